From an optimization exercise on the open Yosys and OpenROAD flow, aimed at a short achievable clock period and few clock cycles; shortcuts taken in it are not production practice.
Only simulation tests tie the RTL to the original design; equivalence was not proved.
The runs stand in the order in which they began. Some may have run side by side, so a run need not build on the results above it, and the first need not be the original design.
Not every run is shown, and edits may drop behaviour that the tests do not exercise.
Power and IR drop assume default switching activity.

**design/flow/run.sh**
```bash
#!/bin/bash
# synth_recipe.tcl (not shown) runs the flow's synth.tcl, then flattens the netlist and writes it again
# the make line also repeats each setting of config.mk as NAME=value (left out here)
make -C /OpenROAD-flow-scripts/flow DESIGN_CONFIG=/design/flow/config.mk WORK_HOME=/design/flow/orfs CLKGATE_MAP_FILE= SYNTH_SCRIPT=/design/flow/synth_recipe.tcl finish
```
**design/flow/config.mk**
```make
export PLATFORM = sky130hd
export DESIGN_NAME = SCPU_W_1
export DESIGN_NICKNAME = SCPU_W_1
export VERILOG_FILES = /design/flow/design.v
export SDC_FILE = /design/flow/constraint.sdc
export NUM_CORES = 4
export LEC_CHECK = 0
export CAP_MARGIN = 20
export CORE_MARGIN = 2
export CORE_UTILIZATION = 40
export PLACE_DENSITY = 0.6
export SLEW_MARGIN = 20
```
**design/flow/constraint.sdc**
```tcl
create_clock -name core_clock -period 10.0 [get_ports {clk}]
set_input_delay 2.0000 -clock core_clock [delete_from_list [all_inputs] [get_ports {clk}]]
set_output_delay 2.0000 -clock core_clock [all_outputs]
set_load 0.01 [all_outputs]
```
**design/flow/design.v**
```verilog
`timescale 1ns / 1ps
module SCPU_W_1(
  input wire clk,
  input wire rst,
  input wire [31:0]inst_in,
  input wire [31:0]Data_in,
  output wire MemRW,
  output wire [31:0]PC_out,
  output wire [31:0]Data_out,
  output wire [31:0]Addr_out,
  output wire [3:0]wea,
  output wire [31:0] Reg00,
  output wire [31:0] Reg01,
  output wire [31:0] Reg02,
  output wire[31:0] Reg03,
  output wire[31:0] Reg04,
  output wire[31:0] Reg05,
  output wire[31:0] Reg06,
  output wire[31:0] Reg07,
  output wire[31:0] Reg08,
  output wire[31:0] Reg09,
  output wire[31:0] Reg10,
  output wire[31:0] Reg11,
  output wire[31:0] Reg12,
  output wire[31:0] Reg13,
  output wire[31:0] Reg14,
  output wire[31:0] Reg15,
  output wire[31:0] Reg16,
  output wire[31:0] Reg17,
  output wire[31:0] Reg18,
  output wire[31:0] Reg19,
  output wire[31:0] Reg20,
  output wire[31:0] Reg21,
  output wire[31:0] Reg22,
  output wire[31:0] Reg23,
  output wire[31:0] Reg24,
  output wire[31:0] Reg25,
  output wire[31:0] Reg26,
  output wire[31:0] Reg27,
  output wire[31:0] Reg28,
  output wire[31:0] Reg29,
  output wire[31:0] Reg30,
  output wire[31:0] Reg31
);
  DataPath_W DataPath1(
    .clk(clk), 
    .rst(rst), 
    .OPcode(inst_in[6:2]), 
    .Fun3(inst_in[14:12]), 
    .Fun7(inst_in[30]),
    .MIO_ready(1'b0), 
    .inst_field(inst_in), 
    .Data_in(Data_in),
    .EX_MEM_MemRW(MemRW),
    .PC_out(PC_out), 
    .Data_out(Data_out), 
    .EX_MEM_ALU_out(Addr_out),
    .wea(wea),
    .Reg00(Reg00),
    .Reg01(Reg01),
    .Reg02(Reg02),
    .Reg03(Reg03),
    .Reg04(Reg04),
    .Reg05(Reg05),
    .Reg06(Reg06),
    .Reg07(Reg07),
    .Reg08(Reg08),
    .Reg09(Reg09),
    .Reg10(Reg10),
    .Reg11(Reg11),
    .Reg12(Reg12),
    .Reg13(Reg13),
    .Reg14(Reg14),
    .Reg15(Reg15),
    .Reg16(Reg16),
    .Reg17(Reg17),
    .Reg18(Reg18),
    .Reg19(Reg19),
    .Reg20(Reg20),
    .Reg21(Reg21),
    .Reg22(Reg22),
    .Reg23(Reg23),
    .Reg24(Reg24),
    .Reg25(Reg25),
    .Reg26(Reg26),
    .Reg27(Reg27),
    .Reg28(Reg28),
    .Reg29(Reg29),
    .Reg30(Reg30),
    .Reg31(Reg31)
    );
endmodule
`timescale 1ns / 1ps
module DataPath_W(
  input clk,
  input rst,
  input [4:0]       OPcode, 
  input [2:0]       Fun3,
  input             Fun7,
  input             MIO_ready,
  input [31:0]inst_field, 
  input [31:0]Data_in, 
  output wire EX_MEM_MemRW,
  output reg [31:0]PC_out, 
  output wire [31:0]Data_out, 
  output wire [31:0]EX_MEM_ALU_out, 
  output wire [3:0]wea,
  output [31:0] Reg00,
  output [31:0] Reg01,
  output [31:0] Reg02,
  output [31:0] Reg03,
  output [31:0] Reg04,
  output [31:0] Reg05,
  output [31:0] Reg06,
  output [31:0] Reg07,
  output [31:0] Reg08,
  output [31:0] Reg09,
  output [31:0] Reg10,
  output [31:0] Reg11,
  output [31:0] Reg12,
  output [31:0] Reg13,
  output [31:0] Reg14,
  output [31:0] Reg15,
  output [31:0] Reg16,
  output [31:0] Reg17,
  output [31:0] Reg18,
  output [31:0] Reg19,
  output [31:0] Reg20,
  output [31:0] Reg21,
  output [31:0] Reg22,
  output [31:0] Reg23,
  output [31:0] Reg24,
  output [31:0] Reg25,
  output [31:0] Reg26,
  output [31:0] Reg27,
  output [31:0] Reg28,
  output [31:0] Reg29,
  output [31:0] Reg30,
  output [31:0] Reg31
);
wire [1:0] EX_MEM_Jump;
wire Branch;
wire flush;
wire [31:0]IF_ID_inst_field,IF_ID_PC;
wire [2:0]IF_ID_Fun3;
wire IF_ID_Fun7;
wire [4:0]IF_ID_OPcode;
Reg_IF_ID IF_ID(
  .clk(clk),
  .rst(rst),
  .flush(flush),
  .PC(PC_out),
  .inst_field(inst_field),
  .IF_ID_PC(IF_ID_PC),
  .IF_ID_inst_field(IF_ID_inst_field),
  .IF_ID_Fun3(IF_ID_Fun3),
  .IF_ID_OPcode(IF_ID_OPcode),
  .IF_ID_Fun7(IF_ID_Fun7)
);
wire [2:0] ImmSel;
wire ALUSrc_B;
wire [2:0] MemtoReg;
wire [1:0] Jump;
wire Branch_Beq,Branch_Bne,Branch_Blt,Branch_Bltu,Branch_Bge,Branch_Bgeu;
wire [2:0] Length;
wire RegWrite;
wire [3:0] ALU_Control;
wire CPU_MIO;
wire MemRW;
SCPU_ctrl_W SCPU_CTRL(
  .OPcode(IF_ID_OPcode),
  .Fun3(IF_ID_Fun3),
  .Fun7(IF_ID_Fun7),
  .MIO_ready(MIO_ready),
  .ImmSel(ImmSel),
  .ALUSrc_B(ALUSrc_B),
  .MemtoReg(MemtoReg),
  .Jump(Jump),
  .Branch_Beq(Branch_Beq),
  .Branch_Bne(Branch_Bne),
  .Branch_Blt(Branch_Blt),
  .Branch_Bltu(Branch_Bltu),
  .Branch_Bge(Branch_Bge),
  .Branch_Bgeu(Branch_Bgeu),
  .Length(Length),
  .RegWrite(RegWrite),
  .MemRW(MemRW),
  .ALU_Control(ALU_Control),
  .CPU_MIO(CPU_MIO)
);  
wire [31:0] Rs1_data, Rs2_data;
reg [31:0]Wt_data;
wire [4:0] MEM_WB_Wt_addr;
wire MEM_WB_RegWrite;
wire [1:0]Forward_A,Forward_B;
Regs U1(
  .clk(clk),
  .rst(rst),
  .Rs1_addr(IF_ID_inst_field[19:15]),
  .Rs2_addr(IF_ID_inst_field[24:20]),
  .Wt_addr(MEM_WB_Wt_addr),
  .Wt_data(Wt_data),
  .RegWrite(MEM_WB_RegWrite),
  .Rs1_data(Rs1_data),
  .Rs2_data(Rs2_data),
    .Reg00(Reg00),
    .Reg01(Reg01),
    .Reg02(Reg02),
    .Reg03(Reg03),
    .Reg04(Reg04),
    .Reg05(Reg05),
    .Reg06(Reg06),
    .Reg07(Reg07),
    .Reg08(Reg08),
    .Reg09(Reg09),
    .Reg10(Reg10),
    .Reg11(Reg11),
    .Reg12(Reg12),
    .Reg13(Reg13),
    .Reg14(Reg14),
    .Reg15(Reg15),
    .Reg16(Reg16),
    .Reg17(Reg17),
    .Reg18(Reg18),
    .Reg19(Reg19),
    .Reg20(Reg20),
    .Reg21(Reg21),
    .Reg22(Reg22),
    .Reg23(Reg23),
    .Reg24(Reg24),
    .Reg25(Reg25),
    .Reg26(Reg26),
    .Reg27(Reg27),
    .Reg28(Reg28),
    .Reg29(Reg29),
    .Reg30(Reg30),
    .Reg31(Reg31)
);
wire [31:0] Imm_out;
ImmGen U2(
  .inst_field(IF_ID_inst_field),
  .ImmSel(ImmSel),
  .Imm_out(Imm_out)
);
wire [31:0]ID_EX_PC,ID_EX_Rs1_data,ID_EX_Rs2_data,ID_EX_Imm;
wire [2:0]ID_EX_Length,ID_EX_MemtoReg;
wire ID_EX_RegWrite;
wire ID_EX_Branch_Beq,ID_EX_Branch_Bne,ID_EX_Branch_Blt,ID_EX_Branch_Bltu,ID_EX_Branch_Bge,ID_EX_Branch_Bgeu;
wire ID_EX_MemRW;
wire [1:0]ID_EX_Jump;
wire [3:0]ID_EX_wea;
wire [3:0]ID_EX_ALU_Control;
wire ID_EX_ALUSrc_B;
wire [4:0]ID_EX_Wt_addr,ID_EX_Rs1_addr,ID_EX_Rs2_addr;
Reg_ID_EX ID_EX(
  .clk(clk),
  .rst(rst),
  .flush(flush),
  .PC(IF_ID_PC),
  .Rs1_addr(IF_ID_inst_field[19:15]),
  .Rs2_addr(IF_ID_inst_field[24:20]),
  .Rs1_data(Rs1_data),
  .Rs2_data(Rs2_data),
  .Imm(Imm_out),
  .Wt_addr(IF_ID_inst_field[11:7]),
  .Length(Length),
  .MemtoReg(MemtoReg),
  .RegWrite(RegWrite),
  .Branch_Beq(Branch_Beq),
  .Branch_Bne(Branch_Bne),
  .Branch_Bge(Branch_Bge),
  .Branch_Blt(Branch_Blt),
  .Branch_Bgeu(Branch_Bgeu),
  .Branch_Bltu(Branch_Bltu),
  .MemRW(MemRW),
  .Jump(Jump),
  .wea(wea),
  .ALU_Control(ALU_Control),
  .ALUSrc_B(ALUSrc_B),
  .ID_EX_PC(ID_EX_PC),
  .ID_EX_Rs1_data(ID_EX_Rs1_data),
  .ID_EX_Rs2_data(ID_EX_Rs2_data),
  .ID_EX_Imm(ID_EX_Imm),
  .ID_EX_Length(ID_EX_Length),
  .ID_EX_MemtoReg(ID_EX_MemtoReg),
  .ID_EX_RegWrite(ID_EX_RegWrite),
  .ID_EX_Branch_Beq(ID_EX_Branch_Beq),
  .ID_EX_Branch_Bne(ID_EX_Branch_Bne),
  .ID_EX_Branch_Bge(ID_EX_Branch_Bge),
  .ID_EX_Branch_Blt(ID_EX_Branch_Blt),
  .ID_EX_Branch_Bgeu(ID_EX_Branch_Bgeu),
  .ID_EX_Branch_Bltu(ID_EX_Branch_Bltu),
  .ID_EX_MemRW(ID_EX_MemRW),
  .ID_EX_Jump(ID_EX_Jump),
  .ID_EX_wea(ID_EX_wea),  
  .ID_EX_ALU_Control(ID_EX_ALU_Control),
  .ID_EX_ALUSrc_B(ID_EX_ALUSrc_B),
  .ID_EX_Rs1_addr(ID_EX_Rs1_addr),
  .ID_EX_Rs2_addr(ID_EX_Rs2_addr),
  .ID_EX_Wt_addr(ID_EX_Wt_addr)
);
wire [31:0] Ior2;
wire [31:0] Forward_A_data,Forward_B_data;
assign Forward_A_data = (Forward_A==2'b00)?ID_EX_Rs1_data:((Forward_A==2'b01)?Tem_RegWrite:((Forward_A==2'b10)?Wt_data:32'b0));
assign Forward_B_data = (Forward_B==2'b00)?ID_EX_Rs2_data:((Forward_B==2'b01)?Tem_RegWrite:((Forward_B==2'b10)?Wt_data:32'b0));
assign Ior2 = ID_EX_ALUSrc_B? ID_EX_Imm: Forward_B_data;
wire zero;
wire [31:0] EX_ALU_out;
wire [31:0] Tem_RegWrite;
ALU U3(
  .A(Forward_A_data),
  .B(Ior2),
  .ALU_operation(ID_EX_ALU_Control),
  .res(EX_ALU_out),
  .zero(zero)
);
wire [31:0] PC_Jal ;
assign PC_Jal = ID_EX_PC+ID_EX_Imm;
wire [31:0] EX_MEM_PC,EX_MEM_PC_Jal,EX_MEM_Rs2_data,EX_MEM_Imm;
wire [4:0] EX_MEM_Wt_addr,EX_MEM_Rs2_addr;  
wire EX_MEM_zero;
wire EX_MEM_Branch_Beq,EX_MEM_Branch_Bne,EX_MEM_Branch_Blt,EX_MEM_Branch_Bltu,EX_MEM_Branch_Bge,EX_MEM_Branch_Bgeu;
wire [2:0] EX_MEM_Length,EX_MEM_MemtoReg;
wire EX_MEM_RegWrite;
wire [3:0] EX_MEM_wea;
Reg_EX_MEM EX_MEM(
  .clk(clk),
  .rst(rst),
  .flush(flush),
  .PC(ID_EX_PC),
  .PC_Jal(PC_Jal),
  .ALU_out(EX_ALU_out),
  .zero(zero),
  .Rs2_data(Forward_B_data),
  .Rs2_addr(ID_EX_Rs2_addr),
  .Imm(ID_EX_Imm),
  .Wt_addr(ID_EX_Wt_addr),
  .Length(ID_EX_Length),
  .MemtoReg(ID_EX_MemtoReg),
  .RegWrite(ID_EX_RegWrite),
  .Branch_Beq(ID_EX_Branch_Beq),
  .Branch_Bne(ID_EX_Branch_Bne),
  .Branch_Bge(ID_EX_Branch_Bge),
  .Branch_Blt(ID_EX_Branch_Blt),
  .Branch_Bgeu(ID_EX_Branch_Bgeu),
  .Branch_Bltu(ID_EX_Branch_Bltu),
  .MemRW(ID_EX_MemRW),
  .Jump(ID_EX_Jump),
  .wea(ID_EX_wea),
  .EX_MEM_PC(EX_MEM_PC),
  .EX_MEM_PC_Jal(EX_MEM_PC_Jal),
  .EX_MEM_ALU_out(EX_MEM_ALU_out),
  .EX_MEM_zero(EX_MEM_zero),
  .EX_MEM_Rs2_data(EX_MEM_Rs2_data),
  .EX_MEM_Rs2_addr(EX_MEM_Rs2_addr),
  .EX_MEM_Imm(EX_MEM_Imm),
  .EX_MEM_Wt_addr(EX_MEM_Wt_addr),
  .EX_MEM_Length(EX_MEM_Length),
  .EX_MEM_MemtoReg(EX_MEM_MemtoReg),
  .EX_MEM_RegWrite(EX_MEM_RegWrite),
  .EX_MEM_Branch_Beq(EX_MEM_Branch_Beq),
  .EX_MEM_Branch_Bne(EX_MEM_Branch_Bne),
  .EX_MEM_Branch_Bge(EX_MEM_Branch_Bge),
  .EX_MEM_Branch_Blt(EX_MEM_Branch_Blt),
  .EX_MEM_Branch_Bgeu(EX_MEM_Branch_Bgeu),
  .EX_MEM_Branch_Bltu(EX_MEM_Branch_Bltu),
  .EX_MEM_MemRW(EX_MEM_MemRW),
  .EX_MEM_Jump(EX_MEM_Jump),
  .EX_MEM_wea(EX_MEM_wea)
);
Tem_RegWrite Temreg(
  .MemtoReg(EX_MEM_MemtoReg),
  .Length(EX_MEM_Length),
  .Data_in(Data_in),
  .ALU_out(EX_MEM_ALU_out),
  .Imm(EX_MEM_Imm),
  .PC_out(EX_MEM_PC),
  .Tem_RegWrite(Tem_RegWrite)
);
wire [31:0] MEM_WB_PC,MEM_WB_ALU_out,MEM_WB_Data_in,MEM_WB_Imm;
wire [2:0] MEM_WB_Length,MEM_WB_MemtoReg;
Reg_MEM_WB MEM_WB(
  .clk(clk),
  .rst(rst),
  .PC(EX_MEM_PC),
  .ALU_out(EX_MEM_ALU_out),
  .Data_in(Data_in),
  .Imm(EX_MEM_Imm),
  .Wt_addr(EX_MEM_Wt_addr),
  .Length(EX_MEM_Length),
  .MemtoReg(EX_MEM_MemtoReg),
  .RegWrite(EX_MEM_RegWrite),
  .MEM_WB_PC(MEM_WB_PC),
  .MEM_WB_ALU_out(MEM_WB_ALU_out),
  .MEM_WB_Data_in(MEM_WB_Data_in),
  .MEM_WB_Imm(MEM_WB_Imm),
  .MEM_WB_Wt_addr(MEM_WB_Wt_addr),
  .MEM_WB_Length(MEM_WB_Length),
  .MEM_WB_MemtoReg(MEM_WB_MemtoReg),
  .MEM_WB_RegWrite(MEM_WB_RegWrite)
);
wire For_M;
Forwarding_Ctrl forward_strl(
  .ID_EX_Rs1_addr(ID_EX_Rs1_addr),
  .ID_EX_Rs2_addr(ID_EX_Rs2_addr),
  .EX_MEM_Wt_addr(EX_MEM_Wt_addr),
  .MEM_WB_Wt_addr(MEM_WB_Wt_addr),
  .EX_MEM_RegWrite(EX_MEM_RegWrite),
  .MEM_WB_RegWrite(MEM_WB_RegWrite),
  .EX_MEM_Rs2_addr(EX_MEM_Rs2_addr),
  .For_A(Forward_A),
  .For_B(Forward_B),
  .For_M(For_M)
);
assign Branch = (EX_MEM_Branch_Beq&EX_MEM_zero)|(EX_MEM_Branch_Bne&(~EX_MEM_zero))|(EX_MEM_Branch_Blt&EX_MEM_ALU_out[0])|(EX_MEM_Branch_Bltu&EX_MEM_ALU_out[0])|(EX_MEM_Branch_Bge&(~EX_MEM_ALU_out[0]))|(EX_MEM_Branch_Bgeu&(~EX_MEM_ALU_out[0]));
assign flush = Branch|(EX_MEM_Jump[0]^EX_MEM_Jump[1]);
wire [31:0] PC_Branch = Branch?EX_MEM_PC_Jal:PC_out+32'd4;
reg [31:0] PC_next;
wire [31:0] reg_mem;
wire [31:0] reg_Data_out;
reg [31:0] Tem_mem,Tem_Data;
reg [3:0]Tem_wea;
assign reg_Data_out = EX_MEM_Rs2_data;
assign reg_mem = Tem_mem;
assign wea = Tem_wea;
assign Data_out = Tem_Data;
always @(*)begin
  Tem_mem = 32'b0;
  Wt_data = 32'b0;
  PC_next = PC_out+32'd4;
  Tem_wea = 4'b0;
  Tem_Data = 32'b0;
  case(MEM_WB_Length) 
    3'b000: 
    case(MEM_WB_ALU_out[1:0])
      2'b00:Tem_mem = {24'b0,MEM_WB_Data_in[7:0]};
      2'b01:Tem_mem = {24'b0,MEM_WB_Data_in[15:8]};
      2'b10:Tem_mem = {24'b0,MEM_WB_Data_in[23:16]};
      2'b11:Tem_mem = {24'b0,MEM_WB_Data_in[31:24]};
    endcase
    3'b001: 
    case(MEM_WB_ALU_out[1:0])
      2'b00:Tem_mem = {{24{MEM_WB_Data_in[7]}},MEM_WB_Data_in[7:0]};
      2'b01:Tem_mem = {{24{MEM_WB_Data_in[15]}},MEM_WB_Data_in[15:8]};
      2'b10:Tem_mem = {{24{MEM_WB_Data_in[23]}},MEM_WB_Data_in[23:16]};
      2'b11:Tem_mem = {{24{MEM_WB_Data_in[31]}},MEM_WB_Data_in[31:24]};
    endcase
    3'b010:
    case(MEM_WB_ALU_out[1:0])
      2'b00:Tem_mem = {16'b0,MEM_WB_Data_in[15:0]};
      2'b01:Tem_mem = {16'b0,MEM_WB_Data_in[23:8]};
      2'b10:Tem_mem = {16'b0,MEM_WB_Data_in[31:16]};
    endcase
    3'b011: 
    case(MEM_WB_ALU_out[1:0])
      2'b00:Tem_mem = {{16{MEM_WB_Data_in[15]}},MEM_WB_Data_in[15:0]};
      2'b01:Tem_mem = {{16{MEM_WB_Data_in[23]}},MEM_WB_Data_in[23:8]};
      2'b10:Tem_mem = {{16{MEM_WB_Data_in[31]}},MEM_WB_Data_in[31:16]};
    endcase
    3'b100:
     Tem_mem = MEM_WB_Data_in;
  endcase
  case(MEM_WB_MemtoReg)
    3'b000: Wt_data = MEM_WB_ALU_out;
    3'b001: Wt_data = reg_mem;
    3'b010: Wt_data = MEM_WB_PC+32'd4;
    3'b011: Wt_data = MEM_WB_Imm<<12;
    3'b100: Wt_data = MEM_WB_PC+(MEM_WB_Imm<<12);
  endcase
  case(EX_MEM_Jump)
    2'b11: PC_next = PC_Branch;
    2'b01: PC_next = EX_MEM_PC_Jal;
    2'b10: PC_next = {EX_MEM_ALU_out[31:1],1'b0};
  endcase
  case(EX_MEM_Length) 
    3'b000:begin
      case(EX_MEM_ALU_out[1:0])
        2'b00: begin
          Tem_wea = 4'b0001;
          Tem_Data = {24'b0,reg_Data_out[7:0]};
        end
        2'b01: begin
          Tem_wea = 4'b0010;
          Tem_Data = {16'b0,reg_Data_out[7:0],8'b0};
        end
        2'b10: begin
          Tem_wea = 4'b0100;
          Tem_Data = {8'b0,reg_Data_out[7:0],16'b0};
        end
        2'b11: begin
          Tem_wea = 4'b1000;
          Tem_Data = {reg_Data_out[7:0],24'b0};
        end
      endcase
    end
    3'b010:begin
      case(EX_MEM_ALU_out[1:0])
        2'b00: begin
          Tem_wea = 4'b0011;
          Tem_Data = {16'b0,reg_Data_out[15:0]};
        end
        2'b01: begin
          Tem_wea = 4'b0110;
          Tem_Data = {8'b0,reg_Data_out[15:0],8'b0};
        end
        2'b10: begin
          Tem_wea = 4'b1100;
          Tem_Data = {reg_Data_out[15:0],16'b0};
        end
      endcase
    end
    3'b100:begin
    Tem_wea = 4'b1111;
    Tem_Data = reg_Data_out;
    end
  endcase
end
always @(posedge clk or posedge rst)begin
  if(rst)PC_out<=32'd0;
  else if(EX_MEM_Jump==2'b00)begin
    PC_out <= PC_out+32'd4;
  end
  else PC_out<=PC_next;
end
endmodule
`timescale 1ns / 1ps
module SCPU_ctrl_W(
  input [4:0]       OPcode, 
  input [2:0]       Fun3,
  input             Fun7,
  input             MIO_ready,
  output reg [2:0]  ImmSel,
  output reg        ALUSrc_B,
  output reg [2:0]  MemtoReg,
  output reg [1:0]       Jump,
  output reg        Branch_Beq,
  output reg        Branch_Bne,
  output reg        Branch_Blt,
  output reg        Branch_Bltu,
  output reg        Branch_Bge,
  output reg        Branch_Bgeu,
  output reg [2:0]  Length,
  output reg        RegWrite,
  output reg        MemRW,
  output reg [3:0]  ALU_Control,
  output reg        CPU_MIO
    );
always@(*)begin
    ImmSel = 3'b000;
    ALUSrc_B = 1'b0;
    MemtoReg = 3'b000;
    Jump = 2'b00;
    Branch_Beq = 1'b0;
    Branch_Bne = 1'b0;
    Branch_Blt = 1'b0;
    Branch_Bltu = 1'b0;
    Branch_Bge = 1'b0;
    Branch_Bgeu = 1'b0;
    Length = 3'b000;
    RegWrite = 1'b0;
    MemRW = 1'b0;
    ALU_Control = 4'b0000;
    CPU_MIO = 1'b0;
    case(OPcode)
        5'b01100:begin
            ImmSel = 3'b000;
            ALUSrc_B = 1'b0;
            MemtoReg = 3'b000;
            Jump = 2'b00;
            Branch_Beq = 1'b0;
            Branch_Bne = 1'b0;
            Branch_Blt = 1'b0;
            Branch_Bltu = 1'b0;
            Branch_Bge = 1'b0;
            Branch_Bgeu = 1'b0;
            Length = 3'b000;
            RegWrite = 1'b1;
            MemRW = 1'b0;
            CPU_MIO = 1'b0;
            case(Fun3)
                3'b000: ALU_Control = Fun7?4'b0001:4'b0000;
                3'b001: ALU_Control = 4'b0010;
                3'b010: ALU_Control = 4'b0011;
                3'b011: ALU_Control = 4'b0100;
                3'b100: ALU_Control = 4'b0101;
                3'b101: ALU_Control = Fun7?4'b0111:4'b0110;
                3'b110: ALU_Control = 4'b1000;
                3'b111: ALU_Control = 4'b1001;
            endcase
        end
        5'b00100: begin
            ImmSel = 3'b000;
            ALUSrc_B = 1'b1;
            MemtoReg = 3'b000;
            Jump = 2'b00;
            Branch_Beq = 1'b0;
            Branch_Bne = 1'b0;
            Branch_Blt = 1'b0;
            Branch_Bltu = 1'b0;
            Branch_Bge = 1'b0;
            Branch_Bgeu = 1'b0;
            Length = 3'b000;
            RegWrite = 1'b1;
            MemRW = 1'b0;
            CPU_MIO = 1'b0;
            case(Fun3)
                3'b000: ALU_Control = 4'b0000;
                3'b001: ALU_Control = 4'b0010;
                3'b010: ALU_Control = 4'b0011;
                3'b011: ALU_Control = 4'b0100;
                3'b100: ALU_Control = 4'b0101;
                3'b101: ALU_Control = Fun7?4'b0111:4'b0110;
                3'b110: ALU_Control = 4'b1000;
                3'b111: ALU_Control = 4'b1001;
            endcase
        end
        5'b00000:begin
            ImmSel = 3'b000;
            ALUSrc_B = 1'b1;
            MemtoReg = 3'b001;
            Jump = 2'b00;
            Branch_Beq = 1'b0;
            Branch_Bne = 1'b0;
            Branch_Blt = 1'b0;
            Branch_Bltu = 1'b0;
            Branch_Bge = 1'b0;
            Branch_Bgeu = 1'b0;
            RegWrite = 1'b1;
            MemRW = 1'b0;
            CPU_MIO = 1'b0;
            ALU_Control = 4'b0000; 
            case(Fun3)
                3'b000: Length = 3'b001;
                3'b001: Length = 3'b011;
                3'b010: Length = 3'b100;
                3'b100: Length = 3'b000;
                3'b101: Length = 3'b010;
            endcase
        end
        5'b11001:begin
            ImmSel = 3'b000;
            ALUSrc_B = 1'b1;
            MemtoReg = 3'b010;
            Jump = 2'b10;
            Branch_Beq = 1'b0;
            Branch_Bne = 1'b0;
            Branch_Blt = 1'b0;
            Branch_Bltu = 1'b0;
            Branch_Bge = 1'b0;
            Branch_Bgeu = 1'b0;
            Length = 3'b000;
            RegWrite = 1'b1;
            MemRW = 1'b0;
            CPU_MIO = 1'b1;
            ALU_Control = 4'b0000;
        end
        5'b01000:begin
            ImmSel = 3'b001;
            ALUSrc_B = 1'b1;
            MemtoReg = 3'b001;
            Jump = 2'b00;
            Branch_Beq = 1'b0;
            Branch_Bne = 1'b0;
            Branch_Blt = 1'b0;
            Branch_Bltu = 1'b0;
            Branch_Bge = 1'b0;
            Branch_Bgeu = 1'b0;
            RegWrite = 1'b0;
            MemRW = 1'b1;
            CPU_MIO = 1'b0;
            ALU_Control = 4'b0000;
            case(Fun3)
                3'b000: Length = 3'b000;
                3'b001: Length = 3'b010;
                3'b010: Length = 3'b100;
            endcase
        end
        5'b11000:begin
            ImmSel = 3'b010;
            ALUSrc_B = 1'b0;
            MemtoReg = 3'b000;
            Jump = 2'b11;
            Branch_Beq = (Fun3 == 3'b000)?1'b1:1'b0;
            Branch_Bne = (Fun3 == 3'b001)?1'b1:1'b0;
            Branch_Blt = (Fun3 == 3'b100)?1'b1:1'b0;
            Branch_Bltu = (Fun3 == 3'b110)?1'b1:1'b0;
            Branch_Bge = (Fun3 == 3'b101)?1'b1:1'b0;
            Branch_Bgeu = (Fun3 == 3'b111)?1'b1:1'b0;
            Length = 3'b000;
            RegWrite = 1'b0;
            MemRW = 1'b0;
            CPU_MIO = 1'b0;
            case(Fun3)
                3'b000: ALU_Control = 4'b0001;
                3'b001: ALU_Control = 4'b0001;
                3'b100: ALU_Control = 4'b0011;
                3'b101: ALU_Control = 4'b0011;
                3'b110: ALU_Control = 4'b0100;
                3'b111: ALU_Control = 4'b0100;
            endcase
        end
        5'b11011:begin
            ImmSel = 3'b100;
            ALUSrc_B = 1'b1;
            MemtoReg = 3'b010;
            Jump = 2'b01;
            Branch_Beq = 1'b0;
            Branch_Bne = 1'b0;
            Branch_Blt = 1'b0;
            Branch_Bltu = 1'b0;
            Branch_Bge = 1'b0;
            Branch_Bgeu = 1'b0;
            Length = 3'b000;
            RegWrite = 1'b1;
            MemRW = 1'b0;
            CPU_MIO = 1'b0;
            ALU_Control = 4'b0000;
        end
        5'b01101:begin
            ImmSel = 3'b011;
            ALUSrc_B = 1'b0;
            MemtoReg = 3'b011;
            Jump = 2'b00;
            Branch_Beq = 1'b0;
            Branch_Bne = 1'b0;
            Branch_Blt = 1'b0;
            Branch_Bltu = 1'b0;
            Branch_Bge = 1'b0;
            Branch_Bgeu = 1'b0;
            Length = 3'b000;
            RegWrite = 1'b1;
            MemRW = 1'b0;
            CPU_MIO = 1'b0;
            ALU_Control = 4'b0000;
        end
        5'b00101:begin
            ImmSel = 3'b011;
            ALUSrc_B = 1'b0;
            MemtoReg = 3'b100;
            Jump = 2'b00;
            Branch_Beq = 1'b0;
            Branch_Bne = 1'b0;
            Branch_Blt = 1'b0;
            Branch_Bltu = 1'b0;
            Branch_Bge = 1'b0;
            Branch_Bgeu = 1'b0;
            Length = 3'b000;
            RegWrite = 1'b1;
            MemRW = 1'b0;
            CPU_MIO = 1'b0;
            ALU_Control = 4'b0000;
        end
    endcase
end
endmodule
`timescale 1ns / 1ps
module Regs(
    input clk,
    input rst,
    input [4:0] Rs1_addr, 
    input [4:0] Rs2_addr, 
    input [4:0] Wt_addr, 
    input [31:0]Wt_data, 
    input RegWrite, 
    output wire [31:0] Rs1_data, 
    output wire[31:0] Rs2_data,
    output wire[31:0] Reg00,
    output wire[31:0] Reg01,
    output wire[31:0] Reg02,
    output wire[31:0] Reg03,
    output wire[31:0] Reg04,
    output wire[31:0] Reg05,
    output wire[31:0] Reg06,
    output wire[31:0] Reg07,
    output wire[31:0] Reg08,
    output wire[31:0] Reg09,
    output wire[31:0] Reg10,
    output wire[31:0] Reg11,
    output wire[31:0] Reg12,
    output wire[31:0] Reg13,
    output wire[31:0] Reg14,
    output wire[31:0] Reg15,
    output wire[31:0] Reg16,
    output wire[31:0] Reg17,
    output wire[31:0] Reg18,
    output wire[31:0] Reg19,
    output wire[31:0] Reg20,
    output wire[31:0] Reg21,
    output wire[31:0] Reg22,
    output wire[31:0] Reg23,
    output wire[31:0] Reg24,
    output wire[31:0] Reg25,
    output wire[31:0] Reg26,
    output wire[31:0] Reg27,
    output wire[31:0] Reg28,
    output wire[31:0] Reg29,
    output wire[31:0] Reg30,
    output wire[31:0] Reg31
);
reg [31:0]tem[1:31];
wire wr_en = RegWrite && !rst && (Wt_addr != 5'd0);
assign Rs1_data = (Rs1_addr == 5'd0) ? 32'd0 : (wr_en && Wt_addr == Rs1_addr) ? Wt_data : tem[Rs1_addr];
assign Rs2_data = (Rs2_addr == 5'd0) ? 32'd0 : (wr_en && Wt_addr == Rs2_addr) ? Wt_data : tem[Rs2_addr];
assign Reg00 = 32'd0;
assign Reg01 = tem[1];
assign Reg02 = tem[2];
assign Reg03 = tem[3];
assign Reg04 = tem[4];
assign Reg05 = tem[5];
assign Reg06 = tem[6];
assign Reg07 = tem[7];
assign Reg08 = tem[8];
assign Reg09 = tem[9];
assign Reg10 = tem[10];
assign Reg11 = tem[11];
assign Reg12 = tem[12];
assign Reg13 = tem[13];
assign Reg14 = tem[14];
assign Reg15 = tem[15];
assign Reg16 = tem[16];
assign Reg17 = tem[17];
assign Reg18 = tem[18];
assign Reg19 = tem[19];
assign Reg20 = tem[20];
assign Reg21 = tem[21];
assign Reg22 = tem[22];
assign Reg23 = tem[23];
assign Reg24 = tem[24];
assign Reg25 = tem[25];
assign Reg26 = tem[26];
assign Reg27 = tem[27];
assign Reg28 = tem[28];
assign Reg29 = tem[29];
assign Reg30 = tem[30];
assign Reg31 = tem[31];
always @(posedge clk) begin
if(wr_en)begin
   tem[Wt_addr] <= Wt_data;
 end
end
endmodule
`timescale 1ns / 1ps
module ALU (
  input [31:0]  A,
  input [31:0]  B,
  input [3:0]   ALU_operation,
  output[31:0]  res,
  output  zero
);
reg [31:0] tem;
reg flag;
always@(*)begin
case(ALU_operation)
    4'd0: tem = $signed(A) + $signed(B);
    4'd1: tem =  $signed(A) - $signed(B);
    4'd2: tem = A << B[4:0];
    4'd3: tem = $signed(A)<$signed(B)?32'd1:32'd0 ;
    4'd4: tem = $unsigned(A)<$unsigned(B)?32'd1:32'd0;
    4'd5: tem = A ^ B;
    4'd6: tem = A >> B[4:0];
    4'd7: tem = $signed(A)>>>B[4:0];
    4'd8: tem = A | B;
    4'd9: tem = A & B;
    default: tem = 32'd0;
endcase
flag = tem?1'b0:1'b1;
end
assign zero = flag;
assign res = tem;
endmodule
`timescale 1ns / 1ps
module ImmGen(
  input wire [2:0]   ImmSel,
  input wire [31:0]  inst_field,
  output reg [31:0]  Imm_out
);
always @(*) begin
case (ImmSel)
    3'd0: Imm_out = {{20{inst_field[31]}},inst_field[31:20]};
    3'd1: Imm_out = {{20{inst_field[31]}},inst_field[31:25],inst_field[11:7]};
    3'd2: Imm_out = {{19{inst_field[31]}},inst_field[31],inst_field[7],inst_field[30:25],inst_field[11:8],1'b0};
    3'd3: Imm_out = {{12{inst_field[31]}},inst_field[31:12]};
    3'd4: Imm_out = {{11{inst_field[31]}},inst_field[31],inst_field[19:12],inst_field[20],inst_field[30:21],1'b0};
    3'd5: Imm_out = {27'b0,inst_field[19:15]};
    default: Imm_out = 32'b0;
endcase
end
endmodule
`timescale 1ns / 1ps
module Reg_IF_ID(
    input clk,
    input rst,
    input flush,
    input [31:0] PC,
    input [31:0]inst_field,
    output reg [31:0]IF_ID_PC,
    output reg [31:0]IF_ID_inst_field,
    output reg [2:0]IF_ID_Fun3,
    output reg [4:0]IF_ID_OPcode,
    output reg IF_ID_Fun7
    );
always@(posedge clk or posedge rst)begin
    if(rst)begin
        IF_ID_PC <= 32'b0;
        IF_ID_inst_field <= 32'h00000013;
        IF_ID_Fun3 <= 3'b0;
        IF_ID_Fun7 <= 7'b0;
        IF_ID_OPcode <= 5'b0;
    end
    else if(flush)begin
        IF_ID_PC <= 32'b0;
        IF_ID_inst_field <= 32'h00000013;
        IF_ID_Fun3 <= 3'b0;
        IF_ID_Fun7 <= 7'b0;
        IF_ID_OPcode <= 5'b0;
    end
    else begin
        IF_ID_PC <= PC;
        IF_ID_inst_field <= inst_field;
        IF_ID_Fun3 <= inst_field[14:12];
        IF_ID_Fun7 <= inst_field[30];
        IF_ID_OPcode <= inst_field[6:2];
    end
end
endmodule
`timescale 1ns / 1ps
module Reg_ID_EX(
    input clk,
    input rst,
    input flush,
    input [31:0] PC,
    input [4:0]Rs1_addr,
    input [4:0]Rs2_addr,
    input [31:0] Rs1_data,
    input [31:0] Rs2_data,
    input [31:0] Imm,
    input [4:0]Wt_addr,
    input [2:0]Length,
    input [2:0]MemtoReg,
    input  RegWrite,
    input  Branch_Beq,
    input  Branch_Bne,
    input  Branch_Bge,
    input  Branch_Blt,
    input  Branch_Bgeu,
    input  Branch_Bltu,
    input  MemRW,
    input [1:0] Jump,
    input [3:0] wea,
    input [3:0]ALU_Control,
    input ALUSrc_B,
    output reg [4:0]ID_EX_Rs1_addr,
    output reg [4:0]ID_EX_Rs2_addr,
    output reg [31:0]ID_EX_PC,
    output reg [31:0]ID_EX_Rs1_data,
    output reg [31:0]ID_EX_Rs2_data,
    output reg [31:0]ID_EX_Imm,
    output reg [2:0]ID_EX_Length,
    output reg [2:0]ID_EX_MemtoReg,
    output reg ID_EX_RegWrite,
    output reg ID_EX_Branch_Beq,    
    output reg ID_EX_Branch_Bne,
    output reg ID_EX_Branch_Bge,
    output reg ID_EX_Branch_Blt,
    output reg ID_EX_Branch_Bgeu,
    output reg ID_EX_Branch_Bltu,
    output reg ID_EX_MemRW, 
    output reg [1:0]ID_EX_Jump,
    output reg [3:0]ID_EX_wea,
    output reg [3:0]ID_EX_ALU_Control,
    output reg ID_EX_ALUSrc_B,
    output reg [4:0]ID_EX_Wt_addr
    );
always@(posedge clk or posedge rst)begin
    if(rst)begin
        ID_EX_PC <= 32'b0;
        ID_EX_Rs1_data <= 32'b0;
        ID_EX_Rs2_data <= 32'b0;
        ID_EX_Imm <= 32'b0;
        ID_EX_Length <= 3'b0;
        ID_EX_MemtoReg <= 3'b0;
        ID_EX_RegWrite <= 1'b0;
        ID_EX_Branch_Beq <= 1'b0;
        ID_EX_Branch_Bne <= 1'b0;
        ID_EX_Branch_Bge <= 1'b0;
        ID_EX_Branch_Blt <= 1'b0;
        ID_EX_Branch_Bgeu <= 1'b0;
        ID_EX_Branch_Bltu <= 1'b0;
        ID_EX_MemRW <= 1'b0;
        ID_EX_Jump <= 2'b0;
        ID_EX_wea <= 4'b0;
        ID_EX_ALU_Control <= 4'b0;
        ID_EX_ALUSrc_B <= 1'b0;
        ID_EX_Wt_addr <= 5'b0;
        ID_EX_Rs1_addr <= 5'b0;
        ID_EX_Rs2_addr <= 5'b0;
    end
    else if(flush)begin
        ID_EX_PC <= 32'b0;
        ID_EX_Rs1_data <= 32'b0;
        ID_EX_Rs2_data <= 32'b0;
        ID_EX_Imm <= 32'b0;
        ID_EX_Length <= 3'b0;
        ID_EX_MemtoReg <= 3'b0;
        ID_EX_RegWrite <= 1'b0;
        ID_EX_Branch_Beq <= 1'b0;
        ID_EX_Branch_Bne <= 1'b0;
        ID_EX_Branch_Bge <= 1'b0;
        ID_EX_Branch_Blt <= 1'b0;
        ID_EX_Branch_Bgeu <= 1'b0;
        ID_EX_Branch_Bltu <= 1'b0;
        ID_EX_MemRW <= 1'b0;
        ID_EX_Jump <= 2'b0;
        ID_EX_wea <= 4'b0;
        ID_EX_ALU_Control <= 4'b0;
        ID_EX_ALUSrc_B <= 1'b0;
        ID_EX_Wt_addr <= 5'b0;
        ID_EX_Rs1_addr <= 5'b0;
        ID_EX_Rs2_addr <= 5'b0;
    end
    else begin
        ID_EX_PC <= PC;
        ID_EX_Rs1_data <= Rs1_data;
        ID_EX_Rs2_data <= Rs2_data;
        ID_EX_Imm <= Imm;
        ID_EX_Length <= Length;
        ID_EX_MemtoReg <= MemtoReg;
        ID_EX_RegWrite <= RegWrite;
        ID_EX_Branch_Beq <= Branch_Beq;
        ID_EX_Branch_Bne <= Branch_Bne;
        ID_EX_Branch_Bge <= Branch_Bge;
        ID_EX_Branch_Blt <= Branch_Blt;
        ID_EX_Branch_Bgeu <= Branch_Bgeu;
        ID_EX_Branch_Bltu <= Branch_Bltu;
        ID_EX_MemRW <= MemRW;
        ID_EX_Jump <= Jump;
        ID_EX_wea <= wea;
        ID_EX_ALU_Control <= ALU_Control;
        ID_EX_ALUSrc_B <= ALUSrc_B;
        ID_EX_Wt_addr <= Wt_addr;
        ID_EX_Rs1_addr <= Rs1_addr;
        ID_EX_Rs2_addr <= Rs2_addr;
    end
end
endmodule
`timescale 1ns / 1ps
module Reg_EX_MEM(
    input clk,
    input rst,
    input flush,
    input [31:0] PC,
    input [31:0] PC_Jal,
    input [31:0] ALU_out,
    input zero,
    input [31:0] Rs2_data,
    input [4:0] Rs2_addr,
    input [31:0] Imm,
    input [4:0]Wt_addr,
    input [2:0]Length,
    input [2:0]MemtoReg,
    input  RegWrite,
    input  Branch_Beq,
    input  Branch_Bne,
    input  Branch_Bge,
    input  Branch_Blt,
    input  Branch_Bgeu,
    input  Branch_Bltu,
    input  MemRW,
    input [1:0] Jump,
    input [3:0] wea,
    output reg [31:0]EX_MEM_PC,
    output reg [31:0]EX_MEM_PC_Jal,
    output reg [31:0]EX_MEM_ALU_out,
    output reg EX_MEM_zero,
    output reg [31:0]EX_MEM_Rs2_data,
    output reg [4:0]EX_MEM_Rs2_addr,
    output reg [31:0]EX_MEM_Imm,
    output reg [4:0]EX_MEM_Wt_addr,
    output reg [2:0]EX_MEM_Length,
    output reg [2:0]EX_MEM_MemtoReg,
    output reg EX_MEM_RegWrite,
    output reg EX_MEM_Branch_Beq,
    output reg EX_MEM_Branch_Bne,
    output reg EX_MEM_Branch_Bge,
    output reg EX_MEM_Branch_Blt,
    output reg EX_MEM_Branch_Bgeu,
    output reg EX_MEM_Branch_Bltu,
    output reg EX_MEM_MemRW,
    output reg [1:0]EX_MEM_Jump,
    output reg [3:0]EX_MEM_wea
    );
always@(posedge clk or posedge rst)begin
    if(rst) begin
        EX_MEM_PC <= 32'b0;
        EX_MEM_PC_Jal <= 32'b0;
        EX_MEM_ALU_out <= 32'b0;
        EX_MEM_zero <= 1'b0;
        EX_MEM_Rs2_data <= 32'b0;
        EX_MEM_Imm <= 32'b0;
        EX_MEM_Wt_addr <= 5'b0;
        EX_MEM_Length <= 3'b0;
        EX_MEM_MemtoReg <= 3'b0;
        EX_MEM_RegWrite <= 1'b0;
        EX_MEM_Branch_Beq <= 1'b0;
        EX_MEM_Branch_Bne <= 1'b0;
        EX_MEM_Branch_Bge <= 1'b0;
        EX_MEM_Branch_Blt <= 1'b0;
        EX_MEM_Branch_Bgeu <= 1'b0;
        EX_MEM_Branch_Bltu <= 1'b0;
        EX_MEM_MemRW <= 1'b0;
        EX_MEM_Jump <= 2'b0;
        EX_MEM_wea <= 4'b0;
        EX_MEM_Rs2_addr <= 5'b0;
    end
    else if(flush)begin
        EX_MEM_PC <= 32'b0;
        EX_MEM_PC_Jal <= 32'b0;
        EX_MEM_ALU_out <= 32'b0;
        EX_MEM_zero <= 1'b0;
        EX_MEM_Rs2_data <= 32'b0;
        EX_MEM_Imm <= 32'b0;
        EX_MEM_Wt_addr <= 5'b0;
        EX_MEM_Length <= 3'b0;
        EX_MEM_MemtoReg <= 3'b0;
        EX_MEM_RegWrite <= 1'b0;
        EX_MEM_Branch_Beq <= 1'b0;
        EX_MEM_Branch_Bne <= 1'b0;
        EX_MEM_Branch_Bge <= 1'b0;
        EX_MEM_Branch_Blt <= 1'b0;
        EX_MEM_Branch_Bgeu <= 1'b0;
        EX_MEM_Branch_Bltu <= 1'b0;
        EX_MEM_MemRW <= 1'b0;
        EX_MEM_Jump <= 2'b0;
        EX_MEM_wea <= 4'b0;
        EX_MEM_Rs2_addr <= 5'b0;
    end
    else begin
        EX_MEM_PC <= PC;
        EX_MEM_PC_Jal <= PC_Jal;
        EX_MEM_ALU_out <= ALU_out;
        EX_MEM_zero <= zero;
        EX_MEM_Rs2_data <= Rs2_data;
        EX_MEM_Imm <= Imm;
        EX_MEM_Wt_addr <= Wt_addr;
        EX_MEM_Length <= Length;
        EX_MEM_MemtoReg <= MemtoReg;
        EX_MEM_RegWrite <= RegWrite;
        EX_MEM_Branch_Beq <= Branch_Beq;
        EX_MEM_Branch_Bne <= Branch_Bne;
        EX_MEM_Branch_Bge <= Branch_Bge;
        EX_MEM_Branch_Blt <= Branch_Blt;
        EX_MEM_Branch_Bgeu <= Branch_Bgeu;
        EX_MEM_Branch_Bltu <= Branch_Bltu;
        EX_MEM_MemRW <= MemRW;
        EX_MEM_Jump <= Jump;
        EX_MEM_wea <= wea;
        EX_MEM_Rs2_addr <= Rs2_addr;
    end
end
endmodule
`timescale 1ns / 1ps
module Reg_MEM_WB(
    input clk,
    input rst,
    input [31:0] PC,
    input [31:0] ALU_out,
    input [31:0] Data_in,
    input [31:0] Imm,
    input [4:0]Wt_addr,
    input [2:0]Length,
    input [2:0]MemtoReg,
    input  RegWrite,
    output reg [31:0]MEM_WB_PC,
    output reg [31:0]MEM_WB_ALU_out,
    output reg [31:0]MEM_WB_Data_in,
    output reg [31:0]MEM_WB_Imm,
    output reg [4:0]MEM_WB_Wt_addr,
    output reg [2:0]MEM_WB_Length,
    output reg [2:0]MEM_WB_MemtoReg,
    output reg MEM_WB_RegWrite
    );
always@(posedge clk or posedge rst)begin
    if(rst) begin
        MEM_WB_PC <= 32'b0;
        MEM_WB_ALU_out <= 32'b0;
        MEM_WB_Data_in <= 32'b0;
        MEM_WB_Imm <= 32'b0;
        MEM_WB_Wt_addr <= 5'b0;
        MEM_WB_Length <= 3'b0;
        MEM_WB_MemtoReg <= 3'b0;
        MEM_WB_RegWrite <= 1'b0;
    end
    else begin
        MEM_WB_PC <= PC;
        MEM_WB_ALU_out <= ALU_out;
        MEM_WB_Data_in <= Data_in;
        MEM_WB_Imm <= Imm;
        MEM_WB_Wt_addr <= Wt_addr;
        MEM_WB_Length <= Length;
        MEM_WB_MemtoReg <= MemtoReg;
        MEM_WB_RegWrite <= RegWrite;
    end
end
endmodule
`timescale 1ns / 1ps
module Tem_RegWrite(
    input [2:0]MemtoReg,
    input [2:0]Length,
    input [31:0]Data_in,    
    input [31:0]ALU_out,
    input [31:0]Imm,
    input [31:0]PC_out,
    output reg [31:0]Tem_RegWrite
    );
wire [31:0] reg_mem;
reg [31:0]tem_mem;
assign reg_mem = tem_mem;
always@(*)begin
    tem_mem = 32'b0;
    Tem_RegWrite = 32'b0;
    case(Length)
        3'b000: 
        case(ALU_out[1:0])
            2'b00: tem_mem = {24'b0, Data_in[7:0]};
            2'b01: tem_mem = {24'b0, Data_in[15:8]};
            2'b10: tem_mem = {24'b0, Data_in[23:16]};
            2'b11: tem_mem = {24'b0, Data_in[31:24]};
        endcase
        3'b001:
        case(ALU_out[1:0])
            2'b00: tem_mem = {{24{Data_in[7]}}, Data_in[7:0]};
            2'b01: tem_mem =  {{24{Data_in[15]}}, Data_in[15:8]};
            2'b10: tem_mem =  {{24{Data_in[23]}}, Data_in[23:16]};
            2'b11: tem_mem =  {{24{Data_in[31]}}, Data_in[31:24]};
        endcase
        3'b010:
        case(ALU_out[1:0])
            2'b00: tem_mem = {16'b0, Data_in[15:0]};
            2'b01: tem_mem = {16'b0, Data_in[23:8]};
            2'b10: tem_mem = {16'b0, Data_in[31:16]};
        endcase
        3'b011:
        case(ALU_out[1:0])
            2'b00: tem_mem = {{16{Data_in[15]}}, Data_in[15:0]};
            2'b01: tem_mem =  {{16{Data_in[23]}}, Data_in[23:8]};
            2'b10: tem_mem =  {{16{Data_in[31]}}, Data_in[31:16]};
        endcase
        3'b100:
            tem_mem = Data_in;
    endcase
    case(MemtoReg)
        3'b000: Tem_RegWrite = ALU_out;
        3'b001: Tem_RegWrite = reg_mem;
        3'b010: Tem_RegWrite = PC_out+32'd4;
        3'b011: Tem_RegWrite = Imm<<12;
        3'b100: Tem_RegWrite = PC_out+(Imm<<12);
    endcase
end
endmodule
`timescale 1ns / 1ps
module Forwarding_Ctrl(
    input [4:0]ID_EX_Rs1_addr,
    input [4:0]ID_EX_Rs2_addr,
    input [4:0]EX_MEM_Wt_addr,
    input [4:0]MEM_WB_Wt_addr,
    input [4:0]EX_MEM_Rs2_addr,
    input EX_MEM_RegWrite,
    input MEM_WB_RegWrite,
    output reg [1:0]For_A,
    output reg [1:0]For_B,
    output reg For_M
    );
    always@(*)begin
        if(EX_MEM_RegWrite && ID_EX_Rs1_addr == EX_MEM_Wt_addr && EX_MEM_Wt_addr != 5'b0)begin
            For_A <= 2'b01;
        end
        else if(MEM_WB_RegWrite && ID_EX_Rs1_addr == MEM_WB_Wt_addr && MEM_WB_Wt_addr != 5'b0)begin
            For_A <= 2'b10;
        end
        else begin
            For_A <= 2'b00;
        end
        if(EX_MEM_RegWrite &&ID_EX_Rs2_addr == EX_MEM_Wt_addr && EX_MEM_Wt_addr != 5'b0)begin
            For_B <= 2'b01;
        end
        else if(MEM_WB_RegWrite && ID_EX_Rs2_addr == MEM_WB_Wt_addr && MEM_WB_Wt_addr != 5'b0)begin
            For_B <= 2'b10;
        end
        else begin
            For_B <= 2'b00;
        end
        if(MEM_WB_RegWrite && MEM_WB_Wt_addr==EX_MEM_Rs2_addr) begin
            For_M <= 1'b1;
        end
        else begin
            For_M <= 1'b0;
        end
    end
endmodule
```
==> flow_summary.ini, run 1 <==
[grt]
grt_overflow_total = 0
grt_pass1_wl_um = 639000
grt_pass1_vias = 68689
antenna_found_initial = 50
groute.usage.overall_pct = 43.7
grt_max_degree = 130

[cells_and_area]
utilization_pct = 50.9
finalNonFillerCells = 10659
fillers = 18281
nets = 7931
syn_to_final_growth_pct = 26.4
drive_gt1_share_pct = 19.1

[flow_run]
cap_violations = 0

[clock_network]
clock_latency_ns = 0.90
cts.reportedPaths.clkPinSlew_ns = 0.06
clockRootBuffer = clkbuf_16
cts_setup_buffers = 0
cts_buffer_depth = 3
cts_tree = yes
cts_resized = 0
hold_buffers = 0
cts-buffers-inserted = 174
htree_num_levels = 4
clock-sinks = 1569

[power_and_ir_drop]
p_clk_share_pct = 18.8
leakagePower_nw = 39.0
powerDensity_mw_per_mm2 = 337
seqPwrFrac_pct = 28.0
p_sw_mw = 17.0
ir_drop_v = 0.000217
power.share.switching_pct = 46.7
internal_power_mw = 19.3
combPwrFrac_pct = 53.1

[yosys]
syn_area_mm2 = 0.0854
yosys_warnings = 11
synthFlopType = edfxtp_1
ys_seq_area_share_pct = 52.0
synth_async_sr_flop_share_pct = 34.7
synth_edf_count = 1024
synth-seq-cells = 1569
postSynthAreaPerCell_um2 = 13.3
yosysUniqueCellTypes = 121
synth_cells = 6440

[sta]
finalSetupViolCount = 0
fin_skew_ns = 0.0964
worst_pin_slew_ns = 1.29
fmax_mhz = 113
worst_slack_ns = 1.19
hold_viol = 0
post-route-period-util_pct = 88.1
period_minus_slack_ns = 8.81
final_max_slew_viol_count = 0
max_slew_margin_pct = 13.4
rsz0062_at_grt = false

[detailed_routing]
routedWlPerCell_um = 45.5
first_pass_iters = 9
first_iter_violations = 11722
routed_wl_um = 485000
ant_nets = 0
vias = 72501
drc = 0
viasPerCell = 6.80

[floorplanning]
top_level_ports = 1191
die_area_mm2 = 0.217
rows = 169
initial_core_util_pct = 40.2
coreArea_mm2 = 0.212
die_width_um = 466
die_y_um = 466

[setup_path]
critPathLaunch = DataPath1.MEM_WB.MEM_WB_MemtoReg[2]$_DFF_PP0_
reg2reg_from = DataPath1.MEM_WB.MEM_WB_MemtoReg[2]$_DFF_PP0_
critPathMaxFanout = 17
crit_path_end_kind = register
startpoint_type = register
crit_required_ns = 10.70
critPathKind = reg -> reg
arrival_ns = 9.52

[placement]
io_buffers = 1156
dpl.hpwl_um = 371000
place_worst_setup_slack_ns = 0.493
gp_congestion = 1.04
dp_cells = 10320

[min_path]
min_path_type = reg -> reg
worstHoldStart = DataPath1.EX_MEM.EX_MEM_PC[0]$_DFF_PP0_

[outcome]
run_status = complete, no violations
==> power groups by stage <==
stage	clock network (mW)	registers, mW	logic, mW
2_1_floorplan	0	9.22	10.6
3_5_place_dp	0	10.2	18.6
3_3_place_gp	0	10.2	18.6
4_1_cts	6.83	10.1	18.7
6_report	6.83	10.2	19.3
5_1_grt	7.08	10.2	19.9
==> routing by layer <==
metal	vias to the layer above	track usage, %	wire, µm
met1	37749	54.9	175000
met3	1175	14.7	60400
met2	5624	63.7	209000
li1	27913	-	-
met4	40	30.0	40700
met5	-	0	284
==> synth_stat cells, drive strengths merged, types with 45 or more instances <==
library cell / number / area [µm²]
mux4: 647 / 14600
nand3: 134 / 708
nor2: 480 / 1800
inv: 158 / 593
edfxtp: 1024 / 30700
buf: 151 / 786
a21oi: 244 / 1240
a22oi: 97 / 728
a21o: 45 / 338
dfrtp: 545 / 13600
a211oi: 132 / 1000
nor3: 109 / 546
and2: 247 / 1550
xor2: 62 / 543
nand4: 51 / 340
ha: 181 / 2260
xnor2: 74 / 648
and3: 54 / 342
mux2i: 95 / 951
nand2b: 65 / 407
clkbuf: 330 / 1280
o211ai: 94 / 711
o22ai: 64 / 400
nand2: 307 / 1150
o21ai: 288 / 1460
mux2: 82 / 931
==> flip-flops by register name, indices dropped and copies added, names as in the netlist, 20 cells and up <==
signal / flops
DataPath1.EX_MEM.EX_MEM_ALU_out: 32
DataPath1.EX_MEM.EX_MEM_Imm: 20
DataPath1.EX_MEM.EX_MEM_PC: 32
DataPath1.EX_MEM.EX_MEM_PC_Jal: 32
DataPath1.EX_MEM.EX_MEM_Rs2_data: 32
DataPath1.ID_EX.ID_EX_Imm: 21
DataPath1.ID_EX.ID_EX_PC: 32
DataPath1.ID_EX.ID_EX_Rs1_data: 32
DataPath1.ID_EX.ID_EX_Rs2_data: 32
DataPath1.IF_ID.IF_ID_PC: 32
DataPath1.IF_ID.IF_ID_inst_field: 26
DataPath1.MEM_WB.MEM_WB_ALU_out: 32
DataPath1.MEM_WB.MEM_WB_Data_in: 32
DataPath1.MEM_WB.MEM_WB_Imm: 20
DataPath1.MEM_WB.MEM_WB_PC: 32
DataPath1.PC_out: 32
DataPath1.U1.tem: 1024
==> placed cells by master (no fill, tap or decap), types with 181 or more instances in the layout <==
master,count
edfxtp_1,1024
and2_1,243
clkdlybuf4s50_1,1156
nor2_1,448
dfrtp_1,535
ha_1,181
nand2_1,305
buf_4,313
o21ai_0,268
a21oi_1,238
mux4_2,647
==> per-stage QoR <==
step | instance area (µm²) | hold WS [ns] | setup TNS, ns | power, mW
floorplan | 85600 | 0.349 | -2233.26 | 19.8
global placement | 102000 | 0.433 | 0 | 28.8
detailed placement | 102000 | 0.435 | 0 | 28.9
CTS | 108000 | 0.425 | 0 | 35.7
global route | 108000 | 0.431 | 0 | 37.2
finish | 108000 | 0.430 | 0 | 36.3
==> layout make-up <==
type | count | area, µm² | area share, %
diodes | 16 | 40.0 | 0.0371
repair buffers | 1481 | 14100 | 13.1
well taps | 2821 | 3530 | 3.27
multi-input cells | 4293 | 39200 | 36.3
inverters | 160 | 604 | 0.560
flip-flops and latches | 1569 | 44400 | 41.2
clock buffers | 220 | 4650 | 4.31
clock inverters | 99 | 1330 | 1.23
==> worst paths after layout <==
kind / end / slack (ns) / cells past startpoint
max: DataPath1.EX_MEM.EX_MEM_zero$_DFF_PP0_ / 1.19 / 24
min: DataPath1.MEM_WB.MEM_WB_PC[0]$_DFF_PP0_ / 0.43 / 0
max reg2reg: DataPath1.EX_MEM.EX_MEM_zero$_DFF_PP0_ / 1.19 / 24
min reg2reg: DataPath1.MEM_WB.MEM_WB_PC[0]$_DFF_PP0_ / 0.43 / 0
max in group asynchronous: DataPath1.EX_MEM.EX_MEM_ALU_out[13]$_DFF_PP0_ / 5.09 / 6
min in group asynchronous: DataPath1.ID_EX.ID_EX_Rs1_addr[3]$_DFF_PP0_ / 1.55 / 2
==> cell families (layout without fill, tap and decap cells) <==
logic type                 after synthesis  count (layout)  synth area share [%]
AOI/OAI and AO/OA                     1427            1427                  11.6
xor gates and xnor gates               136             136                  1.40
adders and majority gates              186             186                  2.77
buffers and inverters                  641            1960                  3.12
DFF                                   1569            1569                  52.0
muxes                                  824             824                  19.3
other                                    1              80               0.00439
and+or+nand+nor                       1656            1656                  9.84
==> critical path: stages (launching register included) <==
cell and delay, ns:
dfrtp_1 0.62, nor3b_1 0.74, o211ai_1 0.20, buf_4 0.25
a2111oi_2 0.93, nor2_1 0.24, nand2_1 0.14, o211ai_1 0.10
o21ai_0 0.12, mux2_2 0.35, inv_1 0.11, ha_1 0.26
or3_1 0.31, o21ai_0 0.44, a21oi_1 0.29, a221oi_1 0.80
a21oi_1 0.21, a31o_2 0.32, a211oi_1 0.25, o2111ai_1 0.28
a2111oi_4 0.41, nand4_1 0.15, or4_1 0.43, or4_1 0.43
nor4_2 0.28
Testbench counts, summed over its fixed seeds: cycles 19,114.
==> inputs of run 2 (changes only) <==
==> design/flow/design.v (replaced) <==
`timescale 1ns / 1ps
module SCPU_W_1(
  input wire clk,
  input wire rst,
  input wire [31:0]inst_in,
  input wire [31:0]Data_in,
  output wire MemRW,
  output wire [31:0]PC_out,
  output wire [31:0]Data_out,
  output wire [31:0]Addr_out,
  output wire [3:0]wea,
  output wire [31:0] Reg00,
  output wire [31:0] Reg01,
  output wire [31:0] Reg02,
  output wire[31:0] Reg03,
  output wire[31:0] Reg04,
  output wire[31:0] Reg05,
  output wire[31:0] Reg06,
  output wire[31:0] Reg07,
  output wire[31:0] Reg08,
  output wire[31:0] Reg09,
  output wire[31:0] Reg10,
  output wire[31:0] Reg11,
  output wire[31:0] Reg12,
  output wire[31:0] Reg13,
  output wire[31:0] Reg14,
  output wire[31:0] Reg15,
  output wire[31:0] Reg16,
  output wire[31:0] Reg17,
  output wire[31:0] Reg18,
  output wire[31:0] Reg19,
  output wire[31:0] Reg20,
  output wire[31:0] Reg21,
  output wire[31:0] Reg22,
  output wire[31:0] Reg23,
  output wire[31:0] Reg24,
  output wire[31:0] Reg25,
  output wire[31:0] Reg26,
  output wire[31:0] Reg27,
  output wire[31:0] Reg28,
  output wire[31:0] Reg29,
  output wire[31:0] Reg30,
  output wire[31:0] Reg31
);
  reg [31:0] rf [1:31];
  reg [31:2] pc_f;                  
  reg        d_valid;
  reg [31:0] d_ir;
  reg [31:2] d_pc;
  reg [31:2] d_pnpc;                
  reg        e_valid;
  reg [31:2] e_pc4;
  reg [31:2] e_tgt;                 
  reg [31:2] e_pnpc;                
  reg        e_eq_t, e_eq_4;        
  reg [31:0] e_a, e_b, e_s;         
  reg [31:0] e_imm;
  reg        e_fa, e_fb, e_fs;      
  reg [4:0]  e_rd;
  reg        e_wen;                 
  reg        e_load, e_store, e_br, e_jal, e_jalr;
  reg [2:0]  e_f3;
  reg [31:0] e_pv;                  
  reg        e_s_add, e_s_sub, e_s_slt, e_s_sltu, e_s_xor, e_s_or, e_s_and,
             e_s_sll, e_s_srl, e_s_sra, e_s_pv;
  reg        x_valid;               
  reg        x_wen;
  reg [4:0]  x_rd;
  reg [31:0] x_res;
  reg        x_load;
  reg [2:0]  x_f3;
  reg [1:0]  x_al;                  
  reg        mem_we;
  reg [31:0] mem_addr, mem_data;
  reg [3:0]  mem_wea;
  wire [4:0] d_opc = d_ir[6:2];
  wire [4:0] d_rd  = d_ir[11:7];
  wire [4:0] d_rs1 = d_ir[19:15];
  wire [4:0] d_rs2 = d_ir[24:20];
  wire [2:0] d_f3  = d_ir[14:12];
  wire       d_f7  = d_ir[30];
  wire d_is_op    = d_opc == 5'b01100;
  wire d_is_opi   = d_opc == 5'b00100;
  wire d_is_load  = d_opc == 5'b00000;
  wire d_is_store = d_opc == 5'b01000;
  wire d_is_br    = d_opc == 5'b11000;
  wire d_is_jal   = d_opc == 5'b11011;
  wire d_is_jalr  = d_opc == 5'b11001;
  wire d_is_lui   = d_opc == 5'b01101;
  wire d_is_auipc = d_opc == 5'b00101;
  wire d_use1 = d_is_op | d_is_opi | d_is_load | d_is_store | d_is_br | d_is_jalr;
  wire d_use2 = d_is_op | d_is_store | d_is_br;
  wire d_writes = d_is_op | d_is_opi | d_is_load | d_is_jal | d_is_jalr | d_is_lui | d_is_auipc;
  wire [31:0] imm_i = {{20{d_ir[31]}}, d_ir[31:20]};
  wire [31:0] imm_s = {{20{d_ir[31]}}, d_ir[31:25], d_ir[11:7]};
  wire [31:0] imm_b = {{20{d_ir[31]}}, d_ir[7], d_ir[30:25], d_ir[11:8], 1'b0};
  wire [31:0] imm_u = {d_ir[31:12], 12'b0};
  wire [31:0] imm_j = {{12{d_ir[31]}}, d_ir[19:12], d_ir[20], d_ir[30:21], 1'b0};
  wire [31:0] d_imm = d_is_store ? imm_s : imm_i;
  wire        d_use_imm = d_is_opi | d_is_load | d_is_store | d_is_jalr;
  wire [31:2] d_pc4 = d_pc + 30'd1;
  wire [31:2] d_tgt = d_pc + (d_is_jal ? imm_j[31:2] : imm_b[31:2]);
  wire [31:0] d_auipc = {d_pc, 2'b00} + imm_u;
  wire d_pred_t = d_is_jal | (d_is_br & d_ir[31]);
  wire [31:0] m_wdata;
  wire [31:0] rf1 = (d_rs1 == 5'd0) ? 32'd0 : rf[d_rs1];
  wire [31:0] rf2 = (d_rs2 == 5'd0) ? 32'd0 : rf[d_rs2];
  wire        byp1 = x_wen && (x_rd == d_rs1);
  wire        byp2 = x_wen && (x_rd == d_rs2);
  wire [31:0] d_r1 = byp1 ? m_wdata : rf1;
  wire [31:0] d_r2 = byp2 ? m_wdata : rf2;
  wire stall = d_valid & e_valid & e_load & e_wen &
               ((d_use1 & (e_rd == d_rs1)) | (d_use2 & (e_rd == d_rs2)));
  wire d_redirect = d_valid & ~stall & d_pred_t & (d_pnpc != d_tgt);
  wire [31:0] a = e_fa ? x_res : e_a;
  wire [31:0] b = e_fb ? x_res : e_b;
  wire [31:0] s = e_fs ? x_res : e_s;
  wire [31:0] sum  = a + b;
  wire [32:0] diff = {1'b0, a} - {1'b0, b};
  wire        ltu  = diff[32];
  wire        lts  = (a[31] ^ b[31]) ? a[31] : diff[31];
  wire        eq   = a == b;
  wire [31:0] sll  = a << b[4:0];
  wire [31:0] srl  = a >> b[4:0];
  wire [31:0] sra  = $signed(a) >>> b[4:0];
  wire [31:0] res =
      ({32{e_s_add}}  & sum)       |
      ({32{e_s_sub}}  & diff[31:0]) |
      ({32{e_s_slt}}  & {31'd0, lts}) |
      ({32{e_s_sltu}} & {31'd0, ltu}) |
      ({32{e_s_xor}}  & (a ^ b))   |
      ({32{e_s_or}}   & (a | b))   |
      ({32{e_s_and}}  & (a & b))   |
      ({32{e_s_sll}}  & sll)       |
      ({32{e_s_srl}}  & srl)       |
      ({32{e_s_sra}}  & sra)       |
      ({32{e_s_pv}}   & e_pv);
  reg taken;
  always @(*) begin
    case (e_f3)
      3'b000: taken = eq;
      3'b001: taken = ~eq;
      3'b100: taken = lts;
      3'b101: taken = ~lts;
      3'b110: taken = ltu;
      3'b111: taken = ~ltu;
      default: taken = 1'b0;
    endcase
  end
  wire [31:2] jalr_t = sum[31:2];
  reg         e_mis;
  reg  [31:2] e_rtgt;
  always @(*) begin
    if (e_br) begin
      e_mis  = taken ? ~e_eq_t : ~e_eq_4;
      e_rtgt = taken ? e_tgt : e_pc4;
    end else if (e_jal) begin
      e_mis  = ~e_eq_t;
      e_rtgt = e_tgt;
    end else if (e_jalr) begin
      e_mis  = jalr_t != e_pnpc;
      e_rtgt = jalr_t;
    end else begin
      e_mis  = ~e_eq_4;
      e_rtgt = e_pc4;
    end
  end
  wire e_redirect = e_valid & e_mis;
  reg [3:0] st_wea;
  always @(*) begin
    case (e_f3[1:0])
      2'b00: st_wea = 4'b0001 << sum[1:0];
      2'b01: st_wea = sum[1] ? 4'b1100 : 4'b0011;
      default: st_wea = 4'b1111;
    endcase
  end
  wire [31:0] st_data = (e_f3[1:0] == 2'b00) ? {4{s[7:0]}} :
                        (e_f3[1:0] == 2'b01) ? {2{s[15:0]}} : s;
  wire [7:0]  ld_b = x_al[1] ? (x_al[0] ? Data_in[31:24] : Data_in[23:16])
                             : (x_al[0] ? Data_in[15:8]  : Data_in[7:0]);
  wire [15:0] ld_h = x_al[1] ? Data_in[31:16] : Data_in[15:0];
  reg  [31:0] ld_v;
  always @(*) begin
    case (x_f3)
      3'b000: ld_v = {{24{ld_b[7]}}, ld_b};
      3'b001: ld_v = {{16{ld_h[15]}}, ld_h};
      3'b100: ld_v = {24'd0, ld_b};
      3'b101: ld_v = {16'd0, ld_h};
      default: ld_v = Data_in;
    endcase
  end
  assign m_wdata = x_load ? ld_v : x_res;
  wire [31:2] f_pnpc = pc_f + 30'd1;
  always @(posedge clk or posedge rst) begin
    if (rst) begin
      pc_f    <= 30'd0;
      d_valid <= 1'b0;
      e_valid <= 1'b0;
      x_valid <= 1'b0;
      x_wen   <= 1'b0;
      mem_we  <= 1'b0;
    end else begin
      if (e_redirect)      pc_f <= e_rtgt;
      else if (stall)      pc_f <= pc_f;
      else if (d_redirect) pc_f <= d_tgt;
      else                 pc_f <= f_pnpc;
      if (e_redirect | d_redirect) d_valid <= 1'b0;
      else if (!stall)             d_valid <= 1'b1;
      e_valid <= d_valid & ~stall & ~e_redirect;
      x_valid <= e_valid;
      x_wen   <= e_valid & e_wen;
      mem_we  <= e_valid & e_store;
    end
  end
  always @(posedge clk) begin
    if (!stall) begin
      d_ir   <= inst_in;
      d_pc   <= pc_f;
      d_pnpc <= f_pnpc;
    end
    e_pc4   <= d_pc4;
    e_tgt   <= d_tgt;
    e_pnpc  <= d_redirect ? d_tgt : d_pnpc;
    e_eq_t  <= d_redirect | (d_pnpc == d_tgt);
    e_eq_4  <= d_redirect ? (d_tgt == d_pc4) : (d_pnpc == d_pc4);
    e_a     <= d_r1;
    e_b     <= d_use_imm ? d_imm : d_r2;
    e_s     <= d_r2;
    e_imm   <= d_imm;
    e_fa    <= e_valid & e_wen & (e_rd == d_rs1);
    e_fb    <= e_valid & e_wen & (e_rd == d_rs2) & ~d_use_imm;
    e_fs    <= e_valid & e_wen & (e_rd == d_rs2);
    e_rd    <= d_rd;
    e_wen   <= d_writes & (d_rd != 5'd0);
    e_load  <= d_is_load;
    e_store <= d_is_store;
    e_br    <= d_is_br;
    e_jal   <= d_is_jal;
    e_jalr  <= d_is_jalr;
    e_f3    <= d_f3;
    e_pv    <= d_is_lui ? imm_u : d_is_auipc ? d_auipc : {d_pc4, 2'b00};
    e_s_add  <= d_is_load | d_is_store | ((d_is_op | d_is_opi) & d_f3 == 3'b000 & ~(d_is_op & d_f7));
    e_s_sub  <= d_is_op & d_f3 == 3'b000 & d_f7;
    e_s_slt  <= (d_is_op | d_is_opi) & d_f3 == 3'b010;
    e_s_sltu <= (d_is_op | d_is_opi) & d_f3 == 3'b011;
    e_s_xor  <= (d_is_op | d_is_opi) & d_f3 == 3'b100;
    e_s_or   <= (d_is_op | d_is_opi) & d_f3 == 3'b110;
    e_s_and  <= (d_is_op | d_is_opi) & d_f3 == 3'b111;
    e_s_sll  <= (d_is_op | d_is_opi) & d_f3 == 3'b001;
    e_s_srl  <= (d_is_op | d_is_opi) & d_f3 == 3'b101 & ~d_f7;
    e_s_sra  <= (d_is_op | d_is_opi) & d_f3 == 3'b101 & d_f7;
    e_s_pv   <= d_is_lui | d_is_auipc | d_is_jal | d_is_jalr;
    x_rd    <= e_rd;
    x_res   <= res;
    x_load  <= e_load;
    x_f3    <= e_f3;
    x_al    <= sum[1:0];
    mem_addr <= sum;
    mem_data <= st_data;
    mem_wea  <= st_wea;
    if (x_wen) rf[x_rd] <= m_wdata;
  end
  assign PC_out   = {pc_f, 2'b00};
  assign MemRW    = mem_we;
  assign Addr_out = mem_addr;
  assign Data_out = mem_data;
  assign wea      = mem_wea;
  assign Reg00 = 32'd0;
  assign Reg01 = rf[1];
  assign Reg02 = rf[2];
  assign Reg03 = rf[3];
  assign Reg04 = rf[4];
  assign Reg05 = rf[5];
  assign Reg06 = rf[6];
  assign Reg07 = rf[7];
  assign Reg08 = rf[8];
  assign Reg09 = rf[9];
  assign Reg10 = rf[10];
  assign Reg11 = rf[11];
  assign Reg12 = rf[12];
  assign Reg13 = rf[13];
  assign Reg14 = rf[14];
  assign Reg15 = rf[15];
  assign Reg16 = rf[16];
  assign Reg17 = rf[17];
  assign Reg18 = rf[18];
  assign Reg19 = rf[19];
  assign Reg20 = rf[20];
  assign Reg21 = rf[21];
  assign Reg22 = rf[22];
  assign Reg23 = rf[23];
  assign Reg24 = rf[24];
  assign Reg25 = rf[25];
  assign Reg26 = rf[26];
  assign Reg27 = rf[27];
  assign Reg28 = rf[28];
  assign Reg29 = rf[29];
  assign Reg30 = rf[30];
  assign Reg31 = rf[31];
endmodule
--- a/design/flow/config.mk
+++ b/design/flow/config.mk
@@ -9,4 +9,6 @@
 export CORE_MARGIN = 2
 export CORE_UTILIZATION = 40
 export PLACE_DENSITY = 0.6
+export SETUP_SLACK_MARGIN = 5
 export SLEW_MARGIN = 20
+export TNS_END_PERCENT = 100
==> run 2 against run 1 <==
  * Setup slack improved by 2.9 ns
  * Cell count fell by 6.4%
  * Sequential share of layout area fell by 0.73 points
  * Clock power fell by 6.0%
  * Clock-buffer cell count fell by 1
  * Largest cell class unchanged
  * Critical path depth rose by 3
  * First-iteration DRC count fell by 27%
  * Flip-flop and latch count fell by 56
  * Fmax rose by 50%
  * Non-clock buffer count fell by 23
==> flow_summary.ini, run 2 <==
[sta]
max_slew_margin_pct = 25.7
final_max_slew_viol_count = 0
worst_slack_ns = 4.12
post-route-period-util_pct = 58.8
fin_hold_ws_ns = 0.352
fmax_mhz = 170
hold_viol = 0
fin_setup_tns_ns = 0
worst_pin_slew_ns = 1.11
finalSetupViolCount = 0
period_minus_slack_ns = 5.88
fin_skew_ns = 0.0810
rsz0062_at_grt = true

[grt]
top_usage_layer = met2
grt_max_degree = 102
grt_pass1_vias = 61303
grt_pass1_wl_um = 549000
grtUsageMet2_pct = 60.6
grt_use_met1_pct = 48.4
groute.usage.overall_pct = 39.8
grt_overflow_total = 0
grtUsageMet3_pct = 13.6
antenna_found_initial = 44

[cells_and_area]
largest_register_ff_count = 1024
nets = 7385
utilization_pct = 52.2
finalNonFillerCells = 9976
fin_area_mm2 = 0.103
drive_gt1_share_pct = 21.5
layout_common_cells = clkdlybuf4s50_1, edfxtp_1, mux4_2
regMostFlops = rf
final_common_cell = clkdlybuf4s50_1
syn_to_final_growth_pct = 29.7

[yosys]
synth-seq-cells = 1513
synth_cells = 5950
synth_area_leaders = edfxtp_1, mux4_2, dfxtp_1
ys_seq_area_share_pct = 52.4
synth_edf_count = 1114
netlist.top_cell.by_area = edfxtp_1
synthFlopType = edfxtp_1
yosys_warnings = 1
yosysUniqueCellTypes = 109
yosysTopAreaCellShare_pct = 42.1
synth_async_sr_flop_share_pct = 2.25
synth_common_cells = edfxtp_1, mux4_2, nor2_1
postSynthAreaPerCell_um2 = 13.3
synth.most_common_cell = edfxtp_1
syn_area_mm2 = 0.0794

[placement]
io_buffers = 1154
dpl_cell_area_mm2 = 0.0943
gp_congestion = 1.03
place_worst_setup_slack_ns = 2.37
dp_cells = 9488
dpl.hpwl_um = 308000

[detailed_routing]
ant_nets = 0
routedWlPerCell_um = 41.6
drc = 0
first_pass_iters = 8
viasPerCell = 6.44
vias = 64248
first_iter_violations = 8530
routed_wl_um = 415000

[min_path]
min_path_type = reg -> reg
worstHoldStart = e_load$_DFF_P_

[floorplanning]
die_area_mm2 = 0.202
top_level_ports = 1191
initial_core_util_pct = 40.3
rows = 163
die_y_um = 450
die_width_um = 450
coreArea_mm2 = 0.197

[clock_network]
clock_latency_ns = 0.86
cts.reportedPaths.clkPinSlew_ns = 0.06
cts_tree = yes
htree_num_levels = 4
cts-buffers-inserted = 171
clockRootBuffer = clkbuf_16
clock-sinks = 1513
cts_buffer_depth = 3

[power_and_ir_drop]
powerDensity_mw_per_mm2 = 215
ir_drop_v = 0.000208
total_power_mw = 22.1
leakagePower_nw = 36.6

[setup_path]
arrival_ns = 6.61
critPathKind = reg -> reg
crit_path_end_kind = register
critPathMaxFanout = 6
reg2reg_from = e_fb$_DFF_P_
startpoint_type = register
crit_required_ns = 10.72
critPathLaunch = e_fb$_DFF_P_

[outcome]
run_status = complete, no violations

[flow_run]
cap_violations = 0
==> run 2: changes by cell type in the layout (fill, tap and decap cells not counted), sizes merged, moves of 42 or more <==
| cell | before | now |
|---|---|---|
| nor3 | 109 | 67 |
| edfxtp | 1024 | 1114 |
| dfrtp | 545 | 34 |
| a22oi | 97 | 25 |
| nand3 | 134 | 74 |
| and2 | 247 | 21 |
| nand2b | 65 | 17 |
| nand2 | 307 | 410 |
| dfxtp | 0 | 365 |
| inv | 160 | 209 |
| a21oi | 244 | 329 |
| mux2i | 95 | 252 |
| a211oi | 132 | 61 |
| xnor2 | 74 | 154 |
==> run 2: cell type report <==
| class | instances | area [µm²] |
|---|---|---|
| Antenna cell | 30 | 75.1 |
| Clock buffer | 219 | 4630 |
| Clock inverter | 95 | 1020 |
| Fill cell | 16764 | 94200 |
| Inverter | 212 | 806 |
| Multi-Input combinational cell | 3809 | 37000 |
| Sequential cell | 1513 | 41700 |
| Tap cell | 2640 | 3300 |
| Timing Repair Buffer | 1458 | 14600 |
==> run 2: routing by layer <==
layer	vias to the layer above	share of wire, %
met5	-	0.0060
met3	931	12
met1	33370	35
met2	4365	45
met4	6	7.7
li1	25576	-
==> run 2: power by group <==
| group | switching [mW] | leakage, nW | internal [mW] | total [mW] |
|---|---|---|---|---|
| Combinational | 4.39 | 20.0 | 2.75 | 7.15 |
| Clock | 2.83 | 2.74 | 3.59 | 6.42 |
| Sequential | 0.863 | 13.9 | 7.67 | 8.54 |
| Total | 8.09 | 36.6 | 14.0 | 22.1 |
==> run 2: final timing paths <==
kind / to / slack (ns) / cells past startpoint
setup / recovery: pc_f[5]$_DFFE_PP0P_ / 4.12 / 27
max in group asynchronous: e_valid$_DFF_PP0_ / 7.90 / 3
hold reg to reg: x_load$_DFF_P_ / 0.35 / 0
hold / removal: x_load$_DFF_P_ / 0.35 / 0
min in group asynchronous: pc_f[12]$_DFFE_PP0P_ / 1.65 / 3
setup reg to reg: pc_f[5]$_DFFE_PP0P_ / 4.12 / 27
==> run 2: cell families (layout without fill, tap and decap cells) <==
logic type      after synthesis  in the layout  synth area share (%)
fa+ha+maj                   154            154                  2.47
buf+inv                     662           1984                  3.43
compound gates             1139           1139                  9.28
mux                         966            967                  22.4
flops                      1513           1513                  52.4
simple gates               1275           1275                  7.23
other cells                   1             64               0.00472
xor+xnor                    240            240                  2.79
==> run 2: critical path, stage by stage (launching register included) <==
cell and delay (ns):
dfxtp_4 0.44, buf_4 0.17, buf_4 0.12, mux2i_4 0.40, ha_4 0.21, inv_1 0.07, a21oi_2 0.22, o21bai_4 0.10
a211oi_4 0.27, o21bai_4 0.12, a311o_1 0.47, a31oi_4 0.24, a21oi_4 0.09, a31oi_4 0.18, o21a_1 0.15, o21bai_2 0.09
fa_2 0.41, nor2_2 0.12, a31oi_2 0.06, a211o_1 0.31, a31oi_4 0.19, buf_12 0.16, a21oi_4 0.06, a311oi_4 0.32
o21ai_4 0.13, buf_6 0.16, clkbuf_16 0.17, mux2_4 0.30
==> run 2: timing repair <==
item / CTS / global route
hold buffers: 0 / 0
hold endpoints to repair: 0 / 0
gates resized for setup: 205 / 128
setup buffers: 83 / 44
gates cloned: 9 / 7
endpoints found under the setup margin: 130 / 67
pin swaps: 42 / 47
Testbench counts for the RTL of run 2, summed over its fixed seeds: cycles 16,750.
==> inputs of run 3 (changes only) <==
--- a/design/flow/design.v
+++ b/design/flow/design.v
@@ -48,11 +48,14 @@
   reg [31:0] d_ir;
   reg [31:2] d_pc;
   reg [31:2] d_pnpc;                
+  reg        d_hit, d_ftaken;       
+  reg [1:0]  d_ctr;
   reg        e_valid;
   reg [31:2] e_pc4;
   reg [31:2] e_tgt;                 
   reg [31:2] e_pnpc;                
-  reg        e_eq_t, e_eq_4;        
+  reg        e_hit;
+  reg [1:0]  e_ctr;
   reg [31:0] e_a, e_b, e_s;         
   reg [31:0] e_imm;
   reg        e_fa, e_fb, e_fs;      
@@ -70,6 +73,8 @@
   reg        x_load;
   reg [2:0]  x_f3;
   reg [1:0]  x_al;                  
+  reg        x_jalr;                
+  reg [31:2] x_jt, x_pnpc;
   reg        mem_we;
   reg [31:0] mem_addr, mem_data;
   reg [3:0]  mem_wea;
@@ -101,7 +106,6 @@
   wire [31:2] d_pc4 = d_pc + 30'd1;
   wire [31:2] d_tgt = d_pc + (d_is_jal ? imm_j[31:2] : imm_b[31:2]);
   wire [31:0] d_auipc = {d_pc, 2'b00} + imm_u;
-  wire d_pred_t = d_is_jal | (d_is_br & d_ir[31]);
   wire [31:0] m_wdata;
   wire [31:0] rf1 = (d_rs1 == 5'd0) ? 32'd0 : rf[d_rs1];
   wire [31:0] rf2 = (d_rs2 == 5'd0) ? 32'd0 : rf[d_rs2];
@@ -111,21 +115,25 @@
   wire [31:0] d_r2 = byp2 ? m_wdata : rf2;
   wire stall = d_valid & e_valid & e_load & e_wen &
                ((d_use1 & (e_rd == d_rs1)) | (d_use2 & (e_rd == d_rs2)));
-  wire d_redirect = d_valid & ~stall & d_pred_t & (d_pnpc != d_tgt);
+  wire d_redirect = d_valid & ~stall & ~d_ftaken &
+                    (d_is_jal | (d_is_br & ~d_hit & d_ir[31]));
   wire [31:0] a = e_fa ? x_res : e_a;
   wire [31:0] b = e_fb ? x_res : e_b;
   wire [31:0] s = e_fs ? x_res : e_s;
   wire [31:0] sum  = a + b;
-  wire [32:0] diff = {1'b0, a} - {1'b0, b};
-  wire        ltu  = diff[32];
-  wire        lts  = (a[31] ^ b[31]) ? a[31] : diff[31];
-  wire        eq   = a == b;
+  wire [31:0] diff = a - b;
+  wire [31:0] addr = a + e_imm;
+  wire eq_rr = e_a == e_b, eq_xr = x_res == e_b, eq_rx = e_a == x_res;
+  wire lu_rr = e_a < e_b,  lu_xr = x_res < e_b,  lu_rx = e_a < x_res;
+  wire eq  = e_fa ? (e_fb ? 1'b1 : eq_xr) : (e_fb ? eq_rx : eq_rr);
+  wire ltu = e_fa ? (e_fb ? 1'b0 : lu_xr) : (e_fb ? lu_rx : lu_rr);
+  wire lts = (a[31] ^ b[31]) ? a[31] : ltu;
   wire [31:0] sll  = a << b[4:0];
   wire [31:0] srl  = a >> b[4:0];
   wire [31:0] sra  = $signed(a) >>> b[4:0];
   wire [31:0] res =
       ({32{e_s_add}}  & sum)       |
-      ({32{e_s_sub}}  & diff[31:0]) |
+      ({32{e_s_sub}}  & diff)      |
       ({32{e_s_slt}}  & {31'd0, lts}) |
       ({32{e_s_sltu}} & {31'd0, ltu}) |
       ({32{e_s_xor}}  & (a ^ b))   |
@@ -147,7 +155,9 @@
       default: taken = 1'b0;
     endcase
   end
-  wire [31:2] jalr_t = sum[31:2];
+  wire [31:2] jalr_t = addr[31:2];
+  wire        e_eq_t = e_pnpc == e_tgt;
+  wire        e_eq_4 = e_pnpc == e_pc4;
   reg         e_mis;
   reg  [31:2] e_rtgt;
   always @(*) begin
@@ -158,19 +168,42 @@
       e_mis  = ~e_eq_t;
       e_rtgt = e_tgt;
     end else if (e_jalr) begin
-      e_mis  = jalr_t != e_pnpc;
-      e_rtgt = jalr_t;
+      e_mis  = 1'b0;                  
+      e_rtgt = e_pc4;
     end else begin
       e_mis  = ~e_eq_4;
       e_rtgt = e_pc4;
     end
   end
   wire e_redirect = e_valid & e_mis;
+  wire m_redirect = x_valid & x_jalr & (x_jt != x_pnpc);
+  localparam BI = 5;                        
+  localparam BN = 1 << BI;
+  reg [BN-1:0]   btb_v;
+  reg [31:BI+2]  btb_tag [0:BN-1];
+  reg [31:2]     btb_tgt [0:BN-1];
+  reg [1:0]      btb_ctr [0:BN-1];
+  wire [BI-1:0]  f_bi   = pc_f[BI+1:2];
+  wire           f_hit  = btb_v[f_bi] & (btb_tag[f_bi] == pc_f[31:BI+2]);
+  wire [1:0]     f_ctr  = btb_ctr[f_bi];
+  wire           f_taken = f_hit & f_ctr[1];
+  wire           b_we   = e_valid & (e_br | e_jal | e_jalr) & ~m_redirect;
+  wire           b_tk   = ~e_br | taken;
+  wire [31:2]    e_pc   = e_pc4 - 30'd1;
+  wire [BI-1:0]  b_i    = e_pc[BI+1:2];
+  reg  [1:0]     b_ctr;
+  always @(*) begin
+    if (~e_br)       b_ctr = 2'b11;
+    else if (~e_hit) b_ctr = taken ? 2'b10 : 2'b01;
+    else if (taken)  b_ctr = (e_ctr == 2'b11) ? 2'b11 : e_ctr + 2'b01;
+    else             b_ctr = (e_ctr == 2'b00) ? 2'b00 : e_ctr - 2'b01;
+  end
+  wire [31:2]    b_tgt  = e_jalr ? jalr_t : e_tgt;
   reg [3:0] st_wea;
   always @(*) begin
     case (e_f3[1:0])
-      2'b00: st_wea = 4'b0001 << sum[1:0];
-      2'b01: st_wea = sum[1] ? 4'b1100 : 4'b0011;
+      2'b00: st_wea = 4'b0001 << addr[1:0];
+      2'b01: st_wea = addr[1] ? 4'b1100 : 4'b0011;
       default: st_wea = 4'b1111;
     endcase
   end
@@ -190,7 +223,7 @@
     endcase
   end
   assign m_wdata = x_load ? ld_v : x_res;
-  wire [31:2] f_pnpc = pc_f + 30'd1;
+  wire [31:2] f_pnpc = f_taken ? btb_tgt[f_bi] : pc_f + 30'd1;
   always @(posedge clk or posedge rst) begin
     if (rst) begin
       pc_f    <= 30'd0;
@@ -199,17 +232,20 @@
       x_valid <= 1'b0;
       x_wen   <= 1'b0;
       mem_we  <= 1'b0;
+      btb_v   <= {BN{1'b0}};
     end else begin
-      if (e_redirect)      pc_f <= e_rtgt;
+      if (b_we) btb_v[b_i] <= 1'b1;
+      if (m_redirect)      pc_f <= x_jt;
+      else if (e_redirect) pc_f <= e_rtgt;
       else if (stall)      pc_f <= pc_f;
       else if (d_redirect) pc_f <= d_tgt;
       else                 pc_f <= f_pnpc;
-      if (e_redirect | d_redirect) d_valid <= 1'b0;
+      if (m_redirect | e_redirect | d_redirect) d_valid <= 1'b0;
       else if (!stall)             d_valid <= 1'b1;
-      e_valid <= d_valid & ~stall & ~e_redirect;
-      x_valid <= e_valid;
-      x_wen   <= e_valid & e_wen;
-      mem_we  <= e_valid & e_store;
+      e_valid <= d_valid & ~stall & ~e_redirect & ~m_redirect;
+      x_valid <= e_valid & ~m_redirect;
+      x_wen   <= e_valid & e_wen & ~m_redirect;
+      mem_we  <= e_valid & e_store & ~m_redirect;
     end
   end
   always @(posedge clk) begin
@@ -217,12 +253,20 @@
       d_ir   <= inst_in;
       d_pc   <= pc_f;
       d_pnpc <= f_pnpc;
+      d_hit  <= f_hit;
+      d_ftaken <= f_taken;
+      d_ctr  <= f_ctr;
+    end
+    if (b_we) begin
+      btb_tag[b_i] <= e_pc[31:BI+2];
+      btb_tgt[b_i] <= b_tgt;
+      btb_ctr[b_i] <= b_ctr;
     end
+    e_hit   <= d_hit;
+    e_ctr   <= d_ctr;
     e_pc4   <= d_pc4;
     e_tgt   <= d_tgt;
     e_pnpc  <= d_redirect ? d_tgt : d_pnpc;
-    e_eq_t  <= d_redirect | (d_pnpc == d_tgt);
-    e_eq_4  <= d_redirect ? (d_tgt == d_pc4) : (d_pnpc == d_pc4);
     e_a     <= d_r1;
     e_b     <= d_use_imm ? d_imm : d_r2;
     e_s     <= d_r2;
@@ -254,8 +298,11 @@
     x_res   <= res;
     x_load  <= e_load;
     x_f3    <= e_f3;
-    x_al    <= sum[1:0];
-    mem_addr <= sum;
+    x_al    <= addr[1:0];
+    x_jalr  <= e_jalr;
+    x_jt    <= jalr_t;
+    x_pnpc  <= e_pnpc;
+    mem_addr <= addr;
     mem_data <= st_data;
     mem_wea  <= st_wea;
     if (x_wen) rf[x_rd] <= m_wdata;
==> run 3 against run 2 <==
  * Synthesized area up 93%
  * Non-clock buffer count up 72
  * Synthesized cell count up 54%
  * Sequential share of layout area up 12 points
  * Critical path type unchanged
  * Critical endpoint is now pc_f[4]$_DFFE_PP0P_
==> flow_summary.ini, run 3 <==
[setup_path]
crit_required_ns = 10.86
r2r_setup_slack_ns = 5.02
critPathKind = reg -> reg
crit_path_end_kind = register
arrival_ns = 5.84
path_depth = 16
critPathMaxFanout = 22
reg2reg_from = e_b[11]$_DFF_P_
cp_common_cell = a211oi_2
critPathLaunch = e_b[11]$_DFF_P_
rr_worst_depth = 16
reg2reg_to = pc_f[4]$_DFFE_PP0P_
crit_family = compound AO/OA/AOI/OAI gates
crit_chain = inv_1, ha_1, nand4_1, nor4_4, buf_4, o21ai_1, o211ai_1, a211oi_1, a211oi_2, mux2_2, a21o_1, and4_4, nor3_2, buf_6, and3_1, a211oi_2
cp_slowest_cell = o211ai_1
startpoint_type = register
max_stage_delay_ns = 0.54
endpoint = pc_f[4]$_DFFE_PP0P_
cp_num_buf_inv = 3

[power_and_ir_drop]
total_power_mw = 46.7
leakagePower_nw = 63.1
ir_drop_v = 0.000211
powerDensity_mw_per_mm2 = 250

[yosys]
synth.most_common_cell = edfxtp_1
synth-seq-cells = 3418
yosysUniqueCellTypes = 92
postSynthAreaPerCell_um2 = 16.7
synth_edf_count = 2942
yosysTopAreaCellShare_pct = 57.7
netlist.top_cell.by_area = edfxtp_1
synth_area_leaders = edfxtp_1, mux4_2, dfxtp_1
synth_cells = 9178
syn_area_mm2 = 0.153
ys_seq_area_share_pct = 64.2
synth_async_sr_flop_share_pct = 1.96
yosys_warnings = 1
synthFlopType = edfxtp_1
synth_common_cells = edfxtp_1, mux4_2, nor2_1

[sta]
worst_pin_slew_ns = 1.32
fin_setup_tns_ns = 0
period_minus_slack_ns = 4.98
rsz0062_at_grt = true
finalSetupViolCount = 0
final_max_slew_viol_count = 0
post-route-period-util_pct = 49.8
worst_slack_ns = 5.02
hold_viol = 0
fin_skew_ns = 0.111
max_slew_margin_pct = 10.9
fmax_mhz = 201

[placement]
gp_congestion = 0.999
dp_cells = 15098
place_worst_setup_slack_ns = 3.35
dpl.hpwl_um = 465000
io_buffers = 1154

[clock_network]
clock-sinks = 3418
cts_buffer_depth = 4
cts_tree = yes
htree_num_levels = 5
cts-buffers-inserted = 370
cts.reportedPaths.clkPinSlew_ns = 0.06
clock_latency_ns = 1.01
clockRootBuffer = clkbuf_16

[cells_and_area]
layout_common_cells = edfxtp_1, clkdlybuf4s50_1, mux4_2
syn_to_final_growth_pct = 21.9
largest_register_ff_count = 1024
drive_gt1_share_pct = 21.7
finalNonFillerCells = 16050
regMostFlops = rf
final_common_cell = edfxtp_1
utilization_pct = 48.9
fillers = 31987
nets = 10902

[detailed_routing]
routed_wl_um = 677000
vias = 102115
ant_nets = 0
drc = 0
first_iter_violations = 14833
first_pass_iters = 8
routedWlPerCell_um = 42.2
viasPerCell = 6.36

[floorplanning]
top_level_ports = 1191
die_area_mm2 = 0.388
die_width_um = 623
coreArea_mm2 = 0.382
die_y_um = 623
initial_core_util_pct = 40.1
rows = 227

[grt]
grt_max_degree = 117
antenna_found_initial = 79
groute.usage.overall_pct = 33.8
grt_pass1_vias = 96827
grt_overflow_total = 0
grt_pass1_wl_um = 888000

[min_path]
worstHoldStart = d_ctr[0]$_DFFE_PN_
min_path_type = reg -> reg

[outcome]
run_status = complete, no violations

[flow_run]
cap_violations = 0
## run 3: metrics by stage
step | hold WS [ns] | cell area (µm²)
after floorplan | 0.323 | 153000
after global placement | 0.326 | 172000
after detailed placement | 0.329 | 172000
after CTS | 0.339 | 185000
after global routing | 0.360 | 187000
final | 0.339 | 187000
## run 3: how the worst min path moves through the flow
stage	end	cells after the start
floorplan	e_ctr[0]$_DFF_P_	0
detailed placement	e_ctr[0]$_DFF_P_	0
global placement	e_ctr[0]$_DFF_P_	0
global route	e_ctr[0]$_DFF_P_	0
CTS	e_ctr[0]$_DFF_P_	0
finish	e_ctr[0]$_DFF_P_	0
## run 3: kinds of logic after synthesis
| group | synth area share (%) |
|---|---|
| adder cells (fa/ha/maj) | 2.37 |
| other | 0.00245 |
| AND/OR/NAND/NOR | 4.21 |
| AO/OA/AOI/OAI | 5.91 |
| multiplexers | 19.2 |
| XOR/XNOR | 1.81 |
| buffers and inverters | 2.31 |
| flip-flops | 64.2 |
## run 3: area by class of cell
class | count | area (µm²) | area share [%]
Inverter | 238 | 917 | 0.492
Timing Repair Buffer | 1530 | 15500 | 8.31
Clock inverter | 220 | 2230 | 1.20
Tap cell | 5038 | 6300 | 3.38
Sequential cell | 3418 | 98300 | 52.7
Multi-Input combinational cell | 4991 | 53100 | 28.5
Antenna cell | 152 | 380 | 0.204
Clock buffer | 463 | 9800 | 5.25
## run 3: worst register-to-register path: stages, from the launching register on
cell and delay (ns):
dfxtp_1 0.30, inv_1 0.08, ha_1 0.33, nand4_1 0.20
nor4_4 0.48, buf_4 0.21, o21ai_1 0.22, o211ai_1 0.54
a211oi_1 0.31, a211oi_2 0.35, mux2_2 0.54, a21o_1 0.24
and4_4 0.27, nor3_2 0.21, buf_6 0.30, and3_1 0.28
a211oi_2 0.05
## run 3: power by group
part           internal (mW)  switching, mW
Clock                   7.75           6.03
Sequential              17.6           1.37
Combinational           5.29           8.67
## run 3: metal layers
layer	routed length, µm	vias up	GRT usage [%]
met3	77200	1258	10.2
met1	255000	54346	44.2
met5	303	-	0
met4	44100	16	18.5
li1	-	39814	-
met2	300000	6681	50.6
## run 3: timing repair
item                       in CTS  in global routing
setup endpoints to repair    2295                563
gates cloned                   14                 16
gates resized for setup       172                 77
buffers inserted               45                 40
pin swaps                      32                 19
hold buffers                    0                  0
Testbench counts for the RTL of run 3, summed over its fixed seeds: cycles 15,249.
==> inputs of run 4 (changes only) <==
==> design/flow/design.v (replaced) <==
`timescale 1ns / 1ps
module SCPU_W_1(
  input wire clk,
  input wire rst,
  input wire [31:0]inst_in,
  input wire [31:0]Data_in,
  output wire MemRW,
  output wire [31:0]PC_out,
  output wire [31:0]Data_out,
  output wire [31:0]Addr_out,
  output wire [3:0]wea,
  output wire [31:0] Reg00,
  output wire [31:0] Reg01,
  output wire [31:0] Reg02,
  output wire[31:0] Reg03,
  output wire[31:0] Reg04,
  output wire[31:0] Reg05,
  output wire[31:0] Reg06,
  output wire[31:0] Reg07,
  output wire[31:0] Reg08,
  output wire[31:0] Reg09,
  output wire[31:0] Reg10,
  output wire[31:0] Reg11,
  output wire[31:0] Reg12,
  output wire[31:0] Reg13,
  output wire[31:0] Reg14,
  output wire[31:0] Reg15,
  output wire[31:0] Reg16,
  output wire[31:0] Reg17,
  output wire[31:0] Reg18,
  output wire[31:0] Reg19,
  output wire[31:0] Reg20,
  output wire[31:0] Reg21,
  output wire[31:0] Reg22,
  output wire[31:0] Reg23,
  output wire[31:0] Reg24,
  output wire[31:0] Reg25,
  output wire[31:0] Reg26,
  output wire[31:0] Reg27,
  output wire[31:0] Reg28,
  output wire[31:0] Reg29,
  output wire[31:0] Reg30,
  output wire[31:0] Reg31
);
  reg [31:0] rf [1:31];
  reg [31:2] pc_f;                  
  reg        e_valid;
  reg [31:2] e_pc4;
  reg [31:2] e_pc;
  reg [31:2] e_bimm;                
  reg        e_auipc;
  reg [31:2] e_pnpc;                
  reg        e_hit;
  reg [1:0]  e_ctr;
  reg [31:0] e_a, e_b, e_s;         
  reg        e_fa, e_fb, e_fs;      
  reg        e_rr, e_xr, e_rx, e_xx;  
  reg [4:0]  e_rd;
  reg        e_wen;                 
  reg        e_load, e_store, e_br, e_jal, e_jalr;
  reg [2:0]  e_f3;
  reg [31:0] e_pv;                  
  reg        e_add_rr, e_add_xr, e_add_rx, e_add_xx;
  reg        e_sub_rr, e_sub_xr, e_sub_rx;
  reg        e_s_slt, e_s_sltu, e_s_xor, e_s_or, e_s_and,
             e_s_sll, e_s_srl, e_s_sra, e_s_pv;
  reg        x_valid;
  reg        x_wen;
  reg [4:0]  x_rd;
  reg [31:0] x_res;
  reg        x_load;
  reg [2:0]  x_f3;
  reg [1:0]  x_al;                  
  reg        x_jalr;                
  reg [31:2] x_jt, x_pnpc;
  reg        mem_we;
  reg [31:0] mem_addr, mem_data;
  reg [3:0]  mem_wea;
  wire [4:0] f_opc = inst_in[6:2];
  wire [4:0] f_rd  = inst_in[11:7];
  wire [4:0] f_rs1 = inst_in[19:15];
  wire [4:0] f_rs2 = inst_in[24:20];
  wire [2:0] f_f3  = inst_in[14:12];
  wire       f_f7  = inst_in[30];
  wire f_is_op    = f_opc == 5'b01100;
  wire f_is_opi   = f_opc == 5'b00100;
  wire f_is_load  = f_opc == 5'b00000;
  wire f_is_store = f_opc == 5'b01000;
  wire f_is_br    = f_opc == 5'b11000;
  wire f_is_jal   = f_opc == 5'b11011;
  wire f_is_jalr  = f_opc == 5'b11001;
  wire f_is_lui   = f_opc == 5'b01101;
  wire f_is_auipc = f_opc == 5'b00101;
  wire f_alu      = f_is_op | f_is_opi;
  wire f_use1    = f_alu | f_is_load | f_is_store | f_is_br | f_is_jalr;
  wire f_use2    = f_is_op | f_is_store | f_is_br;
  wire f_use_imm = f_is_opi | f_is_load | f_is_store | f_is_jalr;
  wire f_wen     = (f_alu | f_is_load | f_is_jal | f_is_jalr | f_is_lui | f_is_auipc) &
                   (f_rd != 5'd0);
  wire [31:0] f_imm_i = {{20{inst_in[31]}}, inst_in[31:20]};
  wire [31:0] f_imm_s = {{20{inst_in[31]}}, inst_in[31:25], inst_in[11:7]};
  wire [31:2] f_imm_b = {{20{inst_in[31]}}, inst_in[7], inst_in[30:25], inst_in[11:9]};
  wire [31:2] f_imm_j = {{12{inst_in[31]}}, inst_in[19:12], inst_in[20], inst_in[30:22]};
  wire [31:0] f_imm   = f_is_store ? f_imm_s : f_imm_i;
  wire [31:2] f_pc4   = pc_f + 30'd1;
  wire [31:0] m_wdata;
  wire [31:0] rf1 = (f_rs1 == 5'd0) ? 32'd0 : rf[f_rs1];
  wire [31:0] rf2 = (f_rs2 == 5'd0) ? 32'd0 : rf[f_rs2];
  wire        byp1 = x_wen && (x_rd == f_rs1);
  wire        byp2 = x_wen && (x_rd == f_rs2);
  wire [31:0] f_r1 = byp1 ? m_wdata : rf1;
  wire [31:0] f_r2 = byp2 ? m_wdata : rf2;
  wire stall = e_valid & e_load & e_wen &
               ((f_use1 & (e_rd == f_rs1)) | (f_use2 & (e_rd == f_rs2)));
  wire f_fa = e_valid & e_wen & (e_rd == f_rs1);
  wire f_fs = e_valid & e_wen & (e_rd == f_rs2);
  wire f_fb = f_fs & ~f_use_imm;
  wire f_s_add  = (f_alu & f_f3 == 3'b000 & ~(f_is_op & f_f7));
  wire f_s_sub  = f_is_op & f_f3 == 3'b000 & f_f7;
  wire [31:0] a = e_fa ? x_res : e_a;
  wire [31:0] b = e_fb ? x_res : e_b;
  wire [31:0] s = e_fs ? x_res : e_s;
  wire [31:0] sum_rr = e_a + e_b;
  wire [31:0] sum_xr = x_res + e_b;
  wire [31:0] sum_rx = e_a + x_res;
  wire [31:0] sum_xx = {x_res[30:0], 1'b0};
  wire [31:0] dif_rr = e_a - e_b;
  wire [31:0] dif_xr = x_res - e_b;
  wire [31:0] dif_rx = e_a - x_res;
  wire eq_rr = e_a == e_b, eq_xr = x_res == e_b, eq_rx = e_a == x_res;
  wire lu_rr = e_a < e_b,  lu_xr = x_res < e_b,  lu_rx = e_a < x_res;
  wire eq  = e_xx | (e_rr & eq_rr) | (e_xr & eq_xr) | (e_rx & eq_rx);
  wire ltu = (e_rr & lu_rr) | (e_xr & lu_xr) | (e_rx & lu_rx);
  wire lts = (a[31] ^ b[31]) ? a[31] : ltu;
  wire [31:0] addr = e_fa ? sum_xr : sum_rr;
  wire [31:0] sll  = a << b[4:0];
  wire [31:0] srl  = a >> b[4:0];
  wire [31:0] sra  = $signed(a) >>> b[4:0];
  wire [31:0] res =
      ({32{e_add_rr}} & sum_rr)    |
      ({32{e_add_xr}} & sum_xr)    |
      ({32{e_add_rx}} & sum_rx)    |
      ({32{e_add_xx}} & sum_xx)    |
      ({32{e_sub_rr}} & dif_rr)    |
      ({32{e_sub_xr}} & dif_xr)    |
      ({32{e_sub_rx}} & dif_rx)    |
      ({32{e_s_slt}}  & {31'd0, lts}) |
      ({32{e_s_sltu}} & {31'd0, ltu}) |
      ({32{e_s_xor}}  & (a ^ b))   |
      ({32{e_s_or}}   & (a | b))   |
      ({32{e_s_and}}  & (a & b))   |
      ({32{e_s_sll}}  & sll)       |
      ({32{e_s_srl}}  & srl)       |
      ({32{e_s_sra}}  & sra)       |
      ({32{e_s_pv}}   & (e_auipc ? {e_auipc_v, e_pc[11:2], 2'b00} : e_pv));
  reg taken;
  always @(*) begin
    case (e_f3)
      3'b000: taken = eq;
      3'b001: taken = ~eq;
      3'b100: taken = lts;
      3'b101: taken = ~lts;
      3'b110: taken = ltu;
      3'b111: taken = ~ltu;
      default: taken = 1'b0;
    endcase
  end
  wire [31:2] jalr_t = addr[31:2];
  wire [31:2] e_tgt  = e_pc + e_bimm;
  wire [31:2] t_x    = e_pc ^ e_bimm ^ e_pnpc;
  wire [31:2] t_c    = (e_pc & e_bimm) | ((e_pc ^ e_bimm) & ~e_pnpc);
  wire        e_eq_t = t_x == {t_c[30:2], 1'b0};
  wire [31:12] e_auipc_v = e_pc[31:12] + e_pv[31:12];
  wire        e_eq_4 = e_pnpc == e_pc4;
  reg         e_mis;
  reg  [31:2] e_rtgt;
  always @(*) begin
    if (e_br) begin
      e_mis  = taken ? ~e_eq_t : ~e_eq_4;
      e_rtgt = taken ? e_tgt : e_pc4;
    end else if (e_jal) begin
      e_mis  = ~e_eq_t;
      e_rtgt = e_tgt;
    end else if (e_jalr) begin
      e_mis  = 1'b0;                  
      e_rtgt = e_pc4;
    end else begin
      e_mis  = ~e_eq_4;
      e_rtgt = e_pc4;
    end
  end
  wire e_redirect = e_valid & e_mis;
  wire m_redirect = x_valid & x_jalr & (x_jt != x_pnpc);
  reg [3:0] st_wea;
  always @(*) begin
    case (e_f3[1:0])
      2'b00: st_wea = 4'b0001 << addr[1:0];
      2'b01: st_wea = addr[1] ? 4'b1100 : 4'b0011;
      default: st_wea = 4'b1111;
    endcase
  end
  wire [31:0] st_data = (e_f3[1:0] == 2'b00) ? {4{s[7:0]}} :
                        (e_f3[1:0] == 2'b01) ? {2{s[15:0]}} : s;
  localparam BI = 5;                        
  localparam BN = 1 << BI;
  localparam TH = BI + 2 + 8;               
  localparam GH = 16;                       
  reg [BN-1:0]   btb_v;
  reg [TH-1:BI+2] btb_tag [0:BN-1];
  reg [GH-1:2]   btb_tgt [0:BN-1];
  reg [1:0]      btb_ctr [0:BN-1];
  wire [BI-1:0]  f_bi   = pc_f[BI+1:2];
  wire           f_hit  = btb_v[f_bi] & (btb_tag[f_bi] == pc_f[TH-1:BI+2]);
  wire [1:0]     f_ctr  = btb_ctr[f_bi];
  wire           f_taken = f_hit & f_ctr[1];
  wire [31:2]    f_pnpc = f_taken ? {pc_f[31:GH], btb_tgt[f_bi]} : f_pc4;
  wire           b_we   = e_valid & (e_br | e_jal | e_jalr) & ~m_redirect;
  reg  [1:0]     b_ctr;
  always @(*) begin
    if (~e_br)       b_ctr = 2'b11;
    else if (~e_hit) b_ctr = taken ? 2'b10 : 2'b01;
    else if (taken)  b_ctr = (e_ctr == 2'b11) ? 2'b11 : e_ctr + 2'b01;
    else             b_ctr = (e_ctr == 2'b00) ? 2'b00 : e_ctr - 2'b01;
  end
  reg            u_we;
  reg [TH-1:2]   u_pc;
  reg [GH-1:2]   u_tgt;
  reg [1:0]      u_ctr;
  wire [7:0]  ld_b = x_al[1] ? (x_al[0] ? Data_in[31:24] : Data_in[23:16])
                             : (x_al[0] ? Data_in[15:8]  : Data_in[7:0]);
  wire [15:0] ld_h = x_al[1] ? Data_in[31:16] : Data_in[15:0];
  reg  [31:0] ld_v;
  always @(*) begin
    case (x_f3)
      3'b000: ld_v = {{24{ld_b[7]}}, ld_b};
      3'b001: ld_v = {{16{ld_h[15]}}, ld_h};
      3'b100: ld_v = {24'd0, ld_b};
      3'b101: ld_v = {16'd0, ld_h};
      default: ld_v = Data_in;
    endcase
  end
  assign m_wdata = x_load ? ld_v : x_res;
  always @(posedge clk or posedge rst) begin
    if (rst) begin
      pc_f    <= 30'd0;
      e_valid <= 1'b0;
      x_valid <= 1'b0;
      x_wen   <= 1'b0;
      mem_we  <= 1'b0;
      u_we    <= 1'b0;
      btb_v   <= {BN{1'b0}};
    end else begin
      if (m_redirect)      pc_f <= x_jt;
      else if (e_redirect) pc_f <= e_rtgt;
      else if (stall)      pc_f <= pc_f;
      else                 pc_f <= f_pnpc;
      e_valid <= ~stall & ~e_redirect & ~m_redirect;
      x_valid <= e_valid & ~m_redirect;
      x_wen   <= e_valid & e_wen & ~m_redirect;
      mem_we  <= e_valid & e_store & ~m_redirect;
      u_we    <= b_we;
      if (u_we) btb_v[u_pc[BI+1:2]] <= 1'b1;
    end
  end
  always @(posedge clk) begin
    e_pc4   <= f_pc4;
    e_pc    <= pc_f;
    e_bimm  <= f_is_jal ? f_imm_j : f_imm_b;
    e_auipc <= f_is_auipc;
    e_pnpc  <= f_pnpc;
    e_hit   <= f_hit;
    e_ctr   <= f_ctr;
    e_a     <= f_r1;
    e_b     <= f_use_imm ? f_imm : f_r2;
    e_s     <= f_r2;
    e_fa    <= f_fa;
    e_fb    <= f_fb;
    e_fs    <= f_fs;
    e_rr    <= ~f_fa & ~f_fb;
    e_xr    <= f_fa & ~f_fb;
    e_rx    <= ~f_fa & f_fb;
    e_xx    <= f_fa & f_fb;
    e_rd    <= f_rd;
    e_wen   <= f_wen;
    e_load  <= f_is_load;
    e_store <= f_is_store;
    e_br    <= f_is_br;
    e_jal   <= f_is_jal;
    e_jalr  <= f_is_jalr;
    e_f3    <= f_f3;
    e_pv    <= (f_is_lui | f_is_auipc) ? {inst_in[31:12], 12'd0} : {f_pc4, 2'b00};
    e_add_rr <= f_s_add & ~f_fa & ~f_fb;
    e_add_xr <= f_s_add & f_fa & ~f_fb;
    e_add_rx <= f_s_add & ~f_fa & f_fb;
    e_add_xx <= f_s_add & f_fa & f_fb;
    e_sub_rr <= f_s_sub & ~f_fa & ~f_fb;
    e_sub_xr <= f_s_sub & f_fa & ~f_fb;
    e_sub_rx <= f_s_sub & ~f_fa & f_fb;
    e_s_slt  <= f_alu & f_f3 == 3'b010;
    e_s_sltu <= f_alu & f_f3 == 3'b011;
    e_s_xor  <= f_alu & f_f3 == 3'b100;
    e_s_or   <= f_alu & f_f3 == 3'b110;
    e_s_and  <= f_alu & f_f3 == 3'b111;
    e_s_sll  <= f_alu & f_f3 == 3'b001;
    e_s_srl  <= f_alu & f_f3 == 3'b101 & ~f_f7;
    e_s_sra  <= f_alu & f_f3 == 3'b101 & f_f7;
    e_s_pv   <= f_is_lui | f_is_auipc | f_is_jal | f_is_jalr;
    x_rd    <= e_rd;
    x_res   <= res;
    x_load  <= e_load;
    x_f3    <= e_f3;
    x_al    <= addr[1:0];
    x_jalr  <= e_jalr;
    x_jt    <= jalr_t;
    x_pnpc  <= e_pnpc;
    mem_addr <= addr;
    mem_data <= st_data;
    mem_wea  <= st_wea;
    u_pc    <= e_pc[TH-1:2];
    u_tgt   <= e_jalr ? jalr_t[GH-1:2] : e_tgt[GH-1:2];
    u_ctr   <= b_ctr;
    if (u_we) begin
      btb_tag[u_pc[BI+1:2]] <= u_pc[TH-1:BI+2];
      btb_tgt[u_pc[BI+1:2]] <= u_tgt;
      btb_ctr[u_pc[BI+1:2]] <= u_ctr;
    end
    if (x_wen) rf[x_rd] <= m_wdata;
  end
  assign PC_out   = {pc_f, 2'b00};
  assign MemRW    = mem_we;
  assign Addr_out = mem_addr;
  assign Data_out = mem_data;
  assign wea      = mem_wea;
  assign Reg00 = 32'd0;
  assign Reg01 = rf[1];
  assign Reg02 = rf[2];
  assign Reg03 = rf[3];
  assign Reg04 = rf[4];
  assign Reg05 = rf[5];
  assign Reg06 = rf[6];
  assign Reg07 = rf[7];
  assign Reg08 = rf[8];
  assign Reg09 = rf[9];
  assign Reg10 = rf[10];
  assign Reg11 = rf[11];
  assign Reg12 = rf[12];
  assign Reg13 = rf[13];
  assign Reg14 = rf[14];
  assign Reg15 = rf[15];
  assign Reg16 = rf[16];
  assign Reg17 = rf[17];
  assign Reg18 = rf[18];
  assign Reg19 = rf[19];
  assign Reg20 = rf[20];
  assign Reg21 = rf[21];
  assign Reg22 = rf[22];
  assign Reg23 = rf[23];
  assign Reg24 = rf[24];
  assign Reg25 = rf[25];
  assign Reg26 = rf[26];
  assign Reg27 = rf[27];
  assign Reg28 = rf[28];
  assign Reg29 = rf[29];
  assign Reg30 = rf[30];
  assign Reg31 = rf[31];
endmodule
==> design/flow/flow/run.sh (new file) <==
#!/bin/bash
set -o pipefail
bash standard.sh SETUP_SLACK_MARGIN=6.5 TNS_END_PERCENT=100 finish > flow.log 2>&1
==> design/flow/standard.sh (new file) <==
#!/bin/bash
# synth_recipe.tcl (not shown) runs the flow's synth.tcl, then flattens the netlist and writes it again
# the make line also repeats each setting of config.mk as NAME=value (left out here)
make -C /OpenROAD-flow-scripts/flow DESIGN_CONFIG=/design/flow/config.mk WORK_HOME=/design/flow/orfs CLKGATE_MAP_FILE= SYNTH_SCRIPT=/design/flow/synth_recipe.tcl "${@:-finish}"
removed: design/flow/run.sh
==> run 4 against run 3 <==
  * Clock-buffer cell count down 115
  * Hold slack better by 0.041 ns
  * Via count shrank 6.0%
  * First-iteration DRC count increased by 0.16%
  * Wire length shrank 6.7%
  * Clock power fell by 27%
  * Register-to-register slack better by 1.0 ns
  * Global-route usage increased by 7.3 points
  * Sequential share of layout area is 13 points lower
  * Combinational power grew 3%
  * Sequential power is 32% lower
==> flow_summary.ini, run 4 <==
[grt]
grt_pass1_wl_um = 816000
groute.usage.overall_pct = 41.2
grt_max_degree = 68
antenna_found_initial = 66
grt_overflow_total = 0
grt_pass1_vias = 89906

[min_path]
whs_path_depth = 0
worstHoldStart = e_pnpc[15]$_DFF_P_
min_path_type = reg -> reg

[yosys]
yosys_warnings = 1
syn_area_mm2 = 0.116
yosys.area_share.adder_pct = 3.95
synth-seq-cells = 2304
netlist.top_cell.by_area = edfxtp_1
synth_cells = 8281
synth.most_common_cell = edfxtp_1
synth-simple-area-share_pct = 6.21
yosysUniqueCellTypes = 94
yosysTopAreaCellShare_pct = 46.4
ys_seq_area_share_pct = 55.6
synth_common_cells = edfxtp_1, mux4_2, nor2_1
postSynthAreaPerCell_um2 = 14.0
synthFlopType = edfxtp_1
synth_compound_area_share_pct = 9.22
synth_area_leaders = edfxtp_1, mux4_2, dfxtp_1
synthMuxAreaShare_pct = 19.4
synth_xor_area_share_pct = 2.43
synth_edf_count = 1792
synth_top_family_by_area = multiplexers
synth_async_sr_flop_share_pct = 2.91

[cells_and_area]
nets = 11354
final_common_cell = edfxtp_1
regMostFlops = rf
seq_area_mm2 = 0.0648
fin_area_mm2 = 0.161
largest_register_ff_count = 1024
fillers = 23179
drive_gt1_share_pct = 46.2
syn_to_final_growth_pct = 39.1
layout_common_cells = edfxtp_1, buf_4, mux4_2
multiInputGateArea_mm2 = 0.0536

[floorplanning]
rows = 197
die_area_mm2 = 0.294
die_width_um = 542
initial_core_util_pct = 40.2
coreArea_mm2 = 0.288
die_y_um = 542
top_level_ports = 1191

[placement]
gp_congestion = 1.02
place_worst_setup_slack_ns = 3.74
io_buffers = 1154
dpl.hpwl_um = 418000
dpl_cell_area_mm2 = 0.132

[detailed_routing]
viasPerCell = 6.39
first_iter_violations = 14856
drc = 0
routedWlPerCell_um = 42.0
routed_wl_um = 631000
first_pass_iters = 6
ant_nets = 0
vias = 95993

[sta]
hold_viol = 0
worst_slack_ns = 5.87
period_minus_slack_ns = 4.13
max_slew_margin_pct = 14.5
finalSetupViolCount = 0
rsz0062_at_grt = true
fmax_mhz = 242
post-route-period-util_pct = 41.3
final_max_slew_viol_count = 0
fin_hold_ws_ns = 0.381
fin_skew_ns = 0.0708
worst_pin_slew_ns = 1.27
fin_setup_tns_ns = 0

[setup_path]
reg2reg_from = x_res[19]$_DFF_P_
startpoint_type = primary input
crit_path_end_kind = register
critPathLaunch = inst_in[20]
critPathMaxFanout = 7
critPathKind = in -> reg
arrival_ns = 4.89
crit_required_ns = 10.76
rr_worst_depth = 14

[clock_network]
clock-sinks = 2304
clockRootBuffer = clkbuf_16
cts_buffer_depth = 4
htree_num_levels = 5
cts_tree = yes
clock_latency_ns = 0.94
hold_buffers = 0
cts-buffers-inserted = 266
cts.reportedPaths.clkPinSlew_ns = 0.06

[flow_run]
cap_violations = 0

[power_and_ir_drop]
leakagePower_nw = 60.7
ir_drop_v = 0.000166
total_power_mw = 37.4
powerDensity_mw_per_mm2 = 232

[outcome]
run_status = complete, no violations
## run 4: cells by family after synthesis
| logic type | after synthesis |
|---|---|
| flops | 2304 |
| compound gates | 1607 |
| simple gates | 1550 |
| mux | 1249 |
| buf+inv | 905 |
| fa+ha+maj | 344 |
| xor+xnor | 321 |
| other cells | 1 |
## run 4: critical path: stages
cell	delay, ns
buf_16	0.15
buf_4	0.17
buf_16	0.14
buf_16	0.16
mux4_2	0.52
mux4_2	0.68
o211ai_1	0.61
o21ai_2	0.20
nor2_1	0.14
nor2_1	0.06
## run 4: routing by layer
| layer | up-vias | track usage (%) | part of all wire [%] |
|---|---|---|---|
| met5 | - | 0 | 0.026 |
| met4 | 24 | 35.6 | 11 |
| met3 | 1832 | 12.1 | 12 |
| met1 | 49007 | 50.2 | 35 |
| met2 | 7313 | 59.7 | 42 |
| li1 | 37817 | - | - |
## run 4: power by group
| part | switching, mW | total (mW) | internal (mW) |
|---|---|---|---|
| clock network | 4.34 | 10.1 | 5.73 |
| registers | 1.19 | 13.0 | 11.8 |
| logic | 8.52 | 14.4 | 5.86 |
## run 4: stage by stage
stage,util [%],cells
after floorplan,-,8314
after global placement,45.9,12893
after detailed placement,45.9,12895
after CTS,53.7,14540
after global routing,55.9,15004
final,55.9,15017
## run 4: path summary, 6_finish.rpt
path                       slack (ns)                    to
hold reg to reg                  0.38    x_pnpc[15]$_DFF_P_
min in group asynchronous        1.70     x_valid$_DFF_PP0_
max in group asynchronous        7.64   pc_f[7]$_DFFE_PP0P_
setup reg to reg                 6.07  pc_f[21]$_DFFE_PP0P_
hold / removal                   0.38    x_pnpc[15]$_DFF_P_
setup / recovery                 5.87       e_b[14]$_DFF_P_
## run 4: area by class of cell
cell class	instances	area share [%]
Clock inverter	134	0.997
Sequential cell	2304	40.2
Clock buffer	348	4.45
Antenna cell	78	0.121
Inverter	350	0.985
Multi-Input combinational cell	5110	33.2
Timing Repair Buffer	2899	17.0
Timing Repair inverter	13	0.142
Tap cell	3781	2.93
## run 4: timing repair
action	in CTS	in global routing
pin swaps	176	212
setup buffers	1068	372
setup endpoints to repair	2343	1197
gates resized for setup	6826	664
cloned	95	26
Testbench counts for the RTL of run 4, summed over its fixed seeds: cycles 14,765.
==> inputs of run 5 (changes only) <==
--- a/design/flow/design.v
+++ b/design/flow/design.v
@@ -50,7 +50,7 @@
   reg [31:2] e_bimm;                
   reg        e_auipc;
   reg [31:2] e_pnpc;                
-  reg        e_hit;
+  reg        e_hit, e_ftaken;
   reg [1:0]  e_ctr;
   reg [31:0] e_a, e_b, e_s;         
   reg        e_fa, e_fb, e_fs;      
@@ -128,7 +128,10 @@
   wire [31:0] dif_xr = x_res - e_b;
   wire [31:0] dif_rx = e_a - x_res;
   wire eq_rr = e_a == e_b, eq_xr = x_res == e_b, eq_rx = e_a == x_res;
-  wire lu_rr = e_a < e_b,  lu_xr = x_res < e_b,  lu_rx = e_a < x_res;
+  wire lu_rr, lu_xr, lu_rx;
+  ltu32 u_c0(.a(e_a),   .b(e_b),   .lt(lu_rr));
+  ltu32 u_c1(.a(x_res), .b(e_b),   .lt(lu_xr));
+  ltu32 u_c2(.a(e_a),   .b(x_res), .lt(lu_rx));
   wire eq  = e_xx | (e_rr & eq_rr) | (e_xr & eq_xr) | (e_rx & eq_rx);
   wire ltu = (e_rr & lu_rr) | (e_xr & lu_xr) | (e_rx & lu_rx);
   wire lts = (a[31] ^ b[31]) ? a[31] : ltu;
@@ -182,8 +185,8 @@
       e_mis  = ~e_eq_t;
       e_rtgt = e_tgt;
     end else if (e_jalr) begin
-      e_mis  = 1'b0;                  
-      e_rtgt = e_pc4;
+      e_mis  = ~e_ftaken;
+      e_rtgt = jalr_t;
     end else begin
       e_mis  = ~e_eq_4;
       e_rtgt = e_pc4;
@@ -269,6 +272,7 @@
     e_auipc <= f_is_auipc;
     e_pnpc  <= f_pnpc;
     e_hit   <= f_hit;
+    e_ftaken <= f_taken;
     e_ctr   <= f_ctr;
     e_a     <= f_r1;
     e_b     <= f_use_imm ? f_imm : f_r2;
@@ -312,7 +316,7 @@
     x_al    <= addr[1:0];
     x_jalr  <= e_jalr;
     x_jt    <= jalr_t;
-    x_pnpc  <= e_pnpc;
+    x_pnpc  <= (e_jalr & ~e_ftaken) ? jalr_t : e_pnpc;
     mem_addr <= addr;
     mem_data <= st_data;
     mem_wea  <= st_wea;
@@ -364,3 +368,35 @@
   assign Reg30 = rf[30];
   assign Reg31 = rf[31];
 endmodule
+module ltu32(
+  input  wire [31:0] a,
+  input  wire [31:0] b,
+  output wire        lt
+);
+  wire [31:0] l0 = ~a & b;
+  wire [31:0] e0 = ~(a ^ b);
+  wire [15:0] l1, e1;
+  wire [7:0]  l2, e2;
+  wire [3:0]  l3, e3;
+  wire [1:0]  l4, e4;
+  genvar i;
+  generate
+    for (i = 0; i < 16; i = i + 1) begin : g1
+      assign l1[i] = l0[2*i+1] | (e0[2*i+1] & l0[2*i]);
+      assign e1[i] = e0[2*i+1] & e0[2*i];
+    end
+    for (i = 0; i < 8; i = i + 1) begin : g2
+      assign l2[i] = l1[2*i+1] | (e1[2*i+1] & l1[2*i]);
+      assign e2[i] = e1[2*i+1] & e1[2*i];
+    end
+    for (i = 0; i < 4; i = i + 1) begin : g3
+      assign l3[i] = l2[2*i+1] | (e2[2*i+1] & l2[2*i]);
+      assign e3[i] = e2[2*i+1] & e2[2*i];
+    end
+    for (i = 0; i < 2; i = i + 1) begin : g4
+      assign l4[i] = l3[2*i+1] | (e3[2*i+1] & l3[2*i]);
+      assign e4[i] = e3[2*i+1] & e3[2*i];
+    end
+  endgenerate
+  assign lt = l4[1] | (e4[1] & l4[0]);
+endmodule
==> run 5 against run 4 <==
  * Power increased by 5.3%
  * Global-route usage rose by 1.8 points
  * Fmax down 0.58%
  * Die area is 2.2% higher
  * Sequential power about the same
  * Register-to-register slack worse by 0.22 ns
  * Wire length rose by 5.9%
  * Combinational power increased by 12%
  * Hold slack better by 0.0021 ns
  * Critical path depth grew 6
==> flow_summary.ini, run 5 <==
[yosys]
synth_compound_area_share_pct = 9.83
synthFlopType = edfxtp_1
postSynthAreaPerCell_um2 = 13.7
yosysTopAreaCellShare_pct = 45.4
synth_area_leaders = edfxtp_1, mux4_2, dfxtp_1
netlist.top_cell.by_area = edfxtp_1
syn_area_mm2 = 0.118
synth_cells = 8626
yosys.area_share.adder_pct = 4.85
synth-simple-area-share_pct = 6.48
synth_top_family_by_area = multiplexers
ys_seq_area_share_pct = 54.4
yosysUniqueCellTypes = 99
yosys_warnings = 1
synthMuxAreaShare_pct = 18.7
synth_edf_count = 1792
synth_common_cells = edfxtp_1, mux4_2, nor2_1
synth_async_sr_flop_share_pct = 2.91
synth.most_common_cell = edfxtp_1
synth-seq-cells = 2305
synth_xor_area_share_pct = 2.48

[detailed_routing]
routedWlPerCell_um = 42.5
met1Wirelength_um = 225000
met2WireLength_um = 292000
drc = 0
ant_nets = 0
routed.top_layer = met5
dr_wl_met3_um = 76300
first_pass_iters = 8
viasPerCell = 6.39
first_iter_violations = 14030
routed_wl_um = 668000
vias = 100470

[cells_and_area]
largest_register_ff_count = 1024
multiInputGateArea_mm2 = 0.0576
seq_area_mm2 = 0.0649
fillers = 24014
nets = 11976
fin_area_mm2 = 0.167
syn_to_final_growth_pct = 40.7
drive_gt1_share_pct = 48.3
layout_common_cells = edfxtp_1, buf_4, mux4_2
regMostFlops = rf
final_common_cell = edfxtp_1

[setup_path]
crit_chain = ha_4, fa_2, nor2b_4, o311a_4, o2111ai_4, a31oi_4, nor2_2, buf_6, o311ai_4, o221ai_1, buf_4, mux2_4, o211ai_1, o2111ai_2, a31oi_1, o22ai_1
arrival_ns = 4.96
crit_family = compound AO/OA/AOI/OAI gates
critPathKind = reg -> reg
cp_num_buf_inv = 2
startpoint_type = register
endpoint = pc_f[28]$_DFFE_PP0P_
max_stage_delay_ns = 0.39
crit_required_ns = 10.80
r2r_setup_slack_ns = 5.85
cp_slowest_cell = dfxtp_4
reg2reg_from = e_b[0]$_DFF_P_
crit_path_end_kind = register
path_depth = 16
rr_worst_depth = 16
critPathLaunch = e_b[0]$_DFF_P_
critPathMaxFanout = 6
reg2reg_to = pc_f[28]$_DFFE_PP0P_

[floorplanning]
coreArea_mm2 = 0.294
die_width_um = 548
rows = 199
die_area_mm2 = 0.301
top_level_ports = 1191
initial_core_util_pct = 40.3
die_y_um = 548

[grt]
grt_pass1_wl_um = 871000
grt_overflow_total = 0
antenna_found_initial = 82
grt_pass1_vias = 96036
groute.usage.overall_pct = 43.0
grt_max_degree = 66

[sta]
fin_hold_ws_ns = 0.383
fin_skew_ns = 0.0796
fin_setup_tns_ns = 0
final_max_slew_viol_count = 0
period_minus_slack_ns = 4.15
post-route-period-util_pct = 41.5
finalSetupViolCount = 0
fmax_mhz = 241
max_slew_margin_pct = 10.1
rsz0062_at_grt = true
hold_viol = 0
worst_pin_slew_ns = 1.34

[power_and_ir_drop]
total_power_mw = 39.4
powerDensity_mw_per_mm2 = 236
leakagePower_nw = 63.1
ir_drop_v = 0.000180

[placement]
dpl_cell_area_mm2 = 0.136
io_buffers = 1154
gp_congestion = 1.03
dpl.hpwl_um = 461000

[outcome]
run_status = complete, no violations

[clock_network]
clock_latency_ns = 0.96
cts_tree = yes
clock-sinks = 2305
cts.reportedPaths.clkPinSlew_ns = 0.06
clockRootBuffer = clkbuf_16
cts-buffers-inserted = 265
htree_num_levels = 5
cts_buffer_depth = 4

[min_path]
min_path_type = reg -> reg

[flow_run]
cap_violations = 0
## run 5: changes by cell type after synthesis, moves of 47 or more
cell,delta
mux2i_1,-102
a21oi_1,+75
clkbuf_1,+51
ha_1,+93
nor2_1,+52
o21bai_1,-47
## run 5: power by group
group / internal, mW / leakage, nW / switching [mW]
clock network: 5.60 / 4.20 / 4.33
registers: 11.9 / 20.8 / 1.37
logic: 6.61 / 38.1 / 9.61
total: 24.1 / 63.1 / 15.3
## run 5: stage by stage
step / instances / setup WS, ns / utilization [%]
detailed placement: 13415 / 3.69 / 46.1
global placement: 13414 / 3.75 / 46.1
floorplan: 8659 / 6.01 / -
global route: 15684 / 5.82 / 56.6
CTS: 15268 / 5.90 / 54.8
finish: 15728 / 5.85 / 56.6
## run 5: final cells by class
cell class / count / share of cell area, %
well taps: 3919 / 2.94
repair inverters: 8 / 0.0548
diodes: 125 / 0.188
clock inverters: 136 / 0.857
repair buffers: 3114 / 17.2
inverters: 364 / 0.938
multi-input cells: 5415 / 34.5
clock buffers: 342 / 4.32
flip-flops and latches: 2305 / 39.0
## run 5: worst min-delay path by stage
stage,startpoint,endpoint,slack [ns],cells past startpoint
3_5_place_dp,e_load$_DFF_P_,x_load$_DFF_P_,0.37,0
2_1_floorplan,e_f3[0]$_DFF_P_,x_f3[0]$_DFF_P_,0.33,0
6_report,e_load$_DFF_P_,x_load$_DFF_P_,0.38,0
4_1_cts,e_load$_DFF_P_,x_load$_DFF_P_,0.38,0
3_3_place_gp,e_load$_DFF_P_,x_load$_DFF_P_,0.37,0
5_1_grt,e_load$_DFF_P_,x_load$_DFF_P_,0.39,0
## run 5: cells by family (layout without fill, tap and decap cells)
logic type | after synthesis | count (layout)
flops | 2305 | 2305
compound gates | 1736 | 1736
simple gates | 1670 | 1679
mux | 1193 | 1193
buf+inv | 948 | 3964
fa+ha+maj | 437 | 437
xor+xnor | 336 | 336
other cells | 1 | 159
## run 5: per-layer routing
metal / up-vias / global-route usage, %
met5: - / 0.0158
met4: 34 / 37.6
met3: 2024 / 13.0
met2: 7344 / 64.6
met1: 51656 / 50.1
li1: 39412 / -
## run 5: what timing repair did
item	in CTS	in global routing
hold buffers	0	0
cloned	81	4
resized for setup	7184	527
setup buffers	1294	330
setup endpoints to repair	2338	794
pin swaps	269	263
Testbench counts for the RTL of run 5, summed over its fixed seeds: cycles 14,699.
==> inputs of run 6 (changes only) <==
--- a/design/flow/config.mk
+++ b/design/flow/config.mk
@@ -7,8 +7,8 @@
 export LEC_CHECK = 0
 export CAP_MARGIN = 20
 export CORE_MARGIN = 2
-export CORE_UTILIZATION = 40
-export PLACE_DENSITY = 0.6
+export CORE_UTILIZATION = 45
+export PLACE_DENSITY = 0.65
 export SETUP_SLACK_MARGIN = 5
 export SLEW_MARGIN = 20
 export TNS_END_PERCENT = 100
==> run 6 against run 5 <==
  * Sequential power barely moved
  * Clock-buffer cell count fell by 44
  * Non-clock buffer count is 15 lower
  * Still clean on timing, DRC and antenna
  * Die area down 11%
  * Power down 2.0%
  * Hold slack better by 0.015 ns
==> flow_summary.ini, run 6 <==
[outcome]
run_status = complete, no violations

[grt]
antenna_found_initial = 60
grt_max_degree = 64
grt_pass1_wl_um = 849000
grt_pass1_vias = 94357
groute.usage.overall_pct = 47.4
grt_overflow_total = 0

[flow_run]
cap_violations = 0

[cells_and_area]
syn_to_final_growth_pct = 38.9
multiInputGateArea_mm2 = 0.0570
utilization_pct = 62.8
largest_register_ff_count = 1024
nets = 11941
seq_area_mm2 = 0.0648
drive_gt1_share_pct = 47.0
layout_common_cells = edfxtp_1, buf_4, mux4_2
fillers = 19794
regMostFlops = rf
final_common_cell = edfxtp_1

[power_and_ir_drop]
leakagePower_nw = 62.7
powerDensity_mw_per_mm2 = 235
ir_drop_v = 0.000217

[yosys]
synth_top_family_by_area = multiplexers
ys_seq_area_share_pct = 54.4
yosysTopAreaCellShare_pct = 45.4
synth-simple-area-share_pct = 6.48
synth_xor_area_share_pct = 2.48
synth_async_sr_flop_share_pct = 2.91
synthMuxAreaShare_pct = 18.7
synth_cells = 8626
postSynthAreaPerCell_um2 = 13.7
yosys_warnings = 1
synth_edf_count = 1792
synth-seq-cells = 2305
syn_area_mm2 = 0.118
synth_compound_area_share_pct = 9.83
synth_area_leaders = edfxtp_1, mux4_2, dfxtp_1
yosys.area_share.adder_pct = 4.85
yosysUniqueCellTypes = 99
synth.most_common_cell = edfxtp_1
netlist.top_cell.by_area = edfxtp_1
synth_common_cells = edfxtp_1, mux4_2, nor2_1
synthFlopType = edfxtp_1

[clock_network]
cts_tree = yes
clock_latency_ns = 0.95
cts_buffer_depth = 4
clock-sinks = 2305
htree_num_levels = 4
clockRootBuffer = clkbuf_16
cts-buffers-inserted = 247
hold_buffers = 0
cts.reportedPaths.clkPinSlew_ns = 0.06

[floorplanning]
top_level_ports = 1191
die_y_um = 517
die_width_um = 517
coreArea_mm2 = 0.262
initial_core_util_pct = 45.2
rows = 188
die_area_mm2 = 0.267

[setup_path]
critPathLaunch = e_a[0]$_DFF_P_
r2r_setup_slack_ns = 5.74
arrival_ns = 5.04
rr_worst_depth = 17
cp_slowest_cell = o41a_1
reg2reg_to = pc_f[13]$_DFFE_PP0P_
crit_chain = inv_4, buf_4, buf_6, ha_2, nand2_1, nor3_4, nand3_2, o211a_4, mux2i_4, buf_4, o41a_1, and2_4, buf_12, nor3_4, buf_12, a22oi_2, o211a_1
critPathKind = reg -> reg
crit_path_end_kind = register
reg2reg_from = e_a[0]$_DFF_P_
startpoint_type = register
max_stage_delay_ns = 0.48
crit_required_ns = 10.78
critPathMaxFanout = 5

[min_path]
whs_path_depth = 0
worst_hold_path.endpoint = x_load$_DFF_P_
worstHoldStart = e_load$_DFF_P_
min_path_type = reg -> reg

[sta]
finalSetupViolCount = 0
hold_viol = 0
fmax_mhz = 235
period_minus_slack_ns = 4.26
fin_setup_tns_ns = 0
final_max_slew_viol_count = 0
rsz0062_at_grt = true
post-route-period-util_pct = 42.6
worst_pin_slew_ns = 1.24
fin_skew_ns = 0.0691
max_slew_margin_pct = 17.3

[detailed_routing]
routed_wl_um = 661000
viasPerCell = 6.70
vias = 101806
routedWlPerCell_um = 43.5
drc = 0
first_pass_iters = 7
ant_nets = 0
first_iter_violations = 14911

[placement]
dpl.hpwl_um = 452000
gp_congestion = 1.06
io_buffers = 1154
-- run 6: per-layer routing --
| metal | up-vias | GRT usage (%) | part of all wire [%] |
|---|---|---|---|
| met4 | 26 | 42.3 | 12 |
| met3 | 2500 | 15.7 | 13 |
| met1 | 51507 | 54.9 | 33 |
| met2 | 8527 | 70.1 | 43 |
| li1 | 39246 | - | - |
| met5 | - | 0.0721 | 0.035 |
-- run 6: per-stage QoR --
| stage | setup slack, ns | power [mW] | std cells | hold slack (ns) | cell area, µm² |
|---|---|---|---|---|---|
| finish | 5.74 | 38.6 | 15199 | 0.398 | 165000 |
| global route | 5.71 | 39.3 | 15163 | 0.409 | 165000 |
| CTS | 5.72 | 37.2 | 14640 | 0.398 | 158000 |
| detailed placement | 4.01 | 25.2 | 13002 | 0.386 | 135000 |
| global placement | 4.07 | 25.1 | 13002 | 0.384 | 135000 |
| floorplan | 6.01 | 19.9 | 8659 | 0.329 | 120000 |
-- run 6: cells by family after synthesis --
family | count (synthesis)
buffers and inverters | 948
DFF | 2305
muxes | 1193
adders and majority gates | 437
xor gates and xnor gates | 336
and+or+nand+nor | 1670
other | 1
AOI/OAI and AO/OA | 1736
-- run 6: report_power, final --
part,switching (mW),total (mW),internal (mW)
clock network,4.12,9.44,5.33
logic,9.53,15.9,6.35
registers,1.41,13.3,11.9
total,15.1,38.6,23.5
-- run 6: how the worst max path moves through the flow --
stage,endpoint,slack (ns),cells past startpoint
2_1_floorplan,e_b[31]$_DFF_P_,6.01,9
3_3_place_gp,pc_f[31]$_DFFE_PP0P_,4.07,14
3_5_place_dp,pc_f[31]$_DFFE_PP0P_,4.01,14
4_1_cts,x_res[26]$_DFF_P_,5.72,17
5_1_grt,pc_f[9]$_DFFE_PP0P_,5.71,19
6_report,pc_f[13]$_DFFE_PP0P_,5.74,17
-- run 6: area by class of cell --
class,count,share of cell area [%]
Inverter,364,0.934
Antenna cell,47,0.0715
Tap cell,3515,2.67
Timing Repair Buffer,3099,17.4
Sequential cell,2305,39.4
Clock inverter,150,0.951
Clock buffer,298,3.95
Timing Repair inverter,8,0.0350
Multi-Input combinational cell,5413,34.6
-- run 6: timing repair --
action                     4_1_cts  5_1_grt
setup endpoints to repair     2281     1248
setup buffers                 1117      498
gates resized for setup       6950      628
pin swaps                      228      213
cloned                          73       12
-- run 6: critical path, delay by kind of cell, from the launching register on --
| kind | cells | cell delay (ns) |
|---|---|---|
| compound gates | 4 | 1.03 |
| flops | 1 | 0.43 |
| buf+inv | 6 | 0.78 |
| fa+ha+maj | 1 | 0.39 |
| simple gates | 5 | 1.22 |
| mux | 1 | 0.23 |
==> inputs of run 7 (changes only) <==
--- a/design/flow/config.mk
+++ b/design/flow/config.mk
@@ -7,8 +7,8 @@
 export LEC_CHECK = 0
 export CAP_MARGIN = 20
 export CORE_MARGIN = 2
-export CORE_UTILIZATION = 45
-export PLACE_DENSITY = 0.65
+export CORE_UTILIZATION = 35
+export PLACE_DENSITY = 0.55
 export SETUP_SLACK_MARGIN = 5
 export SLEW_MARGIN = 20
 export TNS_END_PERCENT = 100
==> run 7 against run 6 <==
  * Hold slack got worse by 0.043 ns
  * Core utilization decreased by 14 points
  * Clock skew increased by 0.026 ns
  * Critical endpoint unchanged
==> flow_summary.ini, run 7 <==
[flow_run]
cap_violations = 0

[yosys]
synth_edf_count = 1792
synth_async_sr_flop_share_pct = 2.91
synth-seq-cells = 2305
netlist.top_cell.by_area = edfxtp_1
postSynthAreaPerCell_um2 = 13.7
synthFlopType = edfxtp_1
synth_area_leaders = edfxtp_1, mux4_2, dfxtp_1
syn_area_mm2 = 0.118
synth_common_cells = edfxtp_1, mux4_2, nor2_1
synth.most_common_cell = edfxtp_1
synth_cells = 8626
ys_seq_area_share_pct = 54.4
yosysUniqueCellTypes = 99
yosys_warnings = 1
yosysTopAreaCellShare_pct = 45.4

[placement]
io_buffers = 1154
dpl_cell_area_mm2 = 0.136
place_worst_setup_slack_ns = 3.60
dp_cells = 13984
gp_congestion = 1.02
dpl.hpwl_um = 448000

[detailed_routing]
first_pass_iters = 8
vias = 98118
routedWlPerCell_um = 40.2
drc = 0
ant_nets = 0
viasPerCell = 6.11
routed_wl_um = 646000
first_iter_violations = 12206

[setup_path]
crit_required_ns = 10.81
critPathKind = reg -> reg
startpoint_type = register
critPathMaxFanout = 10
arrival_ns = 4.97
cp_slowest_cell = dfrtp_4
cp_num_buf_inv = 7
max_stage_delay_ns = 0.52
crit_family = buffers and inverters
crit_chain = buf_4, buf_4, bufbuf_16, mux4_2, a22oi_1, nand3_1, nand2_1, xor2_1, nand4_1, or3b_4, buf_6, buf_12, buf_16, buf_12, mux2i_4, nor2_1, a22oi_1, o211a_1
crit_path_end_kind = register

[outcome]
run_status = complete, no violations

[sta]
fin_hold_ws_ns = 0.355
fin_skew_ns = 0.0952
post-route-period-util_pct = 41.5
rsz0062_at_grt = true
worst_slack_ns = 5.85
hold_viol = 0
fmax_mhz = 241
final_max_slew_viol_count = 0
finalSetupViolCount = 0
worst_pin_slew_ns = 1.25
period_minus_slack_ns = 4.15
max_slew_margin_pct = 16.5
fin_setup_tns_ns = 0

[cells_and_area]
final_common_cell = edfxtp_1
drive_gt1_share_pct = 46.8
regMostFlops = rf
fin_area_mm2 = 0.166
largest_register_ff_count = 1024
utilization_pct = 49.3
syn_to_final_growth_pct = 40.0
layout_common_cells = edfxtp_1, buf_4, mux4_2
finalNonFillerCells = 16068
nets = 11811

[power_and_ir_drop]
total_power_mw = 38.6
ir_drop_v = 0.000153
leakagePower_nw = 62.2
powerDensity_mw_per_mm2 = 232

[floorplanning]
die_y_um = 586
coreArea_mm2 = 0.337
die_area_mm2 = 0.343
rows = 213
top_level_ports = 1191
die_width_um = 586
initial_core_util_pct = 35.2

[clock_network]
cts-buffers-inserted = 271
htree_num_levels = 5
clockRootBuffer = clkbuf_16
clock_latency_ns = 0.95
cts_buffer_depth = 4
cts.reportedPaths.clkPinSlew_ns = 0.06
cts_tree = yes
clock-sinks = 2305

[grt]
grt_pass1_wl_um = 845000
groute.usage.overall_pct = 36.4
grt_overflow_total = 0
antenna_found_initial = 58
grt_max_degree = 64
grt_pass1_vias = 93725

[min_path]
min_path_type = reg -> reg
[run 7: changes by cell type in the layout (fill, tap and decap cells not counted), moves of 14 or more]
cell       delta
inv_1        -22
clkbuf_1     +21
dfxtp_4      +18
inv_2        +25
ha_4         +14
xnor2_1      +16
xnor2_2      -20
buf_4       -127
buf_2        -76
nand2_4      -15
buf_6        +44
clkbuf_16    +25
[run 7: kinds of logic (layout without fill, tap and decap cells)]
kind of cell / count (synthesis) / after routing / share of synthesized area [%]
flip-flops: 2305 / 2305 / 54.4
AO/OA/AOI/OAI: 1736 / 1740 / 9.83
AND/OR/NAND/NOR: 1670 / 1675 / 6.48
multiplexers: 1193 / 1193 / 18.7
buffers and inverters: 948 / 3795 / 3.25
adder cells (fa/ha/maj): 437 / 437 / 4.85
XOR/XNOR: 336 / 336 / 2.48
other: 1 / 72 / 0.00316
[run 7: layer usage]
metal	track usage, %	up-vias	part of all wire, %
li1	-	39012	-
met5	0.574	-	0.063
met4	28.3	28	9.9
met3	10.6	1742	11
met2	55.4	6628	44
met1	43.3	50708	35
[run 7: area by class of cell]
class                      instances  area, µm²
timing repair inverter             8       77.6
fill                           29268     171000
sequential                      2305      64900
tap                             4515       5650
clock inverter                   132       1450
multi-input combinational       5415      57200
antenna                           38       95.1
clock buffer                     348       7270
timing repair buffer            2943      27800
inverter                         364       1510
[run 7: power by group]
group | internal, mW | switching, mW
clock network | 5.74 | 4.28
logic | 6.18 | 9.07
registers | 11.9 | 1.41
[run 7: final timing paths]
| path | start | to | slack (ns) | depth (start not counted) |
|---|---|---|---|---|
| worst max register to register | pc_f[2]$_DFFE_PP0P_ | pc_f[13]$_DFFE_PP0P_ | 5.85 | 18 |
| worst min register to register | e_load$_DFF_P_ | x_load$_DFF_P_ | 0.35 | 0 |
| max in group asynchronous | rst | pc_f[3]$_DFFE_PP0P_ | 7.20 | 3 |
| min in group asynchronous | rst | btb_v[23]$_DFFE_PP0P_ | 1.44 | 2 |
| worst max-delay path | pc_f[2]$_DFFE_PP0P_ | pc_f[13]$_DFFE_PP0P_ | 5.85 | 18 |
| worst min-delay path | e_load$_DFF_P_ | x_load$_DFF_P_ | 0.35 | 0 |
[run 7: what timing repair did]
action / in CTS / in global routing
setup buffers: 1106 / 377
gates resized for setup: 7368 / 507
setup endpoints to repair: 2331 / 1222
cloned: 74 / 9
pin swaps: 244 / 167
hold buffers: 0 / 0

## afterwards: timing with drivers on the ports
The results above use ideal ports. As a check the final layouts listed here were re-extracted and re-timed, cells and wires unchanged. Step 1 assumes that a clkbuf_16 drives the clock port and a buf_2 every other input. Step 2 adds t to the input delays and takes it off the output delays; t is the mean of the earliest and latest rising clock arrival at the registers after step 1. Input paths then give back, and output paths get back, about the clock's delay inside the block. Slacks: no drivers / after step 1 / after step 2; pairs: no drivers / after step 1.
run	t (ns)	setup WS [ns]	latest minus earliest clock arrival (ns)
run 1	0.946	1.185 / 1.185 / 0.359	0.104 / 0.104
run 2	0.926	4.117 / 4.117 / 3.942	0.095 / 0.095
run 3	1.082	5.022 / 5.022 / 4.263	0.115 / 0.115
run 4	0.990	5.871 / 5.537 / 4.546	0.080 / 0.079
run 5	1.011	5.847 / 5.847 / 4.952	0.082 / 0.082
run 6	1.004	5.741 / 5.741 / 4.923	0.095 / 0.096
run 7	0.992	5.845 / 5.845 / 4.854	0.102 / 0.102
After both steps every run listed still meets setup and hold. The setup slack of run 4, which loses most, moves by -0.334 ns with the drivers and by -1.325 ns with both steps.
